Source: an optimization exercise on an open RTL-to-GDS flow (aim: small area and a short achievable clock period). Production flows keep margins and buffers that such runs may drop.
RTL that was checked went through simulation tests only; none was proved equivalent to the original.
Order is by start time. A run may have started before the one above it ended, and the first run may already hold edits.
Not every run is shown, and edits may drop behaviour that the tests do not exercise.
Only the layout flow was run in runs 2 and 3; the RTL was not checked for function there.

==> design/flow/design.v <==
module ALU_top (clk, A, B, sel, Cin, Y, Cout, Negative, Zero, Overflow);
	input clk;
	input [31:0] A, B;
	input [3:0] sel;
	input Cin;
	output reg [31:0] Y;
	output reg Cout, Negative, Zero, Overflow;
	reg [31:0] a_q, b_q;
	reg [3:0] sel_q;
	reg cin_q;
	wire [31:0] y_d;
	wire cout_d, neg_d, zero_d, ovf_d;
	ALU core (.A(a_q), .B(b_q), .sel(sel_q), .Cin(cin_q), .Y(y_d),
		.Cout(cout_d), .Negative(neg_d), .Zero(zero_d), .Overflow(ovf_d));
	always @(posedge clk) begin
		a_q <= A;
		b_q <= B;
		sel_q <= sel;
		cin_q <= Cin;
		Y <= y_d;
		Cout <= cout_d;
		Negative <= neg_d;
		Zero <= zero_d;
		Overflow <= ovf_d;
	end
endmodule

module AND (a, b, out);
	input a, b;
	output out;
	wire w1;
	nand nand1(w1,a,b);
	nand nand2(out,w1,w1);
endmodule
module OR (a, b, out);
	input a, b;
	output out;
	wire w1,w2,w3;	
	nand nand1(w1,a,a);
	nand nand2(w2,b,b);
	nand nand3(out,w1,w2);
endmodule
module NOT (a, out);
	input a;
	output out;
	nand nand1(out,a,a);
endmodule
module NOR (a, b, out);
	input a, b;
	output out;
	wire w1,w2;
	nand nand1 (w1,a,b);
	XOR	nand2 (.a(a),.b(b),.out(w2));
	XOR	nand3 (.a(w1),.b(w2),.out(out));
endmodule
module XOR (a, b, out);
	input a, b;
	output out;
	wire w1,w2;
	nand nand1 (w1,a,b);
	OR	nand2	(.a(a) ,.b(b),.out(w2));
	AND	nand3	(.a(w1) ,.b(w2),.out(out));
endmodule
module HalfAdder(a,b,c,s);
	input a,b;
	output c,s;
	and and1 (c,a,b);
	xor xor1 (s,a,b);
endmodule
module FullAdder(a,b,cin,cout,s);
	input a,b,cin;
	output cout,s;
	wire g,p,cp;
	HalfAdder	ha1(.a(a),.b(b),.c(g),.s(p));
	HalfAdder ha2(.a(p),.b(cin),.c(cp),.s(s));
	or or1(cout,g,cp);
endmodule
module AdderSubtractor (A, B, Cin, mode, Cout, Sum);
	input [31:0] A, B;
	input Cin, mode;
	output [31:0] Sum;
	output Cout;
	parameter n = 32;
	wire [31:0] Bw,carry;
	wire sel;		
	assign Bw[31:0] = B[31:0]^ {32{mode}};
	assign carry[0] = mode? 1'b1: Cin;
	FullAdder fa1 (.a(A[0]) , .b(Bw[0]) , .cin(carry[0]) , .cout(carry[1]) , .s(Sum[0]));
	FullAdder fa2 (.a(A[1]) , .b(Bw[1]) , .cin(carry[1]) , .cout(carry[2]) , .s(Sum[1]));
	FullAdder fa3 (.a(A[2]) , .b(Bw[2]) , .cin(carry[2]) , .cout(carry[3]) , .s(Sum[2]));
	FullAdder fa4 (.a(A[3]) , .b(Bw[3]) , .cin(carry[3]) , .cout(carry[4]) , .s(Sum[3]));
	FullAdder fa5 (.a(A[4]) , .b(Bw[4]) , .cin(carry[4]) , .cout(carry[5]) , .s(Sum[4]));
	FullAdder fa6 (.a(A[5]) , .b(Bw[5]) , .cin(carry[5]) , .cout(carry[6]) , .s(Sum[5]));
	FullAdder fa7 (.a(A[6]) , .b(Bw[6]) , .cin(carry[6]) , .cout(carry[7]) , .s(Sum[6]));
	FullAdder fa8 (.a(A[7]) , .b(Bw[7]) , .cin(carry[7]) , .cout(carry[8]) , .s(Sum[7]));
	FullAdder fa9 (.a(A[8]) , .b(Bw[8]) , .cin(carry[8]) , .cout(carry[9]) , .s(Sum[8]));
	FullAdder fa10(.a(A[9]) , .b(Bw[9]) , .cin(carry[9]) , .cout(carry[10]) , .s(Sum[9]));
	FullAdder fa11(.a(A[10]) , .b(Bw[10]) , .cin(carry[10]) , .cout(carry[11]) , .s(Sum[10]));
	FullAdder fa12(.a(A[11]) , .b(Bw[11]) , .cin(carry[11]) , .cout(carry[12]) , .s(Sum[11]));
	FullAdder fa13(.a(A[12]) , .b(Bw[12]) , .cin(carry[12]) , .cout(carry[13]) , .s(Sum[12]));
	FullAdder fa14(.a(A[13]) , .b(Bw[13]) , .cin(carry[13]) , .cout(carry[14]) , .s(Sum[13]));
	FullAdder fa15(.a(A[14]) , .b(Bw[14]) , .cin(carry[14]) , .cout(carry[15]) , .s(Sum[14]));
	FullAdder fa16(.a(A[15]) , .b(Bw[15]) , .cin(carry[15]) , .cout(carry[16]) , .s(Sum[15]));
	FullAdder fa17(.a(A[16]) , .b(Bw[16]) , .cin(carry[16]) , .cout(carry[17]) , .s(Sum[16]));
	FullAdder fa18(.a(A[17]) , .b(Bw[17]) , .cin(carry[17]) , .cout(carry[18]) , .s(Sum[17]));
	FullAdder fa19(.a(A[18]) , .b(Bw[18]) , .cin(carry[18]) , .cout(carry[19]) , .s(Sum[18]));
	FullAdder fa20(.a(A[19]) , .b(Bw[19]) , .cin(carry[19]) , .cout(carry[20]) , .s(Sum[19]));
	FullAdder fa21(.a(A[20]) , .b(Bw[20]) , .cin(carry[20]) , .cout(carry[21]) , .s(Sum[20]));
	FullAdder fa22(.a(A[21]) , .b(Bw[21]) , .cin(carry[21]) , .cout(carry[22]) , .s(Sum[21]));
	FullAdder fa23(.a(A[22]) , .b(Bw[22]) , .cin(carry[22]) , .cout(carry[23]) , .s(Sum[22]));
	FullAdder fa24(.a(A[23]) , .b(Bw[23]) , .cin(carry[23]) , .cout(carry[24]) , .s(Sum[23]));
	FullAdder fa25(.a(A[24]) , .b(Bw[24]) , .cin(carry[24]) , .cout(carry[25]) , .s(Sum[24]));
	FullAdder fa26(.a(A[25]) , .b(Bw[25]) , .cin(carry[25]) , .cout(carry[26]) , .s(Sum[25]));
	FullAdder fa27(.a(A[26]) , .b(Bw[26]) , .cin(carry[26]) , .cout(carry[27]) , .s(Sum[26]));
	FullAdder fa28(.a(A[27]) , .b(Bw[27]) , .cin(carry[27]) , .cout(carry[28]) , .s(Sum[27]));
	FullAdder fa29(.a(A[28]) , .b(Bw[28]) , .cin(carry[28]) , .cout(carry[29]) , .s(Sum[28]));
	FullAdder fa30(.a(A[29]) , .b(Bw[29]) , .cin(carry[29]) , .cout(carry[30]) , .s(Sum[29]));
	FullAdder fa31(.a(A[30]) , .b(Bw[30]) , .cin(carry[30]) , .cout(carry[31]) , .s(Sum[30]));
	FullAdder fa32(.a(A[31]) , .b(Bw[31]) , .cin(carry[31]) , .cout(Cout) , .s(Sum[31]));
endmodule
module floatPointAdder (A,B,C);
	input [31:0] A,B;
	output [31:0] C;
	wire [24:0] man_temp,shift_temp,another;
	wire [7:0]shift;
	wire greater,temp,dif_sign,equ_exp;
	assign dif_sign = A[31]==B[31] ? 1'b0 : 1'b1 ;
	assign greater = A[30:23] > B[30:23] ? 1'b1 : ( equ_exp ?  (A[22:0]>=B[22:0]):1'b0) ;
	assign equ_exp =(A[30:23] == B[30:23]);
	assign shift[7:0] = greater ? A[30:23] - B[30:23] : B[30:23] - A[30:23];
	assign shift_temp[23:0] = greater ? {1'b1,B[22:0]} >> shift [7:0] : {1'b1,A[22:0]} >> shift [7:0];
	assign another[23:0] = greater ? {1'b1,A[22:0]} : {1'b1,B[22:0]};
	assign man_temp [24:0] = dif_sign ? another[23:0] - shift_temp[23:0] : another[23:0] + shift_temp[23:0] ;
	assign C[22:0] = man_temp[24] ? man_temp[23:1] : man_temp[22:0];
	assign C[30:23] = man_temp[24] ? (greater ? A[30:23]:B[30:23]) + 1 : (greater ? A[30:23]:B[30:23]) ;
	assign C[31] = dif_sign ? (greater ? A[31]:B[31]) : A[31];
endmodule
module floatPointMul (A,B,C);
	input [31:0] A,B;
	output [31:0] C;
	wire[7:0]exp_temp;
	wire[47:0]man_temp;
	wire sign;
	xor xor1 (C[31],A[31],B[31]);
	assign man_temp[47:0] = {1'b1,A[22:0]} * {1'b1,B[22:0]};
	assign C[22:0] = man_temp[47] ? man_temp[46:24] : man_temp[45:23];
	assign exp_temp [7:0] = A [30:23] + B[30:23];
	assign C[30:23] =  man_temp[47]? exp_temp [7:0] + 1'b1 : exp_temp [7:0];
endmodule
module ALU (A, B, sel, Cin, Y, Cout, Negative, Zero, Overflow);
	input [31:0] A, B;
	input [3:0] sel;
	input Cin;
	output [31:0] Y;
	output Cout, Negative, Zero, Overflow;
	reg [31:0]Y; 
	reg	Cout, Negative, Zero, Overflow;
	wire[6:0]gateOutput;
	wire[31:0]add_sum,sub_sum,fadd_out,fmul_out;
	wire add_out,sub_out;
	always @ (*) begin
		Y = 32'b0;
		Cout = 1'b0;
		Negative = 1'b0;
		Zero = 1'b0;
		Overflow = 1'b0;
		if (sel<=5)	begin
			Y[31:1] = {31{1'b0}};
			Cout = 1'b0;
			Negative = 1'b0;
			Overflow = 1'b0;
			case (sel)
				4'b0000:begin
					Y[0] = gateOutput[0];
					Zero = ~gateOutput[0];
				end
				4'b0001:begin
					Y[0] = gateOutput[1];
					Zero = ~gateOutput[1];
				end
				4'b0010:begin
					Y[0] = gateOutput[2];
					Zero = ~gateOutput[2];
				end
				4'b0011:begin
					Y[0] = gateOutput[3];
					Zero = ~gateOutput[3];
				end
				4'b0100:begin
					Y[0] = gateOutput[4];
					Zero = ~gateOutput[4];
				end
				4'b0101:begin
					Y[0] = gateOutput[5];
					Zero = ~gateOutput[5];
				end
			endcase
		end
		else begin
			case (sel)
				4'b0110:begin 
					Cout = add_out;
					Negative = add_sum[31];
					Zero = (add_sum[31:0] == 0)? 1'b1 : 1'b0 ;
					Overflow = (~(A[31]^B[31])) & (A[31] != add_sum[31]) ? 1'b1 : 1'b0;
					Y[31:0] = add_sum[31:0];
				end	
				4'b0111:begin
					Cout = 1'b0;
					Negative = sub_sum[31];
					Zero = (sub_sum[31:0] == 0)? 1'b1 : 1'b0 ;
					Overflow = (~(A[31]^(B[31]^{32{1'b1}}))) & (A[31] != sub_sum[31]) ? 1'b1 : 1'b0;
					Y[31:0] = sub_sum[31:0];
				end
				4'b1000:begin 
					Cout = 1'b0;
					Negative = 1'b0;
					Zero = (sub_sum[31:0] == 0)? 1'b1 : 1'b0 ; 
					Overflow = (~(A[31]^(B[31]^{32{1'b1}}))) & (A[31] != sub_sum[31]) ? 1'b1 : 1'b0;
					Y[31:0] = (sub_sum[31]==1) ? (sub_sum[31:0]^{32{1'b1}})+1'b1  : (sub_sum[31:0]);
				end
				4'b1001:begin  
					Y[31:0] = A[15:0]* B[15:0];
					Cout = 0;  
					Overflow = 1'b0;  
					Negative = 1'b0;  
					Zero = (Y[31:0]==0)? 1'b1 : 1'b0;
				end
				4'b1010:begin 
					Y[31:0] = A[31:0]<<1;
					Negative = A[30];
					Cout = A[31];
					Zero = (Y[31:0]==0)? 1'b1:1'b0;
					Overflow = Cout? 1'b1:1'b0;
				end
				4'b1011:begin 
					Y[31:0] = A[31:0]<<<1;
					Negative = A[30];
					Cout = A[31];
					Zero = (Y[31:0]==0)? 1'b1:1'b0;
					Overflow = Cout? 1'b1:1'b0;
				end
				4'b1100:begin 
					Y[31:0] = A[31:0]>>1;
					Negative = Y[31];
					Zero = (Y[31:0]==0)? 1'b1:1'b0;
					Cout = 1'b0;
					Overflow = 1'b0;
				end
				4'b1101:begin
					Y[30:0] = A[31:0]>>>1;
					Y[31] = A[31];
					Negative = Y[31];
					Zero = (Y[31:0]==0)? 1'b1:1'b0;
					Overflow = 1'b0;
					Cout = 1'b0;
				end
				4'b1110:begin
					Y[31:0] = fadd_out[31:0];
					Cout = 0 ;
					Overflow =0;
					Negative = Y[31];
					Zero = (Y[22:0]==0)? 1'b1 : 1'b0 ;
				end
				4'b1111:begin
					Y[31:0] = fmul_out[31:0];
					Negative = Y[31];
					Zero = (Y[30:0]==0) ? 1'b1 : 1'b0;
					Cout = 0;
					Overflow =0;
				end
			endcase
		end
	end
	AND	 mod1 (.a(A[0]),.b(B[0]),.out(gateOutput[0]));
	OR	 mod2 (.a(A[0]),.b(B[0]),.out(gateOutput[1]));
	NOT	 mod3 (.a(A[0]),.out(gateOutput[2]));
	NOR	 mod4 (.a(A[0]),.b(B[0]),.out(gateOutput[3]));
	XOR	 mod5 (.a(A[0]),.b(B[0]),.out(gateOutput[4]));
	nand (gateOutput[5],A[0],B[0]);
	AdderSubtractor mod7 (.A(A[31:0]), .B(B[31:0]), .Cin(Cin), .mode(1'b0), .Cout(add_out), .Sum(add_sum[31:0]));
	AdderSubtractor mod8 (.A(A[31:0]), .B(B[31:0]), .Cin(1'b0), .mode(1'b1), .Cout(sub_out), .Sum(sub_sum[31:0])); 
	floatPointMul   mod16 (.A(A[31:0]),.B(B[31:0]),.C(fmul_out));
	floatPointAdder	mod15 (.A(A[31:0]),.B(B[31:0]),.C(fadd_out));
endmodule
==> design/flow/run.sh <==
#!/bin/bash
# synth_recipe.tcl (not shown) runs the flow's synth.tcl, then flattens the netlist and writes it again
# the make line also repeats each setting of config.mk as NAME=value (left out here)
make -C /OpenROAD-flow-scripts/flow DESIGN_CONFIG=/design/flow/config.mk WORK_HOME=/design/flow/orfs CLKGATE_MAP_FILE= SYNTH_SCRIPT=/design/flow/synth_recipe.tcl finish
==> design/flow/config.mk <==
export PLATFORM = sky130hd
export DESIGN_NAME = ALU_top
export DESIGN_NICKNAME = ALU_top
export VERILOG_FILES = /design/flow/design.v
export SDC_FILE = /design/flow/constraint.sdc
export NUM_CORES = 4
export LEC_CHECK = 0
export CAP_MARGIN = 20
export CORE_MARGIN = 2
export CORE_UTILIZATION = 40
export SLEW_MARGIN = 20
==> design/flow/constraint.sdc <==
create_clock -name core_clock -period 17.0 [get_ports {clk}]
set_input_delay 3.4000 -clock core_clock [delete_from_list [all_inputs] [get_ports {clk}]]
set_output_delay 3.4000 -clock core_clock [all_outputs]
set_load 0.01 [all_outputs]
==> results of run 1 <==
## flip-flops by register name, summed over array words and instances (netlist names)
signal    count
Cout          1
Negative      1
Overflow      1
Y            32
Zero          1
a_q          32
b_q          32
cin_q         1
sel_q         4
## cell families (layout without fill, tap and decap cells)
| group | Yosys count | count (layout) | synth area share, % |
|---|---|---|---|
| muxes | 98 | 98 | 2.98 |
| adders and majority gates | 1111 | 1111 | 51.5 |
| and+or+nand+nor | 1140 | 1140 | 13.3 |
| xor gates and xnor gates | 133 | 133 | 3.12 |
| AOI/OAI and AO/OA | 664 | 664 | 11.8 |
| DFF | 105 | 105 | 5.57 |
| buffers and inverters | 1159 | 1162 | 11.7 |
| other | 0 | 4 | 0 |
## placed cells by master (no fill, tap or decap), types with 16 or more instances in the layout
cell	netlist	final
inv_1	939	939
fa_1	741	741
nand2_1	442	442
nor2_1	401	401
ha_1	370	369
o21ai_0	169	169
a21oi_1	162	162
dfxtp_1	105	105
clkdlybuf4s50_1	0	105
buf_4	4	89
mux2i_1	79	79
xnor2_1	76	74
xor2_1	55	54
nand3_1	51	50
nor3_1	44	44
o221ai_1	34	34
a21o_1	30	30
o211ai_1	24	24
nand4_1	23	23
nand2b_1	22	22
o31ai_1	22	22
nor4_1	22	22
a22oi_1	21	21
a211oi_1	20	20
a31oi_1	20	20
nor2b_1	18	18
and3_1	17	17
or4_1	16	16
## worst max-delay path, delay by kind of cell (launching register included)
| kind | cells | cell delay (ns) |
|---|---|---|
| adders and majority gates | 30 | 12.01 |
| buffers and inverters | 3 | 0.97 |
| AOI/OAI and AO/OA | 4 | 0.94 |
| DFF | 1 | 0.75 |
| xor gates and xnor gates | 1 | 0.60 |
| and+or+nand+nor | 1 | 0.06 |
## cell usage after synthesis, types with 18 or more instances
library cell and number:
o31ai_1 22, nand2b_1 22, a22oi_1 21, nor3_1 44, nand4_1 23, ha_1 370
a21o_1 30, nand2_1 442, xor2_1 55, xnor2_1 76, a31oi_1 20, dfxtp_1 105
nor2b_1 18, o211ai_1 24, o221ai_1 34, mux2i_1 79, fa_1 741, nand3_1 51
buf_1 43, a21oi_1 162, clkbuf_1 145, o21ai_0 169, nor2_1 401, a211oi_1 20
inv_1 939, nor4_1 22
## routing by layer
layer	part of all wire, %	routed length [um]	track usage [%]
met1	40	61600	42.2
met4	5.9	8990	15.2
met5	0.018	28	0
met2	44	66400	48.4
met3	10	15200	7.63
## area by class of cell
cell class,instances,area [um2]
antenna,4,10.0
clock buffer,9,225
clock inverter,6,72.6
fill,9408,52900
inverter,953,3580
multi-input combinational,3146,31300
sequential,105,2100
tap,1254,1570
timing repair buffer,194,1720
## stage by stage
step,utilization (%),std cells
2_1_floorplan,-,4410
3_3_place_gp,43.1,5652
3_5_place_dp,43.1,5652
4_1_cts,43.4,5667
5_1_grt,43.4,5667
6_report,43.4,5671
## how the worst max path moves through the flow
stage | cells past startpoint | to | from
after floorplan | 43 | Y[11]$_SDFF_PN0_ | a_q[0]$_DFF_P_
after global placement | 39 | Y[27]$_SDFF_PN0_ | b_q[1]$_DFF_P_
after detailed placement | 39 | Y[27]$_SDFF_PN0_ | b_q[1]$_DFF_P_
after CTS | 39 | Y[27]$_SDFF_PN0_ | b_q[1]$_DFF_P_
after global routing | 39 | Y[27]$_SDFF_PN0_ | b_q[1]$_DFF_P_
final | 39 | Y[27]$_SDFF_PN0_ | b_q[1]$_DFF_P_
==> reports/qor.yml, run 1 <==
timing:
  hold_viol_final: 0
  fmax_mhz: 64.5
  period_share_pct: 91.2
  slew_violations: 0
  final.setup_skew_ns: 0.0249
  tightest_slew_ns: 1.23
  fin_crit_ns: 15.50
  maxSlewHeadroom_pct: 17.5
  rsz0062_at_grt: "no"
  setup_tns_ns: 0
  hold_ws_ns: 0.665
  setup_violations: 0
  worst_slack_ns: 1.50
floorplanning:
  io_pins: 106
  initial_core_util_pct: 40.4
  die-area_um2: 96900
  rows: 112
  die_width_um: 311
  core-area_um2: 93500
  die_y_um: 311
synth:
  synth_top_area_share_pct: 39.3
  yosysWarnings: 2
  synth.area.top_cells: "fa_1, ha_1, inv_1"
  synth_cell_type_count: 106
  synth_ff_type: "dfxtp_1"
  syn_inst: 4410
  syn_area_per_cell_um2: 8.56
  synth_area_um2: 37800
  synth_edf_count: 0
  yosys.area.top_type: "fa_1"
  async_flop_share_pct: 0
  seq_area_frac_synth_pct: 5.57
  ys_ff_latch: 105
finish:
  fin_nets: 5590
  design_area_um2: 40600
  drive_above_1_share_pct: 4.33
  syn2layout_area_growth_pct: 7.41
critical_path:
  reg2reg_to: "Y[27]$_SDFF_PN0_"
  rrSetupSlack_ns: 1.50
  reg2reg_from: "b_q[1]$_DFF_P_"
  slowest_delay_ns: 0.75
  rr_worst_depth: 39
  path_class: "reg2reg"
  cp_slowest_cell: "dfxtp_1"
  worstPathArrival_ns: 15.78
  cp_max_fo: 16
  crit_top_cell: "fa_1"
  critical_path_required_ns: 17.28
  start_kind: "flip-flop"
  critPathCaptureType: "flip-flop"
place:
  place.gp.congestion: 1.03
  dp_slack_ns: 1.69
  io_buffer_count: 105
  detailed_place_hpwl_um: 122000
  postPlaceCellArea_um2: 40300
worst_hold_path:
  worstHoldPathCells: 2
  hold_start: "a_q[31]$_DFF_P_"
  hold_path.class: "reg2reg"
  min_to: "Cout$_SDFF_PN0_"
clocking:
  cts_tree: "built"
  cts_buffers: 9
  post-cts-setup-buffers: 0
  htreeDepth: 3
  cts.clk_slew.worst_paths_ns: 0.10
  cts.path.max_buffers: 2
  clock_sinks: 105
  cts_hold_buf: 0
  clk_latency_ns: 0.43
  cts_resized: 0
  cts_root_buf: "clkbuf_16"
run_status:
  status: "complete, no violations"
routing:
  drt-vias-per-instance: 5.76
  dr.pass1.iters: 8
  drt-initial-drc-count: 3555
  wire_per_inst_um: 26.8
  drc: 0
  drtAntennaViolNets: 0
  dr_total_vias: 32700
  wl_um: 152000
global_route:
  grt_pass1_vias: 33400
  antenna_found_initial: 7
  grt_max_degree: 66
  grt_pass1_wl_um: 225000
  overflow: 0
  grt.total_usage_pct: 31.7
run:
  drv_cap: 0
Power of run 1 is left out: the tool's default activity adds up to more than one toggle a clock period on the data nets, which glitch-free logic cannot reach.
==> run 2: too many edits to list; what changed since run 1 <==
design/flow/design.v: 285 -> 2975 lines; modules unchanged: 1
  FA: new, 6 lines
  XNR2: new, 5 lines
  OR2: new, 5 lines
  XOR2: new, 5 lines
  NOR2: new, 5 lines
  PPN3: new, 5 lines
  PPN: new, 5 lines
  ALU: edited, 136 -> 2912 lines, shown in part
  removed: AND, OR, NOT, NOR, XOR, HalfAdder, FullAdder, AdderSubtractor, floatPointAdder, floatPointMul
==> module FA as of run 2 <==
module FA (a, b, c, s, co);
  input a, b, c;
  output s, co;
  assign s = a ^ b ^ c;
  assign co = (a & b) | (c & (a ^ b));
endmodule
==> module XNR2 as of run 2 <==
module XNR2 (a, b, y);
  input a, b;
  output y;
  assign y = ~(a ^ b);
endmodule
==> module OR2 as of run 2 <==
module OR2 (a, b, y);
  input a, b;
  output y;
  assign y = a | b;
endmodule
==> module XOR2 as of run 2 <==
module XOR2 (a, b, y);
  input a, b;
  output y;
  assign y = a ^ b;
endmodule
==> module NOR2 as of run 2 <==
module NOR2 (a, b, y);
  input a, b;
  output y;
  assign y = ~(a | b);
endmodule
==> module PPN3 as of run 2 <==
module PPN3 (a, b, g, y);
  input a, b, g;
  output y;
  assign y = ~(a & b & g);
endmodule
==> module PPN as of run 2 <==
module PPN (a, b, y);
  input a, b;
  output y;
  assign y = ~(a & b);
endmodule
==> module ALU as of run 2, first 53 of 2912 lines <==
module ALU (A, B, sel, Cin, Y, Cout, Negative, Zero, Overflow);
  input [31:0] A, B;
  input [3:0] sel;
  input Cin;
  output reg [31:0] Y;
  output Cout, Negative, Zero, Overflow;
  wire s6 = (sel == 4'd6);
  wire s8 = (sel == 4'd8);
  wire s9 = (sel == 4'd9);
  wire sub = (sel == 4'd7) | s8 | (sel == 4'd14);
  wire [31:0] Bw = B ^ {32{sub}};
  wire [31:0] ap = A ^ Bw;
  wire [31:0] ag = A & Bw;
  wire pg1 = ag[1] | (ap[1] & ag[0]);
  wire pp2 = ap[1] & ap[0];
  wire pg3 = ag[3] | (ap[3] & ag[2]);
  wire pp4 = ap[3] & ap[2];
  wire pg5 = ag[5] | (ap[5] & ag[4]);
  wire pp6 = ap[5] & ap[4];
  wire pg7 = ag[7] | (ap[7] & ag[6]);
  wire pp8 = ap[7] & ap[6];
  wire pg9 = ag[9] | (ap[9] & ag[8]);
  wire pp10 = ap[9] & ap[8];
  wire pg11 = ag[11] | (ap[11] & ag[10]);
  wire pp12 = ap[11] & ap[10];
  wire pg13 = ag[13] | (ap[13] & ag[12]);
  wire pp14 = ap[13] & ap[12];
  wire pg15 = ag[15] | (ap[15] & ag[14]);
  wire pp16 = ap[15] & ap[14];
  wire pg17 = ag[17] | (ap[17] & ag[16]);
  wire pp18 = ap[17] & ap[16];
  wire pg19 = ag[19] | (ap[19] & ag[18]);
  wire pp20 = ap[19] & ap[18];
  wire pg21 = ag[21] | (ap[21] & ag[20]);
  wire pp22 = ap[21] & ap[20];
  wire pg23 = ag[23] | (ap[23] & ag[22]);
  wire pp24 = ap[23] & ap[22];
  wire pg25 = ag[25] | (ap[25] & ag[24]);
  wire pp26 = ap[25] & ap[24];
  wire pg27 = ag[27] | (ap[27] & ag[26]);
  wire pp28 = ap[27] & ap[26];
  wire pg29 = ag[29] | (ap[29] & ag[28]);
  wire pp30 = ap[29] & ap[28];
  wire pg31 = ag[31] | (ap[31] & ag[30]);
  wire pp32 = ap[31] & ap[30];
  wire pg33 = ag[2] | (ap[2] & pg1);
  wire pp34 = ap[2] & pp2;
  wire pg35 = pg3 | (pp4 & pg1);
  wire pp36 = pp4 & pp2;
  wire pg37 = ag[6] | (ap[6] & pg5);
  wire pp38 = ap[6] & pp6;
  wire pg39 = pg7 | (pp8 & pg5);
  wire pp40 = pp8 & pp6;
--- a/design/flow/config.mk
+++ b/design/flow/config.mk
@@ -8,4 +8,5 @@
 export CAP_MARGIN = 20
 export CORE_MARGIN = 2
-export CORE_UTILIZATION = 40
+export CORE_UTILIZATION = 65
 export SLEW_MARGIN = 20
+export SYNTH_HIERARCHICAL = 1
==> run 2 against run 1 <==
Against the previous run:
- maximum frequency increased by 43%
- wire length fell by 32%
- synthesized cell count fell by 31%
- final cell count is 35% lower
- synthesized area is 28% lower
- sequential share of layout area grew 2.0 points
- still clean
- via count decreased by 19%
==> reports/qor.yml, run 2 <==
run_status:
  status: "complete, no violations"
timing:
  period_share_pct: 63.9  # -27 points
  fin_crit_ns: 10.87  # -4.63 ns
  tightest_slew_ns: 1.29  # +0.0572 ns
  final.setup_skew_ns: 0.0294  # +0.00456 ns
  maxSlewHeadroom_pct: 13.4  # -4.1 points
  fmax_mhz: 92.0  # +43%
  setup_tns_ns: 0  # unchanged
  slew_violations: 0  # unchanged
  hold_viol_final: 0  # unchanged
  setup_violations: 0  # unchanged
  rsz0062_at_grt: "no"
place:
  place.gp.congestion: 1.06  # +3.2%
  io_buffer_count: 105  # unchanged
  detailed_place_hpwl_um: 72900  # -40%
clocking:
  cts_tree: "built"
  htreeDepth: 3  # unchanged
  cts_hold_buf: 0  # unchanged
  cts_buffers: 9  # unchanged
  cts_resized: 0  # unchanged
  clock_sinks: 105  # unchanged
  post-cts-setup-buffers: 0  # unchanged
  cts.clk_slew.worst_paths_ns: 0.11  # about the same
  clk_latency_ns: 0.43  # about the same
  cts_root_buf: "clkbuf_16"
  cts.path.max_buffers: 2  # unchanged
worst_hold_path:
  hold_path.class: "reg2reg"
  worstHoldPathCells: 2  # unchanged
synth:
  synth_ff_type: "dfxtp_1"
  synth_area_um2: 27100  # -28%
  syn_area_per_cell_um2: 8.93  # +4.3%
  yosysWarnings: 8  # +6
  synth.area.top_cells: "fa_1, dfxtp_1, nand2_1"
  syn_inst: 3039  # -31%
  synth_edf_count: 0  # unchanged
  synth_top_area_share_pct: 36.0  # -3.3 points
  async_flop_share_pct: 0  # unchanged
  synth.most_common_cell: "fa_1"
  synth_common_cells: "fa_1, nand2_1, nand3_1"
  synth_cell_type_count: 89  # -16%
  ys_ff_latch: 105  # unchanged
  seq_area_frac_synth_pct: 7.75  # +2.2 points
  yosys.area.top_type: "fa_1"
floorplanning:
  core-area_um2: 41000  # -56%
  die_width_um: 208  # -33%
  rows: 74  # -34%
  initial_core_util_pct: 66.2  # +26 points
  io_pins: 106  # unchanged
  die-area_um2: 43400  # -55%
  die_y_um: 208  # -33%
finish:
  layout_commonest_cell: "fa_1"
  top_regs: "Y x32, a_q x32, b_q x32"
  fillers: 3102  # -67%
  syn2layout_area_growth_pct: 8.61
  most-common-layout-cells: "fa_1, nand2_1, nand3_1, nor2_1, xnor2_1"
  fin_nets: 3785  # -32%
  drive_above_1_share_pct: 5.82  # +1.5 points
global_route:
  grt_use_met3_pct: 15.2  # +7.6 points
  grt.total_usage_pct: 48.4  # +17 points
  grt_pass1_wl_um: 159000  # -29%
  overflow: 0  # unchanged
  grt_max_degree: 145  # +120%
  busiest_layer: "met2"
  antenna_found_initial: 3  # -4
  met2_usage_pct: 73.2  # +25 points
  grt.met1_usage_pct: 59.4  # +17 points
  grt_pass1_vias: 28100  # -16%
critical_path:
  cp_slowest_cell: "buf_4"
  endpoint: "Zero$_DFF_P_"
  reg2reg_to: "Zero$_DFF_P_"
  rr_worst_depth: 26  # -33%
  critPathTopFamily: "compound AO/OA/AOI/OAI gates"
  cp.depth: 26  # -33%
  path_class: "reg2reg"
  cp_max_fo: 144  # +128
  slowest_delay_ns: 0.88  # +0.13 ns
  reg2reg_from: "sel_q[2]$_DFF_P_"
  cp_num_buf_inv: 4  # +1
  rrSetupSlack_ns: 6.13  # +4.63 ns
  crit_top_cell: "fa_1"
  start_kind: "flip-flop"
  critPathLaunch: "sel_q[2]$_DFF_P_"
  critical_path_required_ns: 17.36  # +0.08 ns
  worstPathArrival_ns: 11.23  # -4.55 ns
  critPathCaptureType: "flip-flop"
routing:
  drt-initial-drc-count: 3580  # +0.70%
  drt-vias-per-instance: 7.22  # +25%
  dr_total_vias: 26600  # -19%
  drc: 0  # unchanged
  drtAntennaViolNets: 0  # unchanged
  wire_per_inst_um: 28.1  # +4.6%
  wl_um: 103000  # -32%
  dr.pass1.iters: 11  # +3
run:
  drv_cap: 0  # unchanged
-- run 2: layer usage --
metal | up-vias | wire [um]
met5 | - | 13
met4 | 2 | 8350
met3 | 689 | 15500
met2 | 2305 | 44600
met1 | 12700 | 34900
li1 | 10900 | -
-- run 2: worst min-delay path, cell delays in order (launching register included) --
cell and delay [ns]:
dfxtp_1 0.49, nand2_1 0.15, o31ai_1 0.10
-- run 2: worst min-delay path by stage --
stage / end / from
2_1_floorplan: Negative$_DFF_P_ / sel_q[1]$_DFF_P_
3_3_place_gp: Overflow$_DFF_P_ / a_q[31]$_DFF_P_
5_1_grt: Overflow$_DFF_P_ / a_q[31]$_DFF_P_
3_5_place_dp: Overflow$_DFF_P_ / a_q[31]$_DFF_P_
4_1_cts: Overflow$_DFF_P_ / a_q[31]$_DFF_P_
6_report: Overflow$_DFF_P_ / a_q[31]$_DFF_P_
-- run 2: final cells by class --
class,instances,area (um2),area share (%)
Clock buffer,9,225,0.764
Multi-Input combinational cell,2780,24500,83.2
Clock inverter,7,80.1,0.272
Tap cell,532,666,2.26
Timing Repair Buffer,179,1610,5.45
Inverter,64,248,0.841
Sequential cell,105,2110,7.14
Antenna cell,4,10.0,0.0340
-- run 2: metrics by stage --
stage                     util, %  worst slack [ns]  hold slack (ns)  instance area (um2)  std cells
after floorplan                 -              2.27            0.515                27200       3044
after global placement       71.1              6.85            0.758                29100       3660
after detailed placement     71.1              6.46            0.750                29100       3660
after CTS                    71.8              6.48            0.770                29500       3676
after global routing         71.8              5.56            0.822                29500       3676
final                        71.9              6.13            0.810                29500       3680
-- run 2: per-module statistics from Yosys (local to each module, per instance) --
module	copies in the design	area, um2	cells	flip-flops and latches
PPN	303	3.75	1	0
OR2	22	6.26	1	0
ALU_top	1	2100	105	105
NOR2	47	3.75	1	0
ALU	1	11900	1735	0
FA	484	20.0	1	0
PPN3	273	5.00	1	0
XOR2	48	8.76	1	0
XNR2	22	8.76	1	0
-- run 2: cell families after synthesis --
group,Yosys count,synth area share [%]
other cells,1,0.0138
xor+xnor,306,9.88
buf+inv,159,2.29
mux,122,5.46
fa+ha+maj,576,40.1
flops,105,7.75
simple gates,1238,21.1
compound gates,532,13.4
Power of run 2 is left out for the same reason.
==> run 3: too many edits to list; what changed since run 2 <==
design/flow/design.v: 2975 -> 2969 lines; modules unchanged: 7
  ALU: edited, 2912 -> 2911 lines, shown in part
  removed: PPN3
==> module ALU, changes in run 3, first 49 of 2291 lines <==
@@ -309,1159 +309,1158 @@
   assign fadd[30:23] = fnorm ? big_e + 8'd1 : big_e;
   assign fadd[31] = A[31] ^ (dif & ~greater);
-  wire ns9 = ~s9;
   wire [23:0] mx = {~s9, A[22:16] & {7{~s9}}, A[15:0]};
   wire [23:0] my = {~s9, B[22:16] & {7{~s9}}, B[15:0]};
   wire q265;
-  PPN uq265 (.a(A[0]), .b(B[0]), .y(q265));
+  PPN uq265 (.a(mx[0]), .b(my[0]), .y(q265));
   wire q266;
-  PPN uq266 (.a(A[0]), .b(B[1]), .y(q266));
+  PPN uq266 (.a(mx[0]), .b(my[1]), .y(q266));
   wire q267;
-  PPN uq267 (.a(A[0]), .b(B[2]), .y(q267));
+  PPN uq267 (.a(mx[0]), .b(my[2]), .y(q267));
   wire q268;
-  PPN uq268 (.a(A[0]), .b(B[3]), .y(q268));
+  PPN uq268 (.a(mx[0]), .b(my[3]), .y(q268));
   wire q269;
-  PPN uq269 (.a(A[0]), .b(B[4]), .y(q269));
+  PPN uq269 (.a(mx[0]), .b(my[4]), .y(q269));
   wire q270;
-  PPN uq270 (.a(A[0]), .b(B[5]), .y(q270));
+  PPN uq270 (.a(mx[0]), .b(my[5]), .y(q270));
   wire q271;
-  PPN uq271 (.a(A[0]), .b(B[6]), .y(q271));
+  PPN uq271 (.a(mx[0]), .b(my[6]), .y(q271));
   wire q272;
-  PPN uq272 (.a(A[0]), .b(B[7]), .y(q272));
+  PPN uq272 (.a(mx[0]), .b(my[7]), .y(q272));
   wire q273;
-  PPN uq273 (.a(A[0]), .b(B[8]), .y(q273));
+  PPN uq273 (.a(mx[0]), .b(my[8]), .y(q273));
   wire q274;
-  PPN uq274 (.a(A[0]), .b(B[9]), .y(q274));
+  PPN uq274 (.a(mx[0]), .b(my[9]), .y(q274));
   wire q275;
-  PPN uq275 (.a(A[0]), .b(B[10]), .y(q275));
+  PPN uq275 (.a(mx[0]), .b(my[10]), .y(q275));
   wire q276;
-  PPN uq276 (.a(A[0]), .b(B[11]), .y(q276));
+  PPN uq276 (.a(mx[0]), .b(my[11]), .y(q276));
   wire q277;
-  PPN uq277 (.a(A[0]), .b(B[12]), .y(q277));
+  PPN uq277 (.a(mx[0]), .b(my[12]), .y(q277));
   wire q278;
-  PPN uq278 (.a(A[0]), .b(B[13]), .y(q278));
+  PPN uq278 (.a(mx[0]), .b(my[13]), .y(q278));
   wire q279;
==> run 3 against run 2 <==
Against the previous run:
- clock-buffer cell count is 1 higher
- utilization fell by 0.50 points
- highest routed layer unchanged
- still clean on timing, DRC and antenna
- register-to-register slack improved by 0.05 ns
==> reports/qor.yml, run 3 <==
run_status:
  status: "complete, no violations"
place:
  detailed_place_hpwl_um: 72600  # -0.41%
  dp_slack_ns: 6.47  # +0.00445 ns
  place.gp.congestion: 1.06  # -0.54%
  dp_cells: 3524  # -3.7%
  io_buffer_count: 105  # unchanged
clocking:
  post-cts-setup-buffers: 0  # unchanged
  clock_sinks: 105  # unchanged
  cts_hold_buf: 0  # unchanged
  cts.clk_slew.worst_paths_ns: 0.09  # -0.02 ns
  cts.path.max_buffers: 2  # unchanged
  cts_resized: 0  # unchanged
  htreeDepth: 3  # unchanged
  cts_root_buf: "clkbuf_16"
  cts_tree: "built"
  cts_buffers: 9  # unchanged
  clk_latency_ns: 0.42  # about the same
critical_path:
  critical_path_required_ns: 17.31  # -0.05 ns
  start_kind: "flip-flop"
  critPathCaptureType: "flip-flop"
  critPathLaunch: "sel_q[2]$_DFF_P_"
  worstPathArrival_ns: 11.13  # -0.10 ns
  cp_max_fo: 61  # -58%
  path_class: "reg2reg"
  reg2reg_from: "sel_q[2]$_DFF_P_"
floorplanning:
  rows: 73  # -1.4%
  io_pins: 106  # unchanged
  die-area_um2: 41600  # -4.1%
  die_width_um: 204  # -2.1%
  initial_core_util_pct: 65.6  # -0.55 points
  core-area_um2: 39600  # -3.4%
  die_y_um: 204  # -2.1%
global_route:
  grt_pass1_wl_um: 154000  # -3.1%
  grt_use_met3_pct: 18.6  # +3.3 points
  grt_pass1_vias: 26100  # -7.0%
  antenna_found_initial: 5  # +2
  grt_max_degree: 62  # -57%
  grt.met1_usage_pct: 61.4  # +2.0 points
  busiest_layer: "met2"
  met2_usage_pct: 73.9  # +0.74 points
  grt.total_usage_pct: 50.2  # +1.8 points
  overflow: 0  # unchanged
routing:
  drc: 0  # unchanged
  dr_total_vias: 25300  # -4.9%
  dr.pass1.iters: 9  # -2
  drt-vias-per-instance: 7.14  # -1.2%
  wire_per_inst_um: 28.9  # +3.1%
  drt-initial-drc-count: 3483  # -2.7%
  drtAntennaViolNets: 0  # unchanged
  wl_um: 102000  # -0.79%
synth:
  yosysWarnings: 8  # unchanged
  synth_ff_type: "dfxtp_1"
  synth_edf_count: 0  # unchanged
  async_flop_share_pct: 0  # unchanged
  synth.area.top_cells: "fa_1, nand2_1, dfxtp_1"
  synth_area_um2: 26000  # -4.2%
  synth_cell_type_count: 86  # -3.4%
  syn_area_per_cell_um2: 8.93  # about the same
  yosys.area.top_type: "fa_1"
  synth.most_common_cell: "nand2_1"
  synth_top_area_share_pct: 37.6  # +1.6 points
  synth_common_cells: "nand2_1, fa_1, xnor2_1"
  seq_area_frac_synth_pct: 8.08  # +0.34 points
  syn_inst: 2914  # -4.1%
  ys_ff_latch: 105  # unchanged
finish:
  layout_commonest_cell: "nand2_1"
  fin_nets: 3657  # -3.4%
  most-common-layout-cells: "nand2_1, fa_1, xnor2_1, nor2_1, a21oi_1"
  syn2layout_area_growth_pct: 8.75
  top_regs: "Y x32, a_q x32, b_q x32"
  stdcell_count: 3542  # -3.8%
  drive_above_1_share_pct: 5.70  # -0.12 points
  utilization_pct: 71.3  # -0.50 points
timing:
  rsz0062_at_grt: "no"
  slew_violations: 0  # unchanged
  fin_crit_ns: 10.82  # -0.0460 ns
  period_share_pct: 63.7  # -0.27 points
  setup_tns_ns: 0  # unchanged
  maxSlewHeadroom_pct: 18.9  # +5.5 points
  worst_slack_ns: 6.18  # +0.0460 ns
  final.setup_skew_ns: 0.0194  # -0.0101 ns
  fmax_mhz: 92.4  # +0.43%
  tightest_slew_ns: 1.22  # -0.0686 ns
  hold_viol_final: 0  # unchanged
  setup_violations: 0  # unchanged
worst_hold_path:
  hold_path.class: "reg2reg"
  hold_start: "a_q[31]$_DFF_P_"
run:
  drv_cap: 0  # unchanged
==> run 3: routing by layer <==
metal,vias to the layer above,share of wire [%]
li1,10200,-
met1,12200,34
met2,2205,42
met3,674,16
met4,10,8.9
met5,-,0.063
==> run 3: kinds of logic after synthesis <==
| group | after synthesis | share of synthesized area (%) |
|---|---|---|
| AND/OR/NAND/NOR | 1145 | 19.0 |
| adder cells (fa/ha/maj) | 576 | 41.8 |
| AO/OA/AOI/OAI | 530 | 13.7 |
| XOR/XNOR | 311 | 10.5 |
| buffers and inverters | 145 | 2.13 |
| flip-flops | 105 | 8.08 |
| multiplexers | 101 | 4.74 |
| other | 1 | 0.0144 |
==> run 3: layout make-up <==
| type | instances | area, um2 |
|---|---|---|
| clock inverters | 6 | 56.3 |
| repair buffers | 170 | 1560 |
| diodes | 1 | 2.50 |
| fillers | 3011 | 11400 |
| multi-input cells | 2669 | 23500 |
| flip-flops and latches | 105 | 2100 |
| inverters | 56 | 210 |
| clock buffers | 10 | 229 |
| well taps | 525 | 657 |
==> run 3: critical path: stages, from the launching register on <==
cell	delay (ns)
dfxtp_1	0.86
nor4_2	0.08
buf_4	0.26
inv_2	0.35
buf_4	0.62
and2_1	1.04
nand2_1	0.24
fa_1	0.65
fa_1	0.45
fa_1	0.51
fa_1	0.45
fa_1	0.49
fa_1	0.58
xor2_1	0.37
a21o_1	0.18
a21o_1	0.15
a21oi_1	0.10
o21bai_1	0.22
a21o_1	0.14
a221o_1	0.24
a21oi_1	0.19
o31ai_1	0.66
a21oi_1	0.22
xnor2_2	0.15
buf_4	0.47
nand4_1	0.28
o311a_1	0.38
a211o_1	0.28
==> run 3: final timing paths <==
path / cells past startpoint / slack, ns / to
worst max-delay path: 27 / 6.18 / Y[30]$_DFF_P_
worst min-delay path: 3 / 0.72 / Cout$_DFF_P_
worst max register to register: 27 / 6.18 / Y[30]$_DFF_P_
worst min register to register: 3 / 0.72 / Cout$_DFF_P_
==> run 3: through the flow <==
stage | hold slack, ns | area (um2)
2_1_floorplan | 0.602 | 26000
3_3_place_gp | 0.699 | 27900
3_5_place_dp | 0.697 | 27900
4_1_cts | 0.710 | 28200
5_1_grt | 0.759 | 28300
6_report | 0.721 | 28300
==> run 3: per-module statistics from Yosys, one instance, submodules excluded <==
| module | copies in the design | cell area, um2 | flops+latches | cells |
|---|---|---|---|---|
| PPN | 576 | 3.75 | 0 | 1 |
| ALU_top | 1 | 2100 | 105 | 105 |
| XOR2 | 48 | 8.76 | 0 | 1 |
| XNR2 | 22 | 8.76 | 0 | 1 |
| FA | 484 | 20.0 | 0 | 1 |
| ALU | 1 | 11100 | 0 | 1610 |
| NOR2 | 47 | 3.75 | 0 | 1 |
| OR2 | 22 | 6.26 | 0 | 1 |
Power of run 3 is left out for the same reason.
==> run 4: too many edits to list; what changed since run 3 <==
design/flow/design.v: 2969 -> 2371 lines; modules unchanged: 7
  DN9: new, 5 lines
  PPN3: new, 5 lines
  HAP: new, 6 lines
  BSEL: new, 5 lines
  ALU: edited, 2911 -> 2292 lines, shown in part
==> module DN9 as of run 4 <==
module DN9 (sel, y);
  input [3:0] sel;
  output y;
  assign y = ~(sel == 4'd9);
endmodule
==> module PPN3 as of run 4 <==
module PPN3 (a, b, g, y);
  input a, b, g;
  output y;
  assign y = ~(a & b & g);
endmodule
==> module HAP as of run 4 <==
module HAP (a, b, s, co);
  input a, b;
  output s, co;
  assign s = a ^ b;
  assign co = a & b;
endmodule
==> module BSEL as of run 4 <==
module BSEL (o, x, t, xp, y);
  input o, x, t, xp;
  output y;
  assign y = ~((o & x) | (t & xp));
endmodule
==> module ALU, changes in run 4, first 33 of 3832 lines <==
@@ -8,5 +8,5 @@
   wire s8 = (sel == 4'd8);
   wire s9 = (sel == 4'd9);
-  wire sub = (sel == 4'd7) | s8 | (sel == 4'd14);
+  wire sub = (sel == 4'd7) | s8;
   wire [31:0] Bw = B ^ {32{sub}};
   wire [31:0] ap = A ^ Bw;
@@ -174,6 +174,5 @@
   wire [31:0] aG = {pg159, pg157, pg155, pg153, pg151, pg149, pg147, pg145, pg143, pg141, pg139, pg137, pg135, pg133, pg131, pg129, pg111, pg109, pg107, pg105, pg103, pg101, pg99, pg97, pg71, pg69, pg67, pg65, pg35, pg33, pg1, ag[0]};
   wire [31:0] aP = {pp160, pp158, pp156, pp154, pp152, pp150, pp148, pp146, pp144, pp142, pp140, pp138, pp136, pp134, pp132, pp130, pp112, pp110, pp108, pp106, pp104, pp102, pp100, pp98, pp72, pp70, pp68, pp66, pp36, pp34, pp2, ap[0]};
-  wire greater = aG[30] | aP[30];
-  wire neg = ap[31] ^ greater;           
+  wire neg = ap[31] ^ (aG[30] | aP[30]);    
   wire x = s6 ? Cin : ~(s8 & neg);
   wire [31:0] ac = {aG[30:0] | (aP[30:0] & {31{x}}), x};
@@ -185,9 +184,11 @@
   wire [8:0] d1 = {1'b0, eA} - {1'b0, eB};
   wire [7:0] d2 = eB - eA;
-  wire [7:0] shift = d1[8] ? d2 : d1[7:0];
-  wire [7:0] big_e = d1[8] ? eB : eA;
+  wire bgt = d1[8];                      
+  wire eqE = (eA == eB);
+  wire [7:0] shift = bgt ? d2 : d1[7:0];
+  wire [7:0] big_e = bgt ? eB : eA;
   wire [23:0] mA = {1'b1, A[22:0]}, mB = {1'b1, B[22:0]};
-  wire [23:0] small_m = greater ? mB : mA;
-  wire [23:0] big_m = greater ? mA : mB;
+  wire [23:0] small_m = bgt ? mA : mB;
+  wire [23:0] big_m = bgt ? mB : mA;
   wire shz = (|shift[7:5]) | (&shift[4:3]);
   wire [23:0] sh = shz ? 24'b0 : (small_m >> shift[4:0]);
@@ -302,2201 +303,1352 @@
   wire [23:0] fG = {pg263, pg261, pg259, pg257, pg255, pg253, pg251, pg249, pg247, pg245, pg243, pg241, pg239, pg237, pg235, pg233, pg215, pg213, pg211, pg209, pg187, pg185, pg161, fg[0]};
removed: design/flow/run.sh
==> design/flow/flow/run.sh (new file) <==
#!/bin/bash
# Own layout flow: the standard flow (standard.sh) with two changes.
#  1. Synthesis: the standard synthesis script, except that the final ABC
#     technology mapping uses flow/abc_area_map.script (area-oriented "map -a"
#     instead of "map -B 0.9" with buffering/upsizing). Registers, fsm/share
#     skipping, flattening and renaming are those of synth_recipe.tcl.
#  2. Timing repair after CTS and global routing aims for 10 ns of setup slack
#     (SETUP_SLACK_MARGIN); the clock period and constraints are unchanged.
# Each tool's output is in orfs/logs/ and the whole run's in run_standard.log.
set -euo pipefail
here=$(pwd)
cp flow/abc_area_map.script "$here/abc_area_map.script"
{
  echo 'proc abc {args} {'
  echo '  set i [lsearch -exact $args -script]'
  echo "  if {\$i >= 0} { lset args [expr {\$i + 1}] $here/abc_area_map.script }"
  echo '  yosys abc {*}$args'
  echo '}'
  cat synth_recipe.tcl
} > my_synth.tcl
echo "export SETUP_SLACK_MARGIN = 10" >> config.mk
sed "s|SYNTH_SCRIPT=[^ ]*|SYNTH_SCRIPT=$here/my_synth.tcl|" standard.sh > my_standard.sh
grep -q "SYNTH_SCRIPT=$here/my_synth.tcl" my_standard.sh
bash my_standard.sh > run_standard.log 2>&1
==> design/flow/flow/abc_area_map.script (new file) <==
strash
dch
map -a
topo
stime -c
==> design/flow/standard.sh (new file) <==
#!/bin/bash
# synth_recipe.tcl (not shown) runs the flow's synth.tcl, then flattens the netlist and writes it again
# the make line also repeats each setting of config.mk as NAME=value (left out here)
make -C /OpenROAD-flow-scripts/flow DESIGN_CONFIG=/design/flow/config.mk WORK_HOME=/design/flow/orfs CLKGATE_MAP_FILE= SYNTH_SCRIPT=/design/flow/synth_recipe.tcl "${@:-finish}"
--- a/design/flow/config.mk
+++ b/design/flow/config.mk
@@ -8,5 +8,6 @@
 export CAP_MARGIN = 20
 export CORE_MARGIN = 2
-export CORE_UTILIZATION = 65
+export CORE_UTILIZATION = 50
 export SLEW_MARGIN = 20
 export SYNTH_HIERARCHICAL = 1
+export SETUP_SLACK_MARGIN = 10
==> run 4 against run 3 <==
Against the previous run:
- setup slack improved by 3.4 ns
- utilization decreased by 2.9 points
- sequential cell count unchanged
- clock-buffer cell count unchanged
- synthesized cell count increased by 9.8%
- wire length increased by 18%
- critical endpoint is now Y[14]$_DFF_P_
==> reports/qor.yml, run 4 <==
synth:
  synth.area.top_cells: "fa_1, xor2_1, a22oi_1"
  ys_ff_latch: 105  # unchanged
  syn_inst: 3201  # +9.8%
  synth_area_um2: 24600  # -5.3%
  yosysWarnings: 8  # unchanged
  seq_area_frac_synth_pct: 8.54  # +0.45 points
  syn_area_per_cell_um2: 7.69  # -14%
  synth_ff_type: "dfxtp_1"
  synth_cell_type_count: 47  # -45%
  synth_edf_count: 0  # unchanged
  async_flop_share_pct: 0  # unchanged
  yosys.area.top_type: "fa_1"
  synth.most_common_cell: "xor2_1"
  synth_common_cells: "xor2_1, nand2_1, clkinv_1"
  synth_top_area_share_pct: 21.3  # -16 points
routing:
  wl_um: 121000  # +18%
  wl_met1_um: 45200  # +30%
  wl_met2_um: 50100  # +17%
  topRoutingLayerUsed: "met5"
  drt-initial-drc-count: 3826  # +9.8%
  drt-vias-per-instance: 6.70  # -6.1%
  drc: 0  # unchanged
  wl_met3_um: 17100  # +7.5%
  dr.pass1.iters: 9  # unchanged
  wire_per_inst_um: 28.2  # -2.6%
  dr_total_vias: 28900  # +14%
  drtAntennaViolNets: 0  # unchanged
critical_path:
  critical_path_required_ns: 17.25  # -0.06 ns
  critPathCaptureType: "flip-flop"
  reg2reg_from: "a_q[23]$_DFF_P_"
  cp_slowest_cell: "a311oi_4"
  cp.depth: 47  # +74%
  start_kind: "flip-flop"
  path_class: "reg2reg"
  rr_worst_depth: 47  # +74%
  slowest_delay_ns: 0.43  # -0.61 ns
  cp_num_buf_inv: 11  # +7
  cp_max_fo: 8  # -87%
  rrSetupSlack_ns: 9.59  # +3.42 ns
  critPathLaunch: "a_q[23]$_DFF_P_"
  worstPathArrival_ns: 7.66  # -3.47 ns
  reg2reg_to: "Y[14]$_DFF_P_"
  endpoint: "Y[14]$_DFF_P_"
  critPathTopFamily: "compound AO/OA/AOI/OAI gates"
  crit_top_cell: "nor2_4"
global_route:
  grt.total_usage_pct: 46.5  # -3.7 points
  grt_pass1_vias: 28000  # +7.4%
  grt_max_degree: 61  # -1.6%
  antenna_found_initial: 7  # +2
  overflow: 0  # unchanged
  grt_pass1_wl_um: 175000  # +13%
clocking:
  clock_sinks: 105  # unchanged
  cts_tree: "built"
  cts_root_buf: "clkbuf_16"
  htreeDepth: 3  # unchanged
  cts.path.max_buffers: 2  # unchanged
  cts_hold_buf: 0  # unchanged
  cts_buffers: 9  # unchanged
  clk_latency_ns: 0.43  # about the same
  cts.clk_slew.worst_paths_ns: 0.12  # +0.03 ns
timing:
  setup_tns_ns: 0  # unchanged
  final.setup_skew_ns: 0.0409  # +0.0215 ns
  period_share_pct: 43.6  # -20 points
  rsz0062_at_grt: "yes"
  hold_viol_final: 0  # unchanged
  setup_violations: 0  # unchanged
  fmax_mhz: 135  # +46%
  tightest_slew_ns: 1.42  # +0.207 ns
  slew_violations: 0  # unchanged
  maxSlewHeadroom_pct: 4.08  # -15 points
  fin_crit_ns: 7.41  # -3.42 ns
finish:
  layout_commonest_cell: "xor2_1"
  syn2layout_area_growth_pct: 35.4
  fillers: 3980  # +32%
  fin_nets: 4074  # +11%
  most-common-layout-cells: "xor2_1, nand2_1, a22oi_1, clkinv_1, nor2_1"
  drive_above_1_share_pct: 25.5  # +20 points
  seqCellArea_um2: 2170  # +3.0%
  multi_input_area_um2: 24400  # +4.2%
  top_regs: "Y x32, a_q x32, b_q x32"
place:
  detailed_place_hpwl_um: 85800  # +18%
  place.gp.congestion: 1.06  # -0.22%
  io_buffer_count: 105  # unchanged
run_status:
  status: "complete, no violations"
run:
  drv_cap: 0  # unchanged
floorplanning:
  die_y_um: 226  # +11%
  io_pins: 106  # unchanged
  core-area_um2: 48700  # +23%
  rows: 81  # +11%
  initial_core_util_pct: 50.5  # -15 points
  die_width_um: 226  # +11%
  die-area_um2: 51000  # +23%
worst_hold_path:
  hold_path.class: "reg2reg"
==> run 4: metrics by stage <==
step / cell area (um2) / worst slack [ns] / util [%] / hold WS, ns / std cells
detailed placement: 27600 / 7.40 / 56.6 / 0.643 / 4037
global placement: 27600 / 7.33 / 56.6 / 0.631 / 4036
finish: 33300 / 9.59 / 68.4 / 0.603 / 4309
global route: 33300 / 9.50 / 68.4 / 0.622 / 4305
floorplan: 25200 / 8.68 / - / 0.523 / 3205
CTS: 31400 / 9.88 / 64.4 / 0.619 / 4219
==> run 4: worst register-to-register path: cells and delay by family (launching register included) <==
kind	cells	cell delay (ns)
adders and majority gates	3	0.81
AOI/OAI and AO/OA	14	2.75
and+or+nand+nor	18	1.97
buffers and inverters	11	1.08
xor gates and xnor gates	1	0.25
DFF	1	0.39
==> run 4: area by class of cell <==
type | instances | share of cell area, %
diodes | 4 | 0.0300
clock buffers | 10 | 0.717
clock inverters | 6 | 0.206
inverters | 349 | 4.72
multi-input cells | 2762 | 73.3
flip-flops and latches | 105 | 6.49
well taps | 664 | 2.49
repair buffers | 400 | 11.8
repair inverters | 9 | 0.188
==> run 4: kinds of logic (layout without fill, tap and decap cells) <==
kind of cell	count (synthesis)	after routing	share of synthesized area [%]
flip-flops	105	105	8.54
AND/OR/NAND/NOR	880	888	15.1
adder cells (fa/ha/maj)	368	368	26.7
other	1	9	0.0152
XOR/XNOR	568	569	20.2
buffers and inverters	349	774	5.32
AO/OA/AOI/OAI	925	927	23.9
multiplexers	5	5	0.203
==> run 4: how the worst min path moves through the flow <==
stage | start | to | cells after the start
2_1_floorplan | a_q[31]$_DFF_P_ | Cout$_DFF_P_ | 2
3_3_place_gp | a_q[31]$_DFF_P_ | Cout$_DFF_P_ | 2
3_5_place_dp | a_q[23]$_DFF_P_ | Y[24]$_DFF_P_ | 2
4_1_cts | sel_q[1]$_DFF_P_ | Negative$_DFF_P_ | 1
5_1_grt | a_q[29]$_DFF_P_ | Y[30]$_DFF_P_ | 2
6_report | a_q[29]$_DFF_P_ | Y[30]$_DFF_P_ | 2
==> run 4: per-module statistics from Yosys, one instance, submodules excluded <==
module   area [um2]  times used  flip-flops and latches  cells
OR2            6.26          33                       0      1
XOR2           8.76          52                       0      1
DN9            8.76           2                       0      2
FA             20.0         253                       0      1
ALU           13800           1                       0   2338
ALU_top        2100           1                     105    105
XNR2           8.76          33                       0      1
BSEL           7.51         300                       0      1
HAP            12.5          12                       0      1
NOR2           3.75          47                       0      1
PPN            3.75          24                       0      1
==> run 4: layer usage <==
metal	track usage [%]	vias up
met1	60.1	13900
li1	-	12100
met5	0	-
met2	68.4	2259
met3	15.4	623
met4	25.1	8
==> run 4: what timing repair did <==
action / in CTS / in global routing
resized for setup: 464 / 306
pin swaps: 111 / 117
endpoints found under the setup margin: 35 / 34
gates cloned: 26 / 4
endpoints found under the hold margin: 0 / 0
buffers inserted: 140 / 81
Power of run 4 is left out for the same reason.
==> run 5, diff against run 4 <==
--- a/design/flow/design.v
+++ b/design/flow/design.v
@@ -396,7 +396,10 @@
   wire [23:0] mx = {~s9, A[22:16] & {7{~s9}}, A[15:0]};
   wire [23:0] my = {~s9, B[22:16] & {7{~s9}}, B[15:0]};
-  wire [23:0] xg = {ns9, A[22:16] & {7{ns9}}, A[15:0]};    
+  wire ns9x, ns9y;
+  DN9 udn9x (.sel(sel), .y(ns9x));
+  DN9 udn9y (.sel(sel), .y(ns9y));
+  wire [23:0] xg = {ns9x, A[22:16] & {7{ns9x}}, A[15:0]};    
   wire [23:0] xu = {1'b1, A[22:0]};                       
-  wire [24:0] yv = {ns9, B[22:16] & {7{ns9}}, B[15:0], 1'b0};   
+  wire [24:0] yv = {ns9y, B[22:16] & {7{ns9y}}, B[15:0], 1'b0};   
   wire bo0 = yv[1] ^ yv[0];
   wire bt0 = (yv[2] & ~yv[1] & ~yv[0]) | (~yv[2] & yv[1] & yv[0]);
@@ -2343,8 +2346,6 @@
   wire zf = fnorm ? ~(|fman[23:1]) : ~(|fman[22:0]);
   wire zm = prod[47] ? (~(|prod[46:24]) & (esum == 8'hff)) : (~(|prod[45:23]) & (esum == 8'h00));
-  wire [31:0] zq = mp[31:0] ^ {ra[30:0] | rb[30:0], 1'b0};
-  wire zp = ~(|zq);
-  wire za = (A == B);
-  wire zadd = s6 ? ~(|asum) : za;
+  wire zp = ~(|prod[31:0]);
+  wire zadd = ~(|asum);               
   reg zo;
   always @(*) begin
==> design/flow/flow/run.sh (replaced) <==
#!/bin/bash
# Own layout flow: the standard flow (standard.sh) with three changes.
#  1. Synthesis: the standard synthesis script, except that the final ABC
#     technology mapping uses flow/abc_area_map.script (area-oriented "map -a"
#     instead of "map -B 0.9" with buffering/upsizing). Registers, fsm/share
#     skipping, flattening and renaming are those of synth_recipe.tcl.
#  2. The timing repair after CTS aims for 10 ns of setup slack
#     (SETUP_SLACK_MARGIN); the clock period and constraints are unchanged.
#  3. After global routing only the design (slew/cap) repair and hold repair
#     run: the setup margin there is 0, so no further setup-driven upsizing.
# Each tool's output is in orfs/logs/ and the whole run's in run_*.log here.
set -euo pipefail
here=$(pwd)
cp flow/abc_area_map.script "$here/abc_area_map.script"
{
  echo 'proc abc {args} {'
  echo '  set i [lsearch -exact $args -script]'
  echo "  if {\$i >= 0} { lset args [expr {\$i + 1}] $here/abc_area_map.script }"
  echo '  yosys abc {*}$args'
  echo '}'
  cat synth_recipe.tcl
} > my_synth.tcl
sed "s|SYNTH_SCRIPT=[^ ]*|SYNTH_SCRIPT=$here/my_synth.tcl|" standard.sh > my_standard.sh
grep -q "SYNTH_SCRIPT=$here/my_synth.tcl" my_standard.sh
bash my_standard.sh cts SETUP_SLACK_MARGIN=10 > run_to_cts.log 2>&1
bash my_standard.sh finish SETUP_SLACK_MARGIN=0 > run_finish.log 2>&1
==> design/flow/config.mk (replaced) <==
export PLATFORM = sky130hd
export DESIGN_NAME = ALU_top
export DESIGN_NICKNAME = ALU_top
export VERILOG_FILES = /design/flow/design.v
export SDC_FILE = /design/flow/constraint.sdc
export NUM_CORES = 4
export LEC_CHECK = 0
export CAP_MARGIN = 40
export CORE_MARGIN = 2
export CORE_UTILIZATION = 55
export SLEW_MARGIN = 40
export SYNTH_HIERARCHICAL = 1
==> run 5 against run 4 <==
Against the previous run:
- utilization increased by 0.35 points
- wire length decreased by 13%
- critical path type unchanged
- die area shrank 11%
==> reports/qor.yml, run 5 <==
global_route:
  grt_pass1_vias: 26600  # -5.0%
  grt_pass1_wl_um: 158000  # -9.5%
  overflow: 0  # unchanged
  grt.total_usage_pct: 46.7  # +0.26 points
  grt_max_degree: 42  # -31%
  antenna_found_initial: 2  # -5
floorplanning:
  die-area_um2: 45400  # -11%
  io_pins: 106  # unchanged
  die_y_um: 213  # -5.7%
  rows: 76  # -6.2%
  core-area_um2: 43100  # -12%
  die_width_um: 213  # -5.7%
  initial_core_util_pct: 55.8  # +5.3 points
finish:
  layout_commonest_cell: "xor2_1"
  fillers: 3654  # -8.2%
  utilization_pct: 68.8  # +0.35 points
  most-common-layout-cells: "xor2_1, a22oi_1, nand2_1, nor2_1, clkinv_1"
  drive_above_1_share_pct: 15.4  # -10 points
  syn2layout_area_growth_pct: 23.2
  fin_nets: 3867  # -5.1%
  top_regs: "Y x32, a_q x32, b_q x32"
timing:
  hold_ws_ns: 0.620  # +0.0167 ns
  period_share_pct: 42.8  # -0.74 points
  tightest_slew_ns: 0.929  # -0.495 ns
  setup_tns_ns: 0  # unchanged
  rsz0062_at_grt: "no"
  fmax_mhz: 137  # +1.7%
  hold_viol_final: 0  # unchanged
  fin_crit_ns: 7.28  # -0.126 ns
  final.setup_skew_ns: 0.0228  # -0.0181 ns
  maxSlewHeadroom_pct: 37.9  # +34 points
  slew_violations: 0  # unchanged
  setup_violations: 0  # unchanged
critical_path:
  reg2reg_to: "Zero$_DFF_P_"
  critPathCaptureType: "flip-flop"
  critical_path_required_ns: 17.33  # +0.08 ns
  critPathLaunch: "b_q[11]$_DFF_P_"
  rrSetupSlack_ns: 9.72  # +0.13 ns
  reg2reg_from: "b_q[11]$_DFF_P_"
  worstPathArrival_ns: 7.61  # -0.05 ns
  endpoint: "Zero$_DFF_P_"
  rr_worst_depth: 26  # -45%
  cp_max_fo: 25  # +17
  start_kind: "flip-flop"
  path_class: "reg2reg"
clocking:
  cts.path.max_buffers: 2  # unchanged
  clock_sinks: 105  # unchanged
  cts_buffers: 9  # unchanged
  cts_hold_buf: 0  # unchanged
  cts_root_buf: "clkbuf_16"
  cts_tree: "built"
  htreeDepth: 3  # unchanged
  clk_latency_ns: 0.42  # about the same
  cts.clk_slew.worst_paths_ns: 0.09  # -0.03 ns
synth:
  seq_area_frac_synth_pct: 8.74  # +0.20 points
  yosysWarnings: 8  # unchanged
  syn_inst: 3104  # -3.0%
  ys_ff_latch: 105  # unchanged
  async_flop_share_pct: 0  # unchanged
  synth_cell_type_count: 44  # -6.4%
  synth_ff_type: "dfxtp_1"
  synth_area_um2: 24000  # -2.3%
  synth_edf_count: 0  # unchanged
  syn_area_per_cell_um2: 7.75  # +0.71%
  synth_common_cells: "xor2_1, clkinv_1, nand2_1"
  synth.most_common_cell: "xor2_1"
  synth_top_area_share_pct: 21.8  # +0.51 points
  yosys.area.top_type: "fa_1"
  synth.area.top_cells: "fa_1, xor2_1, a22oi_1"
routing:
  dr.pass1.iters: 10  # +1
  drt-vias-per-instance: 6.61  # -1.4%
  topRoutingLayerUsed: "met4"
  wl_met1_um: 37600  # -17%
  dr_total_vias: 26600  # -8.0%
  drc: 0  # unchanged
  drt-initial-drc-count: 3410  # -11%
  drtAntennaViolNets: 0  # unchanged
  wl_um: 105000  # -13%
  wl_met2_um: 45500  # -9.3%
  wire_per_inst_um: 26.1  # -7.2%
  wl_met3_um: 12300  # -28%
place:
  io_buffer_count: 105  # unchanged
  detailed_place_hpwl_um: 78500  # -8.6%
  place.gp.congestion: 1.00  # -4.9%
run_status:
  status: "complete, no violations"
worst_hold_path:
  hold_path.class: "reg2reg"
run:
  drv_cap: 0  # unchanged
## run 5: changes by cell type in the layout (fill, tap and decap cells not counted), sizes merged, moves of 13 or more
cell	previous run	this run
buf	290	188
clkinv	323	338
inv	36	1
nand2	358	334
nor4	28	15
o21ai	227	240
xnor2	47	109
xor2	522	456
## run 5: Yosys stat by module (local to each module, per instance)
module / copies in the design / cell area, um2 / flops+latches
ALU: 1 / 13200 / 0
ALU_top: 1 / 2100 / 105
FA: 253 / 20.0 / 0
HAP: 12 / 12.5 / 0
DN9: 4 / 8.76 / 0
XNR2: 33 / 8.76 / 0
XOR2: 52 / 8.76 / 0
BSEL: 300 / 7.51 / 0
OR2: 33 / 6.26 / 0
NOR2: 47 / 3.75 / 0
PPN: 24 / 3.75 / 0
## run 5: per-stage QoR
stage	std cells	setup WS (ns)	area (um2)
2_1_floorplan	3108	8.81	24400
3_3_place_gp	3855	7.84	26700
3_5_place_dp	3863	7.69	26900
4_1_cts	4017	9.95	29600
5_1_grt	4019	9.17	29600
6_report	4022	9.72	29600
## run 5: cell type report
type                    count  area (um2)  area share (%)
multi-input cells        2682       22100            74.6
repair buffers            297        2930            9.89
flip-flops and latches    105        2140            7.23
inverters                 333        1400            4.74
well taps                 585         732            2.47
clock buffers              11         264           0.891
clock inverters             5        46.3           0.156
diodes                      3        7.51          0.0253
repair inverters            1        5.00          0.0169
## run 5: how the worst min path moves through the flow
stage | from | endpoint | slack [ns] | cells after the start
4_1_cts | a_q[25]$_DFF_P_ | Y[26]$_DFF_P_ | 0.61 | 2
2_1_floorplan | a_q[31]$_DFF_P_ | Cout$_DFF_P_ | 0.54 | 2
3_3_place_gp | a_q[28]$_DFF_P_ | Y[27]$_DFF_P_ | 0.63 | 2
6_report | a_q[25]$_DFF_P_ | Y[26]$_DFF_P_ | 0.62 | 2
3_5_place_dp | a_q[28]$_DFF_P_ | Y[27]$_DFF_P_ | 0.64 | 2
5_1_grt | a_q[25]$_DFF_P_ | Y[26]$_DFF_P_ | 0.65 | 2
## run 5: worst max-delay path: stages, from the launching register on
cell	delay, ns
dfxtp_2	0.50
clkinv_1	0.30
nand3_1	0.21
nand2_2	0.39
a22oi_1	0.35
fa_1	0.51
fa_1	0.48
fa_1	0.58
fa_1	0.44
fa_1	0.61
xor2_2	0.20
clkinv_2	0.11
nor2_1	0.12
clkinv_1	0.10
nor2_1	0.12
clkinv_1	0.08
o221ai_1	0.15
a21oi_1	0.10
clkinv_1	0.06
a21oi_1	0.15
o41ai_2	0.42
nand4_1	0.14
nand2_1	0.13
xor2_2	0.23
nor4b_2	0.25
nand4_1	0.17
o311ai_1	0.28
## run 5: cell families (layout without fill, tap and decap cells)
kind of cell,Yosys count,in the layout,synth area share [%]
flops,105,105,8.74
xor+xnor,564,565,20.5
buf+inv,333,647,5.20
simple gates,832,842,14.4
other cells,1,8,0.0156
fa+ha+maj,368,368,27.3
compound gates,897,898,23.6
mux,4,4,0.172
## run 5: metal layers
metal / up-vias / track usage [%]
met5: - / 0
met4: 0 / 37.4
met3: 554 / 11.3
met2: 1946 / 71.8
met1: 12600 / 55.9
li1: 11500 / -
## run 5: what timing repair did
action                     in CTS  in global routing
resized for setup             319                  0
setup endpoints to repair      34                  0
buffers inserted              118                  0
Power of run 5 is left out for the same reason.
==> run 6, diff against run 5 <==
--- a/design/flow/design.v
+++ b/design/flow/design.v
@@ -68,4 +68,24 @@
   assign co = a & b;
 endmodule
+module INV (a, y);
+  input a;
+  output y;
+  assign y = ~a;
+endmodule
+module AOI21 (a1, a2, b1, y);
+  input a1, a2, b1;
+  output y;
+  assign y = ~((a1 & a2) | b1);
+endmodule
+module OAI21 (a1, a2, b1, y);
+  input a1, a2, b1;
+  output y;
+  assign y = ~((a1 | a2) & b1);
+endmodule
+module NAND2 (a, b, y);
+  input a, b;
+  output y;
+  assign y = ~(a & b);
+endmodule
 module BSEL (o, x, t, xp, y);
   input o, x, t, xp;
@@ -1831,455 +1851,859 @@
   XOR2 ump47 (.a(ra_n[47]), .b(rb_n[47]), .y(mp[47]));
   NOR2 umg47 (.a(ra_n[47]), .b(rb_n[47]), .y(mg[47]));
-  wire pg1185 = mg[1] | (mp[1] & mg[0]);
-  wire pp1186 = mp[1] & mp[0];
-  wire pg1187 = mg[2] | (mp[2] & mg[1]);
-  wire pp1188 = mp[2] & mp[1];
-  wire pg1189 = mg[3] | (mp[3] & mg[2]);
-  wire pp1190 = mp[3] & mp[2];
-  wire pg1191 = mg[4] | (mp[4] & mg[3]);
-  wire pp1192 = mp[4] & mp[3];
-  wire pg1193 = mg[5] | (mp[5] & mg[4]);
-  wire pp1194 = mp[5] & mp[4];
-  wire pg1195 = mg[6] | (mp[6] & mg[5]);
-  wire pp1196 = mp[6] & mp[5];
-  wire pg1197 = mg[7] | (mp[7] & mg[6]);
-  wire pp1198 = mp[7] & mp[6];
-  wire pg1199 = mg[8] | (mp[8] & mg[7]);
-  wire pp1200 = mp[8] & mp[7];
-  wire pg1201 = mg[9] | (mp[9] & mg[8]);
-  wire pp1202 = mp[9] & mp[8];
-  wire pg1203 = mg[10] | (mp[10] & mg[9]);
-  wire pp1204 = mp[10] & mp[9];
-  wire pg1205 = mg[11] | (mp[11] & mg[10]);
-  wire pp1206 = mp[11] & mp[10];
-  wire pg1207 = mg[12] | (mp[12] & mg[11]);
-  wire pp1208 = mp[12] & mp[11];
-  wire pg1209 = mg[13] | (mp[13] & mg[12]);
-  wire pp1210 = mp[13] & mp[12];
-  wire pg1211 = mg[14] | (mp[14] & mg[13]);
-  wire pp1212 = mp[14] & mp[13];
-  wire pg1213 = mg[15] | (mp[15] & mg[14]);
-  wire pp1214 = mp[15] & mp[14];
-  wire pg1215 = mg[16] | (mp[16] & mg[15]);
-  wire pp1216 = mp[16] & mp[15];
-  wire pg1217 = mg[17] | (mp[17] & mg[16]);
-  wire pp1218 = mp[17] & mp[16];
-  wire pg1219 = mg[18] | (mp[18] & mg[17]);
-  wire pp1220 = mp[18] & mp[17];
-  wire pg1221 = mg[19] | (mp[19] & mg[18]);
-  wire pp1222 = mp[19] & mp[18];
-  wire pg1223 = mg[20] | (mp[20] & mg[19]);
-  wire pp1224 = mp[20] & mp[19];
-  wire pg1225 = mg[21] | (mp[21] & mg[20]);
-  wire pp1226 = mp[21] & mp[20];
-  wire pg1227 = mg[22] | (mp[22] & mg[21]);
-  wire pp1228 = mp[22] & mp[21];
-  wire pg1229 = mg[23] | (mp[23] & mg[22]);
-  wire pp1230 = mp[23] & mp[22];
-  wire pg1231 = mg[24] | (mp[24] & mg[23]);
-  wire pp1232 = mp[24] & mp[23];
-  wire pg1233 = mg[25] | (mp[25] & mg[24]);
-  wire pp1234 = mp[25] & mp[24];
-  wire pg1235 = mg[26] | (mp[26] & mg[25]);
-  wire pp1236 = mp[26] & mp[25];
-  wire pg1237 = mg[27] | (mp[27] & mg[26]);
-  wire pp1238 = mp[27] & mp[26];
-  wire pg1239 = mg[28] | (mp[28] & mg[27]);
-  wire pp1240 = mp[28] & mp[27];
-  wire pg1241 = mg[29] | (mp[29] & mg[28]);
-  wire pp1242 = mp[29] & mp[28];
-  wire pg1243 = mg[30] | (mp[30] & mg[29]);
-  wire pp1244 = mp[30] & mp[29];
-  wire pg1245 = mg[31] | (mp[31] & mg[30]);
-  wire pp1246 = mp[31] & mp[30];
-  wire pg1247 = mg[32] | (mp[32] & mg[31]);
-  wire pp1248 = mp[32] & mp[31];
-  wire pg1249 = mg[33] | (mp[33] & mg[32]);
-  wire pp1250 = mp[33] & mp[32];
-  wire pg1251 = mg[34] | (mp[34] & mg[33]);
-  wire pp1252 = mp[34] & mp[33];
-  wire pg1253 = mg[35] | (mp[35] & mg[34]);
-  wire pp1254 = mp[35] & mp[34];
-  wire pg1255 = mg[36] | (mp[36] & mg[35]);
-  wire pp1256 = mp[36] & mp[35];
-  wire pg1257 = mg[37] | (mp[37] & mg[36]);
-  wire pp1258 = mp[37] & mp[36];
-  wire pg1259 = mg[38] | (mp[38] & mg[37]);
-  wire pp1260 = mp[38] & mp[37];
-  wire pg1261 = mg[39] | (mp[39] & mg[38]);
-  wire pp1262 = mp[39] & mp[38];
-  wire pg1263 = mg[40] | (mp[40] & mg[39]);
-  wire pp1264 = mp[40] & mp[39];
-  wire pg1265 = mg[41] | (mp[41] & mg[40]);
-  wire pp1266 = mp[41] & mp[40];
-  wire pg1267 = mg[42] | (mp[42] & mg[41]);
-  wire pp1268 = mp[42] & mp[41];
-  wire pg1269 = mg[43] | (mp[43] & mg[42]);
-  wire pp1270 = mp[43] & mp[42];
-  wire pg1271 = mg[44] | (mp[44] & mg[43]);
-  wire pp1272 = mp[44] & mp[43];
-  wire pg1273 = mg[45] | (mp[45] & mg[44]);
-  wire pp1274 = mp[45] & mp[44];
-  wire pg1275 = mg[46] | (mp[46] & mg[45]);
-  wire pp1276 = mp[46] & mp[45];
-  wire pg1277 = mg[47] | (mp[47] & mg[46]);
-  wire pp1278 = mp[47] & mp[46];
-  wire pg1279 = pg1187 | (pp1188 & mg[0]);
-  wire pp1280 = pp1188 & mp[0];
-  wire pg1281 = pg1189 | (pp1190 & pg1185);
-  wire pp1282 = pp1190 & pp1186;
-  wire pg1283 = pg1191 | (pp1192 & pg1187);
-  wire pp1284 = pp1192 & pp1188;
-  wire pg1285 = pg1193 | (pp1194 & pg1189);
-  wire pp1286 = pp1194 & pp1190;
-  wire pg1287 = pg1195 | (pp1196 & pg1191);
-  wire pp1288 = pp1196 & pp1192;
-  wire pg1289 = pg1197 | (pp1198 & pg1193);
-  wire pp1290 = pp1198 & pp1194;
-  wire pg1291 = pg1199 | (pp1200 & pg1195);
-  wire pp1292 = pp1200 & pp1196;
-  wire pg1293 = pg1201 | (pp1202 & pg1197);
-  wire pp1294 = pp1202 & pp1198;
-  wire pg1295 = pg1203 | (pp1204 & pg1199);
-  wire pp1296 = pp1204 & pp1200;
-  wire pg1297 = pg1205 | (pp1206 & pg1201);
-  wire pp1298 = pp1206 & pp1202;
-  wire pg1299 = pg1207 | (pp1208 & pg1203);
-  wire pp1300 = pp1208 & pp1204;
-  wire pg1301 = pg1209 | (pp1210 & pg1205);
-  wire pp1302 = pp1210 & pp1206;
-  wire pg1303 = pg1211 | (pp1212 & pg1207);
-  wire pp1304 = pp1212 & pp1208;
-  wire pg1305 = pg1213 | (pp1214 & pg1209);
-  wire pp1306 = pp1214 & pp1210;
-  wire pg1307 = pg1215 | (pp1216 & pg1211);
-  wire pp1308 = pp1216 & pp1212;
-  wire pg1309 = pg1217 | (pp1218 & pg1213);
-  wire pp1310 = pp1218 & pp1214;
-  wire pg1311 = pg1219 | (pp1220 & pg1215);
-  wire pp1312 = pp1220 & pp1216;
-  wire pg1313 = pg1221 | (pp1222 & pg1217);
-  wire pp1314 = pp1222 & pp1218;
-  wire pg1315 = pg1223 | (pp1224 & pg1219);
-  wire pp1316 = pp1224 & pp1220;
-  wire pg1317 = pg1225 | (pp1226 & pg1221);
-  wire pp1318 = pp1226 & pp1222;
-  wire pg1319 = pg1227 | (pp1228 & pg1223);
-  wire pp1320 = pp1228 & pp1224;
-  wire pg1321 = pg1229 | (pp1230 & pg1225);
-  wire pp1322 = pp1230 & pp1226;
-  wire pg1323 = pg1231 | (pp1232 & pg1227);
-  wire pp1324 = pp1232 & pp1228;
-  wire pg1325 = pg1233 | (pp1234 & pg1229);
-  wire pp1326 = pp1234 & pp1230;
-  wire pg1327 = pg1235 | (pp1236 & pg1231);
-  wire pp1328 = pp1236 & pp1232;
-  wire pg1329 = pg1237 | (pp1238 & pg1233);
-  wire pp1330 = pp1238 & pp1234;
-  wire pg1331 = pg1239 | (pp1240 & pg1235);
-  wire pp1332 = pp1240 & pp1236;
-  wire pg1333 = pg1241 | (pp1242 & pg1237);
-  wire pp1334 = pp1242 & pp1238;
-  wire pg1335 = pg1243 | (pp1244 & pg1239);
-  wire pp1336 = pp1244 & pp1240;
-  wire pg1337 = pg1245 | (pp1246 & pg1241);
-  wire pp1338 = pp1246 & pp1242;
-  wire pg1339 = pg1247 | (pp1248 & pg1243);
-  wire pp1340 = pp1248 & pp1244;
-  wire pg1341 = pg1249 | (pp1250 & pg1245);
-  wire pp1342 = pp1250 & pp1246;
-  wire pg1343 = pg1251 | (pp1252 & pg1247);
-  wire pp1344 = pp1252 & pp1248;
-  wire pg1345 = pg1253 | (pp1254 & pg1249);
-  wire pp1346 = pp1254 & pp1250;
-  wire pg1347 = pg1255 | (pp1256 & pg1251);
-  wire pp1348 = pp1256 & pp1252;
-  wire pg1349 = pg1257 | (pp1258 & pg1253);
-  wire pp1350 = pp1258 & pp1254;
-  wire pg1351 = pg1259 | (pp1260 & pg1255);
-  wire pp1352 = pp1260 & pp1256;
-  wire pg1353 = pg1261 | (pp1262 & pg1257);
-  wire pp1354 = pp1262 & pp1258;
-  wire pg1355 = pg1263 | (pp1264 & pg1259);
-  wire pp1356 = pp1264 & pp1260;
-  wire pg1357 = pg1265 | (pp1266 & pg1261);
-  wire pp1358 = pp1266 & pp1262;
-  wire pg1359 = pg1267 | (pp1268 & pg1263);
-  wire pp1360 = pp1268 & pp1264;
-  wire pg1361 = pg1269 | (pp1270 & pg1265);
-  wire pp1362 = pp1270 & pp1266;
-  wire pg1363 = pg1271 | (pp1272 & pg1267);
-  wire pp1364 = pp1272 & pp1268;
-  wire pg1365 = pg1273 | (pp1274 & pg1269);
-  wire pp1366 = pp1274 & pp1270;
-  wire pg1367 = pg1275 | (pp1276 & pg1271);
-  wire pp1368 = pp1276 & pp1272;
-  wire pg1369 = pg1277 | (pp1278 & pg1273);
-  wire pp1370 = pp1278 & pp1274;
-  wire pg1371 = pg1283 | (pp1284 & mg[0]);
-  wire pp1372 = pp1284 & mp[0];
-  wire pg1373 = pg1285 | (pp1286 & pg1185);
-  wire pp1374 = pp1286 & pp1186;
-  wire pg1375 = pg1287 | (pp1288 & pg1279);
-  wire pp1376 = pp1288 & pp1280;
-  wire pg1377 = pg1289 | (pp1290 & pg1281);
-  wire pp1378 = pp1290 & pp1282;
-  wire pg1379 = pg1291 | (pp1292 & pg1283);
-  wire pp1380 = pp1292 & pp1284;
-  wire pg1381 = pg1293 | (pp1294 & pg1285);
-  wire pp1382 = pp1294 & pp1286;
-  wire pg1383 = pg1295 | (pp1296 & pg1287);
-  wire pp1384 = pp1296 & pp1288;
-  wire pg1385 = pg1297 | (pp1298 & pg1289);
-  wire pp1386 = pp1298 & pp1290;
-  wire pg1387 = pg1299 | (pp1300 & pg1291);
-  wire pp1388 = pp1300 & pp1292;
-  wire pg1389 = pg1301 | (pp1302 & pg1293);
-  wire pp1390 = pp1302 & pp1294;
-  wire pg1391 = pg1303 | (pp1304 & pg1295);
-  wire pp1392 = pp1304 & pp1296;
-  wire pg1393 = pg1305 | (pp1306 & pg1297);
-  wire pp1394 = pp1306 & pp1298;
-  wire pg1395 = pg1307 | (pp1308 & pg1299);
-  wire pp1396 = pp1308 & pp1300;
-  wire pg1397 = pg1309 | (pp1310 & pg1301);
-  wire pp1398 = pp1310 & pp1302;
-  wire pg1399 = pg1311 | (pp1312 & pg1303);
-  wire pp1400 = pp1312 & pp1304;
-  wire pg1401 = pg1313 | (pp1314 & pg1305);
-  wire pp1402 = pp1314 & pp1306;
-  wire pg1403 = pg1315 | (pp1316 & pg1307);
-  wire pp1404 = pp1316 & pp1308;
-  wire pg1405 = pg1317 | (pp1318 & pg1309);
-  wire pp1406 = pp1318 & pp1310;
-  wire pg1407 = pg1319 | (pp1320 & pg1311);
-  wire pp1408 = pp1320 & pp1312;
-  wire pg1409 = pg1321 | (pp1322 & pg1313);
-  wire pp1410 = pp1322 & pp1314;
-  wire pg1411 = pg1323 | (pp1324 & pg1315);
-  wire pp1412 = pp1324 & pp1316;
-  wire pg1413 = pg1325 | (pp1326 & pg1317);
-  wire pp1414 = pp1326 & pp1318;
-  wire pg1415 = pg1327 | (pp1328 & pg1319);
-  wire pp1416 = pp1328 & pp1320;
-  wire pg1417 = pg1329 | (pp1330 & pg1321);
-  wire pp1418 = pp1330 & pp1322;
-  wire pg1419 = pg1331 | (pp1332 & pg1323);
-  wire pp1420 = pp1332 & pp1324;
-  wire pg1421 = pg1333 | (pp1334 & pg1325);
-  wire pp1422 = pp1334 & pp1326;
-  wire pg1423 = pg1335 | (pp1336 & pg1327);
-  wire pp1424 = pp1336 & pp1328;
-  wire pg1425 = pg1337 | (pp1338 & pg1329);
-  wire pp1426 = pp1338 & pp1330;
-  wire pg1427 = pg1339 | (pp1340 & pg1331);
-  wire pp1428 = pp1340 & pp1332;
-  wire pg1429 = pg1341 | (pp1342 & pg1333);
-  wire pp1430 = pp1342 & pp1334;
-  wire pg1431 = pg1343 | (pp1344 & pg1335);
-  wire pp1432 = pp1344 & pp1336;
-  wire pg1433 = pg1345 | (pp1346 & pg1337);
-  wire pp1434 = pp1346 & pp1338;
-  wire pg1435 = pg1347 | (pp1348 & pg1339);
-  wire pp1436 = pp1348 & pp1340;
-  wire pg1437 = pg1349 | (pp1350 & pg1341);
-  wire pp1438 = pp1350 & pp1342;
-  wire pg1439 = pg1351 | (pp1352 & pg1343);
-  wire pp1440 = pp1352 & pp1344;
-  wire pg1441 = pg1353 | (pp1354 & pg1345);
-  wire pp1442 = pp1354 & pp1346;
-  wire pg1443 = pg1355 | (pp1356 & pg1347);
-  wire pp1444 = pp1356 & pp1348;
-  wire pg1445 = pg1357 | (pp1358 & pg1349);
-  wire pp1446 = pp1358 & pp1350;
-  wire pg1447 = pg1359 | (pp1360 & pg1351);
-  wire pp1448 = pp1360 & pp1352;
-  wire pg1449 = pg1361 | (pp1362 & pg1353);
-  wire pp1450 = pp1362 & pp1354;
-  wire pg1451 = pg1363 | (pp1364 & pg1355);
-  wire pp1452 = pp1364 & pp1356;
-  wire pg1453 = pg1365 | (pp1366 & pg1357);
-  wire pp1454 = pp1366 & pp1358;
-  wire pg1455 = pg1367 | (pp1368 & pg1359);
-  wire pp1456 = pp1368 & pp1360;
-  wire pg1457 = pg1369 | (pp1370 & pg1361);
-  wire pp1458 = pp1370 & pp1362;
-  wire pg1459 = pg1379 | (pp1380 & mg[0]);
-  wire pp1460 = pp1380 & mp[0];
-  wire pg1461 = pg1381 | (pp1382 & pg1185);
-  wire pp1462 = pp1382 & pp1186;
-  wire pg1463 = pg1383 | (pp1384 & pg1279);
-  wire pp1464 = pp1384 & pp1280;
-  wire pg1465 = pg1385 | (pp1386 & pg1281);
-  wire pp1466 = pp1386 & pp1282;
-  wire pg1467 = pg1387 | (pp1388 & pg1371);
-  wire pp1468 = pp1388 & pp1372;
-  wire pg1469 = pg1389 | (pp1390 & pg1373);
-  wire pp1470 = pp1390 & pp1374;
-  wire pg1471 = pg1391 | (pp1392 & pg1375);
-  wire pp1472 = pp1392 & pp1376;
-  wire pg1473 = pg1393 | (pp1394 & pg1377);
-  wire pp1474 = pp1394 & pp1378;
-  wire pg1475 = pg1395 | (pp1396 & pg1379);
-  wire pp1476 = pp1396 & pp1380;
-  wire pg1477 = pg1397 | (pp1398 & pg1381);
-  wire pp1478 = pp1398 & pp1382;
-  wire pg1479 = pg1399 | (pp1400 & pg1383);
-  wire pp1480 = pp1400 & pp1384;
-  wire pg1481 = pg1401 | (pp1402 & pg1385);
-  wire pp1482 = pp1402 & pp1386;
-  wire pg1483 = pg1403 | (pp1404 & pg1387);
-  wire pp1484 = pp1404 & pp1388;
-  wire pg1485 = pg1405 | (pp1406 & pg1389);
-  wire pp1486 = pp1406 & pp1390;
-  wire pg1487 = pg1407 | (pp1408 & pg1391);
-  wire pp1488 = pp1408 & pp1392;
-  wire pg1489 = pg1409 | (pp1410 & pg1393);
-  wire pp1490 = pp1410 & pp1394;
-  wire pg1491 = pg1411 | (pp1412 & pg1395);
-  wire pp1492 = pp1412 & pp1396;
-  wire pg1493 = pg1413 | (pp1414 & pg1397);
-  wire pp1494 = pp1414 & pp1398;
-  wire pg1495 = pg1415 | (pp1416 & pg1399);
-  wire pp1496 = pp1416 & pp1400;
-  wire pg1497 = pg1417 | (pp1418 & pg1401);
-  wire pp1498 = pp1418 & pp1402;
-  wire pg1499 = pg1419 | (pp1420 & pg1403);
-  wire pp1500 = pp1420 & pp1404;
-  wire pg1501 = pg1421 | (pp1422 & pg1405);
-  wire pp1502 = pp1422 & pp1406;
-  wire pg1503 = pg1423 | (pp1424 & pg1407);
-  wire pp1504 = pp1424 & pp1408;
-  wire pg1505 = pg1425 | (pp1426 & pg1409);
-  wire pp1506 = pp1426 & pp1410;
-  wire pg1507 = pg1427 | (pp1428 & pg1411);
-  wire pp1508 = pp1428 & pp1412;
-  wire pg1509 = pg1429 | (pp1430 & pg1413);
-  wire pp1510 = pp1430 & pp1414;
-  wire pg1511 = pg1431 | (pp1432 & pg1415);
-  wire pp1512 = pp1432 & pp1416;
-  wire pg1513 = pg1433 | (pp1434 & pg1417);
-  wire pp1514 = pp1434 & pp1418;
-  wire pg1515 = pg1435 | (pp1436 & pg1419);
-  wire pp1516 = pp1436 & pp1420;
-  wire pg1517 = pg1437 | (pp1438 & pg1421);
-  wire pp1518 = pp1438 & pp1422;
-  wire pg1519 = pg1439 | (pp1440 & pg1423);
-  wire pp1520 = pp1440 & pp1424;
-  wire pg1521 = pg1441 | (pp1442 & pg1425);
-  wire pp1522 = pp1442 & pp1426;
-  wire pg1523 = pg1443 | (pp1444 & pg1427);
-  wire pp1524 = pp1444 & pp1428;
-  wire pg1525 = pg1445 | (pp1446 & pg1429);
-  wire pp1526 = pp1446 & pp1430;
-  wire pg1527 = pg1447 | (pp1448 & pg1431);
-  wire pp1528 = pp1448 & pp1432;
-  wire pg1529 = pg1449 | (pp1450 & pg1433);
-  wire pp1530 = pp1450 & pp1434;
-  wire pg1531 = pg1451 | (pp1452 & pg1435);
-  wire pp1532 = pp1452 & pp1436;
-  wire pg1533 = pg1453 | (pp1454 & pg1437);
-  wire pp1534 = pp1454 & pp1438;
-  wire pg1535 = pg1455 | (pp1456 & pg1439);
-  wire pp1536 = pp1456 & pp1440;
-  wire pg1537 = pg1457 | (pp1458 & pg1441);
-  wire pp1538 = pp1458 & pp1442;
-  wire pg1539 = pg1475 | (pp1476 & mg[0]);
-  wire pp1540 = pp1476 & mp[0];
-  wire pg1541 = pg1477 | (pp1478 & pg1185);
-  wire pp1542 = pp1478 & pp1186;
-  wire pg1543 = pg1479 | (pp1480 & pg1279);
-  wire pp1544 = pp1480 & pp1280;
-  wire pg1545 = pg1481 | (pp1482 & pg1281);
-  wire pp1546 = pp1482 & pp1282;
-  wire pg1547 = pg1483 | (pp1484 & pg1371);
-  wire pp1548 = pp1484 & pp1372;
-  wire pg1549 = pg1485 | (pp1486 & pg1373);
-  wire pp1550 = pp1486 & pp1374;
-  wire pg1551 = pg1487 | (pp1488 & pg1375);
-  wire pp1552 = pp1488 & pp1376;
-  wire pg1553 = pg1489 | (pp1490 & pg1377);
-  wire pp1554 = pp1490 & pp1378;
-  wire pg1555 = pg1491 | (pp1492 & pg1459);
-  wire pp1556 = pp1492 & pp1460;
-  wire pg1557 = pg1493 | (pp1494 & pg1461);
-  wire pp1558 = pp1494 & pp1462;
-  wire pg1559 = pg1495 | (pp1496 & pg1463);
-  wire pp1560 = pp1496 & pp1464;
-  wire pg1561 = pg1497 | (pp1498 & pg1465);
-  wire pp1562 = pp1498 & pp1466;
-  wire pg1563 = pg1499 | (pp1500 & pg1467);
-  wire pp1564 = pp1500 & pp1468;
-  wire pg1565 = pg1501 | (pp1502 & pg1469);
-  wire pp1566 = pp1502 & pp1470;
-  wire pg1567 = pg1503 | (pp1504 & pg1471);
-  wire pp1568 = pp1504 & pp1472;
-  wire pg1569 = pg1505 | (pp1506 & pg1473);
-  wire pp1570 = pp1506 & pp1474;
-  wire pg1571 = pg1507 | (pp1508 & pg1475);
-  wire pp1572 = pp1508 & pp1476;
-  wire pg1573 = pg1509 | (pp1510 & pg1477);
-  wire pp1574 = pp1510 & pp1478;
-  wire pg1575 = pg1511 | (pp1512 & pg1479);
-  wire pp1576 = pp1512 & pp1480;
-  wire pg1577 = pg1513 | (pp1514 & pg1481);
-  wire pp1578 = pp1514 & pp1482;
-  wire pg1579 = pg1515 | (pp1516 & pg1483);
-  wire pp1580 = pp1516 & pp1484;
-  wire pg1581 = pg1517 | (pp1518 & pg1485);
-  wire pp1582 = pp1518 & pp1486;
-  wire pg1583 = pg1519 | (pp1520 & pg1487);
-  wire pp1584 = pp1520 & pp1488;
-  wire pg1585 = pg1521 | (pp1522 & pg1489);
-  wire pp1586 = pp1522 & pp1490;
-  wire pg1587 = pg1523 | (pp1524 & pg1491);
-  wire pp1588 = pp1524 & pp1492;
-  wire pg1589 = pg1525 | (pp1526 & pg1493);
-  wire pp1590 = pp1526 & pp1494;
-  wire pg1591 = pg1527 | (pp1528 & pg1495);
-  wire pp1592 = pp1528 & pp1496;
-  wire pg1593 = pg1529 | (pp1530 & pg1497);
-  wire pp1594 = pp1530 & pp1498;
-  wire pg1595 = pg1531 | (pp1532 & pg1499);
-  wire pp1596 = pp1532 & pp1500;
-  wire pg1597 = pg1533 | (pp1534 & pg1501);
-  wire pp1598 = pp1534 & pp1502;
-  wire pg1599 = pg1535 | (pp1536 & pg1503);
-  wire pp1600 = pp1536 & pp1504;
-  wire pg1601 = pg1537 | (pp1538 & pg1505);
-  wire pp1602 = pp1538 & pp1506;
-  wire pg1603 = pg1571 | (pp1572 & mg[0]);
-  wire pp1604 = pp1572 & mp[0];
-  wire pg1605 = pg1573 | (pp1574 & pg1185);
-  wire pp1606 = pp1574 & pp1186;
-  wire pg1607 = pg1575 | (pp1576 & pg1279);
-  wire pp1608 = pp1576 & pp1280;
-  wire pg1609 = pg1577 | (pp1578 & pg1281);
-  wire pp1610 = pp1578 & pp1282;
-  wire pg1611 = pg1579 | (pp1580 & pg1371);
-  wire pp1612 = pp1580 & pp1372;
-  wire pg1613 = pg1581 | (pp1582 & pg1373);
-  wire pp1614 = pp1582 & pp1374;
-  wire pg1615 = pg1583 | (pp1584 & pg1375);
-  wire pp1616 = pp1584 & pp1376;
-  wire pg1617 = pg1585 | (pp1586 & pg1377);
-  wire pp1618 = pp1586 & pp1378;
-  wire pg1619 = pg1587 | (pp1588 & pg1459);
-  wire pp1620 = pp1588 & pp1460;
-  wire pg1621 = pg1589 | (pp1590 & pg1461);
-  wire pp1622 = pp1590 & pp1462;
-  wire pg1623 = pg1591 | (pp1592 & pg1463);
-  wire pp1624 = pp1592 & pp1464;
-  wire pg1625 = pg1593 | (pp1594 & pg1465);
-  wire pp1626 = pp1594 & pp1466;
-  wire pg1627 = pg1595 | (pp1596 & pg1467);
-  wire pp1628 = pp1596 & pp1468;
-  wire pg1629 = pg1597 | (pp1598 & pg1469);
-  wire pp1630 = pp1598 & pp1470;
-  wire pg1631 = pg1599 | (pp1600 & pg1471);
-  wire pp1632 = pp1600 & pp1472;
-  wire pg1633 = pg1601 | (pp1602 & pg1473);
-  wire pp1634 = pp1602 & pp1474;
-  wire [47:0] mG = {pg1633, pg1631, pg1629, pg1627, pg1625, pg1623, pg1621, pg1619, pg1617, pg1615, pg1613, pg1611, pg1609, pg1607, pg1605, pg1603, pg1569, pg1567, pg1565, pg1563, pg1561, pg1559, pg1557, pg1555, pg1553, pg1551, pg1549, pg1547, pg1545, pg1543, pg1541, pg1539, pg1473, pg1471, pg1469, pg1467, pg1465, pg1463, pg1461, pg1459, pg1377, pg1375, pg1373, pg1371, pg1281, pg1279, pg1185, mg[0]};
+  wire kg1185;
+  AOI21 ukg1185 (.a1(mp[1]), .a2(mg[0]), .b1(mg[1]), .y(kg1185));
+  wire kg1186;
+  AOI21 ukg1186 (.a1(mp[2]), .a2(mg[1]), .b1(mg[2]), .y(kg1186));
+  wire kp1187;
+  NAND2 ukp1187 (.a(mp[2]), .b(mp[1]), .y(kp1187));
+  wire kg1188;
+  AOI21 ukg1188 (.a1(mp[3]), .a2(mg[2]), .b1(mg[3]), .y(kg1188));
+  wire kp1189;
+  NAND2 ukp1189 (.a(mp[3]), .b(mp[2]), .y(kp1189));
+  wire kg1190;
+  AOI21 ukg1190 (.a1(mp[4]), .a2(mg[3]), .b1(mg[4]), .y(kg1190));
+  wire kp1191;
+  NAND2 ukp1191 (.a(mp[4]), .b(mp[3]), .y(kp1191));
+  wire kg1192;
+  AOI21 ukg1192 (.a1(mp[5]), .a2(mg[4]), .b1(mg[5]), .y(kg1192));
+  wire kp1193;
+  NAND2 ukp1193 (.a(mp[5]), .b(mp[4]), .y(kp1193));
+  wire kg1194;
+  AOI21 ukg1194 (.a1(mp[6]), .a2(mg[5]), .b1(mg[6]), .y(kg1194));
+  wire kp1195;
+  NAND2 ukp1195 (.a(mp[6]), .b(mp[5]), .y(kp1195));
+  wire kg1196;
+  AOI21 ukg1196 (.a1(mp[7]), .a2(mg[6]), .b1(mg[7]), .y(kg1196));
+  wire kp1197;
+  NAND2 ukp1197 (.a(mp[7]), .b(mp[6]), .y(kp1197));
+  wire kg1198;
+  AOI21 ukg1198 (.a1(mp[8]), .a2(mg[7]), .b1(mg[8]), .y(kg1198));
+  wire kp1199;
+  NAND2 ukp1199 (.a(mp[8]), .b(mp[7]), .y(kp1199));
+  wire kg1200;
+  AOI21 ukg1200 (.a1(mp[9]), .a2(mg[8]), .b1(mg[9]), .y(kg1200));
+  wire kp1201;
+  NAND2 ukp1201 (.a(mp[9]), .b(mp[8]), .y(kp1201));
+  wire kg1202;
+  AOI21 ukg1202 (.a1(mp[10]), .a2(mg[9]), .b1(mg[10]), .y(kg1202));
+  wire kp1203;
+  NAND2 ukp1203 (.a(mp[10]), .b(mp[9]), .y(kp1203));
+  wire kg1204;
+  AOI21 ukg1204 (.a1(mp[11]), .a2(mg[10]), .b1(mg[11]), .y(kg1204));
+  wire kp1205;
+  NAND2 ukp1205 (.a(mp[11]), .b(mp[10]), .y(kp1205));
+  wire kg1206;
+  AOI21 ukg1206 (.a1(mp[12]), .a2(mg[11]), .b1(mg[12]), .y(kg1206));
+  wire kp1207;
+  NAND2 ukp1207 (.a(mp[12]), .b(mp[11]), .y(kp1207));
+  wire kg1208;
+  AOI21 ukg1208 (.a1(mp[13]), .a2(mg[12]), .b1(mg[13]), .y(kg1208));
+  wire kp1209;
+  NAND2 ukp1209 (.a(mp[13]), .b(mp[12]), .y(kp1209));
+  wire kg1210;
+  AOI21 ukg1210 (.a1(mp[14]), .a2(mg[13]), .b1(mg[14]), .y(kg1210));
+  wire kp1211;
+  NAND2 ukp1211 (.a(mp[14]), .b(mp[13]), .y(kp1211));
+  wire kg1212;
+  AOI21 ukg1212 (.a1(mp[15]), .a2(mg[14]), .b1(mg[15]), .y(kg1212));
+  wire kp1213;
+  NAND2 ukp1213 (.a(mp[15]), .b(mp[14]), .y(kp1213));
+  wire kg1214;
+  AOI21 ukg1214 (.a1(mp[16]), .a2(mg[15]), .b1(mg[16]), .y(kg1214));
+  wire kp1215;
+  NAND2 ukp1215 (.a(mp[16]), .b(mp[15]), .y(kp1215));
+  wire kg1216;
+  AOI21 ukg1216 (.a1(mp[17]), .a2(mg[16]), .b1(mg[17]), .y(kg1216));
+  wire kp1217;
+  NAND2 ukp1217 (.a(mp[17]), .b(mp[16]), .y(kp1217));
+  wire kg1218;
+  AOI21 ukg1218 (.a1(mp[18]), .a2(mg[17]), .b1(mg[18]), .y(kg1218));
+  wire kp1219;
+  NAND2 ukp1219 (.a(mp[18]), .b(mp[17]), .y(kp1219));
+  wire kg1220;
+  AOI21 ukg1220 (.a1(mp[19]), .a2(mg[18]), .b1(mg[19]), .y(kg1220));
+  wire kp1221;
+  NAND2 ukp1221 (.a(mp[19]), .b(mp[18]), .y(kp1221));
+  wire kg1222;
+  AOI21 ukg1222 (.a1(mp[20]), .a2(mg[19]), .b1(mg[20]), .y(kg1222));
+  wire kp1223;
+  NAND2 ukp1223 (.a(mp[20]), .b(mp[19]), .y(kp1223));
+  wire kg1224;
+  AOI21 ukg1224 (.a1(mp[21]), .a2(mg[20]), .b1(mg[21]), .y(kg1224));
+  wire kp1225;
+  NAND2 ukp1225 (.a(mp[21]), .b(mp[20]), .y(kp1225));
+  wire kg1226;
+  AOI21 ukg1226 (.a1(mp[22]), .a2(mg[21]), .b1(mg[22]), .y(kg1226));
+  wire kp1227;
+  NAND2 ukp1227 (.a(mp[22]), .b(mp[21]), .y(kp1227));
+  wire kg1228;
+  AOI21 ukg1228 (.a1(mp[23]), .a2(mg[22]), .b1(mg[23]), .y(kg1228));
+  wire kp1229;
+  NAND2 ukp1229 (.a(mp[23]), .b(mp[22]), .y(kp1229));
+  wire kg1230;
+  AOI21 ukg1230 (.a1(mp[24]), .a2(mg[23]), .b1(mg[24]), .y(kg1230));
+  wire kp1231;
+  NAND2 ukp1231 (.a(mp[24]), .b(mp[23]), .y(kp1231));
+  wire kg1232;
+  AOI21 ukg1232 (.a1(mp[25]), .a2(mg[24]), .b1(mg[25]), .y(kg1232));
+  wire kp1233;
+  NAND2 ukp1233 (.a(mp[25]), .b(mp[24]), .y(kp1233));
+  wire kg1234;
+  AOI21 ukg1234 (.a1(mp[26]), .a2(mg[25]), .b1(mg[26]), .y(kg1234));
+  wire kp1235;
+  NAND2 ukp1235 (.a(mp[26]), .b(mp[25]), .y(kp1235));
+  wire kg1236;
+  AOI21 ukg1236 (.a1(mp[27]), .a2(mg[26]), .b1(mg[27]), .y(kg1236));
+  wire kp1237;
+  NAND2 ukp1237 (.a(mp[27]), .b(mp[26]), .y(kp1237));
+  wire kg1238;
+  AOI21 ukg1238 (.a1(mp[28]), .a2(mg[27]), .b1(mg[28]), .y(kg1238));
+  wire kp1239;
+  NAND2 ukp1239 (.a(mp[28]), .b(mp[27]), .y(kp1239));
+  wire kg1240;
+  AOI21 ukg1240 (.a1(mp[29]), .a2(mg[28]), .b1(mg[29]), .y(kg1240));
+  wire kp1241;
+  NAND2 ukp1241 (.a(mp[29]), .b(mp[28]), .y(kp1241));
+  wire kg1242;
+  AOI21 ukg1242 (.a1(mp[30]), .a2(mg[29]), .b1(mg[30]), .y(kg1242));
+  wire kp1243;
+  NAND2 ukp1243 (.a(mp[30]), .b(mp[29]), .y(kp1243));
+  wire kg1244;
+  AOI21 ukg1244 (.a1(mp[31]), .a2(mg[30]), .b1(mg[31]), .y(kg1244));
+  wire kp1245;
+  NAND2 ukp1245 (.a(mp[31]), .b(mp[30]), .y(kp1245));
+  wire kg1246;
+  AOI21 ukg1246 (.a1(mp[32]), .a2(mg[31]), .b1(mg[32]), .y(kg1246));
+  wire kp1247;
+  NAND2 ukp1247 (.a(mp[32]), .b(mp[31]), .y(kp1247));
+  wire kg1248;
+  AOI21 ukg1248 (.a1(mp[33]), .a2(mg[32]), .b1(mg[33]), .y(kg1248));
+  wire kp1249;
+  NAND2 ukp1249 (.a(mp[33]), .b(mp[32]), .y(kp1249));
+  wire kg1250;
+  AOI21 ukg1250 (.a1(mp[34]), .a2(mg[33]), .b1(mg[34]), .y(kg1250));
+  wire kp1251;
+  NAND2 ukp1251 (.a(mp[34]), .b(mp[33]), .y(kp1251));
+  wire kg1252;
+  AOI21 ukg1252 (.a1(mp[35]), .a2(mg[34]), .b1(mg[35]), .y(kg1252));
+  wire kp1253;
+  NAND2 ukp1253 (.a(mp[35]), .b(mp[34]), .y(kp1253));
+  wire kg1254;
+  AOI21 ukg1254 (.a1(mp[36]), .a2(mg[35]), .b1(mg[36]), .y(kg1254));
+  wire kp1255;
+  NAND2 ukp1255 (.a(mp[36]), .b(mp[35]), .y(kp1255));
+  wire kg1256;
+  AOI21 ukg1256 (.a1(mp[37]), .a2(mg[36]), .b1(mg[37]), .y(kg1256));
+  wire kp1257;
+  NAND2 ukp1257 (.a(mp[37]), .b(mp[36]), .y(kp1257));
+  wire kg1258;
+  AOI21 ukg1258 (.a1(mp[38]), .a2(mg[37]), .b1(mg[38]), .y(kg1258));
+  wire kp1259;
+  NAND2 ukp1259 (.a(mp[38]), .b(mp[37]), .y(kp1259));
+  wire kg1260;
+  AOI21 ukg1260 (.a1(mp[39]), .a2(mg[38]), .b1(mg[39]), .y(kg1260));
+  wire kp1261;
+  NAND2 ukp1261 (.a(mp[39]), .b(mp[38]), .y(kp1261));
+  wire kg1262;
+  AOI21 ukg1262 (.a1(mp[40]), .a2(mg[39]), .b1(mg[40]), .y(kg1262));
+  wire kp1263;
+  NAND2 ukp1263 (.a(mp[40]), .b(mp[39]), .y(kp1263));
+  wire kg1264;
+  AOI21 ukg1264 (.a1(mp[41]), .a2(mg[40]), .b1(mg[41]), .y(kg1264));
+  wire kp1265;
+  NAND2 ukp1265 (.a(mp[41]), .b(mp[40]), .y(kp1265));
+  wire kg1266;
+  AOI21 ukg1266 (.a1(mp[42]), .a2(mg[41]), .b1(mg[42]), .y(kg1266));
+  wire kp1267;
+  NAND2 ukp1267 (.a(mp[42]), .b(mp[41]), .y(kp1267));
+  wire kg1268;
+  AOI21 ukg1268 (.a1(mp[43]), .a2(mg[42]), .b1(mg[43]), .y(kg1268));
+  wire kp1269;
+  NAND2 ukp1269 (.a(mp[43]), .b(mp[42]), .y(kp1269));
+  wire kg1270;
+  AOI21 ukg1270 (.a1(mp[44]), .a2(mg[43]), .b1(mg[44]), .y(kg1270));
+  wire kp1271;
+  NAND2 ukp1271 (.a(mp[44]), .b(mp[43]), .y(kp1271));
+  wire kg1272;
+  AOI21 ukg1272 (.a1(mp[45]), .a2(mg[44]), .b1(mg[45]), .y(kg1272));
+  wire kp1273;
+  NAND2 ukp1273 (.a(mp[45]), .b(mp[44]), .y(kp1273));
+  wire kg1274;
+  AOI21 ukg1274 (.a1(mp[46]), .a2(mg[45]), .b1(mg[46]), .y(kg1274));
+  wire kp1275;
+  NAND2 ukp1275 (.a(mp[46]), .b(mp[45]), .y(kp1275));
+  wire kg1276;
+  AOI21 ukg1276 (.a1(mp[47]), .a2(mg[46]), .b1(mg[47]), .y(kg1276));
+  wire kp1277;
+  NAND2 ukp1277 (.a(mp[47]), .b(mp[46]), .y(kp1277));
+  wire iv1278;
+  INV uiv1278 (.a(mg[0]), .y(iv1278));
+  wire iv1279;
+  INV uiv1279 (.a(mp[0]), .y(iv1279));
+  wire kg1280;
+  OAI21 ukg1280 (.a1(kp1187), .a2(iv1278), .b1(kg1186), .y(kg1280));
+  wire kg1281;
+  OAI21 ukg1281 (.a1(kp1189), .a2(kg1185), .b1(kg1188), .y(kg1281));
+  wire kg1282;
+  OAI21 ukg1282 (.a1(kp1191), .a2(kg1186), .b1(kg1190), .y(kg1282));
+  wire kp1283;
+  NOR2 ukp1283 (.a(kp1191), .b(kp1187), .y(kp1283));
+  wire kg1284;
+  OAI21 ukg1284 (.a1(kp1193), .a2(kg1188), .b1(kg1192), .y(kg1284));
+  wire kp1285;
+  NOR2 ukp1285 (.a(kp1193), .b(kp1189), .y(kp1285));
+  wire kg1286;
+  OAI21 ukg1286 (.a1(kp1195), .a2(kg1190), .b1(kg1194), .y(kg1286));
+  wire kp1287;
+  NOR2 ukp1287 (.a(kp1195), .b(kp1191), .y(kp1287));
+  wire kg1288;
+  OAI21 ukg1288 (.a1(kp1197), .a2(kg1192), .b1(kg1196), .y(kg1288));
+  wire kp1289;
+  NOR2 ukp1289 (.a(kp1197), .b(kp1193), .y(kp1289));
+  wire kg1290;
+  OAI21 ukg1290 (.a1(kp1199), .a2(kg1194), .b1(kg1198), .y(kg1290));
+  wire kp1291;
+  NOR2 ukp1291 (.a(kp1199), .b(kp1195), .y(kp1291));
+  wire kg1292;
+  OAI21 ukg1292 (.a1(kp1201), .a2(kg1196), .b1(kg1200), .y(kg1292));
+  wire kp1293;
+  NOR2 ukp1293 (.a(kp1201), .b(kp1197), .y(kp1293));
+  wire kg1294;
+  OAI21 ukg1294 (.a1(kp1203), .a2(kg1198), .b1(kg1202), .y(kg1294));
+  wire kp1295;
+  NOR2 ukp1295 (.a(kp1203), .b(kp1199), .y(kp1295));
+  wire kg1296;
+  OAI21 ukg1296 (.a1(kp1205), .a2(kg1200), .b1(kg1204), .y(kg1296));
+  wire kp1297;
+  NOR2 ukp1297 (.a(kp1205), .b(kp1201), .y(kp1297));
+  wire kg1298;
+  OAI21 ukg1298 (.a1(kp1207), .a2(kg1202), .b1(kg1206), .y(kg1298));
+  wire kp1299;
+  NOR2 ukp1299 (.a(kp1207), .b(kp1203), .y(kp1299));
+  wire kg1300;
+  OAI21 ukg1300 (.a1(kp1209), .a2(kg1204), .b1(kg1208), .y(kg1300));
+  wire kp1301;
+  NOR2 ukp1301 (.a(kp1209), .b(kp1205), .y(kp1301));
+  wire kg1302;
+  OAI21 ukg1302 (.a1(kp1211), .a2(kg1206), .b1(kg1210), .y(kg1302));
+  wire kp1303;
+  NOR2 ukp1303 (.a(kp1211), .b(kp1207), .y(kp1303));
+  wire kg1304;
+  OAI21 ukg1304 (.a1(kp1213), .a2(kg1208), .b1(kg1212), .y(kg1304));
+  wire kp1305;
+  NOR2 ukp1305 (.a(kp1213), .b(kp1209), .y(kp1305));
+  wire kg1306;
+  OAI21 ukg1306 (.a1(kp1215), .a2(kg1210), .b1(kg1214), .y(kg1306));
+  wire kp1307;
+  NOR2 ukp1307 (.a(kp1215), .b(kp1211), .y(kp1307));
+  wire kg1308;
+  OAI21 ukg1308 (.a1(kp1217), .a2(kg1212), .b1(kg1216), .y(kg1308));
+  wire kp1309;
+  NOR2 ukp1309 (.a(kp1217), .b(kp1213), .y(kp1309));
+  wire kg1310;
+  OAI21 ukg1310 (.a1(kp1219), .a2(kg1214), .b1(kg1218), .y(kg1310));
+  wire kp1311;
+  NOR2 ukp1311 (.a(kp1219), .b(kp1215), .y(kp1311));
+  wire kg1312;
+  OAI21 ukg1312 (.a1(kp1221), .a2(kg1216), .b1(kg1220), .y(kg1312));
+  wire kp1313;
+  NOR2 ukp1313 (.a(kp1221), .b(kp1217), .y(kp1313));
+  wire kg1314;
+  OAI21 ukg1314 (.a1(kp1223), .a2(kg1218), .b1(kg1222), .y(kg1314));
+  wire kp1315;
+  NOR2 ukp1315 (.a(kp1223), .b(kp1219), .y(kp1315));
+  wire kg1316;
+  OAI21 ukg1316 (.a1(kp1225), .a2(kg1220), .b1(kg1224), .y(kg1316));
+  wire kp1317;
+  NOR2 ukp1317 (.a(kp1225), .b(kp1221), .y(kp1317));
+  wire kg1318;
+  OAI21 ukg1318 (.a1(kp1227), .a2(kg1222), .b1(kg1226), .y(kg1318));
+  wire kp1319;
+  NOR2 ukp1319 (.a(kp1227), .b(kp1223), .y(kp1319));
+  wire kg1320;
+  OAI21 ukg1320 (.a1(kp1229), .a2(kg1224), .b1(kg1228), .y(kg1320));
+  wire kp1321;
+  NOR2 ukp1321 (.a(kp1229), .b(kp1225), .y(kp1321));
+  wire kg1322;
+  OAI21 ukg1322 (.a1(kp1231), .a2(kg1226), .b1(kg1230), .y(kg1322));
+  wire kp1323;
+  NOR2 ukp1323 (.a(kp1231), .b(kp1227), .y(kp1323));
+  wire kg1324;
+  OAI21 ukg1324 (.a1(kp1233), .a2(kg1228), .b1(kg1232), .y(kg1324));
+  wire kp1325;
+  NOR2 ukp1325 (.a(kp1233), .b(kp1229), .y(kp1325));
+  wire kg1326;
+  OAI21 ukg1326 (.a1(kp1235), .a2(kg1230), .b1(kg1234), .y(kg1326));
+  wire kp1327;
+  NOR2 ukp1327 (.a(kp1235), .b(kp1231), .y(kp1327));
+  wire kg1328;
+  OAI21 ukg1328 (.a1(kp1237), .a2(kg1232), .b1(kg1236), .y(kg1328));
+  wire kp1329;
+  NOR2 ukp1329 (.a(kp1237), .b(kp1233), .y(kp1329));
+  wire kg1330;
+  OAI21 ukg1330 (.a1(kp1239), .a2(kg1234), .b1(kg1238), .y(kg1330));
+  wire kp1331;
+  NOR2 ukp1331 (.a(kp1239), .b(kp1235), .y(kp1331));
+  wire kg1332;
+  OAI21 ukg1332 (.a1(kp1241), .a2(kg1236), .b1(kg1240), .y(kg1332));
+  wire kp1333;
+  NOR2 ukp1333 (.a(kp1241), .b(kp1237), .y(kp1333));
+  wire kg1334;
+  OAI21 ukg1334 (.a1(kp1243), .a2(kg1238), .b1(kg1242), .y(kg1334));
+  wire kp1335;
+  NOR2 ukp1335 (.a(kp1243), .b(kp1239), .y(kp1335));
+  wire kg1336;
+  OAI21 ukg1336 (.a1(kp1245), .a2(kg1240), .b1(kg1244), .y(kg1336));
+  wire kp1337;
+  NOR2 ukp1337 (.a(kp1245), .b(kp1241), .y(kp1337));
+  wire kg1338;
+  OAI21 ukg1338 (.a1(kp1247), .a2(kg1242), .b1(kg1246), .y(kg1338));
+  wire kp1339;
+  NOR2 ukp1339 (.a(kp1247), .b(kp1243), .y(kp1339));
+  wire kg1340;
+  OAI21 ukg1340 (.a1(kp1249), .a2(kg1244), .b1(kg1248), .y(kg1340));
+  wire kp1341;
+  NOR2 ukp1341 (.a(kp1249), .b(kp1245), .y(kp1341));
+  wire kg1342;
+  OAI21 ukg1342 (.a1(kp1251), .a2(kg1246), .b1(kg1250), .y(kg1342));
+  wire kp1343;
+  NOR2 ukp1343 (.a(kp1251), .b(kp1247), .y(kp1343));
+  wire kg1344;
+  OAI21 ukg1344 (.a1(kp1253), .a2(kg1248), .b1(kg1252), .y(kg1344));
+  wire kp1345;
+  NOR2 ukp1345 (.a(kp1253), .b(kp1249), .y(kp1345));
+  wire kg1346;
+  OAI21 ukg1346 (.a1(kp1255), .a2(kg1250), .b1(kg1254), .y(kg1346));
+  wire kp1347;
+  NOR2 ukp1347 (.a(kp1255), .b(kp1251), .y(kp1347));
+  wire kg1348;
+  OAI21 ukg1348 (.a1(kp1257), .a2(kg1252), .b1(kg1256), .y(kg1348));
+  wire kp1349;
+  NOR2 ukp1349 (.a(kp1257), .b(kp1253), .y(kp1349));
+  wire kg1350;
+  OAI21 ukg1350 (.a1(kp1259), .a2(kg1254), .b1(kg1258), .y(kg1350));
+  wire kp1351;
+  NOR2 ukp1351 (.a(kp1259), .b(kp1255), .y(kp1351));
+  wire kg1352;
+  OAI21 ukg1352 (.a1(kp1261), .a2(kg1256), .b1(kg1260), .y(kg1352));
+  wire kp1353;
+  NOR2 ukp1353 (.a(kp1261), .b(kp1257), .y(kp1353));
+  wire kg1354;
+  OAI21 ukg1354 (.a1(kp1263), .a2(kg1258), .b1(kg1262), .y(kg1354));
+  wire kp1355;
+  NOR2 ukp1355 (.a(kp1263), .b(kp1259), .y(kp1355));
+  wire kg1356;
+  OAI21 ukg1356 (.a1(kp1265), .a2(kg1260), .b1(kg1264), .y(kg1356));
+  wire kp1357;
+  NOR2 ukp1357 (.a(kp1265), .b(kp1261), .y(kp1357));
+  wire kg1358;
+  OAI21 ukg1358 (.a1(kp1267), .a2(kg1262), .b1(kg1266), .y(kg1358));
+  wire kp1359;
+  NOR2 ukp1359 (.a(kp1267), .b(kp1263), .y(kp1359));
+  wire kg1360;
+  OAI21 ukg1360 (.a1(kp1269), .a2(kg1264), .b1(kg1268), .y(kg1360));
+  wire kp1361;
+  NOR2 ukp1361 (.a(kp1269), .b(kp1265), .y(kp1361));
+  wire kg1362;
+  OAI21 ukg1362 (.a1(kp1271), .a2(kg1266), .b1(kg1270), .y(kg1362));
+  wire kp1363;
+  NOR2 ukp1363 (.a(kp1271), .b(kp1267), .y(kp1363));
+  wire kg1364;
+  OAI21 ukg1364 (.a1(kp1273), .a2(kg1268), .b1(kg1272), .y(kg1364));
+  wire kp1365;
+  NOR2 ukp1365 (.a(kp1273), .b(kp1269), .y(kp1365));
+  wire kg1366;
+  OAI21 ukg1366 (.a1(kp1275), .a2(kg1270), .b1(kg1274), .y(kg1366));
+  wire kp1367;
+  NOR2 ukp1367 (.a(kp1275), .b(kp1271), .y(kp1367));
+  wire kg1368;
+  OAI21 ukg1368 (.a1(kp1277), .a2(kg1272), .b1(kg1276), .y(kg1368));
+  wire kp1369;
+  NOR2 ukp1369 (.a(kp1277), .b(kp1273), .y(kp1369));
+  wire kg1370;
+  AOI21 ukg1370 (.a1(kp1283), .a2(mg[0]), .b1(kg1282), .y(kg1370));
+  wire iv1371;
+  INV uiv1371 (.a(kg1185), .y(iv1371));
+  wire kg1372;
+  AOI21 ukg1372 (.a1(kp1285), .a2(iv1371), .b1(kg1284), .y(kg1372));
+  wire kg1373;
+  AOI21 ukg1373 (.a1(kp1287), .a2(kg1280), .b1(kg1286), .y(kg1373));
+  wire kg1374;
+  AOI21 ukg1374 (.a1(kp1289), .a2(kg1281), .b1(kg1288), .y(kg1374));
+  wire kg1375;
+  AOI21 ukg1375 (.a1(kp1291), .a2(kg1282), .b1(kg1290), .y(kg1375));
+  wire kp1376;
+  NAND2 ukp1376 (.a(kp1291), .b(kp1283), .y(kp1376));
+  wire kg1377;
+  AOI21 ukg1377 (.a1(kp1293), .a2(kg1284), .b1(kg1292), .y(kg1377));
+  wire kp1378;
+  NAND2 ukp1378 (.a(kp1293), .b(kp1285), .y(kp1378));
+  wire kg1379;
+  AOI21 ukg1379 (.a1(kp1295), .a2(kg1286), .b1(kg1294), .y(kg1379));
+  wire kp1380;
+  NAND2 ukp1380 (.a(kp1295), .b(kp1287), .y(kp1380));
+  wire kg1381;
+  AOI21 ukg1381 (.a1(kp1297), .a2(kg1288), .b1(kg1296), .y(kg1381));
+  wire kp1382;
+  NAND2 ukp1382 (.a(kp1297), .b(kp1289), .y(kp1382));
+  wire kg1383;
+  AOI21 ukg1383 (.a1(kp1299), .a2(kg1290), .b1(kg1298), .y(kg1383));
+  wire kp1384;
+  NAND2 ukp1384 (.a(kp1299), .b(kp1291), .y(kp1384));
+  wire kg1385;
+  AOI21 ukg1385 (.a1(kp1301), .a2(kg1292), .b1(kg1300), .y(kg1385));
+  wire kp1386;
+  NAND2 ukp1386 (.a(kp1301), .b(kp1293), .y(kp1386));
+  wire kg1387;
+  AOI21 ukg1387 (.a1(kp1303), .a2(kg1294), .b1(kg1302), .y(kg1387));
+  wire kp1388;
+  NAND2 ukp1388 (.a(kp1303), .b(kp1295), .y(kp1388));
+  wire kg1389;
+  AOI21 ukg1389 (.a1(kp1305), .a2(kg1296), .b1(kg1304), .y(kg1389));
+  wire kp1390;
+  NAND2 ukp1390 (.a(kp1305), .b(kp1297), .y(kp1390));
+  wire kg1391;
+  AOI21 ukg1391 (.a1(kp1307), .a2(kg1298), .b1(kg1306), .y(kg1391));
+  wire kp1392;
+  NAND2 ukp1392 (.a(kp1307), .b(kp1299), .y(kp1392));
+  wire kg1393;
+  AOI21 ukg1393 (.a1(kp1309), .a2(kg1300), .b1(kg1308), .y(kg1393));
+  wire kp1394;
+  NAND2 ukp1394 (.a(kp1309), .b(kp1301), .y(kp1394));
+  wire kg1395;
+  AOI21 ukg1395 (.a1(kp1311), .a2(kg1302), .b1(kg1310), .y(kg1395));
+  wire kp1396;
+  NAND2 ukp1396 (.a(kp1311), .b(kp1303), .y(kp1396));
+  wire kg1397;
+  AOI21 ukg1397 (.a1(kp1313), .a2(kg1304), .b1(kg1312), .y(kg1397));
+  wire kp1398;
+  NAND2 ukp1398 (.a(kp1313), .b(kp1305), .y(kp1398));
+  wire kg1399;
+  AOI21 ukg1399 (.a1(kp1315), .a2(kg1306), .b1(kg1314), .y(kg1399));
+  wire kp1400;
+  NAND2 ukp1400 (.a(kp1315), .b(kp1307), .y(kp1400));
+  wire kg1401;
+  AOI21 ukg1401 (.a1(kp1317), .a2(kg1308), .b1(kg1316), .y(kg1401));
+  wire kp1402;
+  NAND2 ukp1402 (.a(kp1317), .b(kp1309), .y(kp1402));
+  wire kg1403;
+  AOI21 ukg1403 (.a1(kp1319), .a2(kg1310), .b1(kg1318), .y(kg1403));
+  wire kp1404;
+  NAND2 ukp1404 (.a(kp1319), .b(kp1311), .y(kp1404));
+  wire kg1405;
+  AOI21 ukg1405 (.a1(kp1321), .a2(kg1312), .b1(kg1320), .y(kg1405));
+  wire kp1406;
+  NAND2 ukp1406 (.a(kp1321), .b(kp1313), .y(kp1406));
+  wire kg1407;
+  AOI21 ukg1407 (.a1(kp1323), .a2(kg1314), .b1(kg1322), .y(kg1407));
+  wire kp1408;
+  NAND2 ukp1408 (.a(kp1323), .b(kp1315), .y(kp1408));
+  wire kg1409;
+  AOI21 ukg1409 (.a1(kp1325), .a2(kg1316), .b1(kg1324), .y(kg1409));
+  wire kp1410;
+  NAND2 ukp1410 (.a(kp1325), .b(kp1317), .y(kp1410));
+  wire kg1411;
+  AOI21 ukg1411 (.a1(kp1327), .a2(kg1318), .b1(kg1326), .y(kg1411));
+  wire kp1412;
+  NAND2 ukp1412 (.a(kp1327), .b(kp1319), .y(kp1412));
+  wire kg1413;
+  AOI21 ukg1413 (.a1(kp1329), .a2(kg1320), .b1(kg1328), .y(kg1413));
+  wire kp1414;
+  NAND2 ukp1414 (.a(kp1329), .b(kp1321), .y(kp1414));
+  wire kg1415;
+  AOI21 ukg1415 (.a1(kp1331), .a2(kg1322), .b1(kg1330), .y(kg1415));
+  wire kp1416;
+  NAND2 ukp1416 (.a(kp1331), .b(kp1323), .y(kp1416));
+  wire kg1417;
+  AOI21 ukg1417 (.a1(kp1333), .a2(kg1324), .b1(kg1332), .y(kg1417));
+  wire kp1418;
+  NAND2 ukp1418 (.a(kp1333), .b(kp1325), .y(kp1418));
+  wire kg1419;
+  AOI21 ukg1419 (.a1(kp1335), .a2(kg1326), .b1(kg1334), .y(kg1419));
+  wire kp1420;
+  NAND2 ukp1420 (.a(kp1335), .b(kp1327), .y(kp1420));
+  wire kg1421;
+  AOI21 ukg1421 (.a1(kp1337), .a2(kg1328), .b1(kg1336), .y(kg1421));
+  wire kp1422;
+  NAND2 ukp1422 (.a(kp1337), .b(kp1329), .y(kp1422));
+  wire kg1423;
+  AOI21 ukg1423 (.a1(kp1339), .a2(kg1330), .b1(kg1338), .y(kg1423));
+  wire kp1424;
+  NAND2 ukp1424 (.a(kp1339), .b(kp1331), .y(kp1424));
+  wire kg1425;
+  AOI21 ukg1425 (.a1(kp1341), .a2(kg1332), .b1(kg1340), .y(kg1425));
+  wire kp1426;
+  NAND2 ukp1426 (.a(kp1341), .b(kp1333), .y(kp1426));
+  wire kg1427;
+  AOI21 ukg1427 (.a1(kp1343), .a2(kg1334), .b1(kg1342), .y(kg1427));
+  wire kp1428;
+  NAND2 ukp1428 (.a(kp1343), .b(kp1335), .y(kp1428));
+  wire kg1429;
+  AOI21 ukg1429 (.a1(kp1345), .a2(kg1336), .b1(kg1344), .y(kg1429));
+  wire kp1430;
+  NAND2 ukp1430 (.a(kp1345), .b(kp1337), .y(kp1430));
+  wire kg1431;
+  AOI21 ukg1431 (.a1(kp1347), .a2(kg1338), .b1(kg1346), .y(kg1431));
+  wire kp1432;
+  NAND2 ukp1432 (.a(kp1347), .b(kp1339), .y(kp1432));
+  wire kg1433;
+  AOI21 ukg1433 (.a1(kp1349), .a2(kg1340), .b1(kg1348), .y(kg1433));
+  wire kp1434;
+  NAND2 ukp1434 (.a(kp1349), .b(kp1341), .y(kp1434));
+  wire kg1435;
+  AOI21 ukg1435 (.a1(kp1351), .a2(kg1342), .b1(kg1350), .y(kg1435));
+  wire kp1436;
+  NAND2 ukp1436 (.a(kp1351), .b(kp1343), .y(kp1436));
+  wire kg1437;
+  AOI21 ukg1437 (.a1(kp1353), .a2(kg1344), .b1(kg1352), .y(kg1437));
+  wire kp1438;
+  NAND2 ukp1438 (.a(kp1353), .b(kp1345), .y(kp1438));
+  wire kg1439;
+  AOI21 ukg1439 (.a1(kp1355), .a2(kg1346), .b1(kg1354), .y(kg1439));
+  wire kp1440;
+  NAND2 ukp1440 (.a(kp1355), .b(kp1347), .y(kp1440));
+  wire kg1441;
+  AOI21 ukg1441 (.a1(kp1357), .a2(kg1348), .b1(kg1356), .y(kg1441));
+  wire kp1442;
+  NAND2 ukp1442 (.a(kp1357), .b(kp1349), .y(kp1442));
+  wire kg1443;
+  AOI21 ukg1443 (.a1(kp1359), .a2(kg1350), .b1(kg1358), .y(kg1443));
+  wire kp1444;
+  NAND2 ukp1444 (.a(kp1359), .b(kp1351), .y(kp1444));
+  wire kg1445;
+  AOI21 ukg1445 (.a1(kp1361), .a2(kg1352), .b1(kg1360), .y(kg1445));
+  wire kp1446;
+  NAND2 ukp1446 (.a(kp1361), .b(kp1353), .y(kp1446));
+  wire kg1447;
+  AOI21 ukg1447 (.a1(kp1363), .a2(kg1354), .b1(kg1362), .y(kg1447));
+  wire kp1448;
+  NAND2 ukp1448 (.a(kp1363), .b(kp1355), .y(kp1448));
+  wire kg1449;
+  AOI21 ukg1449 (.a1(kp1365), .a2(kg1356), .b1(kg1364), .y(kg1449));
+  wire kp1450;
+  NAND2 ukp1450 (.a(kp1365), .b(kp1357), .y(kp1450));
+  wire kg1451;
+  AOI21 ukg1451 (.a1(kp1367), .a2(kg1358), .b1(kg1366), .y(kg1451));
+  wire kp1452;
+  NAND2 ukp1452 (.a(kp1367), .b(kp1359), .y(kp1452));
+  wire kg1453;
+  AOI21 ukg1453 (.a1(kp1369), .a2(kg1360), .b1(kg1368), .y(kg1453));
+  wire kp1454;
+  NAND2 ukp1454 (.a(kp1369), .b(kp1361), .y(kp1454));
+  wire iv1455;
+  INV uiv1455 (.a(mg[0]), .y(iv1455));
+  wire iv1456;
+  INV uiv1456 (.a(mp[0]), .y(iv1456));
+  wire kg1457;
+  OAI21 ukg1457 (.a1(kp1376), .a2(iv1455), .b1(kg1375), .y(kg1457));
+  wire kg1458;
+  OAI21 ukg1458 (.a1(kp1378), .a2(kg1185), .b1(kg1377), .y(kg1458));
+  wire iv1459;
+  INV uiv1459 (.a(kg1280), .y(iv1459));
+  wire kg1460;
+  OAI21 ukg1460 (.a1(kp1380), .a2(iv1459), .b1(kg1379), .y(kg1460));
+  wire iv1461;
+  INV uiv1461 (.a(kg1281), .y(iv1461));
+  wire kg1462;
+  OAI21 ukg1462 (.a1(kp1382), .a2(iv1461), .b1(kg1381), .y(kg1462));
+  wire kg1463;
+  OAI21 ukg1463 (.a1(kp1384), .a2(kg1370), .b1(kg1383), .y(kg1463));
+  wire kg1464;
+  OAI21 ukg1464 (.a1(kp1386), .a2(kg1372), .b1(kg1385), .y(kg1464));
+  wire kg1465;
+  OAI21 ukg1465 (.a1(kp1388), .a2(kg1373), .b1(kg1387), .y(kg1465));
+  wire kg1466;
+  OAI21 ukg1466 (.a1(kp1390), .a2(kg1374), .b1(kg1389), .y(kg1466));
+  wire kg1467;
+  OAI21 ukg1467 (.a1(kp1392), .a2(kg1375), .b1(kg1391), .y(kg1467));
+  wire kp1468;
+  NOR2 ukp1468 (.a(kp1392), .b(kp1376), .y(kp1468));
+  wire kg1469;
+  OAI21 ukg1469 (.a1(kp1394), .a2(kg1377), .b1(kg1393), .y(kg1469));
+  wire kp1470;
+  NOR2 ukp1470 (.a(kp1394), .b(kp1378), .y(kp1470));
+  wire kg1471;
+  OAI21 ukg1471 (.a1(kp1396), .a2(kg1379), .b1(kg1395), .y(kg1471));
+  wire kp1472;
+  NOR2 ukp1472 (.a(kp1396), .b(kp1380), .y(kp1472));
+  wire kg1473;
+  OAI21 ukg1473 (.a1(kp1398), .a2(kg1381), .b1(kg1397), .y(kg1473));
+  wire kp1474;
+  NOR2 ukp1474 (.a(kp1398), .b(kp1382), .y(kp1474));
+  wire kg1475;
+  OAI21 ukg1475 (.a1(kp1400), .a2(kg1383), .b1(kg1399), .y(kg1475));
+  wire kp1476;
+  NOR2 ukp1476 (.a(kp1400), .b(kp1384), .y(kp1476));
+  wire kg1477;
+  OAI21 ukg1477 (.a1(kp1402), .a2(kg1385), .b1(kg1401), .y(kg1477));
+  wire kp1478;
+  NOR2 ukp1478 (.a(kp1402), .b(kp1386), .y(kp1478));
+  wire kg1479;
+  OAI21 ukg1479 (.a1(kp1404), .a2(kg1387), .b1(kg1403), .y(kg1479));
+  wire kp1480;
+  NOR2 ukp1480 (.a(kp1404), .b(kp1388), .y(kp1480));
+  wire kg1481;
+  OAI21 ukg1481 (.a1(kp1406), .a2(kg1389), .b1(kg1405), .y(kg1481));
+  wire kp1482;
+  NOR2 ukp1482 (.a(kp1406), .b(kp1390), .y(kp1482));
+  wire kg1483;
+  OAI21 ukg1483 (.a1(kp1408), .a2(kg1391), .b1(kg1407), .y(kg1483));
+  wire kp1484;
+  NOR2 ukp1484 (.a(kp1408), .b(kp1392), .y(kp1484));
+  wire kg1485;
+  OAI21 ukg1485 (.a1(kp1410), .a2(kg1393), .b1(kg1409), .y(kg1485));
+  wire kp1486;
+  NOR2 ukp1486 (.a(kp1410), .b(kp1394), .y(kp1486));
+  wire kg1487;
+  OAI21 ukg1487 (.a1(kp1412), .a2(kg1395), .b1(kg1411), .y(kg1487));
+  wire kp1488;
+  NOR2 ukp1488 (.a(kp1412), .b(kp1396), .y(kp1488));
+  wire kg1489;
+  OAI21 ukg1489 (.a1(kp1414), .a2(kg1397), .b1(kg1413), .y(kg1489));
+  wire kp1490;
+  NOR2 ukp1490 (.a(kp1414), .b(kp1398), .y(kp1490));
+  wire kg1491;
+  OAI21 ukg1491 (.a1(kp1416), .a2(kg1399), .b1(kg1415), .y(kg1491));
+  wire kp1492;
+  NOR2 ukp1492 (.a(kp1416), .b(kp1400), .y(kp1492));
+  wire kg1493;
+  OAI21 ukg1493 (.a1(kp1418), .a2(kg1401), .b1(kg1417), .y(kg1493));
+  wire kp1494;
+  NOR2 ukp1494 (.a(kp1418), .b(kp1402), .y(kp1494));
+  wire kg1495;
+  OAI21 ukg1495 (.a1(kp1420), .a2(kg1403), .b1(kg1419), .y(kg1495));
+  wire kp1496;
+  NOR2 ukp1496 (.a(kp1420), .b(kp1404), .y(kp1496));
+  wire kg1497;
+  OAI21 ukg1497 (.a1(kp1422), .a2(kg1405), .b1(kg1421), .y(kg1497));
+  wire kp1498;
+  NOR2 ukp1498 (.a(kp1422), .b(kp1406), .y(kp1498));
+  wire kg1499;
+  OAI21 ukg1499 (.a1(kp1424), .a2(kg1407), .b1(kg1423), .y(kg1499));
+  wire kp1500;
+  NOR2 ukp1500 (.a(kp1424), .b(kp1408), .y(kp1500));
+  wire kg1501;
+  OAI21 ukg1501 (.a1(kp1426), .a2(kg1409), .b1(kg1425), .y(kg1501));
+  wire kp1502;
+  NOR2 ukp1502 (.a(kp1426), .b(kp1410), .y(kp1502));
+  wire kg1503;
+  OAI21 ukg1503 (.a1(kp1428), .a2(kg1411), .b1(kg1427), .y(kg1503));
+  wire kp1504;
+  NOR2 ukp1504 (.a(kp1428), .b(kp1412), .y(kp1504));
+  wire kg1505;
+  OAI21 ukg1505 (.a1(kp1430), .a2(kg1413), .b1(kg1429), .y(kg1505));
+  wire kp1506;
+  NOR2 ukp1506 (.a(kp1430), .b(kp1414), .y(kp1506));
+  wire kg1507;
+  OAI21 ukg1507 (.a1(kp1432), .a2(kg1415), .b1(kg1431), .y(kg1507));
+  wire kp1508;
+  NOR2 ukp1508 (.a(kp1432), .b(kp1416), .y(kp1508));
+  wire kg1509;
+  OAI21 ukg1509 (.a1(kp1434), .a2(kg1417), .b1(kg1433), .y(kg1509));
+  wire kp1510;
+  NOR2 ukp1510 (.a(kp1434), .b(kp1418), .y(kp1510));
+  wire kg1511;
+  OAI21 ukg1511 (.a1(kp1436), .a2(kg1419), .b1(kg1435), .y(kg1511));
+  wire kp1512;
+  NOR2 ukp1512 (.a(kp1436), .b(kp1420), .y(kp1512));
+  wire kg1513;
+  OAI21 ukg1513 (.a1(kp1438), .a2(kg1421), .b1(kg1437), .y(kg1513));
+  wire kp1514;
+  NOR2 ukp1514 (.a(kp1438), .b(kp1422), .y(kp1514));
+  wire kg1515;
+  OAI21 ukg1515 (.a1(kp1440), .a2(kg1423), .b1(kg1439), .y(kg1515));
+  wire kp1516;
+  NOR2 ukp1516 (.a(kp1440), .b(kp1424), .y(kp1516));
+  wire kg1517;
+  OAI21 ukg1517 (.a1(kp1442), .a2(kg1425), .b1(kg1441), .y(kg1517));
+  wire kp1518;
+  NOR2 ukp1518 (.a(kp1442), .b(kp1426), .y(kp1518));
+  wire kg1519;
+  OAI21 ukg1519 (.a1(kp1444), .a2(kg1427), .b1(kg1443), .y(kg1519));
+  wire kp1520;
+  NOR2 ukp1520 (.a(kp1444), .b(kp1428), .y(kp1520));
+  wire kg1521;
+  OAI21 ukg1521 (.a1(kp1446), .a2(kg1429), .b1(kg1445), .y(kg1521));
+  wire kp1522;
+  NOR2 ukp1522 (.a(kp1446), .b(kp1430), .y(kp1522));
+  wire kg1523;
+  OAI21 ukg1523 (.a1(kp1448), .a2(kg1431), .b1(kg1447), .y(kg1523));
+  wire kp1524;
+  NOR2 ukp1524 (.a(kp1448), .b(kp1432), .y(kp1524));
+  wire kg1525;
+  OAI21 ukg1525 (.a1(kp1450), .a2(kg1433), .b1(kg1449), .y(kg1525));
+  wire kp1526;
+  NOR2 ukp1526 (.a(kp1450), .b(kp1434), .y(kp1526));
+  wire kg1527;
+  OAI21 ukg1527 (.a1(kp1452), .a2(kg1435), .b1(kg1451), .y(kg1527));
+  wire kp1528;
+  NOR2 ukp1528 (.a(kp1452), .b(kp1436), .y(kp1528));
+  wire kg1529;
+  OAI21 ukg1529 (.a1(kp1454), .a2(kg1437), .b1(kg1453), .y(kg1529));
+  wire kp1530;
+  NOR2 ukp1530 (.a(kp1454), .b(kp1438), .y(kp1530));
+  wire kg1531;
+  AOI21 ukg1531 (.a1(kp1468), .a2(mg[0]), .b1(kg1467), .y(kg1531));
+  wire iv1532;
+  INV uiv1532 (.a(kg1185), .y(iv1532));
+  wire kg1533;
+  AOI21 ukg1533 (.a1(kp1470), .a2(iv1532), .b1(kg1469), .y(kg1533));
+  wire kg1534;
+  AOI21 ukg1534 (.a1(kp1472), .a2(kg1280), .b1(kg1471), .y(kg1534));
+  wire kg1535;
+  AOI21 ukg1535 (.a1(kp1474), .a2(kg1281), .b1(kg1473), .y(kg1535));
+  wire iv1536;
+  INV uiv1536 (.a(kg1370), .y(iv1536));
+  wire kg1537;
+  AOI21 ukg1537 (.a1(kp1476), .a2(iv1536), .b1(kg1475), .y(kg1537));
+  wire iv1538;
+  INV uiv1538 (.a(kg1372), .y(iv1538));
+  wire kg1539;
+  AOI21 ukg1539 (.a1(kp1478), .a2(iv1538), .b1(kg1477), .y(kg1539));
+  wire iv1540;
+  INV uiv1540 (.a(kg1373), .y(iv1540));
+  wire kg1541;
+  AOI21 ukg1541 (.a1(kp1480), .a2(iv1540), .b1(kg1479), .y(kg1541));
+  wire iv1542;
+  INV uiv1542 (.a(kg1374), .y(iv1542));
+  wire kg1543;
+  AOI21 ukg1543 (.a1(kp1482), .a2(iv1542), .b1(kg1481), .y(kg1543));
+  wire kg1544;
+  AOI21 ukg1544 (.a1(kp1484), .a2(kg1457), .b1(kg1483), .y(kg1544));
+  wire kg1545;
+  AOI21 ukg1545 (.a1(kp1486), .a2(kg1458), .b1(kg1485), .y(kg1545));
+  wire kg1546;
+  AOI21 ukg1546 (.a1(kp1488), .a2(kg1460), .b1(kg1487), .y(kg1546));
+  wire kg1547;
+  AOI21 ukg1547 (.a1(kp1490), .a2(kg1462), .b1(kg1489), .y(kg1547));
+  wire kg1548;
+  AOI21 ukg1548 (.a1(kp1492), .a2(kg1463), .b1(kg1491), .y(kg1548));
+  wire kg1549;
+  AOI21 ukg1549 (.a1(kp1494), .a2(kg1464), .b1(kg1493), .y(kg1549));
+  wire kg1550;
+  AOI21 ukg1550 (.a1(kp1496), .a2(kg1465), .b1(kg1495), .y(kg1550));
+  wire kg1551;
+  AOI21 ukg1551 (.a1(kp1498), .a2(kg1466), .b1(kg1497), .y(kg1551));
+  wire kg1552;
+  AOI21 ukg1552 (.a1(kp1500), .a2(kg1467), .b1(kg1499), .y(kg1552));
+  wire kp1553;
+  NAND2 ukp1553 (.a(kp1500), .b(kp1468), .y(kp1553));
+  wire kg1554;
+  AOI21 ukg1554 (.a1(kp1502), .a2(kg1469), .b1(kg1501), .y(kg1554));
+  wire kp1555;
+  NAND2 ukp1555 (.a(kp1502), .b(kp1470), .y(kp1555));
+  wire kg1556;
+  AOI21 ukg1556 (.a1(kp1504), .a2(kg1471), .b1(kg1503), .y(kg1556));
+  wire kp1557;
+  NAND2 ukp1557 (.a(kp1504), .b(kp1472), .y(kp1557));
+  wire kg1558;
+  AOI21 ukg1558 (.a1(kp1506), .a2(kg1473), .b1(kg1505), .y(kg1558));
+  wire kp1559;
+  NAND2 ukp1559 (.a(kp1506), .b(kp1474), .y(kp1559));
+  wire kg1560;
+  AOI21 ukg1560 (.a1(kp1508), .a2(kg1475), .b1(kg1507), .y(kg1560));
+  wire kp1561;
+  NAND2 ukp1561 (.a(kp1508), .b(kp1476), .y(kp1561));
+  wire kg1562;
+  AOI21 ukg1562 (.a1(kp1510), .a2(kg1477), .b1(kg1509), .y(kg1562));
+  wire kp1563;
+  NAND2 ukp1563 (.a(kp1510), .b(kp1478), .y(kp1563));
+  wire kg1564;
+  AOI21 ukg1564 (.a1(kp1512), .a2(kg1479), .b1(kg1511), .y(kg1564));
+  wire kp1565;
+  NAND2 ukp1565 (.a(kp1512), .b(kp1480), .y(kp1565));
+  wire kg1566;
+  AOI21 ukg1566 (.a1(kp1514), .a2(kg1481), .b1(kg1513), .y(kg1566));
+  wire kp1567;
+  NAND2 ukp1567 (.a(kp1514), .b(kp1482), .y(kp1567));
+  wire kg1568;
+  AOI21 ukg1568 (.a1(kp1516), .a2(kg1483), .b1(kg1515), .y(kg1568));
+  wire kp1569;
+  NAND2 ukp1569 (.a(kp1516), .b(kp1484), .y(kp1569));
+  wire kg1570;
+  AOI21 ukg1570 (.a1(kp1518), .a2(kg1485), .b1(kg1517), .y(kg1570));
+  wire kp1571;
+  NAND2 ukp1571 (.a(kp1518), .b(kp1486), .y(kp1571));
+  wire kg1572;
+  AOI21 ukg1572 (.a1(kp1520), .a2(kg1487), .b1(kg1519), .y(kg1572));
+  wire kp1573;
+  NAND2 ukp1573 (.a(kp1520), .b(kp1488), .y(kp1573));
+  wire kg1574;
+  AOI21 ukg1574 (.a1(kp1522), .a2(kg1489), .b1(kg1521), .y(kg1574));
+  wire kp1575;
+  NAND2 ukp1575 (.a(kp1522), .b(kp1490), .y(kp1575));
+  wire kg1576;
+  AOI21 ukg1576 (.a1(kp1524), .a2(kg1491), .b1(kg1523), .y(kg1576));
+  wire kp1577;
+  NAND2 ukp1577 (.a(kp1524), .b(kp1492), .y(kp1577));
+  wire kg1578;
+  AOI21 ukg1578 (.a1(kp1526), .a2(kg1493), .b1(kg1525), .y(kg1578));
+  wire kp1579;
+  NAND2 ukp1579 (.a(kp1526), .b(kp1494), .y(kp1579));
+  wire kg1580;
+  AOI21 ukg1580 (.a1(kp1528), .a2(kg1495), .b1(kg1527), .y(kg1580));
+  wire kp1581;
+  NAND2 ukp1581 (.a(kp1528), .b(kp1496), .y(kp1581));
+  wire kg1582;
+  AOI21 ukg1582 (.a1(kp1530), .a2(kg1497), .b1(kg1529), .y(kg1582));
+  wire kp1583;
+  NAND2 ukp1583 (.a(kp1530), .b(kp1498), .y(kp1583));
+  wire iv1584;
+  INV uiv1584 (.a(mg[0]), .y(iv1584));
+  wire iv1585;
+  INV uiv1585 (.a(mp[0]), .y(iv1585));
+  wire kg1586;
+  OAI21 ukg1586 (.a1(kp1553), .a2(iv1584), .b1(kg1552), .y(kg1586));
+  wire kg1587;
+  OAI21 ukg1587 (.a1(kp1555), .a2(kg1185), .b1(kg1554), .y(kg1587));
+  wire iv1588;
+  INV uiv1588 (.a(kg1280), .y(iv1588));
+  wire kg1589;
+  OAI21 ukg1589 (.a1(kp1557), .a2(iv1588), .b1(kg1556), .y(kg1589));
+  wire iv1590;
+  INV uiv1590 (.a(kg1281), .y(iv1590));
+  wire kg1591;
+  OAI21 ukg1591 (.a1(kp1559), .a2(iv1590), .b1(kg1558), .y(kg1591));
+  wire kg1592;
+  OAI21 ukg1592 (.a1(kp1561), .a2(kg1370), .b1(kg1560), .y(kg1592));
+  wire kg1593;
+  OAI21 ukg1593 (.a1(kp1563), .a2(kg1372), .b1(kg1562), .y(kg1593));
+  wire kg1594;
+  OAI21 ukg1594 (.a1(kp1565), .a2(kg1373), .b1(kg1564), .y(kg1594));
+  wire kg1595;
+  OAI21 ukg1595 (.a1(kp1567), .a2(kg1374), .b1(kg1566), .y(kg1595));
+  wire iv1596;
+  INV uiv1596 (.a(kg1457), .y(iv1596));
+  wire kg1597;
+  OAI21 ukg1597 (.a1(kp1569), .a2(iv1596), .b1(kg1568), .y(kg1597));
+  wire iv1598;
+  INV uiv1598 (.a(kg1458), .y(iv1598));
+  wire kg1599;
+  OAI21 ukg1599 (.a1(kp1571), .a2(iv1598), .b1(kg1570), .y(kg1599));
+  wire iv1600;
+  INV uiv1600 (.a(kg1460), .y(iv1600));
+  wire kg1601;
+  OAI21 ukg1601 (.a1(kp1573), .a2(iv1600), .b1(kg1572), .y(kg1601));
+  wire iv1602;
+  INV uiv1602 (.a(kg1462), .y(iv1602));
+  wire kg1603;
+  OAI21 ukg1603 (.a1(kp1575), .a2(iv1602), .b1(kg1574), .y(kg1603));
+  wire iv1604;
+  INV uiv1604 (.a(kg1463), .y(iv1604));
+  wire kg1605;
+  OAI21 ukg1605 (.a1(kp1577), .a2(iv1604), .b1(kg1576), .y(kg1605));
+  wire iv1606;
+  INV uiv1606 (.a(kg1464), .y(iv1606));
+  wire kg1607;
+  OAI21 ukg1607 (.a1(kp1579), .a2(iv1606), .b1(kg1578), .y(kg1607));
+  wire iv1608;
+  INV uiv1608 (.a(kg1465), .y(iv1608));
+  wire kg1609;
+  OAI21 ukg1609 (.a1(kp1581), .a2(iv1608), .b1(kg1580), .y(kg1609));
+  wire iv1610;
+  INV uiv1610 (.a(kg1466), .y(iv1610));
+  wire kg1611;
+  OAI21 ukg1611 (.a1(kp1583), .a2(iv1610), .b1(kg1582), .y(kg1611));
+  wire [47:0] mG = {kg1611, kg1609, kg1607, kg1605, kg1603, kg1601, kg1599, kg1597, kg1595, kg1594, kg1593, kg1592, kg1591, kg1589, kg1587, kg1586, ~kg1551, ~kg1550, ~kg1549, ~kg1548, ~kg1547, ~kg1546, ~kg1545, ~kg1544, ~kg1543, ~kg1541, ~kg1539, ~kg1537, ~kg1535, ~kg1534, ~kg1533, ~kg1531, kg1466, kg1465, kg1464, kg1463, kg1462, kg1460, kg1458, kg1457, ~kg1374, ~kg1373, ~kg1372, ~kg1370, kg1281, kg1280, ~kg1185, mg[0]};
   wire [47:0] prod = mp ^ {mG[46:0], 1'b0};
   wire [7:0] esum = eA + eB;
--- a/design/flow/flow/run.sh
+++ b/design/flow/flow/run.sh
@@ -9,4 +9,5 @@
 #  3. After global routing only the design (slew/cap) repair and hold repair
 #     run: the setup margin there is 0, so no further setup-driven upsizing.
+#  4. Port buffers are sky130_fd_sc_hd__buf_1 (every port still gets one).
 # Each tool's output is in orfs/logs/ and the whole run's in run_*.log here.
 set -euo pipefail
@@ -23,4 +24,5 @@
 sed "s|SYNTH_SCRIPT=[^ ]*|SYNTH_SCRIPT=$here/my_synth.tcl|" standard.sh > my_standard.sh
 grep -q "SYNTH_SCRIPT=$here/my_synth.tcl" my_standard.sh
+echo "export BUFFER_PORTS_ARGS = -buffer_cell sky130_fd_sc_hd__buf_1" >> config.mk
 bash my_standard.sh cts SETUP_SLACK_MARGIN=10 > run_to_cts.log 2>&1
 bash my_standard.sh finish SETUP_SLACK_MARGIN=0 > run_finish.log 2>&1
--- a/design/flow/config.mk
+++ b/design/flow/config.mk
@@ -11,2 +11,3 @@
 export SLEW_MARGIN = 40
 export SYNTH_HIERARCHICAL = 1
+export BUFFER_PORTS_ARGS = -buffer_cell sky130_fd_sc_hd__buf_1
==> run 6 against run 5 <==
Against the previous run:
- global-route usage is 0.69 points higher
- final cell count is 1.5% higher
- critical path type unchanged
- final area decreased by 3.1%
==> reports/qor.yml, run 6 <==
place:
  detailed_place_hpwl_um: 82900  # +5.6%
  postPlaceCellArea_um2: 26700  # -0.90%
  io_buffer_count: 105  # unchanged
  place.gp.congestion: 1.10  # +9.1%
  dp_cells: 3988  # +3.2%
routing:
  dr_total_vias: 27200  # +2.3%
  drt-vias-per-instance: 6.66  # +0.79%
  drc: 0  # unchanged
  wire_per_inst_um: 26.9  # +2.9%
  wl_um: 110000  # +4.5%
  drt-initial-drc-count: 3418  # +0.23%
  drtAntennaViolNets: 0  # unchanged
  dr.pass1.iters: 7  # -3
synth:
  synth-compound-area-share_pct: 24.7  # +1.1 points
  synth_area_um2: 24500  # +1.9%
  async_flop_share_pct: 0  # unchanged
  yosysWarnings: 8  # unchanged
  synth_top_area_share_pct: 21.4  # -0.40 points
  syn_inst: 3224  # +3.9%
  synth.area.top_cells: "fa_1, xor2_1, a22oi_1"
  synth_cell_type_count: 36  # -18%
  synth.most_common_cell: "xor2_1"
  ys_ff_latch: 105  # unchanged
  yosys.area_share.simple_pct: 15.3  # +0.92 points
  syn_area_per_cell_um2: 7.60  # -1.9%
  synth_edf_count: 0  # unchanged
  seq_area_frac_synth_pct: 8.58  # -0.16 points
  yosys.area.top_type: "fa_1"
  synth_common_cells: "xor2_1, nand2_1, nor2_1"
  synth-adder-area-share_pct: 26.8  # -0.55 points
  yosys-mux-area-fraction_pct: 0.409  # +0.24 points
  synth_top_family_by_area: "adder cells"
  synthXorXnorAreaFrac_pct: 19.8  # -0.77 points
  synth_ff_type: "dfxtp_1"
critical_path:
  critPathTopFamily: "compound AO/OA/AOI/OAI gates"
  critical_path_required_ns: 17.31  # -0.02 ns
  rrSetupSlack_ns: 9.52  # -0.20 ns
  path_class: "reg2reg"
  cp_num_buf_inv: 9  # +4
  slowest_delay_ns: 0.59  # -0.02 ns
  crit_top_cell: "clkinv_1"
  cp_max_fo: 26  # +4.0%
  cp_slowest_cell: "nor2_2"
  rr_worst_depth: 31  # +19%
  critPathCaptureType: "flip-flop"
  reg2reg_to: "Zero$_DFF_P_"
  start_kind: "flip-flop"
  worstPathArrival_ns: 7.79  # +0.18 ns
  reg2reg_from: "sel_q[3]$_DFF_P_"
global_route:
  antenna_found_initial: 0  # -2
  grt_pass1_vias: 28100  # +5.4%
  grt_pass1_wl_um: 167000  # +5.3%
  grt.total_usage_pct: 47.4  # +0.69 points
  grt_max_degree: 43  # +2.4%
  overflow: 0  # unchanged
worst_hold_path:
  worstHoldPathCells: 1  # -1
  hold_start: "sel_q[1]$_DFF_P_"
  min_to: "Negative$_DFF_P_"
  hold_path.class: "reg2reg"
timing:
  fin_crit_ns: 7.48  # +0.204 ns
  setup_tns_ns: 0  # unchanged
  setup_violations: 0  # unchanged
  rsz0062_at_grt: "no"
  tightest_slew_ns: 0.891  # -0.0379 ns
  maxSlewHeadroom_pct: 40.2  # +2.3 points
  slew_violations: 0  # unchanged
  hold_viol_final: 0  # unchanged
  final.setup_skew_ns: 0.0157  # -0.00705 ns
  hold_ws_ns: 0.592  # -0.0280 ns
  period_share_pct: 44.0  # +1.2 points
  fmax_mhz: 134  # -2.7%
finish:
  design_area_um2: 28700  # -3.1%
  top_regs: "Y x32, a_q x32, b_q x32"
  multi_input_area_um2: 22500  # +2.0%
  stdcell_count: 4082  # +1.5%
  most-common-layout-cells: "xor2_1, nand2_1, a22oi_1, nor2_1, fa_1"
  seqCellArea_um2: 2140  # about the same
  drive_above_1_share_pct: 12.2  # -3.2 points
  fillers: 4027  # +10%
  fin_nets: 3921  # +1.4%
  syn2layout_area_growth_pct: 17.1
  layout_commonest_cell: "xor2_1"
clocking:
  cts_tree: "built"
  clk_latency_ns: 0.40  # -0.02 ns
  cts.path.max_buffers: 2  # unchanged
  cts_buffers: 9  # unchanged
  cts_root_buf: "clkbuf_16"
  cts_hold_buf: 0  # unchanged
  clock_sinks: 105  # unchanged
  htreeDepth: 3  # unchanged
  cts.clk_slew.worst_paths_ns: 0.09  # about the same
run_status:
  status: "complete, no violations"
floorplanning:
  die_y_um: 215  # +0.92%
  die_width_um: 215  # +0.92%
  core-area_um2: 44100  # +2.4%
  die-area_um2: 46300  # +1.8%
  io_pins: 106  # unchanged
  initial_core_util_pct: 55.5  # -0.30 points
  rows: 77  # +1.3%
run:
  drv_cap: 0  # unchanged
[run 6: worst max path at each step]
stage | start | to | slack, ns | cells past startpoint
after floorplan | a_q[27]$_DFF_P_ | Y[11]$_DFF_P_ | 8.89 | 44
after global placement | a_q[24]$_DFF_P_ | Y[30]$_DFF_P_ | 8.29 | 43
after detailed placement | a_q[24]$_DFF_P_ | Y[28]$_DFF_P_ | 8.21 | 42
after CTS | sel_q[1]$_DFF_P_ | Zero$_DFF_P_ | 10.00 | 28
after global routing | sel_q[3]$_DFF_P_ | Zero$_DFF_P_ | 9.11 | 33
final | sel_q[3]$_DFF_P_ | Zero$_DFF_P_ | 9.52 | 31
[run 6: logic make-up (layout without fill, tap and decap cells)]
group	after synthesis	count (layout)
AND/OR/NAND/NOR	917	919
adder cells (fa/ha/maj)	367	367
buffers and inverters	286	541
AO/OA/AOI/OAI	985	988
XOR/XNOR	553	554
flip-flops	105	105
multiplexers	10	10
other	1	6
[run 6: what timing repair did]
action,4_1_cts,5_1_grt
setup buffers,63,0
resized for setup,239,0
endpoints found under the setup margin,35,0
[run 6: metal layers]
layer | track usage, % | vias to the layer above | part of all wire [%]
li1 | - | 11700 | -
met1 | 53.6 | 12700 | 34
met2 | 73.6 | 2026 | 44
met3 | 15.8 | 683 | 13
met4 | 37.7 | 0 | 9.5
met5 | 0 | - | 0
[run 6: layout make-up]
| class | instances | area share [%] |
|---|---|---|
| Sequential cell | 105 | 7.46 |
| Antenna cell | 1 | 0.00872 |
| Tap cell | 592 | 2.58 |
| Inverter | 286 | 4.12 |
| Multi-Input combinational cell | 2843 | 78.5 |
| Clock inverter | 7 | 0.310 |
| Clock buffer | 9 | 0.785 |
| Timing Repair Buffer | 239 | 6.19 |
[run 6: per-stage QoR]
step	setup slack [ns]	utilization, %
after global routing	9.11	65.0
after global placement	8.29	60.3
after floorplan	8.89	-
final	9.52	65.0
after detailed placement	8.21	60.4
after CTS	10.00	64.9
[run 6: Yosys stat by module (local to each module, per instance), a selection]
module	cells	times used	cell area [um2]	flip-flops and latches
XOR2	1	52	8.76	0
PPN	1	24	3.75	0
OAI21	1	99	5.00	0
XNR2	1	33	8.76	0
OR2	1	33	6.26	0
AOI21	1	120	5.00	0
HAP	1	12	12.5	0
DN9	2	4	8.76	0
NAND2	1	99	3.75	0
Power of run 6 is left out for the same reason.
==> run 7, diff against run 6 <==
--- a/design/flow/config.mk
+++ b/design/flow/config.mk
@@ -8,5 +8,5 @@
 export CAP_MARGIN = 40
 export CORE_MARGIN = 2
-export CORE_UTILIZATION = 55
+export CORE_UTILIZATION = 60
 export SLEW_MARGIN = 40
 export SYNTH_HIERARCHICAL = 1
==> run 7 against run 6 <==
Against the previous run:
- clock-buffer cell count up 1
- die area fell by 8.2%
- critical path depth grew 2
- first-iteration DRC count rose by 6.5%
- non-clock buffer count up 26
- synthesized cell count unchanged
- sequential cell count unchanged
- setup slack got worse by 0.052 ns
- via count rose by 3.6%
- synthesized area unchanged
- maximum frequency fell by 0.69%
- critical endpoint unchanged
==> reports/qor.yml, run 7 <==
run_status:
  status: "complete, no violations"
synth:
  synth_top_family_by_area: "adder cells"
  ys_ff_latch: 105  # unchanged
  yosysWarnings: 8  # unchanged
  synth.area.top_cells: "fa_1, xor2_1, a22oi_1"
  synth_ff_type: "dfxtp_1"
  synth_area_um2: 24500  # unchanged
  synth_top_area_share_pct: 21.4  # unchanged
  yosys-mux-area-fraction_pct: 0.409  # unchanged
  yosys.area.top_type: "fa_1"
  syn_inst: 3224  # unchanged
  synth-adder-area-share_pct: 26.8  # unchanged
  yosys.area_share.simple_pct: 15.3  # unchanged
  synth_common_cells: "xor2_1, nand2_1, nor2_1"
  synth_edf_count: 0  # unchanged
  synth-compound-area-share_pct: 24.7  # unchanged
  syn_area_per_cell_um2: 7.60  # unchanged
  synth.most_common_cell: "xor2_1"
  synth_cell_type_count: 36  # unchanged
  seq_area_frac_synth_pct: 8.58  # unchanged
  async_flop_share_pct: 0  # unchanged
  synthXorXnorAreaFrac_pct: 19.8  # unchanged
floorplanning:
  io_pins: 106  # unchanged
  die_width_um: 206  # -4.2%
  rows: 74  # -3.9%
  initial_core_util_pct: 60.4  # +4.9 points
  die_y_um: 206  # -4.2%
  die-area_um2: 42500  # -8.2%
  core-area_um2: 40600  # -8.1%
timing:
  slew_violations: 0  # unchanged
  period_share_pct: 44.3  # +0.31 points
  fin_crit_ns: 7.54  # +0.0521 ns
  setup_violations: 0  # unchanged
  hold_viol_final: 0  # unchanged
  setup_tns_ns: 0  # unchanged
  fmax_mhz: 133  # -0.69%
  maxSlewHeadroom_pct: 36.0  # -4.2 points
  final.setup_skew_ns: 0.0156  # -0.000156 ns
  tightest_slew_ns: 0.960  # +0.0690 ns
  rsz0062_at_grt: "no"
routing:
  drtAntennaViolNets: 0  # unchanged
  dr.pass1.iters: 10  # +3
  dr_total_vias: 28200  # +3.6%
  wire_per_inst_um: 27.4  # +1.8%
  wl_um: 111000  # +0.92%
  drt-initial-drc-count: 3639  # +6.5%
  drt-vias-per-instance: 6.96  # +4.5%
  drc: 0  # unchanged
finish:
  multi_input_area_um2: 22700  # +0.62%
  fillers: 3235  # -20%
  seqCellArea_um2: 2140  # +0.12%
  drive_above_1_share_pct: 13.5  # +1.3 points
  syn2layout_area_growth_pct: 18.4
  fin_nets: 3946  # +0.64%
  layout_commonest_cell: "xor2_1"
  most-common-layout-cells: "xor2_1, nand2_1, a22oi_1, nor2_1, fa_1"
  top_regs: "Y x32, a_q x32, b_q x32"
run:
  drv_cap: 0  # unchanged
clocking:
  cts_root_buf: "clkbuf_16"
  htreeDepth: 3  # unchanged
  clock_sinks: 105  # unchanged
  cts_hold_buf: 0  # unchanged
  cts_tree: "built"
  cts.path.max_buffers: 2  # unchanged
  cts_buffers: 9  # unchanged
  clk_latency_ns: 0.39  # about the same
  cts.clk_slew.worst_paths_ns: 0.09  # about the same
worst_hold_path:
  hold_path.class: "reg2reg"
global_route:
  grt_pass1_wl_um: 166000  # -0.40%
  grt_pass1_vias: 28400  # +1.3%
  overflow: 0  # unchanged
  antenna_found_initial: 4  # +4
  grt.total_usage_pct: 52.1  # +4.7 points
  grt_max_degree: 45  # +4.7%
critical_path:
  cp_max_fo: 26  # unchanged
  slowest_delay_ns: 0.75  # +0.16 ns
  cp_slowest_cell: "a21oi_1"
  start_kind: "flip-flop"
  worstPathArrival_ns: 7.83  # +0.04 ns
  critPathCaptureType: "flip-flop"
  crit_top_cell: "clkinv_1"
  path_class: "reg2reg"
  critical_path_required_ns: 17.30  # about the same
place:
  place.gp.congestion: 1.13  # +3.0%
  io_buffer_count: 105  # unchanged
  detailed_place_hpwl_um: 83100  # +0.29%
==> run 7: path summary, 6_finish.rpt <==
path | cells past startpoint | startpoint | slack [ns] | end
worst max-delay path | 33 | sel_q[3]$_DFF_P_ | 9.46 | Zero$_DFF_P_
worst min-delay path | 1 | sel_q[1]$_DFF_P_ | 0.59 | Negative$_DFF_P_
worst max register to register | 33 | sel_q[3]$_DFF_P_ | 9.46 | Zero$_DFF_P_
worst min register to register | 1 | sel_q[1]$_DFF_P_ | 0.59 | Negative$_DFF_P_
==> run 7: critical path: cells and delay by family, from the launching register on <==
kind,cells,cell delay (ns)
AND/OR/NAND/NOR,11,1.42
flip-flops,1,0.42
buffers and inverters,8,1.54
adder cells (fa/ha/maj),1,0.35
AO/OA/AOI/OAI,11,3.15
XOR/XNOR,2,0.52
==> run 7: what timing repair did <==
action                     in CTS  in global routing
setup endpoints to repair      35                  0
setup buffers                  85                  0
gates resized for setup       268                  0
==> run 7: logic make-up after synthesis <==
kind of cell | Yosys count
compound gates | 985
simple gates | 917
xor+xnor | 553
fa+ha+maj | 367
buf+inv | 286
flops | 105
mux | 10
other cells | 1
==> run 7: modules after synthesis, one instance, submodules excluded, excerpt <==
module	area [um2]	times used	flip-flops and latches	cells inside
ALU_top	2100	1	105	105
FA	20.0	253	0	1
HAP	12.5	12	0	1
DN9	8.76	4	0	2
XOR2	8.76	52	0	1
XNR2	8.76	33	0	1
BSEL	7.51	300	0	1
OR2	6.26	33	0	1
OAI21	5.00	99	0	1
AOI21	5.00	120	0	1
INV	3.75	20	0	1
NAND2	3.75	99	0	1
NOR2	3.75	121	0	1
PPN	3.75	24	0	1
==> run 7: per-layer routing <==
metal	wire, um	track usage, %
met3	14400	17.1
met2	47600	79.7
met4	12700	48.5
met5	8	0.476
met1	36200	57.2
==> run 7: per-stage QoR <==
step / std cells / hold WS (ns) / worst slack (ns) / utilization [%] / area [um2]
after floorplan: 3228 / 0.528 / 8.89 / - / 25000
after global routing: 4046 / 0.616 / 9.22 / 71.5 / 29000
after CTS: 4045 / 0.578 / 10.00 / 71.4 / 29000
final: 4047 / 0.587 / 9.46 / 71.6 / 29000
after detailed placement: 3932 / 0.599 / 7.88 / 65.7 / 26700
after global placement: 3924 / 0.593 / 7.77 / 65.4 / 26500
==> run 7: layout make-up <==
cell class,count,area share [%]
antenna,1,0.00862
clock buffer,10,0.824
clock inverter,6,0.289
inverter,286,4.20
multi-input combinational,2841,78.1
sequential,105,7.39
tap,532,2.29
timing repair buffer,265,6.85
timing repair inverter,1,0.0172
Power of run 7 is left out for the same reason.

[separate check: timing with driven ports]
The results above use ideal ports. As a check the final layouts listed here were re-extracted and re-timed, cells and wires unchanged.
Step 1 assumes that a clkbuf_16 drives the clock port and a buf_2 every other input.
Step 2, shift: input delay + t, output delay - t, t = (earliest + latest rising clock arrival at the registers) / 2. This alone moves slack from input paths to output paths.
Slacks: ideal ports / drivers / drivers and shift; pairs: ideal ports / drivers.
run	t (ns)	slack for setup (ns)	worst register clock-pin slew, ns	worst data-port slew with drivers (ns)	cell pins on the clock port's net
run 1	0.483	1.498 / 1.498 / 1.498	0.10 / 0.10	0.07	1
run 2	0.470	6.131 / 6.131 / 6.131	0.11 / 0.11	0.05	1
run 3	0.460	6.177 / 6.177 / 6.177	0.10 / 0.10	0.11	1
run 4	0.470	9.593 / 9.593 / 9.593	0.12 / 0.12	0.07	1
run 5	0.470	9.719 / 9.719 / 9.719	0.10 / 0.10	0.06	1
run 6	0.443	9.515 / 9.515 / 9.515	0.09 / 0.09	0.04	1
run 7	0.435	9.463 / 9.463 / 9.463	0.09 / 0.09	0.05	1
After both steps setup and hold are still met in every run listed.
